This is an optimization exercise on Yosys and OpenROAD, whose aim is small area, a short achievable clock period and few clock cycles, not a production implementation.
In this exercise RTL edits were held to simulation tests only and were not proved equivalent to the original.
Order is by start time. A run may have started before the one above it ended, and the first run may already hold edits.
Not every run is shown, and edits may drop behaviour that the tests do not exercise.
The clock port is modelled as an ideal driver; clocking choices that lean on that would not hold on a real chip.

### design.v
module alu #(
    parameter INST_W = 4,
    parameter INT_W  = 6,
    parameter FRAC_W = 10,
    parameter DATA_W = INT_W + FRAC_W
)(
    input                      i_clk,
    input                      i_rst_n,
    input                      i_in_valid,
    output                     o_busy,
    input         [INST_W-1:0] i_inst,
    input  signed [DATA_W-1:0] i_data_a,
    input  signed [DATA_W-1:0] i_data_b,
    output                     o_out_valid,
    output        [DATA_W-1:0] o_data
);
parameter IDLE = 2'b00;
parameter MAT_INPUT = 2'b01;
parameter MAT_OUTPUT = 2'b10;
reg [1:0] state, next_state;
wire [INST_W-1:0] inst = i_inst;
wire signed [DATA_W-1:0] a = i_data_a;
wire signed [DATA_W-1:0] b = i_data_b;
reg busy;
reg out_valid;
reg [DATA_W-1:0] data;
reg [35:0] data_acc_r;
reg [3:0] cnt;
reg [1:0] mat [0:7][0:7];
integer i, j;
assign o_busy = busy;
assign o_out_valid = out_valid;
assign o_data = data;
function automatic signed [DATA_W-1:0] add;
    input signed [DATA_W-1:0] a, b;
    reg signed [DATA_W:0] sum;
    begin
        sum = a + b;
        if(sum > $signed({2'b00, {(DATA_W-1){1'b1}}})) begin
            add = {1'b0, {(DATA_W-1){1'b1}}};
        end else if(sum < $signed({2'b11, {(DATA_W-1){1'b0}}})) begin
            add = {1'b1, {(DATA_W-1){1'b0}}};
        end else begin
            add = sum[DATA_W-1:0];
        end
    end
endfunction
function automatic signed [DATA_W-1:0] sub;
    input signed [DATA_W-1:0] a, b;
    reg signed [DATA_W:0] diff;
    begin
        diff = a - b;
        if(diff > $signed({2'b00, {(DATA_W-1){1'b1}}})) begin
            sub = {1'b0, {(DATA_W-1){1'b1}}};
        end else if(diff < $signed({2'b11, {(DATA_W-1){1'b0}}})) begin
            sub = {1'b1, {(DATA_W-1){1'b0}}};
        end else begin
            sub = diff[DATA_W-1:0];
        end
    end
endfunction
wire signed [35:0] data_acc_w = data_acc_r;
wire signed [36:0] mac_w = a * b + data_acc_w;
wire signed [26:0] mac_res_w = (mac_w + (1 <<< 9)) >>> 10;
function automatic signed [DATA_W-1:0] MAC;
    input signed [26:0] a;
        begin
        if (a > $signed({2'b00, {(DATA_W-1){1'b1}}})) begin
            MAC = {1'b0, {(DATA_W-1){1'b1}}};
        end
        else if (a < $signed({2'b11, {(DATA_W-1){1'b0}}})) begin
            MAC = {1'b1, {(DATA_W-1){1'b0}}};
        end
        else begin
            MAC = a[15:0];
        end
    end  
endfunction
function automatic signed [35:0] acc;
    input signed [36:0] mac;
    begin
        if(mac > $signed({2'b00, {(35){1'b1}}})) begin
            acc = {1'b0, {(35){1'b1}}};
        end else if(mac < $signed({2'b11, {(35){1'b0}}})) begin
            acc = {1'b1, {(35){1'b0}}};
        end else begin
            acc = mac[35:0];
        end
    end
endfunction
function automatic signed [DATA_W-1:0] sin_taylor;
    input signed [15:0] a;
    reg signed [31:0] a2;
    reg signed [47:0] a3;
    reg signed [79:0] a5;
    reg signed [96:0] sin0, sin1, sin2;
    reg signed [96:0] sin_res;
    reg signed [DATA_W:0] sin;
    begin
        a2 = a * a;
        a3 = a2 * a;
        a5 = a3 * a2;
        sin0 = a <<< 50;
        sin1 = (16'sh00ab * a3) <<< 20;
        sin2 = 16'sh0009 * a5;
        sin_res = sin0 - sin1 + sin2 + (1 <<< 49);
        sin = sin_res[66:50];
        if(sin > $signed({2'b00, {(DATA_W-1){1'b1}}})) begin
            sin_taylor = {1'b0, {(DATA_W-1){1'b1}}};
        end else if(sin < $signed({2'b11, {(DATA_W-1){1'b0}}})) begin
            sin_taylor = {1'b1, {(DATA_W-1){1'b0}}};
        end else begin
            sin_taylor = sin[DATA_W-1:0];
        end      
    end
endfunction 
function automatic [DATA_W-1:0] B2G;
    input [DATA_W-1:0] a;
    reg [DATA_W-1:0] temp;
    begin
        temp = a >> 1'b1;
        B2G = temp ^ a;
    end
endfunction    
function automatic [DATA_W-1:0] LRCW;
    input [DATA_W-1:0] a, b;
    integer i;
    reg [DATA_W-1:0] temp;
    begin
        temp = b;
        for(i = 0; i < DATA_W; i = i + 1) begin
            temp = a[i] ? {temp[DATA_W-2:0], ~temp[DATA_W-1]} : temp;
        end
        LRCW = temp;
    end
endfunction
function automatic [DATA_W-1:0] RROT;
    input [DATA_W-1:0] a, b;
    integer i;
    reg [3:0] count, bb;
    reg [DATA_W-1:0] temp;
    begin
        temp = a;
        bb = b[3:0];
        count = 4'b0;
        for(i = 0; i < DATA_W; i = i + 1) begin
            temp = (count < bb) ? {temp[0], temp[DATA_W-1:1]} : temp;
            count = (count < bb) ? count + 1 : count;
        end
        RROT = temp;
    end
endfunction
function automatic [DATA_W-1:0] CLZ;
    input [DATA_W-1:0] a;
    integer i;
    reg stop;
    begin
        CLZ = 0;
        stop = 0;
        for(i = DATA_W - 1; i >= 0; i = i - 1) begin
            if(!stop) begin
                CLZ = a[i] ? CLZ : CLZ + 1;
                stop = a[i] ? 1 : 0;
            end
        end
    end
endfunction
function automatic [DATA_W-1:0] RM4;
    input [DATA_W-1:0] a, b;
    integer i;
    begin
        RM4 = 0;
        for(i = 0; i < 13; i = i + 1) begin
            RM4[i] = (a[i +: 4] == b[15-i -: 4]);
        end
    end    
endfunction
always @(posedge i_clk or negedge i_rst_n) begin
    if (!i_rst_n)
        state <= IDLE;
    else
        state <= next_state;
end
always @(*) begin
    next_state = state;
    case(state)
        IDLE: begin
            if(i_in_valid) begin
                case(i_inst)
                    4'b1001: next_state = MAT_INPUT;
                    default: next_state = IDLE;
                endcase
            end
        end
        MAT_INPUT: begin
            if(cnt == 7 && i_in_valid) next_state = MAT_OUTPUT;
            else next_state = MAT_INPUT;
        end
        MAT_OUTPUT: begin
            if(cnt == 8) next_state = IDLE;
            else next_state = MAT_OUTPUT;
        end
    endcase
end
always @(posedge i_clk or negedge i_rst_n) begin
    if(!i_rst_n) begin
        busy <= 0;
        out_valid <=0;
        data <= 0;
        data_acc_r <= 0;
        cnt <= 0;
        for(i = 0; i < 8; i = i + 1) begin
            for(j = 0; j < 8; j = j + 1) begin
                mat[i][j] <= 0;
            end
        end
    end else begin
        case(state)
            IDLE:begin
                out_valid <= 0;
                busy <= 0;
                if(i_in_valid) begin
                    case (inst)
                        4'b0000: data <= add(a, b);
                        4'b0001: data <= sub(a, b);
                        4'b0010: begin
                            data <= MAC(mac_res_w);
                            data_acc_r <= acc(mac_w);
                        end
                        4'b0011: data <= sin_taylor(a);
                        4'b0100: data <= B2G(a);
                        4'b0101: data <= LRCW(a, b);
                        4'b0110: data <= RROT(a, b);
                        4'b0111: data <= CLZ(a);
                        4'b1000: data <= RM4(a, b);
                        4'b1001: begin
                            for(i = 0; i < 8; i = i + 1) begin
                                mat[0][i] <= i_data_a[(i << 1) +:2];
                            end
                            cnt <= 1;
                        end
                        default: data <= {DATA_W{1'b0}};
                    endcase    
                    out_valid <= (inst != 4'b1001) ? 1'b1 : 0;
                    busy <= (inst != 4'b1001) ? 1'b1 : 0;
                end else begin
                    out_valid <= 1'b0;
                end
            end
            MAT_INPUT: begin  
                if(i_in_valid) begin
                        for(i = 0; i < 8; i = i + 1) begin
                            mat[cnt[2:0]][i] <= i_data_a[(i << 1) +:2];
                        end
                        cnt <= (cnt == 7) ? 0 : cnt + 1;
                        busy <= (cnt == 7) ? 1 : 0;
                end
            end
            MAT_OUTPUT: begin
                if(cnt < 8) begin
                    data <= {mat[0][7-cnt], mat[1][7-cnt], mat[2][7-cnt], mat[3][7-cnt],
                            mat[4][7-cnt], mat[5][7-cnt], mat[6][7-cnt], mat[7][7-cnt]};
                    cnt <= cnt + 1;
                    out_valid <= 1'b1;
                    busy <= 1'b1;
                end else begin
                    cnt <= 0;
                    out_valid <= 0;
                    busy <= 0;                    
                end
            end
            default: begin
            end
        endcase
    end 
end
endmodule
### run.sh
#!/bin/bash
# synth_recipe.tcl (not shown) runs the flow's synth.tcl, then flattens the netlist and writes it again
# the make line also repeats each setting of config.mk as NAME=value (left out here)
make -C /OpenROAD-flow-scripts/flow DESIGN_CONFIG=/design/flow/config.mk WORK_HOME=/design/flow/orfs CLKGATE_MAP_FILE= SYNTH_SCRIPT=/design/flow/synth_recipe.tcl finish
### config.mk
export PLATFORM = sky130hd
export DESIGN_NAME = alu
export DESIGN_NICKNAME = alu
export VERILOG_FILES = /design/flow/design.v
export SDC_FILE = /design/flow/constraint.sdc
export NUM_CORES = 4
export LEC_CHECK = 0
export CAP_MARGIN = 20
export CORE_MARGIN = 2
export CORE_UTILIZATION = 40
export SLEW_MARGIN = 20
### constraint.sdc
create_clock -name core_clock -period 36.0 [get_ports {i_clk}]
set_input_delay 7.2000 -clock core_clock [delete_from_list [all_inputs] [get_ports {i_clk}]]
set_output_delay 7.2000 -clock core_clock [all_outputs]
set_load 0.01 [all_outputs]
==> load_flow_metrics.sql, run 1 <==
INSERT INTO impl_metrics (metric_group, metric, value, unit) VALUES
('sta', 'timing.fmax', '28.5', 'MHz'),
('synth', 'synth_top_cell_area_share', '0.433', ''),
('drt', 'drtPass1Iterations', '8', ''),
('placed_design', 'detailedPlacementHpwl', '319000', 'µm'),
('finish', 'layout-drive-gt1-share', '0.0458', ''),
('sta', 'timing.slew.headroom', '0.166', ''),
('sta', 'hold_violations', '0', ''),
('synth', 'post_synth.cell_area_avg', '8.66', 'µm²'),
('grt', 'grt_antenna_before_repair', '32', ''),
('synth', 'netlist_instances', '13600', ''),
('critical_path', 'critPathArrivalTime', '35490', 'ps'),
('placed_design', 'detailedPlace.worstSlack', '788', 'ps'),
('die', 'placement_rows', '199', ''),
('min_path', 'worst_hold_class', 'reg2reg', ''),
('clock_network', 'cts.sink_count', '188', ''),
('drt', 'vias_per_cell', '5.55', ''),
('synth', 'synth_edf_count', '0', ''),
('clock_network', 'cts.reportedPaths.clkPinSlew', '80', 'ps'),
('clock_network', 'ctsLongestPathBuffers', '2', ''),
('drt', 'routed_wl', '404000', 'µm'),
('synth', 'ys_top_cells_by_count', '2,857 x inv_1, 2,548 x fa_1, 1,809 x nand2_1, 1,091 x ha_1, 959 x nor2_1', ''),
('clock_network', 'ctsHoldBuffers', '0', ''),
('clock_network', 'insertion_delay', '520', 'ps'),
('placed_design', 'gp_congestion', '1.00', ''),
('critical_path', 'worst_path_most_repeated_cell', 'fa_1', ''),
('critical_path', 'max_stage_delay', '960', 'ps'),
('die', 'initial_utilization', '0.401', ''),
('clock_network', 'cts-buffers-inserted', '17', ''),
('finish', 'seq_area', '4700', 'µm²'),
('die', 'fp.dieH', '546', 'µm'),
('clock_network', 'ctsHtreeMaxLevel', '4', ''),
('critical_path', 'endpoint_kind', 'flip-flop', ''),
('critical_path', 'timing_worst_setup_path_type', 'in2reg', ''),
('finish', 'fillerInstances', '29600', ''),
('grt', 'grt.total_usage', '0.274', ''),
('sta', 'fin_setup_tns', '0', 'ps'),
('die', 'die_x', '546', 'µm'),
('finish', 'multi_input_gate_area', '100000', 'µm²'),
('synth', 'synth_top_family_by_area', 'adder cells', ''),
('drt', 'drt_first_iter_violations', '8788', ''),
('synth', 'fraction_of_synthesized_cell_area_in_xor_and_xnor_cells', '0.0317', ''),
('placed_design', 'cell_area_placed', '123000', 'µm²'),
('sta', 'slew_violations', '0', ''),
('outcome', 'run_status', 'complete, no violations', ''),
('critical_path', 'timing.critical_path.required', '36340', 'ps'),
('critical_path', 'critPathSlowestCell', 'a211oi_1', ''),
('placed_design', 'port_buffer_count', '56', ''),
('drt', 'num_vias', '95500', ''),
('clock_network', 'post_cts.repair.setup_buffers', '0', ''),
('synth', 'ys_types', '127', ''),
('synth', 'synthesis.yosys.warnings', '2', ''),
('finish', 'syn2layout_area_growth', '5.31', '%'),
('drt', 'antenna_violating_nets_post_route', '0', ''),
('sta', 'worst_tran_pin_value', '1240', 'ps'),
('synth', 'dominant_synthesized_flop_cell', 'dfrtp_1', ''),
('grt', 'wire_length_of_the_first_global_routing_pass', '620000', 'µm'),
('sta', 'max_clock_skew', '23.4', 'ps'),
('synth', 'yosys-top-cells-area', 'fa_1 43%, ha_1 12%, inv_1 9.1%', ''),
('clock_network', 'cts_resized', '0', ''),
('die', 'design.portCount', '57', ''),
('drt', 'avgRoutedWirePerCell', '23.5', 'µm'),
('die', 'core_area', '293000', 'µm²'),
('flow_run', 'maxCapViolCount', '0', ''),
('synth', 'synthMuxAreaShare', '0.0206', ''),
('die', 'design.die.area', '299000', 'µm²'),
('drt', 'post-route-drc-count', '0', ''),
('sta', 'rsz0062_at_grt', 'no', ''),
('synth', 'yosys.cell_count.top_type', 'inv_1', ''),
('sta', 'timing.final.ws_setup', '852', 'ps'),
('synth', 'synth_simple_gate_area_share', '0.141', ''),
('finish', 'num-nets-final', '17000', '');
==> layer usage <==
layer | routed length [µm] | track usage | up-vias
met5 | 167 | 0.00176 | -
met4 | 18900 | 0.107 | 16
met3 | 39900 | 0.0580 | 827
met1 | 163000 | 0.367 | 48600
li1 | - | - | 41800
met2 | 182000 | 0.431 | 4261
==> state kept, by name, indices dropped and copies added (netlist names) <==
| name | cells |
|---|---|
| data | 16 |
| busy | 1 |
| mat | 128 |
| state | 2 |
| cnt | 4 |
| data_acc_r | 36 |
| out_valid | 1 |
==> critical path, delay by kind of cell <==
| kind | cells | cell delay (ps) |
|---|---|---|
| xor+xnor | 9 | 2710 |
| buf+inv | 21 | 2990 |
| simple gates | 12 | 2820 |
| fa+ha+maj | 28 | 12820 |
| compound gates | 24 | 6860 |
==> cell type report <==
cell class              instances  share of cell area
well taps                    3919              0.0396
multi-input cells            9852               0.809
diodes                         11            0.000222
repair buffers                323              0.0206
clock inverters                13             0.00121
clock buffers                  19             0.00357
flip-flops and latches        188              0.0380
inverters                    2894              0.0877
==> cells by family after synthesis <==
family | Yosys count
compound gates | 1807
buf+inv | 3545
other cells | 1
mux | 231
flops | 188
simple gates | 3783
fa+ha+maj | 3640
xor+xnor | 390
==> worst paths after layout <==
path	from	end	slack, ps	cells past startpoint
setup / recovery	i_data_a[4]	data[10]	850	94
hold reg to reg	data_acc_r[1]	data_acc_r[1]	490	2
setup reg to reg	data_acc_r[15]	data[10]	26570	26
min in group asynchronous	i_rst_n	mat[39][0]	6730	1
max in group asynchronous	i_rst_n	data_acc_r[35]	27180	3
hold / removal	data_acc_r[1]	data_acc_r[1]	490	2
==> stage by stage <==
stage                     hold WS, ps  utilization  cells
after CTS                         502        0.422  17200
after floorplan                   456            -  13600
after global placement            478        0.420  17200
after detailed placement          482        0.420  17200
final                             494        0.423  17200
after global routing              526        0.423  17200
==> layout by cell type (no fill, tap or decap), types with 86 or more instances in the layout <==
| cell type | synthesis | routed |
|---|---|---|
| a211oi_1 | 107 | 105 |
| and2_1 | 178 | 178 |
| xor2_1 | 107 | 86 |
| a22oi_1 | 101 | 101 |
| ha_1 | 1091 | 1089 |
| nor2_1 | 959 | 959 |
| nand3_1 | 154 | 153 |
| nand2b_1 | 107 | 107 |
| buf_4 | 3 | 280 |
| nand2_1 | 1809 | 1809 |
| inv_1 | 2857 | 2847 |
| fa_1 | 2548 | 2547 |
| a21o_1 | 152 | 152 |
| mux2i_1 | 159 | 159 |
| dfrtp_1 | 188 | 188 |
| o21ai_0 | 367 | 366 |
| nor3_1 | 170 | 170 |
| xnor2_1 | 258 | 219 |
| a21oi_1 | 371 | 363 |
Testbench counts, summed over its fixed seeds: cycles 10,810.
Power of run 1 is left out: the tool's default activity adds up to more than one toggle a clock period on the data nets, which glitch-free logic cannot reach.
## Run 2: large edit since run 1, in outline
design.v: 277 -> 1665 lines; modules unchanged: 0
  alu: edited, 277 -> 1657 lines, shown in part
  fa_cell: new, 4 lines
  ha_cell: new, 4 lines
==> module alu as of run 2, first 57 of 1657 lines <==
module alu #(
    parameter INST_W = 4,
    parameter INT_W  = 6,
    parameter FRAC_W = 10,
    parameter DATA_W = INT_W + FRAC_W
)(
    input                      i_clk,
    input                      i_rst_n,
    input                      i_in_valid,
    output                     o_busy,
    input         [INST_W-1:0] i_inst,
    input  signed [DATA_W-1:0] i_data_a,
    input  signed [DATA_W-1:0] i_data_b,
    output                     o_out_valid,
    output        [DATA_W-1:0] o_data
);
reg        busy;
reg [2:0]  rows_left;    
reg [1:0]  sc;           
reg        s0_v, s0_row, s0_last;
reg [3:0]  s0_inst;
reg [15:0] s0_a, s0_b;
wire acc_row   = (rows_left != 3'd0);
wire acc_sine  = i_in_valid & ~acc_row & (i_inst == 4'd3);
wire [1:0] sc_n = acc_sine ? 2'd3 : (sc != 2'd0 ? sc - 2'd1 : 2'd0);
always @(posedge i_clk or negedge i_rst_n) begin
    if (!i_rst_n) begin
        busy <= 1'b0;
        rows_left <= 3'd0;
        sc <= 2'd0;
        s0_v <= 1'b0;
        s0_row <= 1'b0;
        s0_last <= 1'b0;
    end else begin
        sc <= sc_n;
        busy <= (sc_n != 2'd0);
        s0_v <= i_in_valid;
        s0_row <= acc_row & (rows_left != 3'd1);
        s0_last <= acc_row & (rows_left == 3'd1);
        if (i_in_valid) begin
            if (acc_row) rows_left <= rows_left - 3'd1;
            else if (i_inst == 4'd9) rows_left <= 3'd7;
        end
    end
end
always @(posedge i_clk) begin
    s0_inst <= i_inst;
    s0_b <= i_data_b;
    if (!busy) s0_a <= i_data_a;
end
assign o_busy = busy;
wire s0_rowany = s0_row | s0_last;
wire s1_op     = s0_v & ~s0_rowany;
wire s1_mac    = s1_op & (s0_inst == 4'd2);
wire s1_sine   = s1_op & (s0_inst == 4'd3);
wire s1_hdr    = s1_op & (s0_inst == 4'd9);
wire s1_simple = s1_op & ~s1_mac & ~s1_sine & ~s1_hdr;
==> module fa_cell as of run 2 <==
module fa_cell(input a, input b, input c, output s, output co);
assign s = a ^ b ^ c;
assign co = (a & b) | (a & c) | (b & c);
endmodule
==> module ha_cell as of run 2 <==
module ha_cell(input a, input b, output s, output co);
assign s = a ^ b;
assign co = a & b;
endmodule
--- a/config.mk
+++ b/config.mk
@@ -10,2 +10,3 @@
 export CORE_UTILIZATION = 40
 export SLEW_MARGIN = 20
+export SYNTH_HIERARCHICAL = 1
==> load_flow_metrics.sql, run 2 <==
INSERT INTO impl_metrics (metric_group, metric, value, unit) VALUES
('synth', 'ys_async_sr_fraction', '0.145', ''),
('synth', 'netlist_instances', '4790', ''),
('finish', 'core_util_final', '0.436', ''),
('grt', 'pin_count_of_the_biggest_net_entering_global_routing', '119', ''),
('sta', 'hold_violations', '0', ''),
('placed_design', 'port_buffer_count', '56', ''),
('synth', 'synth_edf_count', '144', ''),
('critical_path', 'critPathSlowestCell', 'fa_1', ''),
('synth', 'dominant_synthesized_flop_cell', 'dfxtp_1', ''),
('die', 'initial_utilization', '0.404', ''),
('sta', 'rsz0062_at_grt', 'no', ''),
('die', 'die_x', '338', 'µm'),
('clock_network', 'ctsHtreeMaxLevel', '2', ''),
('synth', 'ys_top_cells_by_count', '602 x xnor2_1, 428 x fa_1, 407 x nand2_1, 338 x a22oi_1, 328 x clkbuf_1', ''),
('critical_path', 'path_max_fanout', '48', ''),
('drt', 'drt_first_iter_violations', '4068', ''),
('critical_path', 'reg2reg_depth', '38', ''),
('synth', 'post_synth.cell_area_avg', '9.34', 'µm²'),
('synth', 'post_synthesis_sequential_area_ratio', '0.218', ''),
('critical_path', 'r2r_start', 's0_a[3]', ''),
('placed_design', 'detailedPlacementHpwl', '112000', 'µm'),
('grt', 'grt.overflow.total', '0', ''),
('synth', 'synth_top_family_by_area', 'adder cells', ''),
('min_path', 'number_of_instances_on_the_worst_hold_path', '0', ''),
('critical_path', 'critPathArrivalTime', '11290', 'ps'),
('sta', 'setup_violations', '0', ''),
('die', 'fp.dieH', '338', 'µm'),
('critical_path', 'reg2reg_slack', '25200', 'ps'),
('placed_design', 'placed_cells', '6071', ''),
('critical_path', 'endpoint_kind', 'flip-flop', ''),
('synth', 'synthMuxAreaShare', '0.0414', ''),
('critical_path', 'cp-start-kind', 'flip-flop', ''),
('clock_network', 'insertion_delay', '630', 'ps'),
('die', 'placement_rows', '122', ''),
('clock_network', 'ctsHoldBuffers', '0', ''),
('grt', 'grt.total_usage', '0.272', ''),
('synth', 'synth_top_cell_area_share', '0.191', ''),
('sta', 'fin_crit', '10800', 'ps'),
('drt', 'num_vias', '37900', ''),
('grt', 'wire_length_of_the_first_global_routing_pass', '241000', 'µm'),
('drt', 'routed_wl', '159000', 'µm'),
('sta', 'fin_setup_tns', '0', 'ps'),
('synth', 'ys_types', '104', ''),
('critical_path', 'timing.critical_path.required', '36490', 'ps'),
('synth', 'synthesis.yosys.warnings', '7', ''),
('die', 'core_area', '111000', 'µm²'),
('clock_network', 'cts_resized', '0', ''),
('sta', 'timing.fmax', '92.6', 'MHz'),
('synth', 'synth-compound-area-share', '0.202', ''),
('sta', 'max_clock_skew', '37.3', 'ps'),
('critical_path', 'worst_path_most_repeated_cell', 'fa_1', ''),
('finish', 'final_common_cell', 'xnor2_1', ''),
('clock_network', 'cts-buffers-inserted', '46', ''),
('clock_network', 'ctsLongestPathBuffers', '3', ''),
('flow_run', 'maxCapViolCount', '0', ''),
('finish', 'instances_no_fill', '6158', ''),
('sta', 'timing.slew.headroom', '0.193', ''),
('min_path', 'worst_hold_class', 'reg2reg', ''),
('sta', 'worst_tran_pin_value', '1210', 'ps'),
('grt', 'grt_pass1_vias', '37500', ''),
('synth', 'post_syn_area', '44700', 'µm²'),
('sta', 'slew_violations', '0', ''),
('drt', 'avgRoutedWirePerCell', '25.8', 'µm'),
('clock_network', 'post_cts.repair.setup_buffers', '0', ''),
('clock_network', 'clk_root_buffer_cell', 'clkbuf_16', ''),
('finish', 'syn2layout_area_growth', '8.08', '%'),
('critical_path', 'timing_worst_setup_path_type', 'reg2reg', ''),
('grt', 'grt_antenna_before_repair', '2', ''),
('critical_path', 'max_stage_delay', '570', 'ps'),
('synth', 'post-synth-top-area-cell', 'fa_1', ''),
('clock_network', 'cts.sink_count', '401', ''),
('synth', 'synth.ff_latch_count', '401', ''),
('outcome', 'run_status', 'complete, no violations', ''),
('finish', 'num-nets-final', '5331', ''),
('drt', 'antenna_violating_nets_post_route', '0', ''),
('synth', 'yosys.cell_count.top_type', 'xnor2_1', ''),
('synth', 'fraction_of_synthesized_cell_area_in_xor_and_xnor_cells', '0.138', ''),
('drt', 'drtPass1Iterations', '6', ''),
('critical_path', 'r2r-end', 'acc[26]', ''),
('min_path', 'hold-path-endpoint', 'M[42]', ''),
('finish', 'reg_top3', 'M (112), Q (112), G (67)', ''),
('drt', 'vias_per_cell', '6.15', ''),
('synth', 'yosys-top-cells-area', 'fa_1 19%, xnor2_1 12%, edfxtp_1 9.7%', ''),
('die', 'design.portCount', '57', ''),
('synth', 'post_synth_fa_ha_maj_area_fraction', '0.260', ''),
('clock_network', 'cts.reportedPaths.clkPinSlew', '70', 'ps'),
('die', 'design.die.area', '115000', 'µm²'),
('drt', 'post-route-drc-count', '0', ''),
('placed_design', 'gp_congestion', '0.953', ''),
('min_path', 'hold_path_startpoint', 'M[58]', ''),
('sta', 'layout_worst_path_cycle_share', '0.300', ''),
('synth', 'synth_simple_gate_area_share', '0.0999', ''),
('finish', 'layout-drive-gt1-share', '0.0623', ''),
('critical_path', 'crit_path_start', 's0_a[3]', ''),
('clock_network', 'tritoncts', 'done', ''),
('finish', 'layout.cells.most_common_list', '597 x xnor2_1, 428 x fa_1, 407 x nand2_1, 338 x a22oi_1, 265 x o21ai_0', '');
[run 2: cell count changes after synthesis, sizes merged, moves of 224 or more]
cell	previous run	this run
nor2	962	256
nand2	1810	410
ha	1091	233
clkbuf	552	328
inv	2869	102
a22oi	101	339
xnor2	270	605
fa	2548	428
[run 2: kinds of logic after synthesis]
kind of cell               after synthesis
and+or+nand+nor                        971
AOI/OAI and AO/OA                     1393
xor gates and xnor gates               692
muxes                                  182
DFF                                    401
adders and majority gates              675
buffers and inverters                  476
[run 2: worst max path at each step]
stage          slack (ps)       to  depth (start not counted)
6_report            25200  acc[26]                         38
5_1_grt             24510  acc[31]                         38
4_1_cts             25300  acc[26]                         38
3_5_place_dp        25380  acc[26]                         38
3_3_place_gp        25430  acc[26]                         38
2_1_floorplan       26510  acc[14]                         39
[run 2: critical path, delay by kind of cell (launching register included)]
family                   cells  cell delay, ps
buffers and inverters        3             930
flip-flops                   1             360
adder cells (fa/ha/maj)      9            3790
AND/OR/NAND/NOR              5             840
AO/OA/AOI/OAI               18            4130
XOR/XNOR                     2             240
multiplexers                 1             260
[run 2: stage by stage]
step	worst slack (ps)	cell area (µm²)	hold slack, ps
after detailed placement	25380	46800	419
after CTS	25300	48400	438
final	25200	48400	431
after global routing	24510	48400	450
after floorplan	26510	44700	406
after global placement	25430	46800	417
[run 2: layer usage]
metal	vias to the layer above	wire length, µm	GRT usage
li1	16700	-	-
met1	18700	66200	0.371
met2	2019	70000	0.418
met3	429	15600	0.0573
met4	2	7400	0.116
met5	-	10	0
[run 2: area by class of cell]
cell class              count  area, µm²
well taps                1488       1860
clock buffers              55       1230
fillers                 10900      62500
multi-input cells        3913      33400
clock inverters            30        288
repair buffers            165       1390
inverters                 104        393
flip-flops and latches    401       9760
diodes                      2       5.00
[run 2: modules after synthesis (local to each module, per instance)]
module	flops+latches	area, µm²	cells inside
alu	401	35600	4310
fa_cell	0	20.0	1
ha_cell	0	12.5	1
Testbench counts for the RTL of run 2, summed over its fixed seeds: cycles 7,097.
Power of run 2 is left out for the same reason.
--- run 3: outline of the changes from run 2 ---
design.v: 1665 -> 1706 lines; modules unchanged: 2
  alu: edited, 1657 -> 1695 lines, shown in part
  bsel_cell: new, 3 lines
==> module alu, changes in run 3, first 53 of 2698 lines <==
@@ -16,1266 +16,1351 @@
 );
 reg        busy;
-reg [2:0]  rows_left;    
+reg [2:0]  rl;           
 reg [1:0]  sc;           
-reg        s0_v, s0_row, s0_last;
+reg        s0_v;
 reg [3:0]  s0_inst;
 reg [15:0] s0_a, s0_b;
-wire acc_row   = (rows_left != 3'd0);
-wire acc_sine  = i_in_valid & ~acc_row & (i_inst == 4'd3);
+wire       s0_row   = (rl != 3'd0) & (rl != 3'd1);    
+wire       s0_last  = (rl == 3'd1);                    
+wire [2:0] rl_n = !s0_v ? rl : (rl != 3'd0) ? rl - 3'd1 : (s0_inst == 4'd9) ? 3'd7 : 3'd0;
+wire acc_sine  = i_in_valid & (i_inst == 4'd3) & (rl_n == 3'd0);
 wire [1:0] sc_n = acc_sine ? 2'd3 : (sc != 2'd0 ? sc - 2'd1 : 2'd0);
 always @(posedge i_clk or negedge i_rst_n) begin
     if (!i_rst_n) begin
         busy <= 1'b0;
-        rows_left <= 3'd0;
+        rl <= 3'd0;
         sc <= 2'd0;
         s0_v <= 1'b0;
-        s0_row <= 1'b0;
-        s0_last <= 1'b0;
     end else begin
         sc <= sc_n;
         busy <= (sc_n != 2'd0);
         s0_v <= i_in_valid;
-        s0_row <= acc_row & (rows_left != 3'd1);
-        s0_last <= acc_row & (rows_left == 3'd1);
-        if (i_in_valid) begin
-            if (acc_row) rows_left <= rows_left - 3'd1;
-            else if (i_inst == 4'd9) rows_left <= 3'd7;
-        end
+        rl <= rl_n;
     end
 end
 always @(posedge i_clk) begin
     s0_inst <= i_inst;
+    s0_a <= i_data_a;
     s0_b <= i_data_b;
-    if (!busy) s0_a <= i_data_a;
 end
 assign o_busy = busy;
 wire s0_rowany = s0_row | s0_last;
-wire s1_op     = s0_v & ~s0_rowany;
-wire s1_mac    = s1_op & (s0_inst == 4'd2);
-wire s1_sine   = s1_op & (s0_inst == 4'd3);
-wire s1_hdr    = s1_op & (s0_inst == 4'd9);
-wire s1_simple = s1_op & ~s1_mac & ~s1_sine & ~s1_hdr;
-wire s1_shift  = s1_hdr | (s0_v & s0_row);
==> module bsel_cell as of run 3 <==
module bsel_cell(input one, input two, input neg, input x0, input x1, output p);
assign p = ((one & x0) | (two & x1)) ^ neg;
endmodule
==> load_flow_metrics.sql, run 3 <==
INSERT INTO impl_metrics (metric_group, metric, value, unit) VALUES
('synth', 'synth_edf_count', '152', ''),
('clock_network', 'post_cts.repair.setup_buffers', '0', ''),
('die', 'design.portCount', '57', ''),
('drt', 'detailroute.wirelength.met3', '12600', 'µm'),
('die', 'fp.dieH', '350', 'µm'),
('die', 'placement_rows', '126', ''),
('synth', 'ys_top_cells_by_count', '587 x xnor2_1, 480 x a22oi_2, 428 x fa_1, 286 x a21oi_1, 247 x nand2_1', ''),
('finish', 'layout.cells.most_common_list', '587 x xnor2_1, 480 x a22oi_2, 428 x fa_1, 286 x a21oi_1, 245 x nand2_1', ''),
('sta', 'layout_worst_path_cycle_share', '0.251', ''),
('placed_design', 'detailedPlacementHpwl', '112000', 'µm'),
('synth', 'netlist_instances', '4656', ''),
('finish', 'num-nets-final', '5364', ''),
('flow_run', 'maxCapViolCount', '0', ''),
('sta', 'timing.fmax', '111', 'MHz'),
('grt', 'grt.total_usage', '0.261', ''),
('finish', 'seq_area', '10900', 'µm²'),
('die', 'die_x', '350', 'µm'),
('grt', 'grt_pass1_vias', '39200', ''),
('sta', 'fin_setup_tns', '0', 'ps'),
('die', 'initial_utilization', '0.404', ''),
('sta', 'hold_violations', '0', ''),
('clock_network', 'clk_root_buffer_cell', 'clkbuf_16', ''),
('clock_network', 'cts_resized', '0', ''),
('drt', 'routed-wl-met2', '73300', 'µm'),
('sta', 'fin_crit', '9040', 'ps'),
('critical_path', 'timing_worst_setup_path_type', 'reg2reg', ''),
('sta', 'worst_tran_pin_value', '1290', 'ps'),
('synth', 'ys_async_sr_fraction', '0.140', ''),
('sta', 'rsz0062_at_grt', 'no', ''),
('synth', 'post_synthesis_sequential_area_ratio', '0.227', ''),
('critical_path', 'path_max_fanout', '48', ''),
('clock_network', 'cts.sink_count', '450', ''),
('clock_network', 'insertion_delay', '670', 'ps'),
('critical_path', 'endpoint_kind', 'flip-flop', ''),
('outcome', 'run_status', 'complete, no violations', ''),
('sta', 'final.hold.worst_slack', '435', 'ps'),
('placed_design', 'gp_congestion', '0.974', ''),
('drt', 'avgRoutedWirePerCell', '25.7', 'µm'),
('finish', 'syn2layout_area_growth', '9.56', '%'),
('min_path', 'worst_hold_class', 'reg2reg', ''),
('clock_network', 'ctsHtreeMaxLevel', '2', ''),
('finish', 'core_util_final', '0.443', ''),
('drt', 'antenna_violating_nets_post_route', '0', ''),
('critical_path', 'cp-start-kind', 'flip-flop', ''),
('finish', 'instances_no_fill', '6258', ''),
('synth', 'ys_types', '95', ''),
('placed_design', 'placed_cells', '6157', ''),
('drt', 'vias_per_cell', '6.13', ''),
('drt', 'highest_layer_used_for_signal_routing', 'met5', ''),
('sta', 'slew_violations', '0', ''),
('synth', 'post-synth-top-area-cell', 'fa_1', ''),
('drt', 'routed_wl', '161000', 'µm'),
('synth', 'synth.ff_latch_count', '450', ''),
('placed_design', 'port_buffer_count', '56', ''),
('clock_network', 'cts-buffers-inserted', '52', ''),
('clock_network', 'tritoncts', 'done', ''),
('grt', 'grt_antenna_before_repair', '1', ''),
('synth', 'yosys.cell_count.top_type', 'xnor2_1', ''),
('die', 'design.die.area', '122000', 'µm²'),
('clock_network', 'cts.reportedPaths.clkPinSlew', '70', 'ps'),
('clock_network', 'ctsLongestPathBuffers', '3', ''),
('finish', 'final_common_cell', 'xnor2_1', ''),
('drt', 'drt_first_iter_violations', '3883', ''),
('clock_network', 'ctsHoldBuffers', '0', ''),
('grt', 'grt.overflow.total', '0', ''),
('drt', 'drtPass1Iterations', '6', ''),
('synth', 'dominant_synthesized_flop_cell', 'dfxtp_1', ''),
('finish', 'multi_input_gate_area', '35700', 'µm²'),
('synth', 'post_synth.cell_area_avg', '10.3', 'µm²'),
('die', 'core_area', '118000', 'µm²'),
('synth', 'yosys-top-cells-area', 'fa_1 18%, a22oi_2 13%, xnor2_1 11%', ''),
('critical_path', 'timing.critical_path.required', '36560', 'ps'),
('drt', 'm1WireLength', '70400', 'µm'),
('finish', 'reg_top3', 'M (112), Q (112), G (67)', ''),
('grt', 'pin_count_of_the_biggest_net_entering_global_routing', '93', ''),
('drt', 'num_vias', '38400', ''),
('sta', 'setup_violations', '0', ''),
('critical_path', 'critPathArrivalTime', '9600', 'ps'),
('sta', 'max_clock_skew', '74.7', 'ps'),
('synth', 'post_syn_area', '47800', 'µm²'),
('finish', 'layout-drive-gt1-share', '0.181', ''),
('synth', 'synth_top_cell_area_share', '0.179', ''),
('synth', 'synthesis.yosys.warnings', '7', ''),
('grt', 'wire_length_of_the_first_global_routing_pass', '246000', 'µm'),
('sta', 'timing.slew.headroom', '0.129', ''),
('drt', 'post-route-drc-count', '0', ''),
('finish', 'fillerInstances', '11300', '');
run 3: metal layers:
metal,GRT usage,vias up
li1,-,17000
met1,0.359,19400
met2,0.412,1672
met3,0.0524,283
met4,0.0840,2
met5,0,-
run 3: logic make-up (layout without fill, tap and decap cells):
family          after synthesis  in the layout  share of synthesized area
other cells                   1              9                  0.0000784
buf+inv                     389            447                     0.0315
flops                       450            450                      0.227
xor+xnor                    651            651                      0.119
simple gates                912            912                     0.0937
fa+ha+maj                   648            648                      0.237
mux                         178            178                     0.0401
compound gates             1427           1427                      0.252
run 3: area by class of cell:
type,instances,share of cell area
timing repair buffer,187,0.0297
clock buffer,74,0.0278
antenna,1,0.0000478
clock inverter,24,0.00499
tap,1536,0.0367
sequential,450,0.207
multi-input combinational,3824,0.682
inverter,162,0.0116
run 3: Yosys stat by module, one instance, submodules excluded:
module | copies in the design | area (µm²)
alu | 1 | 28500
bsel_cell | 480 | 21.3
fa_cell | 414 | 20.0
ha_cell | 66 | 12.5
run 3: worst max-delay path, stage by stage (launching register included):
cell and delay [ps]:
dfrtp_4 690, buf_4 430, nand2_2 140, buf_4 650
o21ai_2 540, a22oi_2 330, xnor2_1 170, fa_1 470
fa_1 510, fa_1 520, fa_1 520, fa_1 490
ha_1 380, a21oi_1 180, o21ai_0 140, o41ai_1 510
nand2b_1 130, a211oi_1 720, o21ai_0 480, a21bo_2 380
a2111o_1 420, nand3_1 70
run 3: path summary, 6_finish.rpt:
kind	from	to	slack, ps	depth (start not counted)
min	Q[9]	out_d[9]	430	2
max in group asynchronous	i_rst_n	s1_copy	28540	1
max reg2reg	s1_fresh	G[59]	26960	21
max	s1_fresh	G[59]	26960	21
min in group asynchronous	i_rst_n	out_v	6690	1
min reg2reg	Q[9]	out_d[9]	430	2
run 3: per-stage QoR:
step           setup WS [ps]  area (µm²)
2_1_floorplan          28050       47800
3_3_place_gp           27280       50600
3_5_place_dp           27160       50600
4_1_cts                27100       52300
5_1_grt                26640       52400
6_report               26960       52400
Testbench counts for the RTL of run 3, summed over its fixed seeds: cycles 7,105.
Power of run 3 is left out for the same reason.
==> run 4: changes to the inputs <==
==> flow/run.sh (new file) <==
#!/bin/bash
# Standard synthesis, then the standard layout steps with a larger setup
# margin for repair_timing and plain buffers on the ports. Each step's make
# output goes to its own log file here.
set -euo pipefail
bash standard.sh synth > flow_synth.log 2>&1
bash standard.sh SETUP_SLACK_MARGIN=28 "BUFFER_PORTS_ARGS=-buffer_cell sky130_fd_sc_hd__buf_2" finish > flow_layout.log 2>&1
==> standard.sh (new file) <==
#!/bin/bash
# synth_recipe.tcl (not shown) runs the flow's synth.tcl, then flattens the netlist and writes it again
# the make line also repeats each setting of config.mk as NAME=value (left out here)
make -C /OpenROAD-flow-scripts/flow DESIGN_CONFIG=/design/flow/config.mk WORK_HOME=/design/flow/orfs CLKGATE_MAP_FILE= SYNTH_SCRIPT=/design/flow/synth_recipe.tcl "${@:-finish}"
--- a/config.mk
+++ b/config.mk
@@ -8,5 +8,5 @@
 export CAP_MARGIN = 20
 export CORE_MARGIN = 2
-export CORE_UTILIZATION = 40
+export CORE_UTILIZATION = 50
 export SLEW_MARGIN = 20
 export SYNTH_HIERARCHICAL = 1
removed: run.sh
==> load_flow_metrics.sql, run 4 <==
INSERT INTO impl_metrics (metric_group, metric, value, unit) VALUES
('critical_path', 'timing.critical_path.required', '28800', 'ps'),
('critical_path', 'critPathArrivalTime', '1120', 'ps'),
('synth', 'post_syn_area', '47800', 'µm²'),
('critical_path', 'endpoint_kind', 'primary output', ''),
('clock_network', 'tritoncts', 'done', ''),
('clock_network', 'insertion_delay', '640', 'ps'),
('sta', 'final.hold.worst_slack', '437', 'ps'),
('die', 'die_x', '313', 'µm'),
('synth', 'dominant_synthesized_flop_cell', 'dfxtp_1', ''),
('grt', 'wire_length_of_the_first_global_routing_pass', '244000', 'µm'),
('synth', 'netlist_instances', '4656', ''),
('die', 'fp.dieH', '313', 'µm'),
('drt', 'antenna_violating_nets_post_route', '0', ''),
('min_path', 'worst_hold_class', 'reg2reg', ''),
('die', 'design.die.area', '98100', 'µm²'),
('sta', 'slew_violations', '0', ''),
('drt', 'drt_first_iter_violations', '3641', ''),
('grt', 'grt_antenna_before_repair', '3', ''),
('min_path', 'hold_path_startpoint', 'M[102]', ''),
('synth', 'synthesis.yosys.warnings', '7', ''),
('critical_path', 'r2r_start', 's1_fresh', ''),
('sta', 'fin_setup_tns', '0', 'ps'),
('finish', 'instances_no_fill', '5987', ''),
('drt', 'post-route-drc-count', '0', ''),
('finish', 'layout.cells.most_common_list', '587 x xnor2_1, 481 x a22oi_2, 428 x fa_1, 286 x a21oi_1, 245 x nand2_1', ''),
('critical_path', 'critical_path_cell_count', '1', ''),
('finish', 'layout-drive-gt1-share', '0.196', ''),
('clock_network', 'cts-buffers-inserted', '52', ''),
('grt', 'grt.total_usage', '0.323', ''),
('finish', 'final_common_cell', 'xnor2_1', ''),
('sta', 'worst_tran_pin_value', '1130', 'ps'),
('finish', 'num-nets-final', '5363', ''),
('placed_design', 'port_buffer_count', '56', ''),
('drt', 'drtPass1Iterations', '6', ''),
('clock_network', 'cts.reportedPaths.clkPinSlew', '60', 'ps'),
('drt', 'vias_per_cell', '6.40', ''),
('clock_network', 'ctsHtreeMaxLevel', '2', ''),
('die', 'placement_rows', '113', ''),
('clock_network', 'ctsHoldBuffers', '0', ''),
('placed_design', 'detailedPlacementHpwl', '113000', 'µm'),
('die', 'core_area', '94900', 'µm²'),
('synth', 'post-synth-top-area-cell', 'fa_1', ''),
('outcome', 'run_status', 'complete, no violations', ''),
('synth', 'post_synthesis_sequential_area_ratio', '0.227', ''),
('critical_path', 'path_max_fanout', '1', ''),
('synth', 'ys_top_cells_by_count', '587 x xnor2_1, 480 x a22oi_2, 428 x fa_1, 286 x a21oi_1, 247 x nand2_1', ''),
('die', 'initial_utilization', '0.504', ''),
('placed_design', 'gp_congestion', '0.979', ''),
('critical_path', 'reg2reg_slack', '28190', 'ps'),
('synth', 'synth.ff_latch_count', '450', ''),
('synth', 'synth_top_cell_area_share', '0.179', ''),
('critical_path', 'max_stage_delay', '350', 'ps'),
('critical_path', 'worstPathBufferInverterCount', '1', ''),
('sta', 'hold_violations', '0', ''),
('min_path', 'hold-path-endpoint', 'M[86]', ''),
('drt', 'routed_wl', '160000', 'µm'),
('sta', 'timing.fmax', '120', 'MHz'),
('grt', 'grt.overflow.total', '0', ''),
('drt', 'num_vias', '38300', ''),
('placed_design', 'placed_cells', '5885', ''),
('synth', 'post_synth.cell_area_avg', '10.3', 'µm²'),
('finish', 'syn2layout_area_growth', '8.88', '%'),
('critical_path', 'critPathSlowestCell', 'dfrtp_1', ''),
('sta', 'layout_worst_path_cycle_share', '0.231', ''),
('min_path', 'number_of_instances_on_the_worst_hold_path', '0', ''),
('critical_path', 'crit_path_start', 'busy', ''),
('finish', 'fillerInstances', '8494', ''),
('sta', 'max_clock_skew', '42.2', 'ps'),
('flow_run', 'maxCapViolCount', '0', ''),
('sta', 'fin_crit', '8320', 'ps'),
('critical_path', 'timing.critical_path.cells', 'buf_2', ''),
('finish', 'reg_top3', 'M (112), Q (112), G (67)', ''),
('critical_path', 'cp-start-kind', 'flip-flop', ''),
('synth', 'ys_types', '95', ''),
('clock_network', 'clk_root_buffer_cell', 'clkbuf_16', ''),
('synth', 'ys_async_sr_fraction', '0.140', ''),
('clock_network', 'cts.sink_count', '450', ''),
('critical_path', 'r2r-end', 'G[51]', ''),
('critical_path', 'reg2reg_depth', '20', ''),
('grt', 'pin_count_of_the_biggest_net_entering_global_routing', '103', ''),
('sta', 'rsz0062_at_grt', 'yes', ''),
('synth', 'yosys-top-cells-area', 'fa_1 18%, a22oi_2 13%, xnor2_1 11%', ''),
('critical_path', 'timing_worst_setup_path_type', 'reg2out', ''),
('grt', 'grt_pass1_vias', '38300', ''),
('sta', 'setup_violations', '0', ''),
('sta', 'timing.slew.headroom', '0.245', ''),
('drt', 'avgRoutedWirePerCell', '26.7', 'µm'),
('synth', 'yosys.cell_count.top_type', 'xnor2_1', ''),
('synth', 'synth_edf_count', '152', ''),
('die', 'design.portCount', '57', ''),
('critical_path', 'crit_family', 'flip-flops', ''),
('clock_network', 'ctsLongestPathBuffers', '3', '');
## run 4: cell counts after synthesis
Identical to the previous run, type by type.
## run 4: per-module statistics from Yosys (local to each module, per instance)
module     cells inside  flip-flops and latches  copies in the design  area (µm²)
bsel_cell             2                       0                   480        21.3
alu                3216                     450                     1       28500
ha_cell               1                       0                    66        12.5
fa_cell               1                       0                   414        20.0
## run 4: cell type report
cell class	instances	area (µm²)	area share
Clock buffer	73	1550	0.0297
Timing Repair Buffer	186	1320	0.0254
Tap cell	1265	1580	0.0304
Antenna cell	2	5.00	0.0000962
Inverter	162	608	0.0117
Multi-Input combinational cell	3824	35800	0.688
Sequential cell	450	10900	0.209
Clock inverter	25	314	0.00603
## run 4: cells by family after synthesis
family,after synthesis,share of synthesized area
other,1,0.0000784
adders and majority gates,648,0.237
muxes,178,0.0401
buffers and inverters,389,0.0315
DFF,450,0.227
xor gates and xnor gates,651,0.119
AOI/OAI and AO/OA,1427,0.252
and+or+nand+nor,912,0.0937
## run 4: through the flow
stage               setup WS [ps]  utilization  cell area, µm²
detailed placement          27620        0.527           50000
CTS                         27650        0.546           51800
finish                      27680        0.549           52100
global placement            27760        0.526           49900
global route                27610        0.549           52000
floorplan                   28050            -           47800
## run 4: per-layer routing
| layer | vias to the layer above | part of all wire | routed length, µm | track usage |
|---|---|---|---|---|
| met5 | - | 0.00014 | 23 | 0 |
| li1 | 17000 | - | - | - |
| met4 | 4 | 0.025 | 4080 | 0.0869 |
| met3 | 261 | 0.089 | 14200 | 0.0682 |
| met2 | 1737 | 0.45 | 71400 | 0.497 |
| met1 | 19300 | 0.44 | 70300 | 0.461 |
## run 4: how the worst max path moves through the flow
stage	end
after detailed placement	G[51]
after CTS	o_busy
after floorplan	sc[0]
final	o_busy
after global placement	G[59]
after global routing	o_busy
## run 4: timing repair
| item | CTS | global route |
|---|---|---|
| resized for setup | 4 | 26 |
| buffers inserted | 0 | 1 |
| setup endpoints to repair | 31 | 30 |
Power of run 4 is left out for the same reason.
==> run 5: changes to the inputs <==
--- a/design.v
+++ b/design.v
@@ -17,38 +17,44 @@
 reg        busy;
 reg [2:0]  rl;           
-reg [1:0]  sc;           
 reg        s0_v;
 reg [3:0]  s0_inst;
 reg [15:0] s0_a, s0_b;
+reg [1:0]  sp;           
+reg        s1_sine;
 wire       s0_row   = (rl != 3'd0) & (rl != 3'd1);    
 wire       s0_last  = (rl == 3'd1);                    
-wire [2:0] rl_n = !s0_v ? rl : (rl != 3'd0) ? rl - 3'd1 : (s0_inst == 4'd9) ? 3'd7 : 3'd0;
-wire acc_sine  = i_in_valid & (i_inst == 4'd3) & (rl_n == 3'd0);
-wire [1:0] sc_n = acc_sine ? 2'd3 : (sc != 2'd0 ? sc - 2'd1 : 2'd0);
+wire       s0_rowany = (rl != 3'd0);
+wire       s0_op    = s0_v & ~s0_rowany;
+wire       u_mac    = s0_op & (s0_inst == 4'd2);
+wire       u_sine   = s0_op & (s0_inst == 4'd3);
+wire       unit_nx  = s1_sine | (sp == 2'd1) | (sp == 2'd2);   
+wire       hold     = (u_mac | u_sine) & unit_nx;
+wire       s0_take  = s0_v & ~hold;
+wire [2:0] rl_n = !s0_take ? rl : (rl != 3'd0) ? rl - 3'd1 : (s0_inst == 4'd9) ? 3'd7 : 3'd0;
+wire       in_unit  = i_in_valid & ((i_inst == 4'd2) | (i_inst == 4'd3)) & (rl_n == 3'd0);
+wire       busy_n   = (hold | in_unit) & ((u_sine & ~hold) | s1_sine | (sp == 2'd1));
 always @(posedge i_clk or negedge i_rst_n) begin
     if (!i_rst_n) begin
         busy <= 1'b0;
         rl <= 3'd0;
-        sc <= 2'd0;
         s0_v <= 1'b0;
     end else begin
-        sc <= sc_n;
-        busy <= (sc_n != 2'd0);
-        s0_v <= i_in_valid;
+        busy <= busy_n;
+        s0_v <= hold | i_in_valid;
         rl <= rl_n;
     end
 end
 always @(posedge i_clk) begin
-    s0_inst <= i_inst;
-    s0_a <= i_data_a;
-    s0_b <= i_data_b;
+    if (!hold) begin
+        s0_inst <= i_inst;
+        s0_a <= i_data_a;
+        s0_b <= i_data_b;
+    end
 end
 assign o_busy = busy;
-wire s0_rowany = s0_row | s0_last;
-wire s0_op     = s0_v & ~s0_rowany;
-wire d_mac     = s0_op & (s0_inst == 4'd2);
-wire d_sine    = s0_op & (s0_inst == 4'd3);
+wire d_mac     = u_mac & ~hold;
+wire d_sine    = u_sine & ~hold;
 wire d_hdr     = s0_op & (s0_inst == 4'd9);
-wire d_simple  = s0_op & ~d_mac & ~d_sine & ~d_hdr;
+wire d_simple  = s0_op & ~u_mac & ~u_sine & ~d_hdr;
 wire d_shift   = d_hdr | (s0_v & s0_row);
 wire d_copy    = s0_v & s0_last;
@@ -114,5 +120,5 @@
 end
 wire [19:0] a9 = {{4{s0_a[15]}}, s0_a} + {s0_a[15], s0_a, 3'b000};
-reg        s1_mac, s1_sine, s1_simple, s1_shift, s1_copy, s1_fresh;
+reg        s1_mac, s1_simple, s1_shift, s1_copy, s1_fresh;
 reg [7:0]  b_one, b_two, b_neg;   
 reg [19:0] s1_x;     
@@ -135,5 +141,5 @@
 end
 always @(posedge i_clk) begin
-    if (s0_v) begin
+    if (d_mac | d_sine) begin
         b_one <= bd_one;
         b_two <= bd_two;
@@ -144,10 +150,7 @@
             d_simple ? {4'd0, r_simple} : {4'd0, s0_a};
 end
-reg [1:0] sp;        
 reg [66:0] G;
 reg [36:0] accm;     
 wire [35:0] acc = (accm[36] != accm[35]) ? {accm[36], {35{~accm[36]}}} : accm[35:0];
-reg s2_v;
-reg [1:0] s2_kind;   
 wire [66:0] ux = s1_fresh ? {{47{s1_x[19]}}, s1_x} : G;
 wire [66:0] uc = s1_mac  ? {{31{acc[35]}}, acc} :
@@ -1634,22 +1637,48 @@
         sp <= 2'd0;
         accm <= 37'd0;
-        s2_v <= 1'b0;
-        s2_kind <= 2'd0;
     end else begin
         sp <= s1_sine ? 2'd1 : (sp == 2'd3 ? 2'd0 : (sp != 2'd0 ? sp + 2'd1 : 2'd0));
         if (s1_mac) accm <= uy[36:0];
-        s2_v <= s1_simple | s1_mac | (sp == 2'd3);
-        s2_kind <= s1_mac ? 2'd1 : (s1_simple ? 2'd0 : 2'd2);
     end
 end
 always @(posedge i_clk) begin
-    G[66:16] <= uy[66:16];
-    G[15:0] <= s1_simple ? s1_x[15:0] : uy[15:0];
+    G <= uy;
+end
+wire [36:0] mr = G[36:0] + 37'd512;
+wire [26:0] mq = mr[36:10];
+wire [15:0] r_mac = (mq[26:15] != {12{mq[15]}}) ? {mq[26], {15{~mq[26]}}} : mq[15:0];
+reg        l1_v, l1_mac, l1_sine, l1_shift, l1_copy;
+reg [3:0]  l2_f, l3_f, l4_f;      
+reg [15:0] l1_d, l2_d, l3_d, l4_d;
+always @(posedge i_clk or negedge i_rst_n) begin
+    if (!i_rst_n) begin
+        l1_v <= 1'b0; l1_mac <= 1'b0; l1_sine <= 1'b0; l1_shift <= 1'b0; l1_copy <= 1'b0;
+        l2_f <= 4'd0; l3_f <= 4'd0; l4_f <= 4'd0;
+    end else begin
+        l1_v <= s1_simple | s1_mac | s1_sine;
+        l1_mac <= s1_mac;
+        l1_sine <= s1_sine;
+        l1_shift <= s1_shift;
+        l1_copy <= s1_copy;
+        l2_f <= {l1_v, l1_sine, l1_shift, l1_copy};
+        l3_f <= l2_f;
+        l4_f <= l3_f;
+    end
+end
+always @(posedge i_clk) begin
+    l1_d <= s1_x[15:0];
+    l2_d <= l1_mac ? r_mac : l1_d;
+    l3_d <= l2_d;
+    l4_d <= l3_d;
 end
+wire s2_v    = l4_f[3];
+wire s2_sine = l4_f[2];
+wire s2_shift = l4_f[1];
+wire s2_copy = l4_f[0];
 reg [111:0] M;
 always @(posedge i_clk) begin
-    if (s1_shift) M <= {s1_x[15:0], M[111:16]};
+    if (s2_shift) M <= {l4_d, M[111:16]};
 end
-wire [127:0] rows = {s1_x[15:0], M};
+wire [127:0] rows = {l4_d, M};
 reg [127:0] W;       
 integer k, r;
@@ -1659,10 +1688,7 @@
             W[16*k + 14 - 2*r +: 2] = rows[16*r + 2*(7-k) +: 2];
 end
-wire [36:0] mr = G[36:0] + 37'd512;
-wire [26:0] mq = mr[36:10];
-wire [15:0] r_mac = (mq[26:15] != {12{mq[15]}}) ? {mq[26], {15{~mq[26]}}} : mq[15:0];
 wire [16:0] sv = G[66:50];
 wire [15:0] r_sin = (sv[16] != sv[15]) ? {sv[16], {15{~sv[16]}}} : sv[15:0];
-wire [15:0] R2 = (s2_kind == 2'd1) ? r_mac : (s2_kind == 2'd2) ? r_sin : G[15:0];
+wire [15:0] R2 = s2_sine ? r_sin : l4_d;
 reg [111:0] Q;        
 reg [6:0]  qv;        
@@ -1677,6 +1703,6 @@
         out_v <= 1'b0;
     end else begin
-        out_v <= q_ne | s2_v | s1_copy;
-        if (s1_copy) qv <= 7'h7f;
+        out_v <= q_ne | s2_v | s2_copy;
+        if (s2_copy) qv <= 7'h7f;
         else if (s2_v & q_ne) qv <= {qv_sh[5:0], 1'b1};
         else qv <= qv_sh;
@@ -1686,5 +1712,5 @@
     out_d <= q_ne ? Q[15:0] : (s2_v ? R2 : W[15:0]);
     for (i = 0; i < 7; i = i + 1) begin
-        if (s1_copy) Q[16*i +: 16] <= W[16*(i+1) +: 16];
+        if (s2_copy) Q[16*i +: 16] <= W[16*(i+1) +: 16];
         else if (q_app[i]) Q[16*i +: 16] <= R2;
         else if (i < 6) Q[16*i +: 16] <= Q[16*(i+1) +: 16];
==> load_flow_metrics.sql, run 5 <==
INSERT INTO impl_metrics (metric_group, metric, value, unit) VALUES
('outcome', 'run_status', 'complete, no violations', ''),
('critical_path', 'critPathSlowestCell', 'dfrtp_1', ''),
('finish', 'final_common_cell', 'xnor2_1', ''),
('grt', 'grt_antenna_before_repair', '2', ''),
('sta', 'timing.slew.headroom', '0.170', ''),
('finish', 'num-nets-final', '5208', ''),
('synth', 'netlist_instances', '4413', ''),
('critical_path', 'timing.critical_path.cells', 'buf_2', ''),
('synth', 'yosys.cell_count.top_type', 'xnor2_1', ''),
('clock_network', 'ctsHoldBuffers', '0', ''),
('die', 'core_area', '95200', 'µm²'),
('critical_path', 'path_max_fanout', '1', ''),
('die', 'fp.dieH', '314', 'µm'),
('drt', 'avgRoutedWirePerCell', '26.0', 'µm'),
('die', 'design.die.area', '98600', 'µm²'),
('flow_run', 'maxCapViolCount', '0', ''),
('critical_path', 'cp-start-kind', 'flip-flop', ''),
('clock_network', 'ctsHtreeMaxLevel', '2', ''),
('synth', 'ys_top_cells_by_count', '568 x xnor2_1, 480 x a22oi_2, 428 x fa_1, 316 x o21ai_0, 270 x nand2_1', ''),
('clock_network', 'cts-buffers-inserted', '53', ''),
('synth', 'synth_top_cell_area_share', '0.178', ''),
('drt', 'drt_first_iter_violations', '3533', ''),
('die', 'placement_rows', '113', ''),
('grt', 'pin_count_of_the_biggest_net_entering_global_routing', '78', ''),
('sta', 'fin_crit', '8440', 'ps'),
('finish', 'layout-drive-gt1-share', '0.219', ''),
('die', 'design.portCount', '57', ''),
('drt', 'antenna_violating_nets_post_route', '0', ''),
('synth', 'post-synth-top-area-cell', 'fa_1', ''),
('placed_design', 'detailedPlacementHpwl', '105000', 'µm'),
('synth', 'post_synth.cell_area_avg', '10.9', 'µm²'),
('synth', 'ys_types', '87', ''),
('finish', 'reg_top3', 'M (112), Q (112), G (67)', ''),
('finish', 'layout.cells.most_common_list', '568 x xnor2_1, 480 x a22oi_2, 428 x fa_1, 276 x o21ai_0, 268 x nand2_1', ''),
('sta', 'timing.fmax', '118', 'MHz'),
('placed_design', 'port_buffer_count', '56', ''),
('die', 'die_x', '314', 'µm'),
('clock_network', 'insertion_delay', '650', 'ps'),
('finish', 'fillerInstances', '8338', ''),
('min_path', 'worst_hold_class', 'reg2reg', ''),
('critical_path', 'crit_family', 'flip-flops', ''),
('finish', 'core_util_final', '0.557', ''),
('clock_network', 'clk_root_buffer_cell', 'clkbuf_16', ''),
('clock_network', 'tritoncts', 'done', ''),
('clock_network', 'cts.reportedPaths.clkPinSlew', '70', 'ps'),
('critical_path', 'endpoint_kind', 'primary output', ''),
('critical_path', 'worstPathBufferInverterCount', '1', ''),
('synth', 'synth.ff_latch_count', '526', ''),
('sta', 'layout_worst_path_cycle_share', '0.234', ''),
('clock_network', 'ctsLongestPathBuffers', '3', ''),
('synth', 'dominant_synthesized_flop_cell', 'dfxtp_1', ''),
('synth', 'post_synthesis_sequential_area_ratio', '0.266', ''),
('synth', 'synth_edf_count', '188', ''),
('sta', 'slew_violations', '0', ''),
('grt', 'grt.overflow.total', '0', ''),
('sta', 'setup_violations', '0', ''),
('sta', 'hold_violations', '0', ''),
('drt', 'drtPass1Iterations', '6', ''),
('sta', 'final.hold.worst_slack', '326', 'ps'),
('critical_path', 'critPathArrivalTime', '1240', 'ps'),
('placed_design', 'gp_congestion', '0.953', ''),
('clock_network', 'cts.sink_count', '526', ''),
('synth', 'yosys-top-cells-area', 'fa_1 18%, a22oi_2 13%, edfxtp_1 12%', ''),
('sta', 'worst_tran_pin_value', '1210', 'ps'),
('drt', 'vias_per_cell', '6.26', ''),
('sta', 'max_clock_skew', '46.8', 'ps'),
('drt', 'num_vias', '36500', ''),
('synth', 'post_syn_area', '48000', 'µm²'),
('critical_path', 'timing_worst_setup_path_type', 'reg2out', ''),
('grt', 'grt_pass1_vias', '36700', ''),
('sta', 'fin_setup_tns', '0', 'ps'),
('critical_path', 'timing.critical_path.required', '28800', 'ps'),
('critical_path', 'max_stage_delay', '430', 'ps'),
('grt', 'wire_length_of_the_first_global_routing_pass', '233000', 'µm'),
('grt', 'grt.total_usage', '0.308', ''),
('finish', 'syn2layout_area_growth', '10.3', '%'),
('sta', 'rsz0062_at_grt', 'yes', ''),
('drt', 'routed_wl', '152000', 'µm'),
('die', 'initial_utilization', '0.505', ''),
('drt', 'post-route-drc-count', '0', ''),
('synth', 'ys_async_sr_fraction', '0.143', ''),
('synth', 'synthesis.yosys.warnings', '7', '');
run 5: cell types whose count changed after synthesis, moves of 36 or more:
| cell | delta |
|---|---|
| o21ai_0 | +121 |
| nor2b_1 | -36 |
| mux2i_1 | +69 |
| nor2_1 | -50 |
| edfxtp_1 | +36 |
| a21oi_1 | -72 |
| nand3_1 | -51 |
| o21ai_1 | -43 |
run 5: logic make-up (layout without fill, tap and decap cells):
group,after synthesis,count (layout),synth area share
other,1,10,0.0000781
flip-flops,526,526,0.266
adder cells (fa/ha/maj),648,648,0.236
XOR/XNOR,660,660,0.121
AND/OR/NAND/NOR,688,688,0.0661
buffers and inverters,346,491,0.0278
multiplexers,253,253,0.0552
AO/OA/AOI/OAI,1291,1291,0.228
run 5: worst paths after layout:
check	end	slack [ps]	start	cells after the start
worst min register to register	l3_d[6]	330	l2_d[6]	0
max in group asynchronous	l4_f[0]	28250	i_rst_n	2
worst max register to register	G[62]	28240	b_two[1]	22
worst max-delay path	o_out_valid	27560	out_v	1
min in group asynchronous	accm[29]	6460	i_rst_n	1
worst min-delay path	l3_d[6]	330	l2_d[6]	0
run 5: cell type report:
cell class	count	area, µm²	share of cell area
multi-input cells	3548	34300	0.648
flip-flops and latches	526	12800	0.242
clock inverters	22	282	0.00531
repair buffers	236	1880	0.0355
inverters	156	588	0.0111
well taps	1265	1580	0.0299
diodes	2	5.00	0.0000944
clock buffers	77	1520	0.0286
run 5: stage by stage:
stage	setup WS [ps]	cells	cell area, µm²
finish	27560	5832	53000
global route	27520	5830	53000
CTS	27540	5777	52400
detailed placement	27300	5676	50400
global placement	27380	5676	50300
floorplan	28010	4420	48100
run 5: per-module statistics from Yosys (local to each module, per instance):
module,copies in the design,cells inside
alu,1,2973
bsel_cell,480,2
fa_cell,414,1
ha_cell,66,1
run 5: what timing repair did:
action | in CTS | in global routing
buffers inserted | 2 | 52
gates cloned | 0 | 0
pin swaps | 0 | 8
gates resized for setup | 40 | 38
setup endpoints to repair | 44 | 35
run 5: routing by layer:
metal  part of all wire  wire (µm)  up-vias  GRT usage
met5                  0          0        -          0
met4              0.031       4690        0     0.0895
met3              0.085      12900      326     0.0614
met2               0.44      66700     1656      0.468
met1               0.44      67300    18400      0.446
li1                   -          -    16100          -
Testbench counts for the RTL of run 5, summed over its fixed seeds: cycles 6,264.
Power of run 5 is left out for the same reason.
==> run 6: changes to the inputs <==
--- a/design.v
+++ b/design.v
@@ -1676,16 +1676,4 @@
 wire s2_shift = l4_f[1];
 wire s2_copy = l4_f[0];
-reg [111:0] M;
-always @(posedge i_clk) begin
-    if (s2_shift) M <= {l4_d, M[111:16]};
-end
-wire [127:0] rows = {l4_d, M};
-reg [127:0] W;       
-integer k, r;
-always @(*) begin
-    for (k = 0; k < 8; k = k + 1)
-        for (r = 0; r < 8; r = r + 1)
-            W[16*k + 14 - 2*r +: 2] = rows[16*r + 2*(7-k) +: 2];
-end
 wire [16:0] sv = G[66:50];
 wire [15:0] r_sin = (sv[16] != sv[15]) ? {sv[16], {15{~sv[16]}}} : sv[15:0];
@@ -1693,26 +1681,42 @@
 reg [111:0] Q;        
 reg [6:0]  qv;        
+reg [6:0]  qr;        
 reg [15:0] out_d;
 reg        out_v;
-wire       q_ne = qv[0];
-wire [6:0] qv_sh = {1'b0, qv[6:1]};
-wire [6:0] q_app = ~qv_sh & {qv_sh[5:0], 1'b1};    
+wire [127:0] rows = {l4_d, Q};
+reg  [127:0] W;       
+integer k, r;
+always @(*) begin
+    for (k = 0; k < 8; k = k + 1)
+        for (r = 0; r < 8; r = r + 1)
+            W[16*k + 14 - 2*r +: 2] = rows[16*r + 2*(7-k) +: 2];
+end
+wire       in_any  = s2_v | s2_shift;               
+wire       q_pop   = qv[0] & ~qr[0];                
+wire [6:0] qv_b    = q_pop ? {1'b0, qv[6:1]} : qv;   
+wire [6:0] q_app   = ~qv_b & {qv_b[5:0], 1'b1};    
+wire       direct  = ~qv[0] & s2_v;                 
 always @(posedge i_clk or negedge i_rst_n) begin
     if (!i_rst_n) begin
         qv <= 7'd0;
+        qr <= 7'd0;
         out_v <= 1'b0;
     end else begin
-        out_v <= q_ne | s2_v | s2_copy;
-        if (s2_copy) qv <= 7'h7f;
-        else if (s2_v & q_ne) qv <= {qv_sh[5:0], 1'b1};
-        else qv <= qv_sh;
+        out_v <= s2_copy | q_pop | direct;
+        if (s2_copy) begin
+            qv <= 7'h7f;
+            qr <= 7'd0;
+        end else begin
+            qv <= (in_any & ~direct) ? (qv_b | q_app) : qv_b;
+            qr <= (q_pop ? {1'b0, qr[6:1]} : qr) | ((s2_shift) ? q_app : 7'd0);
+        end
     end
 end
 always @(posedge i_clk) begin
-    out_d <= q_ne ? Q[15:0] : (s2_v ? R2 : W[15:0]);
+    out_d <= s2_copy ? W[15:0] : (q_pop ? Q[15:0] : R2);
     for (i = 0; i < 7; i = i + 1) begin
         if (s2_copy) Q[16*i +: 16] <= W[16*(i+1) +: 16];
         else if (q_app[i]) Q[16*i +: 16] <= R2;
-        else if (i < 6) Q[16*i +: 16] <= Q[16*(i+1) +: 16];
+        else if (q_pop && i < 6) Q[16*i +: 16] <= Q[16*(i+1) +: 16];
     end
 end
==> load_flow_metrics.sql, run 6 <==
INSERT INTO impl_metrics (metric_group, metric, value, unit) VALUES
('outcome', 'run_status', 'complete, no violations', ''),
('die', 'die_x', '308', 'µm'),
('clock_network', 'ctsLongestPathBuffers', '3', ''),
('drt', 'drt_first_iter_violations', '3207', ''),
('drt', 'vias_per_cell', '6.29', ''),
('die', 'design.portCount', '57', ''),
('placed_design', 'detailedPlacementHpwl', '101000', 'µm'),
('finish', 'core_util_final', '0.547', ''),
('critical_path', 'timing.critical_path.cells', 'buf_2', ''),
('drt', 'num_vias', '35400', ''),
('critical_path', 'critPathArrivalTime', '1140', 'ps'),
('synth', 'synth_top_cell_area_share', '0.186', ''),
('synth', 'post_synthesis_sequential_area_ratio', '0.229', ''),
('synth', 'dominant_synthesized_flop_cell', 'edfxtp_1', ''),
('synth', 'yosys-top-cells-area', 'fa_1 19%, a22oi_2 13%, edfxtp_1 11%', ''),
('sta', 'fin_crit', '8340', 'ps'),
('grt', 'grt.total_usage', '0.307', ''),
('clock_network', 'ctsHtreeMaxLevel', '2', ''),
('clock_network', 'clk_root_buffer_cell', 'clkbuf_16', ''),
('synth', 'post_syn_area', '46100', 'µm²'),
('sta', 'hold_violations', '0', ''),
('flow_run', 'maxCapViolCount', '0', ''),
('synth', 'ys_types', '91', ''),
('clock_network', 'tritoncts', 'done', ''),
('sta', 'timing.slew.headroom', '0.254', ''),
('sta', 'max_clock_skew', '36.9', 'ps'),
('finish', 'layout.cells.most_common_list', '588 x xnor2_1, 480 x a22oi_2, 428 x fa_1, 281 x nand2_1, 258 x o21ai_0', ''),
('clock_network', 'insertion_delay', '610', 'ps'),
('critical_path', 'timing.critical_path.required', '28800', 'ps'),
('sta', 'worst_tran_pin_value', '1120', 'ps'),
('die', 'placement_rows', '111', ''),
('drt', 'drtPass1Iterations', '5', ''),
('synth', 'ys_async_sr_fraction', '0.195', ''),
('drt', 'antenna_violating_nets_post_route', '0', ''),
('drt', 'post-route-drc-count', '0', ''),
('die', 'core_area', '91500', 'µm²'),
('sta', 'fin_setup_tns', '0', 'ps'),
('synth', 'yosys.cell_count.top_type', 'xnor2_1', ''),
('critical_path', 'cp-start-kind', 'flip-flop', ''),
('finish', 'syn2layout_area_growth', '8.59', '%'),
('grt', 'grt_pass1_vias', '35500', ''),
('critical_path', 'timing_worst_setup_path_type', 'reg2out', ''),
('finish', 'largest_register_ffs', '112', ''),
('critical_path', 'crit_family', 'flip-flops', ''),
('critical_path', 'worstPathBufferInverterCount', '1', ''),
('critical_path', 'critPathSlowestCell', 'dfrtp_1', ''),
('die', 'initial_utilization', '0.504', ''),
('die', 'design.die.area', '94600', 'µm²'),
('grt', 'pin_count_of_the_biggest_net_entering_global_routing', '97', ''),
('drt', 'avgRoutedWirePerCell', '25.9', 'µm'),
('finish', 'final_common_cell', 'xnor2_1', ''),
('synth', 'synthesis.yosys.warnings', '8', ''),
('grt', 'wire_length_of_the_first_global_routing_pass', '223000', 'µm'),
('placed_design', 'gp_congestion', '0.982', ''),
('placed_design', 'cell_area_placed', '48200', 'µm²'),
('grt', 'gr-usage-met2', '0.483', ''),
('clock_network', 'cts-buffers-inserted', '46', ''),
('grt', 'use_met1', '0.441', ''),
('drt', 'routed_wl', '146000', 'µm'),
('sta', 'setup_violations', '0', ''),
('synth', 'synth.ff_latch_count', '421', ''),
('sta', 'timing.fmax', '120', 'MHz'),
('clock_network', 'cts.reportedPaths.clkPinSlew', '60', 'ps'),
('clock_network', 'cts.sink_count', '421', ''),
('die', 'fp.dieH', '308', 'µm'),
('synth', 'synth_edf_count', '172', ''),
('sta', 'slew_violations', '0', ''),
('critical_path', 'path_max_fanout', '1', ''),
('grt', 'grt.busiest_layer', 'met2', ''),
('sta', 'layout_worst_path_cycle_share', '0.232', ''),
('critical_path', 'max_stage_delay', '380', 'ps'),
('placed_design', 'port_buffer_count', '56', ''),
('finish', 'layout-drive-gt1-share', '0.206', ''),
('synth', 'post-synth-top-area-cell', 'fa_1', ''),
('synth', 'netlist_instances', '4378', ''),
('grt', 'grt.overflow.total', '0', ''),
('synth', 'post_synth.cell_area_avg', '10.5', 'µm²'),
('synth', 'ys_top_cells_by_count', '588 x xnor2_1, 480 x a22oi_2, 428 x fa_1, 300 x o21ai_0, 283 x nand2_1', ''),
('critical_path', 'endpoint_kind', 'primary output', ''),
('grt', 'grt.met3_usage', '0.0467', ''),
('grt', 'grt_antenna_before_repair', '2', ''),
('sta', 'rsz0062_at_grt', 'yes', ''),
('finish', 'reg_top3', 'Q (112), G (67), accm (37)', ''),
('finish', 'max_flop_register', 'Q', ''),
('min_path', 'worst_hold_class', 'reg2reg', ''),
('finish', 'num-nets-final', '5096', ''),
('sta', 'final.hold.worst_slack', '310', 'ps'),
('finish', 'insertedDiodeCount', '0', ''),
('finish', 'fillerInstances', '8124', ''),
('finish', 'finish.instance_area', '50100', 'µm²');
==> run 6: cell types whose count changed in the layout (fill, tap and decap cells not counted), moves of 13 or more <==
cell      before  now
dfxtp_1      253  161
buf_4        154  107
nor2_1       185  212
mux2_2        82  105
xnor2_1      568  588
xor2_1        91   71
o21ai_0      276  258
a31oi_1       20   36
edfxtp_1     188  172
buf_6         26   11
nand2_1      268  281
nor3_1        30   43
==> run 6: logic make-up (layout without fill, tap and decap cells) <==
logic type                 count (synthesis)  after routing  synth area share
AOI/OAI and AO/OA                       1295           1295             0.237
and+or+nand+nor                          736            736            0.0725
xor gates and xnor gates                 659            659             0.125
adders and majority gates                648            648             0.246
DFF                                      421            421             0.229
buffers and inverters                    356            418            0.0300
muxes                                    262            262            0.0601
other                                      1              8         0.0000813
==> run 6: per-module statistics from Yosys, one instance, submodules excluded <==
module,times used,flops+latches,cell area [µm²],cells inside
alu,1,421,26800,2938
bsel_cell,480,0,21.3,2
fa_cell,414,0,20.0,1
ha_cell,66,0,12.5,1
==> run 6: repair_timing <==
| item | in CTS | in global routing |
|---|---|---|
| gates resized for setup | 25 | 14 |
| endpoints found under the setup margin | 40 | 33 |
| hold buffers | 0 | 0 |
| setup buffers | 1 | 2 |
| gates cloned | 0 | 1 |
==> run 6: layer usage <==
layer  part of all wire  up-vias
li1                   -    15900
met1               0.45    17900
met2               0.46     1433
met3              0.073      254
met4              0.025        2
met5           0.000096        -
==> run 6: path summary, 6_finish.rpt <==
kind,start,to,slack (ps),cells past startpoint
max in group asynchronous,i_rst_n,s1_fresh,28600,2
worst max register to register,b_one[1],G[65],28400,20
worst min register to register,l3_d[0],l4_d[0],310,0
min in group asynchronous,i_rst_n,s0_v,6400,1
worst max-delay path,out_v,o_out_valid,27660,1
worst min-delay path,l3_d[0],l4_d[0],310,0
==> run 6: layout make-up <==
cell class	count	area [µm²]	share of cell area
Clock inverter	23	244	0.00487
Inverter	158	593	0.0118
Clock buffer	63	1330	0.0265
Sequential cell	421	10600	0.211
Multi-Input combinational cell	3608	34500	0.689
Timing Repair Buffer	174	1330	0.0265
Tap cell	1186	1480	0.0296
==> run 6: per-stage QoR <==
stage / instances / setup WS (ps)
2_1_floorplan: 4385 / 27980
3_3_place_gp: 5539 / 27560
3_5_place_dp: 5543 / 27530
4_1_cts: 5630 / 27640
5_1_grt: 5633 / 27630
6_report: 5633 / 27660
Testbench counts for the RTL of run 6, summed over its fixed seeds: cycles 6,264.
Power of run 6 is left out for the same reason.
==> run 7: too many edits to list; what changed since run 6 <==
design.v: 1736 -> 1736 lines; modules unchanged: 2
  alu: edited, 1725 -> 1728 lines, shown in part
  removed: bsel_cell
==> module alu, changes in run 7, first 42 of 1039 lines <==
@@ -59,10 +59,9 @@
 wire d_shift   = d_hdr | (s0_v & s0_row);
 wire d_copy    = s0_v & s0_last;
-wire signed [16:0] s_add = $signed(s0_a) + $signed(s0_b);
-wire signed [16:0] s_sub = $signed(s0_a) - $signed(s0_b);
-wire [15:0] r_add = (s_add[16] != s_add[15]) ? {s_add[16], {15{~s_add[16]}}} : s_add[15:0];
-wire [15:0] r_sub = (s_sub[16] != s_sub[15]) ? {s_sub[16], {15{~s_sub[16]}}} : s_sub[15:0];
-wire [15:0] r_gray = s0_a ^ {1'b0, s0_a[15:1]};
 integer i;
+wire        is_sub = s0_inst[0];
+wire signed [16:0] s_as = $signed({s0_a[15], s0_a}) + $signed({s0_b[15] ^ is_sub, s0_b ^ {16{is_sub}}}) + is_sub;
+wire [15:0] r_as = (s_as[16] != s_as[15]) ? {s_as[16], {15{~s_as[16]}}} : s_as[15:0];
+wire [15:0] r_gray = s0_a ^ {1'b0, s0_a[15:1]};
 wire [1:0] pc1 [0:7];
 wire [2:0] pc2 [0:3];
@@ -81,8 +80,14 @@
 endgenerate
 wire [4:0] pc = pc3[0] + pc3[1];
-wire is_lrcw = (s0_inst == 4'd5);
-wire [4:0]  sh_n = is_lrcw ? pc : {1'b0, 4'd0 - s0_b[3:0]};
-wire [31:0] sh_d = is_lrcw ? {s0_b, ~s0_b} : {s0_a, s0_a};
-wire [31:0] sh_o = sh_d << sh_n;
+wire        is_lrcw = (s0_inst == 4'd5);
+wire [3:0]  rot_n = is_lrcw ? pc[3:0] : (4'd0 - s0_b[3:0]);
+wire [15:0] rot_d = is_lrcw ? s0_b : s0_a;
+wire [31:0] rot_w = {rot_d, rot_d} << rot_n;
+wire [15:0] rot_o = rot_w[31:16];
+reg  [15:0] wrap;    
+always @(*) begin
+    for (i = 0; i < 16; i = i + 1) wrap[i] = is_lrcw & ((i < pc) ? 1'b1 : 1'b0);
+end
+wire [15:0] r_sh = rot_o ^ wrap;
 wire        z8 = (s0_a[15:8] == 8'd0);
 wire [7:0]  h8 = z8 ? s0_a[7:0] : s0_a[15:8];
@@ -100,9 +105,7 @@
 always @(*) begin
     case (s0_inst)
-        4'd0: r_simple = r_add;
-        4'd1: r_simple = r_sub;
+        4'd0, 4'd1: r_simple = r_as;
         4'd4: r_simple = r_gray;
-        4'd5: r_simple = sh_o[31:16];
==> flow/run.sh (replaced) <==
#!/bin/bash
# Standard synthesis, then the standard layout steps with a larger setup
# margin for repair_timing, plain buffers on the ports and larger clock-tree
# sink clusters. After clock-tree synthesis the root buffer, which only drives
# the two buffers of the next level, is removed (the clock port then drives
# those two buffers). Each step's output goes to its own log file here.
set -euo pipefail
HERE=$(pwd)
ARGS=(SETUP_SLACK_MARGIN=28
  "BUFFER_PORTS_ARGS=-buffer_cell sky130_fd_sc_hd__buf_2"
  "CTS_ARGS=-sink_clustering_enable -repair_clock_nets -sink_clustering_size 25 -sink_clustering_max_diameter 80")
bash standard.sh synth > flow_synth.log 2>&1
bash standard.sh "${ARGS[@]}" cts > flow_cts.log 2>&1
CTS_ODB=$HERE/orfs/results/$FLOW_PLATFORM/alu/base/4_cts.odb
IN_ODB=$CTS_ODB OUT_ODB=$CTS_ODB.tmp openroad -no_init -exit "$HERE/flow/rmroot.tcl" > flow_rmroot.log 2>&1
mv "$CTS_ODB.tmp" "$CTS_ODB"
bash standard.sh "${ARGS[@]}" finish > flow_layout.log 2>&1
==> flow/rmroot.tcl (new file) <==
# Remove the clock-tree root buffer that only fans out to the next level,
# driving its loads straight from the clock port.
read_db $::env(IN_ODB)
set block [ord::get_db_block]
set clk_net [$block findNet i_clk]
set iterms [$clk_net getITerms]
if {[llength $iterms] == 1} {
  set root [[lindex $iterms 0] getInst]
  set out_net ""
  foreach it [$root getITerms] {
    if {[$it isOutputSignal]} { set out_net [$it getNet] }
  }
  set loads [$out_net getITerms]
  set nl 0
  foreach it $loads { if {[$it isInputSignal]} { incr nl } }
  puts "root [$root getName] drives $nl pins"
  if {$nl <= 4} {
    foreach it $loads {
      if {[$it isInputSignal]} { $it disconnect; $it connect $clk_net }
    }
    foreach it [$root getITerms] { if {[$it getNet] ne "NULL"} { $it disconnect } }
    odb::dbInst_destroy $root
    odb::dbNet_destroy $out_net
    puts "removed root buffer"
  }
}
write_db $::env(OUT_ODB)
==> load_flow_metrics.sql, run 7 <==
INSERT INTO impl_metrics (metric_group, metric, value, unit) VALUES
('critical_path', 'crit_family', 'flip-flops', ''),
('synth', 'dominant_synthesized_flop_cell', 'edfxtp_1', ''),
('grt', 'grt_antenna_before_repair', '0', ''),
('drt', 'drtPass1Iterations', '6', ''),
('min_path', 'worst_hold_class', 'reg2reg', ''),
('die', 'initial_utilization', '0.503', ''),
('sta', 'fin_setup_tns', '0', 'ps'),
('sta', 'max_clock_skew', '25.4', 'ps'),
('clock_network', 'cts.reportedPaths.clkPinSlew', '90', 'ps'),
('flow_run', 'maxCapViolCount', '0', ''),
('clock_network', 'post_cts.repair.setup_buffers', '0', ''),
('die', 'fp.dieH', '299', 'µm'),
('min_path', 'number_of_instances_on_the_worst_hold_path', '0', ''),
('placed_design', 'detailedPlacementHpwl', '93100', 'µm'),
('sta', 'rsz0062_at_grt', 'yes', ''),
('synth', 'ys_top_cells_by_count', '559 x xnor2_1, 479 x a22oi_1, 427 x fa_1, 331 x clkbuf_1, 251 x nand2_1', ''),
('sta', 'slew_violations', '0', ''),
('synth', 'netlist_instances', '4380', ''),
('synth', 'synth-compound-area-share', '0.184', ''),
('clock_network', 'clk_root_buffer_cell', 'clkbuf_16', ''),
('sta', 'hold_violations', '0', ''),
('synth', 'synthMuxAreaShare', '0.0692', ''),
('critical_path', 'endpoint_kind', 'primary output', ''),
('critical_path', 'critical_path_cell_count', '1', ''),
('clock_network', 'tritoncts', 'done', ''),
('drt', 'avgRoutedWirePerCell', '25.5', 'µm'),
('grt', 'wire_length_of_the_first_global_routing_pass', '211000', 'µm'),
('sta', 'fin_crit', '8160', 'ps'),
('die', 'core_area', '86500', 'µm²'),
('critical_path', 'path_max_fanout', '1', ''),
('critical_path', 'max_stage_delay', '390', 'ps'),
('sta', 'worst_tran_pin_value', '1110', 'ps'),
('die', 'placement_rows', '108', ''),
('clock_network', 'ctsHtreeMaxLevel', '1', ''),
('critical_path', 'worstPathBufferInverterCount', '1', ''),
('critical_path', 'timing.critical_path.to', 'o_out_valid', ''),
('drt', 'antenna_violating_nets_post_route', '0', ''),
('synth', 'synth_top_family_by_area', 'adder cells', ''),
('grt', 'grt_pass1_vias', '34400', ''),
('finish', 'max_flop_register', 'Q', ''),
('finish', 'final_common_cell', 'xnor2_1', ''),
('finish', 'largest_register_ffs', '112', ''),
('sta', 'layout_worst_path_cycle_share', '0.227', ''),
('finish', 'num-nets-final', '4861', ''),
('finish', 'instances_no_fill', '5367', ''),
('die', 'design.die.area', '89400', 'µm²'),
('drt', 'post-route-drc-count', '0', ''),
('synth', 'synthesis.yosys.warnings', '8', ''),
('sta', 'timing.fmax', '123', 'MHz'),
('synth', 'post_synth_fa_ha_maj_area_fraction', '0.254', ''),
('critical_path', 'r2r_start', 's1_fresh', ''),
('finish', 'layout-drive-gt1-share', '0.0867', ''),
('critical_path', 'critPathArrivalTime', '960', 'ps'),
('placed_design', 'gp_congestion', '0.945', ''),
('critical_path', 'timing_worst_setup_path_type', 'reg2out', ''),
('sta', 'setup_violations', '0', ''),
('synth', 'post_syn_area', '43500', 'µm²'),
('critical_path', 'critPathSlowestCell', 'dfrtp_1', ''),
('clock_network', 'cts.sink_count', '421', ''),
('synth', 'yosys.cell_count.top_type', 'xnor2_1', ''),
('critical_path', 'r2r-end', 'G[65]', ''),
('drt', 'num_vias', '34200', ''),
('finish', 'reg_top3', 'Q (112), G (67), accm (37)', ''),
('placed_design', 'port_buffer_count', '56', ''),
('grt', 'grt.overflow.total', '0', ''),
('grt', 'grt.total_usage', '0.301', ''),
('critical_path', 'timing.critical_path.required', '28800', 'ps'),
('clock_network', 'ctsLongestPathBuffers', '3', ''),
('synth', 'post-synth-top-area-cell', 'fa_1', ''),
('synth', 'synth_edf_count', '172', ''),
('finish', 'layout.cells.most_common_list', '559 x xnor2_1, 479 x a22oi_1, 427 x fa_1, 250 x nand2_1, 224 x o21ai_0', ''),
('critical_path', 'cp-start-kind', 'flip-flop', ''),
('finish', 'syn2layout_area_growth', '5.00', '%'),
('clock_network', 'cts-buffers-inserted', '24', ''),
('critical_path', 'crit_path_start', 'out_v', ''),
('placed_design', 'placed_cells', '5323', ''),
('synth', 'fraction_of_synthesized_cell_area_in_xor_and_xnor_cells', '0.136', ''),
('clock_network', 'insertion_delay', '460', 'ps'),
('synth', 'synth_simple_gate_area_share', '0.0693', ''),
('drt', 'drt_first_iter_violations', '3494', ''),
('synth', 'post_synthesis_sequential_area_ratio', '0.243', ''),
('synth', 'ys_types', '87', ''),
('die', 'design.portCount', '57', ''),
('critical_path', 'reg2reg_slack', '28260', 'ps'),
('drt', 'routed_wl', '137000', 'µm'),
('grt', 'pin_count_of_the_biggest_net_entering_global_routing', '103', ''),
('synth', 'synth_top_cell_area_share', '0.196', ''),
('die', 'die_x', '299', 'µm'),
('drt', 'vias_per_cell', '6.36', ''),
('synth', 'synth.ff_latch_count', '421', ''),
('synth', 'post_synth.cell_area_avg', '9.93', 'µm²'),
('outcome', 'run_status', 'complete, no violations', ''),
('critical_path', 'timing.critical_path.cells', 'buf_6', ''),
('synth', 'yosys-top-cells-area', 'fa_1 20%, edfxtp_1 12%, xnor2_1 11%', ''),
('synth', 'ys_async_sr_fraction', '0.195', ''),
('finish', 'insertedDiodeCount', '0', ''),
('sta', 'timing.slew.headroom', '0.256', ''),
('critical_path', 'reg2reg_depth', '21', '');
## run 7: cell type report
type                    instances  area [µm²]
fillers                      7853       40800
multi-input cells            3451       31200
flip-flops and latches        421       10600
well taps                    1155        1450
repair buffers                169        1210
clock buffers                  32         631
inverters                     128         480
clock inverters                11         181
## run 7: what timing repair did
| item | 4_1_cts | 5_1_grt |
|---|---|---|
| endpoints found under the hold margin | 0 | 0 |
| endpoints found under the setup margin | 24 | 36 |
| hold buffers | 0 | 0 |
| gates cloned | 0 | 0 |
| resized for setup | 7 | 9 |
## run 7: metrics by stage
| step | hold WS, ps | area (µm²) | setup WS [ps] | utilization |
|---|---|---|---|---|
| after detailed placement | 312 | 44800 | 27650 | 0.518 |
| after floorplan | 310 | 43500 | 28180 | - |
| after global routing | 321 | 45700 | 27810 | 0.528 |
| after global placement | 311 | 44800 | 27670 | 0.518 |
| final | 325 | 45700 | 27840 | 0.528 |
| after CTS | 323 | 45700 | 27670 | 0.528 |
## run 7: layer usage
metal,up-vias,part of all wire,global-route usage
li1,15200,-,-
met1,17200,0.44,0.431
met2,1550,0.45,0.472
met3,253,0.079,0.0516
met4,0,0.026,0.0790
met5,-,0,0
## run 7: kinds of logic (layout without fill, tap and decap cells)
kind of cell               Yosys count  after routing
and+or+nand+nor                    665            665
xor gates and xnor gates           674            674
adders and majority gates          628            628
DFF                                421            421
buffers and inverters              508            340
muxes                              288            288
AOI/OAI and AO/OA                 1196           1196
## run 7: per-module statistics from Yosys, one instance, submodules excluded
module / flops+latches / copies in the design
ha_cell: 0 / 66
fa_cell: 0 / 414
alu: 421 / 1
## run 7: worst min-delay path by stage
stage | startpoint | to | slack (ps)
after floorplan | l2_d[0] | l3_d[0] | 310
after global placement | l2_d[0] | l3_d[0] | 310
after detailed placement | l3_d[2] | l4_d[2] | 310
after CTS | l2_d[1] | l3_d[1] | 320
final | l2_d[1] | l3_d[1] | 330
after global routing | l2_d[1] | l3_d[1] | 320
Testbench counts for the RTL of run 7, summed over its fixed seeds: cycles 6,264.
Power of run 7 is left out for the same reason.
==> run 8: changes to the inputs <==
--- a/design.v
+++ b/design.v
@@ -1635,5 +1635,468 @@
 wire [66:0] ur0 = {t_959,t_957,t_955,t_953,t_951,t_949,t_947,t_945,t_943,t_941,t_939,t_937,t_935,t_933,t_931,t_929,t_927,t_925,t_923,t_921,t_919,t_917,t_915,t_913,t_911,t_909,t_907,t_905,t_903,t_901,t_899,t_897,t_895,t_893,t_891,t_889,t_887,t_885,t_883,t_881,t_879,t_877,t_875,t_873,t_871,t_869,t_867,t_865,t_863,t_861,t_859,t_857,t_855,t_853,t_851,t_849,t_847,t_845,t_843,t_841,t_839,t_837,t_835,t_833,t_831,t_829,t_827};
 wire [66:0] ur1 = {t_958,t_956,t_954,t_952,t_950,t_948,t_946,t_944,t_942,t_940,t_938,t_936,t_934,t_932,t_930,t_928,t_926,t_924,t_922,t_920,t_918,t_916,t_914,t_912,t_910,t_908,t_906,t_904,t_902,t_900,t_898,t_896,t_894,t_892,t_890,t_888,t_886,t_884,t_882,t_880,t_878,t_876,t_874,t_872,t_870,t_868,t_866,t_864,t_862,t_860,t_858,t_856,t_854,t_852,t_850,t_848,t_846,t_844,t_842,t_840,t_838,t_836,t_834,t_832,t_830,t_828,1'b0};
-wire [66:0] uy = ur0 + ur1;
+wire [66:0] uy_g0 = ur0 & ur1;
+wire [66:0] uy_p0 = ur0 ^ ur1;
+wire uy_G0_1 = uy_g0[1] | (uy_p0[1] & uy_g0[0]);
+wire uy_P0_1 = uy_p0[1] & uy_p0[0];
+wire uy_G0_3 = uy_g0[3] | (uy_p0[3] & uy_g0[2]);
+wire uy_P0_3 = uy_p0[3] & uy_p0[2];
+wire uy_G0_5 = uy_g0[5] | (uy_p0[5] & uy_g0[4]);
+wire uy_P0_5 = uy_p0[5] & uy_p0[4];
+wire uy_G0_7 = uy_g0[7] | (uy_p0[7] & uy_g0[6]);
+wire uy_P0_7 = uy_p0[7] & uy_p0[6];
+wire uy_G0_9 = uy_g0[9] | (uy_p0[9] & uy_g0[8]);
+wire uy_P0_9 = uy_p0[9] & uy_p0[8];
+wire uy_G0_11 = uy_g0[11] | (uy_p0[11] & uy_g0[10]);
+wire uy_P0_11 = uy_p0[11] & uy_p0[10];
+wire uy_G0_13 = uy_g0[13] | (uy_p0[13] & uy_g0[12]);
+wire uy_P0_13 = uy_p0[13] & uy_p0[12];
+wire uy_G0_15 = uy_g0[15] | (uy_p0[15] & uy_g0[14]);
+wire uy_P0_15 = uy_p0[15] & uy_p0[14];
+wire uy_G0_17 = uy_g0[17] | (uy_p0[17] & uy_g0[16]);
+wire uy_P0_17 = uy_p0[17] & uy_p0[16];
+wire uy_G0_19 = uy_g0[19] | (uy_p0[19] & uy_g0[18]);
+wire uy_P0_19 = uy_p0[19] & uy_p0[18];
+wire uy_G0_21 = uy_g0[21] | (uy_p0[21] & uy_g0[20]);
+wire uy_P0_21 = uy_p0[21] & uy_p0[20];
+wire uy_G0_23 = uy_g0[23] | (uy_p0[23] & uy_g0[22]);
+wire uy_P0_23 = uy_p0[23] & uy_p0[22];
+wire uy_G0_25 = uy_g0[25] | (uy_p0[25] & uy_g0[24]);
+wire uy_P0_25 = uy_p0[25] & uy_p0[24];
+wire uy_G0_27 = uy_g0[27] | (uy_p0[27] & uy_g0[26]);
+wire uy_P0_27 = uy_p0[27] & uy_p0[26];
+wire uy_G0_29 = uy_g0[29] | (uy_p0[29] & uy_g0[28]);
+wire uy_P0_29 = uy_p0[29] & uy_p0[28];
+wire uy_G0_31 = uy_g0[31] | (uy_p0[31] & uy_g0[30]);
+wire uy_P0_31 = uy_p0[31] & uy_p0[30];
+wire uy_G0_33 = uy_g0[33] | (uy_p0[33] & uy_g0[32]);
+wire uy_P0_33 = uy_p0[33] & uy_p0[32];
+wire uy_G0_35 = uy_g0[35] | (uy_p0[35] & uy_g0[34]);
+wire uy_P0_35 = uy_p0[35] & uy_p0[34];
+wire uy_G0_37 = uy_g0[37] | (uy_p0[37] & uy_g0[36]);
+wire uy_P0_37 = uy_p0[37] & uy_p0[36];
+wire uy_G0_39 = uy_g0[39] | (uy_p0[39] & uy_g0[38]);
+wire uy_P0_39 = uy_p0[39] & uy_p0[38];
+wire uy_G0_41 = uy_g0[41] | (uy_p0[41] & uy_g0[40]);
+wire uy_P0_41 = uy_p0[41] & uy_p0[40];
+wire uy_G0_43 = uy_g0[43] | (uy_p0[43] & uy_g0[42]);
+wire uy_P0_43 = uy_p0[43] & uy_p0[42];
+wire uy_G0_45 = uy_g0[45] | (uy_p0[45] & uy_g0[44]);
+wire uy_P0_45 = uy_p0[45] & uy_p0[44];
+wire uy_G0_47 = uy_g0[47] | (uy_p0[47] & uy_g0[46]);
+wire uy_P0_47 = uy_p0[47] & uy_p0[46];
+wire uy_G0_49 = uy_g0[49] | (uy_p0[49] & uy_g0[48]);
+wire uy_P0_49 = uy_p0[49] & uy_p0[48];
+wire uy_G0_51 = uy_g0[51] | (uy_p0[51] & uy_g0[50]);
+wire uy_P0_51 = uy_p0[51] & uy_p0[50];
+wire uy_G0_53 = uy_g0[53] | (uy_p0[53] & uy_g0[52]);
+wire uy_P0_53 = uy_p0[53] & uy_p0[52];
+wire uy_G0_55 = uy_g0[55] | (uy_p0[55] & uy_g0[54]);
+wire uy_P0_55 = uy_p0[55] & uy_p0[54];
+wire uy_G0_57 = uy_g0[57] | (uy_p0[57] & uy_g0[56]);
+wire uy_P0_57 = uy_p0[57] & uy_p0[56];
+wire uy_G0_59 = uy_g0[59] | (uy_p0[59] & uy_g0[58]);
+wire uy_P0_59 = uy_p0[59] & uy_p0[58];
+wire uy_G0_61 = uy_g0[61] | (uy_p0[61] & uy_g0[60]);
+wire uy_P0_61 = uy_p0[61] & uy_p0[60];
+wire uy_G0_63 = uy_g0[63] | (uy_p0[63] & uy_g0[62]);
+wire uy_P0_63 = uy_p0[63] & uy_p0[62];
+wire uy_G0_65 = uy_g0[65] | (uy_p0[65] & uy_g0[64]);
+wire uy_P0_65 = uy_p0[65] & uy_p0[64];
+wire uy_G1_2 = uy_g0[2] | (uy_p0[2] & uy_G0_1);
+wire uy_P1_2 = uy_p0[2] & uy_P0_1;
+wire uy_G1_3 = uy_G0_3 | (uy_P0_3 & uy_G0_1);
+wire uy_P1_3 = uy_P0_3 & uy_P0_1;
+wire uy_G1_6 = uy_g0[6] | (uy_p0[6] & uy_G0_5);
+wire uy_P1_6 = uy_p0[6] & uy_P0_5;
+wire uy_G1_7 = uy_G0_7 | (uy_P0_7 & uy_G0_5);
+wire uy_P1_7 = uy_P0_7 & uy_P0_5;
+wire uy_G1_10 = uy_g0[10] | (uy_p0[10] & uy_G0_9);
+wire uy_P1_10 = uy_p0[10] & uy_P0_9;
+wire uy_G1_11 = uy_G0_11 | (uy_P0_11 & uy_G0_9);
+wire uy_P1_11 = uy_P0_11 & uy_P0_9;
+wire uy_G1_14 = uy_g0[14] | (uy_p0[14] & uy_G0_13);
+wire uy_P1_14 = uy_p0[14] & uy_P0_13;
+wire uy_G1_15 = uy_G0_15 | (uy_P0_15 & uy_G0_13);
+wire uy_P1_15 = uy_P0_15 & uy_P0_13;
+wire uy_G1_18 = uy_g0[18] | (uy_p0[18] & uy_G0_17);
+wire uy_P1_18 = uy_p0[18] & uy_P0_17;
+wire uy_G1_19 = uy_G0_19 | (uy_P0_19 & uy_G0_17);
+wire uy_P1_19 = uy_P0_19 & uy_P0_17;
+wire uy_G1_22 = uy_g0[22] | (uy_p0[22] & uy_G0_21);
+wire uy_P1_22 = uy_p0[22] & uy_P0_21;
+wire uy_G1_23 = uy_G0_23 | (uy_P0_23 & uy_G0_21);
+wire uy_P1_23 = uy_P0_23 & uy_P0_21;
+wire uy_G1_26 = uy_g0[26] | (uy_p0[26] & uy_G0_25);
+wire uy_P1_26 = uy_p0[26] & uy_P0_25;
+wire uy_G1_27 = uy_G0_27 | (uy_P0_27 & uy_G0_25);
+wire uy_P1_27 = uy_P0_27 & uy_P0_25;
+wire uy_G1_30 = uy_g0[30] | (uy_p0[30] & uy_G0_29);
+wire uy_P1_30 = uy_p0[30] & uy_P0_29;
+wire uy_G1_31 = uy_G0_31 | (uy_P0_31 & uy_G0_29);
+wire uy_P1_31 = uy_P0_31 & uy_P0_29;
+wire uy_G1_34 = uy_g0[34] | (uy_p0[34] & uy_G0_33);
+wire uy_P1_34 = uy_p0[34] & uy_P0_33;
+wire uy_G1_35 = uy_G0_35 | (uy_P0_35 & uy_G0_33);
+wire uy_P1_35 = uy_P0_35 & uy_P0_33;
+wire uy_G1_38 = uy_g0[38] | (uy_p0[38] & uy_G0_37);
+wire uy_P1_38 = uy_p0[38] & uy_P0_37;
+wire uy_G1_39 = uy_G0_39 | (uy_P0_39 & uy_G0_37);
+wire uy_P1_39 = uy_P0_39 & uy_P0_37;
+wire uy_G1_42 = uy_g0[42] | (uy_p0[42] & uy_G0_41);
+wire uy_P1_42 = uy_p0[42] & uy_P0_41;
+wire uy_G1_43 = uy_G0_43 | (uy_P0_43 & uy_G0_41);
+wire uy_P1_43 = uy_P0_43 & uy_P0_41;
+wire uy_G1_46 = uy_g0[46] | (uy_p0[46] & uy_G0_45);
+wire uy_P1_46 = uy_p0[46] & uy_P0_45;
+wire uy_G1_47 = uy_G0_47 | (uy_P0_47 & uy_G0_45);
+wire uy_P1_47 = uy_P0_47 & uy_P0_45;
+wire uy_G1_50 = uy_g0[50] | (uy_p0[50] & uy_G0_49);
+wire uy_P1_50 = uy_p0[50] & uy_P0_49;
+wire uy_G1_51 = uy_G0_51 | (uy_P0_51 & uy_G0_49);
+wire uy_P1_51 = uy_P0_51 & uy_P0_49;
+wire uy_G1_54 = uy_g0[54] | (uy_p0[54] & uy_G0_53);
+wire uy_P1_54 = uy_p0[54] & uy_P0_53;
+wire uy_G1_55 = uy_G0_55 | (uy_P0_55 & uy_G0_53);
+wire uy_P1_55 = uy_P0_55 & uy_P0_53;
+wire uy_G1_58 = uy_g0[58] | (uy_p0[58] & uy_G0_57);
+wire uy_P1_58 = uy_p0[58] & uy_P0_57;
+wire uy_G1_59 = uy_G0_59 | (uy_P0_59 & uy_G0_57);
+wire uy_P1_59 = uy_P0_59 & uy_P0_57;
+wire uy_G1_62 = uy_g0[62] | (uy_p0[62] & uy_G0_61);
+wire uy_P1_62 = uy_p0[62] & uy_P0_61;
+wire uy_G1_63 = uy_G0_63 | (uy_P0_63 & uy_G0_61);
+wire uy_P1_63 = uy_P0_63 & uy_P0_61;
+wire uy_G1_66 = uy_g0[66] | (uy_p0[66] & uy_G0_65);
+wire uy_P1_66 = uy_p0[66] & uy_P0_65;
+wire uy_G2_4 = uy_g0[4] | (uy_p0[4] & uy_G1_3);
+wire uy_P2_4 = uy_p0[4] & uy_P1_3;
+wire uy_G2_5 = uy_G0_5 | (uy_P0_5 & uy_G1_3);
+wire uy_P2_5 = uy_P0_5 & uy_P1_3;
+wire uy_G2_6 = uy_G1_6 | (uy_P1_6 & uy_G1_3);
+wire uy_P2_6 = uy_P1_6 & uy_P1_3;
+wire uy_G2_7 = uy_G1_7 | (uy_P1_7 & uy_G1_3);
+wire uy_P2_7 = uy_P1_7 & uy_P1_3;
+wire uy_G2_12 = uy_g0[12] | (uy_p0[12] & uy_G1_11);
+wire uy_P2_12 = uy_p0[12] & uy_P1_11;
+wire uy_G2_13 = uy_G0_13 | (uy_P0_13 & uy_G1_11);
+wire uy_P2_13 = uy_P0_13 & uy_P1_11;
+wire uy_G2_14 = uy_G1_14 | (uy_P1_14 & uy_G1_11);
+wire uy_P2_14 = uy_P1_14 & uy_P1_11;
+wire uy_G2_15 = uy_G1_15 | (uy_P1_15 & uy_G1_11);
+wire uy_P2_15 = uy_P1_15 & uy_P1_11;
+wire uy_G2_20 = uy_g0[20] | (uy_p0[20] & uy_G1_19);
+wire uy_P2_20 = uy_p0[20] & uy_P1_19;
+wire uy_G2_21 = uy_G0_21 | (uy_P0_21 & uy_G1_19);
+wire uy_P2_21 = uy_P0_21 & uy_P1_19;
+wire uy_G2_22 = uy_G1_22 | (uy_P1_22 & uy_G1_19);
+wire uy_P2_22 = uy_P1_22 & uy_P1_19;
+wire uy_G2_23 = uy_G1_23 | (uy_P1_23 & uy_G1_19);
+wire uy_P2_23 = uy_P1_23 & uy_P1_19;
+wire uy_G2_28 = uy_g0[28] | (uy_p0[28] & uy_G1_27);
+wire uy_P2_28 = uy_p0[28] & uy_P1_27;
+wire uy_G2_29 = uy_G0_29 | (uy_P0_29 & uy_G1_27);
+wire uy_P2_29 = uy_P0_29 & uy_P1_27;
+wire uy_G2_30 = uy_G1_30 | (uy_P1_30 & uy_G1_27);
+wire uy_P2_30 = uy_P1_30 & uy_P1_27;
+wire uy_G2_31 = uy_G1_31 | (uy_P1_31 & uy_G1_27);
+wire uy_P2_31 = uy_P1_31 & uy_P1_27;
+wire uy_G2_36 = uy_g0[36] | (uy_p0[36] & uy_G1_35);
+wire uy_P2_36 = uy_p0[36] & uy_P1_35;
+wire uy_G2_37 = uy_G0_37 | (uy_P0_37 & uy_G1_35);
+wire uy_P2_37 = uy_P0_37 & uy_P1_35;
+wire uy_G2_38 = uy_G1_38 | (uy_P1_38 & uy_G1_35);
+wire uy_P2_38 = uy_P1_38 & uy_P1_35;
+wire uy_G2_39 = uy_G1_39 | (uy_P1_39 & uy_G1_35);
+wire uy_P2_39 = uy_P1_39 & uy_P1_35;
+wire uy_G2_44 = uy_g0[44] | (uy_p0[44] & uy_G1_43);
+wire uy_P2_44 = uy_p0[44] & uy_P1_43;
+wire uy_G2_45 = uy_G0_45 | (uy_P0_45 & uy_G1_43);
+wire uy_P2_45 = uy_P0_45 & uy_P1_43;
+wire uy_G2_46 = uy_G1_46 | (uy_P1_46 & uy_G1_43);
+wire uy_P2_46 = uy_P1_46 & uy_P1_43;
+wire uy_G2_47 = uy_G1_47 | (uy_P1_47 & uy_G1_43);
+wire uy_P2_47 = uy_P1_47 & uy_P1_43;
+wire uy_G2_52 = uy_g0[52] | (uy_p0[52] & uy_G1_51);
+wire uy_P2_52 = uy_p0[52] & uy_P1_51;
+wire uy_G2_53 = uy_G0_53 | (uy_P0_53 & uy_G1_51);
+wire uy_P2_53 = uy_P0_53 & uy_P1_51;
+wire uy_G2_54 = uy_G1_54 | (uy_P1_54 & uy_G1_51);
+wire uy_P2_54 = uy_P1_54 & uy_P1_51;
+wire uy_G2_55 = uy_G1_55 | (uy_P1_55 & uy_G1_51);
+wire uy_P2_55 = uy_P1_55 & uy_P1_51;
+wire uy_G2_60 = uy_g0[60] | (uy_p0[60] & uy_G1_59);
+wire uy_P2_60 = uy_p0[60] & uy_P1_59;
+wire uy_G2_61 = uy_G0_61 | (uy_P0_61 & uy_G1_59);
+wire uy_P2_61 = uy_P0_61 & uy_P1_59;
+wire uy_G2_62 = uy_G1_62 | (uy_P1_62 & uy_G1_59);
+wire uy_P2_62 = uy_P1_62 & uy_P1_59;
+wire uy_G2_63 = uy_G1_63 | (uy_P1_63 & uy_G1_59);
+wire uy_P2_63 = uy_P1_63 & uy_P1_59;
+wire uy_G3_8 = uy_g0[8] | (uy_p0[8] & uy_G2_7);
+wire uy_P3_8 = uy_p0[8] & uy_P2_7;
+wire uy_G3_9 = uy_G0_9 | (uy_P0_9 & uy_G2_7);
+wire uy_P3_9 = uy_P0_9 & uy_P2_7;
+wire uy_G3_10 = uy_G1_10 | (uy_P1_10 & uy_G2_7);
+wire uy_P3_10 = uy_P1_10 & uy_P2_7;
+wire uy_G3_11 = uy_G1_11 | (uy_P1_11 & uy_G2_7);
+wire uy_P3_11 = uy_P1_11 & uy_P2_7;
+wire uy_G3_12 = uy_G2_12 | (uy_P2_12 & uy_G2_7);
+wire uy_P3_12 = uy_P2_12 & uy_P2_7;
+wire uy_G3_13 = uy_G2_13 | (uy_P2_13 & uy_G2_7);
+wire uy_P3_13 = uy_P2_13 & uy_P2_7;
+wire uy_G3_14 = uy_G2_14 | (uy_P2_14 & uy_G2_7);
+wire uy_P3_14 = uy_P2_14 & uy_P2_7;
+wire uy_G3_15 = uy_G2_15 | (uy_P2_15 & uy_G2_7);
+wire uy_P3_15 = uy_P2_15 & uy_P2_7;
+wire uy_G3_24 = uy_g0[24] | (uy_p0[24] & uy_G2_23);
+wire uy_P3_24 = uy_p0[24] & uy_P2_23;
+wire uy_G3_25 = uy_G0_25 | (uy_P0_25 & uy_G2_23);
+wire uy_P3_25 = uy_P0_25 & uy_P2_23;
+wire uy_G3_26 = uy_G1_26 | (uy_P1_26 & uy_G2_23);
+wire uy_P3_26 = uy_P1_26 & uy_P2_23;
+wire uy_G3_27 = uy_G1_27 | (uy_P1_27 & uy_G2_23);
+wire uy_P3_27 = uy_P1_27 & uy_P2_23;
+wire uy_G3_28 = uy_G2_28 | (uy_P2_28 & uy_G2_23);
+wire uy_P3_28 = uy_P2_28 & uy_P2_23;
+wire uy_G3_29 = uy_G2_29 | (uy_P2_29 & uy_G2_23);
+wire uy_P3_29 = uy_P2_29 & uy_P2_23;
+wire uy_G3_30 = uy_G2_30 | (uy_P2_30 & uy_G2_23);
+wire uy_P3_30 = uy_P2_30 & uy_P2_23;
+wire uy_G3_31 = uy_G2_31 | (uy_P2_31 & uy_G2_23);
+wire uy_P3_31 = uy_P2_31 & uy_P2_23;
+wire uy_G3_40 = uy_g0[40] | (uy_p0[40] & uy_G2_39);
+wire uy_P3_40 = uy_p0[40] & uy_P2_39;
+wire uy_G3_41 = uy_G0_41 | (uy_P0_41 & uy_G2_39);
+wire uy_P3_41 = uy_P0_41 & uy_P2_39;
+wire uy_G3_42 = uy_G1_42 | (uy_P1_42 & uy_G2_39);
+wire uy_P3_42 = uy_P1_42 & uy_P2_39;
+wire uy_G3_43 = uy_G1_43 | (uy_P1_43 & uy_G2_39);
+wire uy_P3_43 = uy_P1_43 & uy_P2_39;
+wire uy_G3_44 = uy_G2_44 | (uy_P2_44 & uy_G2_39);
+wire uy_P3_44 = uy_P2_44 & uy_P2_39;
+wire uy_G3_45 = uy_G2_45 | (uy_P2_45 & uy_G2_39);
+wire uy_P3_45 = uy_P2_45 & uy_P2_39;
+wire uy_G3_46 = uy_G2_46 | (uy_P2_46 & uy_G2_39);
+wire uy_P3_46 = uy_P2_46 & uy_P2_39;
+wire uy_G3_47 = uy_G2_47 | (uy_P2_47 & uy_G2_39);
+wire uy_P3_47 = uy_P2_47 & uy_P2_39;
+wire uy_G3_56 = uy_g0[56] | (uy_p0[56] & uy_G2_55);
+wire uy_P3_56 = uy_p0[56] & uy_P2_55;
+wire uy_G3_57 = uy_G0_57 | (uy_P0_57 & uy_G2_55);
+wire uy_P3_57 = uy_P0_57 & uy_P2_55;
+wire uy_G3_58 = uy_G1_58 | (uy_P1_58 & uy_G2_55);
+wire uy_P3_58 = uy_P1_58 & uy_P2_55;
+wire uy_G3_59 = uy_G1_59 | (uy_P1_59 & uy_G2_55);
+wire uy_P3_59 = uy_P1_59 & uy_P2_55;
+wire uy_G3_60 = uy_G2_60 | (uy_P2_60 & uy_G2_55);
+wire uy_P3_60 = uy_P2_60 & uy_P2_55;
+wire uy_G3_61 = uy_G2_61 | (uy_P2_61 & uy_G2_55);
+wire uy_P3_61 = uy_P2_61 & uy_P2_55;
+wire uy_G3_62 = uy_G2_62 | (uy_P2_62 & uy_G2_55);
+wire uy_P3_62 = uy_P2_62 & uy_P2_55;
+wire uy_G3_63 = uy_G2_63 | (uy_P2_63 & uy_G2_55);
+wire uy_P3_63 = uy_P2_63 & uy_P2_55;
+wire uy_G4_16 = uy_g0[16] | (uy_p0[16] & uy_G3_15);
+wire uy_P4_16 = uy_p0[16] & uy_P3_15;
+wire uy_G4_17 = uy_G0_17 | (uy_P0_17 & uy_G3_15);
+wire uy_P4_17 = uy_P0_17 & uy_P3_15;
+wire uy_G4_18 = uy_G1_18 | (uy_P1_18 & uy_G3_15);
+wire uy_P4_18 = uy_P1_18 & uy_P3_15;
+wire uy_G4_19 = uy_G1_19 | (uy_P1_19 & uy_G3_15);
+wire uy_P4_19 = uy_P1_19 & uy_P3_15;
+wire uy_G4_20 = uy_G2_20 | (uy_P2_20 & uy_G3_15);
+wire uy_P4_20 = uy_P2_20 & uy_P3_15;
+wire uy_G4_21 = uy_G2_21 | (uy_P2_21 & uy_G3_15);
+wire uy_P4_21 = uy_P2_21 & uy_P3_15;
+wire uy_G4_22 = uy_G2_22 | (uy_P2_22 & uy_G3_15);
+wire uy_P4_22 = uy_P2_22 & uy_P3_15;
+wire uy_G4_23 = uy_G2_23 | (uy_P2_23 & uy_G3_15);
+wire uy_P4_23 = uy_P2_23 & uy_P3_15;
+wire uy_G4_24 = uy_G3_24 | (uy_P3_24 & uy_G3_15);
+wire uy_P4_24 = uy_P3_24 & uy_P3_15;
+wire uy_G4_25 = uy_G3_25 | (uy_P3_25 & uy_G3_15);
+wire uy_P4_25 = uy_P3_25 & uy_P3_15;
+wire uy_G4_26 = uy_G3_26 | (uy_P3_26 & uy_G3_15);
+wire uy_P4_26 = uy_P3_26 & uy_P3_15;
+wire uy_G4_27 = uy_G3_27 | (uy_P3_27 & uy_G3_15);
+wire uy_P4_27 = uy_P3_27 & uy_P3_15;
+wire uy_G4_28 = uy_G3_28 | (uy_P3_28 & uy_G3_15);
+wire uy_P4_28 = uy_P3_28 & uy_P3_15;
+wire uy_G4_29 = uy_G3_29 | (uy_P3_29 & uy_G3_15);
+wire uy_P4_29 = uy_P3_29 & uy_P3_15;
+wire uy_G4_30 = uy_G3_30 | (uy_P3_30 & uy_G3_15);
+wire uy_P4_30 = uy_P3_30 & uy_P3_15;
+wire uy_G4_31 = uy_G3_31 | (uy_P3_31 & uy_G3_15);
+wire uy_P4_31 = uy_P3_31 & uy_P3_15;
+wire uy_G4_48 = uy_g0[48] | (uy_p0[48] & uy_G3_47);
+wire uy_P4_48 = uy_p0[48] & uy_P3_47;
+wire uy_G4_49 = uy_G0_49 | (uy_P0_49 & uy_G3_47);
+wire uy_P4_49 = uy_P0_49 & uy_P3_47;
+wire uy_G4_50 = uy_G1_50 | (uy_P1_50 & uy_G3_47);
+wire uy_P4_50 = uy_P1_50 & uy_P3_47;
+wire uy_G4_51 = uy_G1_51 | (uy_P1_51 & uy_G3_47);
+wire uy_P4_51 = uy_P1_51 & uy_P3_47;
+wire uy_G4_52 = uy_G2_52 | (uy_P2_52 & uy_G3_47);
+wire uy_P4_52 = uy_P2_52 & uy_P3_47;
+wire uy_G4_53 = uy_G2_53 | (uy_P2_53 & uy_G3_47);
+wire uy_P4_53 = uy_P2_53 & uy_P3_47;
+wire uy_G4_54 = uy_G2_54 | (uy_P2_54 & uy_G3_47);
+wire uy_P4_54 = uy_P2_54 & uy_P3_47;
+wire uy_G4_55 = uy_G2_55 | (uy_P2_55 & uy_G3_47);
+wire uy_P4_55 = uy_P2_55 & uy_P3_47;
+wire uy_G4_56 = uy_G3_56 | (uy_P3_56 & uy_G3_47);
+wire uy_P4_56 = uy_P3_56 & uy_P3_47;
+wire uy_G4_57 = uy_G3_57 | (uy_P3_57 & uy_G3_47);
+wire uy_P4_57 = uy_P3_57 & uy_P3_47;
+wire uy_G4_58 = uy_G3_58 | (uy_P3_58 & uy_G3_47);
+wire uy_P4_58 = uy_P3_58 & uy_P3_47;
+wire uy_G4_59 = uy_G3_59 | (uy_P3_59 & uy_G3_47);
+wire uy_P4_59 = uy_P3_59 & uy_P3_47;
+wire uy_G4_60 = uy_G3_60 | (uy_P3_60 & uy_G3_47);
+wire uy_P4_60 = uy_P3_60 & uy_P3_47;
+wire uy_G4_61 = uy_G3_61 | (uy_P3_61 & uy_G3_47);
+wire uy_P4_61 = uy_P3_61 & uy_P3_47;
+wire uy_G4_62 = uy_G3_62 | (uy_P3_62 & uy_G3_47);
+wire uy_P4_62 = uy_P3_62 & uy_P3_47;
+wire uy_G4_63 = uy_G3_63 | (uy_P3_63 & uy_G3_47);
+wire uy_P4_63 = uy_P3_63 & uy_P3_47;
+wire uy_G5_32 = uy_g0[32] | (uy_p0[32] & uy_G4_31);
+wire uy_P5_32 = uy_p0[32] & uy_P4_31;
+wire uy_G5_33 = uy_G0_33 | (uy_P0_33 & uy_G4_31);
+wire uy_P5_33 = uy_P0_33 & uy_P4_31;
+wire uy_G5_34 = uy_G1_34 | (uy_P1_34 & uy_G4_31);
+wire uy_P5_34 = uy_P1_34 & uy_P4_31;
+wire uy_G5_35 = uy_G1_35 | (uy_P1_35 & uy_G4_31);
+wire uy_P5_35 = uy_P1_35 & uy_P4_31;
+wire uy_G5_36 = uy_G2_36 | (uy_P2_36 & uy_G4_31);
+wire uy_P5_36 = uy_P2_36 & uy_P4_31;
+wire uy_G5_37 = uy_G2_37 | (uy_P2_37 & uy_G4_31);
+wire uy_P5_37 = uy_P2_37 & uy_P4_31;
+wire uy_G5_38 = uy_G2_38 | (uy_P2_38 & uy_G4_31);
+wire uy_P5_38 = uy_P2_38 & uy_P4_31;
+wire uy_G5_39 = uy_G2_39 | (uy_P2_39 & uy_G4_31);
+wire uy_P5_39 = uy_P2_39 & uy_P4_31;
+wire uy_G5_40 = uy_G3_40 | (uy_P3_40 & uy_G4_31);
+wire uy_P5_40 = uy_P3_40 & uy_P4_31;
+wire uy_G5_41 = uy_G3_41 | (uy_P3_41 & uy_G4_31);
+wire uy_P5_41 = uy_P3_41 & uy_P4_31;
+wire uy_G5_42 = uy_G3_42 | (uy_P3_42 & uy_G4_31);
+wire uy_P5_42 = uy_P3_42 & uy_P4_31;
+wire uy_G5_43 = uy_G3_43 | (uy_P3_43 & uy_G4_31);
+wire uy_P5_43 = uy_P3_43 & uy_P4_31;
+wire uy_G5_44 = uy_G3_44 | (uy_P3_44 & uy_G4_31);
+wire uy_P5_44 = uy_P3_44 & uy_P4_31;
+wire uy_G5_45 = uy_G3_45 | (uy_P3_45 & uy_G4_31);
+wire uy_P5_45 = uy_P3_45 & uy_P4_31;
+wire uy_G5_46 = uy_G3_46 | (uy_P3_46 & uy_G4_31);
+wire uy_P5_46 = uy_P3_46 & uy_P4_31;
+wire uy_G5_47 = uy_G3_47 | (uy_P3_47 & uy_G4_31);
+wire uy_P5_47 = uy_P3_47 & uy_P4_31;
+wire uy_G5_48 = uy_G4_48 | (uy_P4_48 & uy_G4_31);
+wire uy_P5_48 = uy_P4_48 & uy_P4_31;
+wire uy_G5_49 = uy_G4_49 | (uy_P4_49 & uy_G4_31);
+wire uy_P5_49 = uy_P4_49 & uy_P4_31;
+wire uy_G5_50 = uy_G4_50 | (uy_P4_50 & uy_G4_31);
+wire uy_P5_50 = uy_P4_50 & uy_P4_31;
+wire uy_G5_51 = uy_G4_51 | (uy_P4_51 & uy_G4_31);
+wire uy_P5_51 = uy_P4_51 & uy_P4_31;
+wire uy_G5_52 = uy_G4_52 | (uy_P4_52 & uy_G4_31);
+wire uy_P5_52 = uy_P4_52 & uy_P4_31;
+wire uy_G5_53 = uy_G4_53 | (uy_P4_53 & uy_G4_31);
+wire uy_P5_53 = uy_P4_53 & uy_P4_31;
+wire uy_G5_54 = uy_G4_54 | (uy_P4_54 & uy_G4_31);
+wire uy_P5_54 = uy_P4_54 & uy_P4_31;
+wire uy_G5_55 = uy_G4_55 | (uy_P4_55 & uy_G4_31);
+wire uy_P5_55 = uy_P4_55 & uy_P4_31;
+wire uy_G5_56 = uy_G4_56 | (uy_P4_56 & uy_G4_31);
+wire uy_P5_56 = uy_P4_56 & uy_P4_31;
+wire uy_G5_57 = uy_G4_57 | (uy_P4_57 & uy_G4_31);
+wire uy_P5_57 = uy_P4_57 & uy_P4_31;
+wire uy_G5_58 = uy_G4_58 | (uy_P4_58 & uy_G4_31);
+wire uy_P5_58 = uy_P4_58 & uy_P4_31;
+wire uy_G5_59 = uy_G4_59 | (uy_P4_59 & uy_G4_31);
+wire uy_P5_59 = uy_P4_59 & uy_P4_31;
+wire uy_G5_60 = uy_G4_60 | (uy_P4_60 & uy_G4_31);
+wire uy_P5_60 = uy_P4_60 & uy_P4_31;
+wire uy_G5_61 = uy_G4_61 | (uy_P4_61 & uy_G4_31);
+wire uy_P5_61 = uy_P4_61 & uy_P4_31;
+wire uy_G5_62 = uy_G4_62 | (uy_P4_62 & uy_G4_31);
+wire uy_P5_62 = uy_P4_62 & uy_P4_31;
+wire uy_G5_63 = uy_G4_63 | (uy_P4_63 & uy_G4_31);
+wire uy_P5_63 = uy_P4_63 & uy_P4_31;
+wire uy_G6_64 = uy_g0[64] | (uy_p0[64] & uy_G5_63);
+wire uy_P6_64 = uy_p0[64] & uy_P5_63;
+wire uy_G6_65 = uy_G0_65 | (uy_P0_65 & uy_G5_63);
+wire uy_P6_65 = uy_P0_65 & uy_P5_63;
+wire uy_G6_66 = uy_G1_66 | (uy_P1_66 & uy_G5_63);
+wire uy_P6_66 = uy_P1_66 & uy_P5_63;
+wire [66:0] uy;
+assign uy[0] = uy_p0[0];
+assign uy[1] = uy_p0[1] ^ uy_g0[0];
+assign uy[2] = uy_p0[2] ^ uy_G0_1;
+assign uy[3] = uy_p0[3] ^ uy_G1_2;
+assign uy[4] = uy_p0[4] ^ uy_G1_3;
+assign uy[5] = uy_p0[5] ^ uy_G2_4;
+assign uy[6] = uy_p0[6] ^ uy_G2_5;
+assign uy[7] = uy_p0[7] ^ uy_G2_6;
+assign uy[8] = uy_p0[8] ^ uy_G2_7;
+assign uy[9] = uy_p0[9] ^ uy_G3_8;
+assign uy[10] = uy_p0[10] ^ uy_G3_9;
+assign uy[11] = uy_p0[11] ^ uy_G3_10;
+assign uy[12] = uy_p0[12] ^ uy_G3_11;
+assign uy[13] = uy_p0[13] ^ uy_G3_12;
+assign uy[14] = uy_p0[14] ^ uy_G3_13;
+assign uy[15] = uy_p0[15] ^ uy_G3_14;
+assign uy[16] = uy_p0[16] ^ uy_G3_15;
+assign uy[17] = uy_p0[17] ^ uy_G4_16;
+assign uy[18] = uy_p0[18] ^ uy_G4_17;
+assign uy[19] = uy_p0[19] ^ uy_G4_18;
+assign uy[20] = uy_p0[20] ^ uy_G4_19;
+assign uy[21] = uy_p0[21] ^ uy_G4_20;
+assign uy[22] = uy_p0[22] ^ uy_G4_21;
+assign uy[23] = uy_p0[23] ^ uy_G4_22;
+assign uy[24] = uy_p0[24] ^ uy_G4_23;
+assign uy[25] = uy_p0[25] ^ uy_G4_24;
+assign uy[26] = uy_p0[26] ^ uy_G4_25;
+assign uy[27] = uy_p0[27] ^ uy_G4_26;
+assign uy[28] = uy_p0[28] ^ uy_G4_27;
+assign uy[29] = uy_p0[29] ^ uy_G4_28;
+assign uy[30] = uy_p0[30] ^ uy_G4_29;
+assign uy[31] = uy_p0[31] ^ uy_G4_30;
+assign uy[32] = uy_p0[32] ^ uy_G4_31;
+assign uy[33] = uy_p0[33] ^ uy_G5_32;
+assign uy[34] = uy_p0[34] ^ uy_G5_33;
+assign uy[35] = uy_p0[35] ^ uy_G5_34;
+assign uy[36] = uy_p0[36] ^ uy_G5_35;
+assign uy[37] = uy_p0[37] ^ uy_G5_36;
+assign uy[38] = uy_p0[38] ^ uy_G5_37;
+assign uy[39] = uy_p0[39] ^ uy_G5_38;
+assign uy[40] = uy_p0[40] ^ uy_G5_39;
+assign uy[41] = uy_p0[41] ^ uy_G5_40;
+assign uy[42] = uy_p0[42] ^ uy_G5_41;
+assign uy[43] = uy_p0[43] ^ uy_G5_42;
+assign uy[44] = uy_p0[44] ^ uy_G5_43;
+assign uy[45] = uy_p0[45] ^ uy_G5_44;
+assign uy[46] = uy_p0[46] ^ uy_G5_45;
+assign uy[47] = uy_p0[47] ^ uy_G5_46;
+assign uy[48] = uy_p0[48] ^ uy_G5_47;
+assign uy[49] = uy_p0[49] ^ uy_G5_48;
+assign uy[50] = uy_p0[50] ^ uy_G5_49;
+assign uy[51] = uy_p0[51] ^ uy_G5_50;
+assign uy[52] = uy_p0[52] ^ uy_G5_51;
+assign uy[53] = uy_p0[53] ^ uy_G5_52;
+assign uy[54] = uy_p0[54] ^ uy_G5_53;
+assign uy[55] = uy_p0[55] ^ uy_G5_54;
+assign uy[56] = uy_p0[56] ^ uy_G5_55;
+assign uy[57] = uy_p0[57] ^ uy_G5_56;
+assign uy[58] = uy_p0[58] ^ uy_G5_57;
+assign uy[59] = uy_p0[59] ^ uy_G5_58;
+assign uy[60] = uy_p0[60] ^ uy_G5_59;
+assign uy[61] = uy_p0[61] ^ uy_G5_60;
+assign uy[62] = uy_p0[62] ^ uy_G5_61;
+assign uy[63] = uy_p0[63] ^ uy_G5_62;
+assign uy[64] = uy_p0[64] ^ uy_G5_63;
+assign uy[65] = uy_p0[65] ^ uy_G6_64;
+assign uy[66] = uy_p0[66] ^ uy_G6_65;
 always @(posedge i_clk or negedge i_rst_n) begin
     if (!i_rst_n) begin
==> load_flow_metrics.sql, run 8 <==
INSERT INTO impl_metrics (metric_group, metric, value, unit) VALUES
('sta', 'worst_tran_pin_value', '1150', 'ps'),
('clock_network', 'ctsLongestPathBuffers', '3', ''),
('sta', 'slew_violations', '0', ''),
('synth', 'netlist_instances', '4184', ''),
('die', 'core_area', '83700', 'µm²'),
('placed_design', 'detailedPlacementHpwl', '84100', 'µm'),
('synth', 'ys_top_cells_by_count', '552 x xnor2_1, 480 x a22oi_1, 432 x fa_1, 318 x clkbuf_1, 228 x nand2_1', ''),
('sta', 'rsz0062_at_grt', 'yes', ''),
('synth', 'post_synthesis_sequential_area_ratio', '0.250', ''),
('min_path', 'hold_path_startpoint', 'l3_d[2]', ''),
('critical_path', 'critPathArrivalTime', '1000', 'ps'),
('grt', 'grt.total_usage', '0.293', ''),
('sta', 'fin_setup_tns', '0', 'ps'),
('finish', 'largest_register_ffs', '112', ''),
('drt', 'drt_first_iter_violations', '3272', ''),
('critical_path', 'max_stage_delay', '410', 'ps'),
('finish', 'layout.cells.most_common_list', '552 x xnor2_1, 480 x a22oi_1, 432 x fa_1, 227 x nand2_1, 214 x o21ai_0', ''),
('synth', 'yosys-top-cells-area', 'fa_1 20%, edfxtp_1 12%, xnor2_1 11%', ''),
('synth', 'yosys.cell_count.top_type', 'xnor2_1', ''),
('die', 'placement_rows', '106', ''),
('finish', 'reg_top3', 'Q (112), G (67), accm (37)', ''),
('sta', 'timing.slew.headroom', '0.233', ''),
('clock_network', 'cts.sink_count', '421', ''),
('drt', 'drtPass1Iterations', '7', ''),
('grt', 'pin_count_of_the_biggest_net_entering_global_routing', '102', ''),
('die', 'design.die.area', '86800', 'µm²'),
('synth', 'ys_types', '89', ''),
('critical_path', 'endpoint_kind', 'primary output', ''),
('placed_design', 'port_buffer_count', '56', ''),
('sta', 'layout_worst_path_cycle_share', '0.228', ''),
('synth', 'ys_async_sr_fraction', '0.195', ''),
('sta', 'fin_crit', '8200', 'ps'),
('finish', 'max_flop_register', 'Q', ''),
('grt', 'wire_length_of_the_first_global_routing_pass', '198000', 'µm'),
('finish', 'num-nets-final', '4682', ''),
('synth', 'post_syn_area', '42200', 'µm²'),
('die', 'initial_utilization', '0.505', ''),
('min_path', 'worst_hold_class', 'reg2reg', ''),
('drt', 'num_vias', '32100', ''),
('drt', 'routed_wl', '126000', 'µm'),
('critical_path', 'timing.critical_path.required', '28800', 'ps'),
('critical_path', 'crit_path_start', 'out_v', ''),
('critical_path', 'critPathSlowestCell', 'dfrtp_1', ''),
('outcome', 'run_status', 'complete, no violations', ''),
('critical_path', 'timing_worst_setup_path_type', 'reg2out', ''),
('clock_network', 'clk_root_buffer_cell', 'clkbuf_16', ''),
('clock_network', 'cts.reportedPaths.clkPinSlew', '100', 'ps'),
('die', 'die_x', '295', 'µm'),
('finish', 'syn2layout_area_growth', '5.02', '%'),
('finish', 'layout-drive-gt1-share', '0.0924', ''),
('synth', 'synth.ff_latch_count', '421', ''),
('drt', 'vias_per_cell', '6.22', ''),
('clock_network', 'cts-buffers-inserted', '24', ''),
('drt', 'post-route-drc-count', '0', ''),
('clock_network', 'ctsHtreeMaxLevel', '1', ''),
('placed_design', 'gp_congestion', '0.939', ''),
('critical_path', 'path_max_fanout', '1', ''),
('critical_path', 'worstPathBufferInverterCount', '1', ''),
('synth', 'post-synth-top-area-cell', 'fa_1', ''),
('drt', 'antenna_violating_nets_post_route', '0', ''),
('flow_run', 'maxCapViolCount', '0', ''),
('sta', 'hold_violations', '0', ''),
('critical_path', 'r2r_start', 'b_neg[4]', ''),
('clock_network', 'insertion_delay', '460', 'ps'),
('synth', 'synth_edf_count', '172', ''),
('sta', 'max_clock_skew', '37.7', 'ps'),
('grt', 'grt_antenna_before_repair', '0', ''),
('die', 'fp.dieH', '295', 'µm'),
('synth', 'synth_top_cell_area_share', '0.205', ''),
('synth', 'synthesis.yosys.warnings', '8', ''),
('clock_network', 'ctsHoldBuffers', '0', ''),
('drt', 'avgRoutedWirePerCell', '24.5', 'µm'),
('sta', 'setup_violations', '0', ''),
('synth', 'dominant_synthesized_flop_cell', 'edfxtp_1', ''),
('sta', 'timing.fmax', '122', 'MHz'),
('critical_path', 'timing.critical_path.cells', 'buf_6', ''),
('synth', 'post_synth.cell_area_avg', '10.1', 'µm²'),
('die', 'design.portCount', '57', ''),
('grt', 'grt.overflow.total', '0', ''),
('critical_path', 'crit_family', 'flip-flops', ''),
('grt', 'grt_pass1_vias', '33100', ''),
('finish', 'insertedDiodeCount', '0', ''),
('critical_path', 'cp-start-kind', 'flip-flop', ''),
('clock_network', 'tritoncts', 'done', ''),
('finish', 'final_common_cell', 'xnor2_1', '');
-- run 8: per-module statistics from Yosys (local to each module, per instance) --
module | cells | cell area [µm²]
fa_cell | 1 | 20.0
ha_cell | 1 | 12.5
alu | 3704 | 33100
-- run 8: cells by family after synthesis --
kind of cell | count (synthesis) | share of synthesized area
flip-flops | 421 | 0.250
AO/OA/AOI/OAI | 1104 | 0.173
XOR/XNOR | 669 | 0.139
AND/OR/NAND/NOR | 595 | 0.0641
buffers and inverters | 505 | 0.0453
multiplexers | 257 | 0.0644
adder cells (fa/ha/maj) | 633 | 0.264
-- run 8: repair_timing --
action,in CTS,in global routing
pin swaps,0,1
endpoints found under the setup margin,20,88
resized for setup,3,22
buffers inserted,0,1
hold endpoints to repair,0,0
-- run 8: path summary, 6_finish.rpt --
path                                    end  slack, ps  depth (start not counted)
worst max-delay path            o_out_valid      27800                          1
worst min-delay path                l4_d[2]        330                          0
worst max register to register        G[65]      28180                         20
worst min register to register      l4_d[2]        330                          0
max in group asynchronous           l4_f[0]      28370                          2
min in group asynchronous              s0_v       6650                          1
-- run 8: worst reg2reg max path, cell delays in order, from the launching register on --
cell      delay (ps)
edfxtp_1         340
buf_4            500
buf_4            730
xnor2_1          260
fa_1             530
fa_1             530
fa_1             560
fa_1             580
fa_1             570
ha_1             280
a211oi_1         250
nor2_1            80
nor2_1           160
o211ai_1         310
nand3b_1         280
o21a_4           240
a221o_1          380
a41o_1           300
or2_2            290
fa_1             380
xor2_1           170
-- run 8: cell type report --
class	instances	area, µm²
fillers	7581	39300
flip-flops and latches	421	10600
repair buffers	165	1160
clock inverters	12	139
multi-input cells	3258	29900
well taps	1134	1420
inverters	141	529
clock buffers	31	626
-- run 8: layer usage --
metal / GRT usage / vias to the layer above / routed length, µm
met5: 0 / - / 0
met4: 0.0851 / 0 / 3570
met3: 0.0411 / 251 / 9120
met2: 0.474 / 1460 / 58800
met1: 0.409 / 16100 / 54900
li1: - / 14300 / -
-- run 8: per-stage QoR --
step / instances / hold WS, ps / setup WS (ps) / util / cell area [µm²]
finish: 5162 / 331 / 27800 / 0.530 / 44300
global route: 5162 / 336 / 27760 / 0.530 / 44300
CTS: 5162 / 329 / 27620 / 0.529 / 44300
detailed placement: 5118 / 314 / 27460 / 0.519 / 43500
global placement: 5117 / 312 / 27390 / 0.519 / 43400
floorplan: 4184 / 310 / 28180 / - / 42200
Testbench counts for the RTL of run 8, summed over its fixed seeds: cycles 6,264.
Power of run 8 is left out for the same reason.
==> run 9: changes to the inputs <==
--- a/config.mk
+++ b/config.mk
@@ -8,5 +8,5 @@
 export CAP_MARGIN = 20
 export CORE_MARGIN = 2
-export CORE_UTILIZATION = 50
+export CORE_UTILIZATION = 65
 export SLEW_MARGIN = 20
 export SYNTH_HIERARCHICAL = 1
==> load_flow_metrics.sql, run 9 <==
INSERT INTO impl_metrics (metric_group, metric, value, unit) VALUES
('outcome', 'run_status', 'complete, no violations', ''),
('finish', 'layout-drive-gt1-share', '0.0914', ''),
('placed_design', 'detailedPlacementHpwl', '88000', 'µm'),
('critical_path', 'r2r_start', 's1_fresh', ''),
('finish', 'layout.cells.most_common_list', '552 x xnor2_1, 480 x a22oi_1, 432 x fa_1, 227 x nand2_1, 214 x o21ai_0', ''),
('finish', 'num-nets-final', '4681', ''),
('synth', 'post_synth.cell_area_avg', '10.1', 'µm²'),
('clock_network', 'post_cts.repair.setup_buffers', '0', ''),
('grt', 'pin_count_of_the_biggest_net_entering_global_routing', '99', ''),
('die', 'placement_rows', '93', ''),
('critical_path', 'critPathArrivalTime', '970', 'ps'),
('drt', 'routed_wl', '133000', 'µm'),
('die', 'design.portCount', '57', ''),
('synth', 'ys_async_sr_fraction', '0.195', ''),
('clock_network', 'tritoncts', 'done', ''),
('finish', 'syn2layout_area_growth', '4.25', '%'),
('sta', 'fin_crit', '8170', 'ps'),
('synth', 'synth.ff_latch_count', '421', ''),
('critical_path', 'path_max_fanout', '1', ''),
('finish', 'fillerInstances', '4939', ''),
('clock_network', 'ctsHtreeMaxLevel', '1', ''),
('placed_design', 'port_buffer_count', '56', ''),
('min_path', 'number_of_instances_on_the_worst_hold_path', '0', ''),
('synth', 'post-synth-top-area-cell', 'fa_1', ''),
('sta', 'layout_worst_path_cycle_share', '0.227', ''),
('clock_network', 'cts.reportedPaths.clkPinSlew', '100', 'ps'),
('grt', 'grt_pass1_vias', '35400', ''),
('drt', 'drt_first_iter_violations', '3996', ''),
('die', 'fp.dieH', '259', 'µm'),
('finish', 'final_common_cell', 'xnor2_1', ''),
('drt', 'post-route-drc-count', '0', ''),
('sta', 'timing.fmax', '122', 'MHz'),
('sta', 'fin_setup_tns', '0', 'ps'),
('placed_design', 'gp_congestion', '0.967', ''),
('critical_path', 'worstPathBufferInverterCount', '1', ''),
('finish', 'multi_input_gate_area', '29900', 'µm²'),
('clock_network', 'ctsLongestPathBuffers', '3', ''),
('min_path', 'hold-path-endpoint', 'l3_d[1]', ''),
('critical_path', 'crit_family', 'flip-flops', ''),
('finish', 'max_flop_register', 'Q', ''),
('sta', 'max_clock_skew', '21.6', 'ps'),
('synth', 'ys_top_cells_by_count', '552 x xnor2_1, 480 x a22oi_1, 432 x fa_1, 318 x clkbuf_1, 228 x nand2_1', ''),
('synth', 'post_synthesis_sequential_area_ratio', '0.250', ''),
('critical_path', 'cp-start-kind', 'flip-flop', ''),
('critical_path', 'r2r-end', 'G[65]', ''),
('finish', 'reg_top3', 'Q (112), G (67), accm (37)', ''),
('critical_path', 'endpoint_kind', 'primary output', ''),
('synth', 'netlist_instances', '4184', ''),
('grt', 'grt.overflow.total', '0', ''),
('drt', 'drtPass1Iterations', '6', ''),
('min_path', 'worst_hold_class', 'reg2reg', ''),
('synth', 'ys_types', '89', ''),
('clock_network', 'clk_root_buffer_cell', 'clkbuf_16', ''),
('drt', 'vias_per_cell', '6.95', ''),
('sta', 'hold_violations', '0', ''),
('die', 'die_x', '259', 'µm'),
('critical_path', 'reg2reg_depth', '21', ''),
('grt', 'grt_antenna_before_repair', '0', ''),
('die', 'design.die.area', '67000', 'µm²'),
('synth', 'synth_top_cell_area_share', '0.205', ''),
('die', 'initial_utilization', '0.656', ''),
('drt', 'antenna_violating_nets_post_route', '0', ''),
('synth', 'synth_edf_count', '172', ''),
('sta', 'rsz0062_at_grt', 'yes', ''),
('critical_path', 'max_stage_delay', '390', 'ps'),
('finish', 'seq_area', '10600', 'µm²'),
('sta', 'setup_violations', '0', ''),
('finish', 'core_util_final', '0.684', ''),
('synth', 'synthesis.yosys.warnings', '8', ''),
('synth', 'dominant_synthesized_flop_cell', 'edfxtp_1', ''),
('grt', 'grt.total_usage', '0.393', ''),
('drt', 'avgRoutedWirePerCell', '27.3', 'µm'),
('critical_path', 'timing.critical_path.cells', 'buf_2', ''),
('clock_network', 'cts_resized', '10', ''),
('finish', 'largest_register_ffs', '112', ''),
('synth', 'yosys-top-cells-area', 'fa_1 20%, edfxtp_1 12%, xnor2_1 11%', ''),
('flow_run', 'maxCapViolCount', '0', ''),
('die', 'core_area', '64300', 'µm²'),
('synth', 'post_syn_area', '42200', 'µm²'),
('critical_path', 'timing.critical_path.required', '28800', 'ps'),
('critical_path', 'reg2reg_slack', '28080', 'ps'),
('finish', 'insertedDiodeCount', '0', ''),
('grt', 'wire_length_of_the_first_global_routing_pass', '204000', 'µm'),
('critical_path', 'timing_worst_setup_path_type', 'reg2out', ''),
('min_path', 'hold_path_startpoint', 'l2_d[1]', ''),
('sta', 'timing.slew.headroom', '0.255', ''),
('sta', 'slew_violations', '0', ''),
('clock_network', 'cts-buffers-inserted', '23', ''),
('synth', 'yosys.cell_count.top_type', 'xnor2_1', ''),
('clock_network', 'ctsHoldBuffers', '0', ''),
('critical_path', 'critPathSlowestCell', 'dfrtp_1', ''),
('clock_network', 'cts.sink_count', '421', ''),
('sta', 'worst_tran_pin_value', '1120', 'ps'),
('clock_network', 'insertion_delay', '450', 'ps'),
('drt', 'num_vias', '33900', '');
-- run 9: cell counts after synthesis --
No cell type changed its count.
-- run 9: area by class of cell --
class	count	share of cell area
clock buffers	33	0.0139
flip-flops and latches	421	0.240
multi-input cells	3258	0.680
clock inverters	8	0.00279
repair buffers	165	0.0271
inverters	141	0.0120
well taps	855	0.0243
-- run 9: worst max-delay path by stage --
stage	cells past startpoint	slack, ps	to	startpoint
after global routing	1	27810	o_out_valid	out_v
final	1	27830	o_out_valid	out_v
after global placement	21	27520	G[65]	s1_fresh
after detailed placement	2	27610	s1_fresh	i_rst_n
after CTS	1	27670	o_out_valid	out_v
after floorplan	4	28180	busy	i_inst[3]
-- run 9: kinds of logic after synthesis --
| logic type | after synthesis | synth area share |
|---|---|---|
| flops | 421 | 0.250 |
| buf+inv | 505 | 0.0453 |
| fa+ha+maj | 633 | 0.264 |
| simple gates | 595 | 0.0641 |
| mux | 257 | 0.0644 |
| compound gates | 1104 | 0.173 |
| xor+xnor | 669 | 0.139 |
-- run 9: per-layer routing --
layer / up-vias / part of all wire / track usage
li1: 14300 / - / -
met1: 16800 / 0.39 / 0.517
met2: 2325 / 0.46 / 0.626
met3: 505 / 0.10 / 0.0909
met4: 0 / 0.048 / 0.171
met5: - / 0 / 0
-- run 9: Yosys stat by module, one instance, submodules excluded --
| module | copies in the design | cells inside | area (µm²) | flip-flops and latches |
|---|---|---|---|---|
| fa_cell | 414 | 1 | 20.0 | 0 |
| ha_cell | 66 | 1 | 12.5 | 0 |
| alu | 1 | 3704 | 33100 | 421 |
-- run 9: through the flow --
step	cells	hold WS, ps	worst slack (ps)	area, µm²
2_1_floorplan	4184	310	28180	42200
3_3_place_gp	4838	312	27520	43100
3_5_place_dp	4840	312	27610	43100
4_1_cts	4882	331	27670	43900
5_1_grt	4881	331	27810	44000
6_report	4881	333	27830	44000
Power of run 9 is left out for the same reason.
==> run 10: changes to the inputs <==
--- a/config.mk
+++ b/config.mk
@@ -6,7 +6,7 @@
 export NUM_CORES = 4
 export LEC_CHECK = 0
-export CAP_MARGIN = 20
+export CAP_MARGIN = 5
 export CORE_MARGIN = 2
-export CORE_UTILIZATION = 65
-export SLEW_MARGIN = 20
+export CORE_UTILIZATION = 50
+export SLEW_MARGIN = 5
 export SYNTH_HIERARCHICAL = 1
==> load_flow_metrics.sql, run 10 <==
INSERT INTO impl_metrics (metric_group, metric, value, unit) VALUES
('synth', 'ys_top_cells_by_count', '552 x xnor2_1, 480 x a22oi_1, 432 x fa_1, 318 x clkbuf_1, 228 x nand2_1', ''),
('die', 'initial_utilization', '0.505', ''),
('placed_design', 'port_buffer_count', '56', ''),
('synth', 'post-synth-top-area-cell', 'fa_1', ''),
('synth', 'ys_async_sr_fraction', '0.195', ''),
('synth', 'post_synthesis_sequential_area_ratio', '0.250', ''),
('die', 'design.die.area', '86800', 'µm²'),
('critical_path', 'worstPathBufferInverterCount', '1', ''),
('synth', 'synth_edf_count', '172', ''),
('critical_path', 'timing.critical_path.cells', 'buf_6', ''),
('critical_path', 'path_max_fanout', '1', ''),
('clock_network', 'cts-buffers-inserted', '25', ''),
('outcome', 'run_status', 'complete, no violations', ''),
('critical_path', 'crit_family', 'flip-flops', ''),
('finish', 'syn2layout_area_growth', '5.08', '%'),
('synth', 'synth_top_cell_area_share', '0.205', ''),
('sta', 'fin_crit', '8210', 'ps'),
('clock_network', 'ctsLongestPathBuffers', '3', ''),
('finish', 'insertedDiodeCount', '0', ''),
('clock_network', 'ctsHtreeMaxLevel', '1', ''),
('die', 'core_area', '83700', 'µm²'),
('clock_network', 'cts.reportedPaths.clkPinSlew', '100', 'ps'),
('clock_network', 'insertion_delay', '460', 'ps'),
('synth', 'post_syn_area', '42200', 'µm²'),
('drt', 'routed_wl', '127000', 'µm'),
('die', 'die_x', '295', 'µm'),
('synth', 'dominant_synthesized_flop_cell', 'edfxtp_1', ''),
('critical_path', 'critPathArrivalTime', '1010', 'ps'),
('synth', 'netlist_instances', '4184', ''),
('sta', 'worst_tran_pin_value', '1150', 'ps'),
('die', 'design.portCount', '57', ''),
('finish', 'largest_register_ffs', '112', ''),
('grt', 'wire_length_of_the_first_global_routing_pass', '197000', 'µm'),
('min_path', 'worst_hold_class', 'reg2reg', ''),
('synth', 'post_synth.cell_area_avg', '10.1', 'µm²'),
('synth', 'yosys-top-cells-area', 'fa_1 20%, edfxtp_1 12%, xnor2_1 11%', ''),
('sta', 'hold_violations', '0', ''),
('sta', 'slew_violations', '0', ''),
('synth', 'yosys.cell_count.top_type', 'xnor2_1', ''),
('sta', 'layout_worst_path_cycle_share', '0.228', ''),
('synth', 'synth.ff_latch_count', '421', ''),
('finish', 'max_flop_register', 'Q', ''),
('drt', 'vias_per_cell', '6.24', ''),
('finish', 'fillerInstances', '7552', ''),
('grt', 'grt_antenna_before_repair', '0', ''),
('critical_path', 'critPathSlowestCell', 'dfrtp_1', ''),
('critical_path', 'endpoint_kind', 'primary output', ''),
('drt', 'avgRoutedWirePerCell', '24.5', 'µm'),
('grt', 'grt.total_usage', '0.292', ''),
('clock_network', 'tritoncts', 'done', ''),
('drt', 'drt_first_iter_violations', '3073', ''),
('critical_path', 'timing.critical_path.required', '28800', 'ps'),
('drt', 'drtPass1Iterations', '6', ''),
('placed_design', 'gp_congestion', '0.939', ''),
('finish', 'reg_top3', 'Q (112), G (67), accm (37)', ''),
('sta', 'rsz0062_at_grt', 'yes', ''),
('critical_path', 'max_stage_delay', '420', 'ps'),
('grt', 'grt.overflow.total', '0', ''),
('clock_network', 'cts.sink_count', '421', ''),
('sta', 'timing.fmax', '122', 'MHz'),
('drt', 'num_vias', '32200', ''),
('die', 'placement_rows', '106', ''),
('finish', 'layout-drive-gt1-share', '0.0926', ''),
('clock_network', 'ctsHoldBuffers', '0', ''),
('synth', 'synthesis.yosys.warnings', '8', ''),
('finish', 'num-nets-final', '4682', ''),
('synth', 'ys_types', '89', ''),
('finish', 'final_common_cell', 'xnor2_1', ''),
('drt', 'antenna_violating_nets_post_route', '0', ''),
('flow_run', 'maxCapViolCount', '0', ''),
('grt', 'pin_count_of_the_biggest_net_entering_global_routing', '102', ''),
('clock_network', 'clk_root_buffer_cell', 'clkbuf_16', ''),
('sta', 'max_clock_skew', '27.7', 'ps'),
('sta', 'fin_setup_tns', '0', 'ps'),
('finish', 'layout.cells.most_common_list', '552 x xnor2_1, 480 x a22oi_1, 432 x fa_1, 227 x nand2_1, 214 x o21ai_0', ''),
('critical_path', 'timing_worst_setup_path_type', 'reg2out', ''),
('drt', 'post-route-drc-count', '0', ''),
('grt', 'grt_pass1_vias', '32900', ''),
('placed_design', 'detailedPlacementHpwl', '83900', 'µm'),
('sta', 'timing.slew.headroom', '0.231', ''),
('sta', 'setup_violations', '0', ''),
('critical_path', 'cp-start-kind', 'flip-flop', ''),
('die', 'fp.dieH', '295', 'µm');
-- run 10: cell count changes in the layout (fill, tap and decap cells not counted), sizes merged --
cell,previous run,this run
buf,165,164
bufinv,1,0
clkbuf,33,32
clkinv,3,5
clkinvlp,1,0
inv,144,149
-- run 10: cell families after synthesis --
| family | share of synthesized area |
|---|---|
| and+or+nand+nor | 0.0641 |
| DFF | 0.250 |
| muxes | 0.0644 |
| adders and majority gates | 0.264 |
| xor gates and xnor gates | 0.139 |
| AOI/OAI and AO/OA | 0.173 |
| buffers and inverters | 0.0453 |
-- run 10: path summary, 6_finish.rpt --
path,startpoint,end,cells after the start,slack [ps]
setup / recovery,out_v,o_out_valid,1,27790
max in group asynchronous,i_rst_n,l4_f[0],2,28330
hold / removal,l3_d[5],l4_d[5],0,330
setup reg to reg,b_neg[3],G[65],20,28210
hold reg to reg,l3_d[5],l4_d[5],0,330
min in group asynchronous,i_rst_n,s0_v,1,6640
-- run 10: final cells by class --
class	count	area (µm²)	share of cell area
inverter	141	529	0.0119
clock inverter	13	169	0.00381
clock buffer	32	631	0.0142
multi-input combinational	3258	29900	0.674
timing repair buffer	164	1160	0.0261
tap	1134	1420	0.0320
sequential	421	10600	0.238
-- run 10: metal layers --
metal | track usage | wire (µm)
met1 | 0.408 | 54900
met5 | 0 | 0
met3 | 0.0446 | 9340
met2 | 0.477 | 59300
met4 | 0.0719 | 2940
-- run 10: timing repair --
action | 4_1_cts | 5_1_grt
pin swaps | 0 | 1
setup buffers | 0 | 1
resized for setup | 5 | 23
setup endpoints to repair | 20 | 86
-- run 10: modules after synthesis, one instance, submodules excluded --
module / flops+latches / cell area, µm² / cells / times used
alu: 421 / 33100 / 3704 / 1
fa_cell: 0 / 20.0 / 1 / 414
ha_cell: 0 / 12.5 / 1 / 66
-- run 10: through the flow --
stage | hold slack, ps | setup WS, ps | cells | util | instance area, µm²
3_3_place_gp | 312 | 27390 | 5117 | 0.519 | 43400
4_1_cts | 331 | 27620 | 5163 | 0.529 | 44300
2_1_floorplan | 310 | 28180 | 4184 | - | 42200
6_report | 328 | 27790 | 5163 | 0.530 | 44400
5_1_grt | 340 | 27760 | 5163 | 0.530 | 44400
3_5_place_dp | 313 | 27450 | 5117 | 0.519 | 43400
Power of run 10 is left out for the same reason.

re-timing with driven ports:
How much do the figures lean on ideal ports? The routed layouts below were timed once more, with nothing changed but the port constraints.
Step 1 (the two cells are an assumption about what drives the block):
set clk [get_ports {i_clk}]
set_driving_cell -lib_cell sky130_fd_sc_hd__clkbuf_16 $clk
set_driving_cell -lib_cell sky130_fd_sc_hd__buf_2 [delete_from_list [all_inputs] $clk]
Step 2 times the ports against the registers' clock, not the clock port: input delays grow and output delays shrink by t, the midpoint of the rising clock arrivals with the driver on.
Slacks: ideal / step 1 / step 2; pairs: ideal / step 1.
run | t, ns | setup slack, ns | worst setup path after step 2 | latest minus earliest clock arrival (ns) | cell pins on the clock port's net
run 1 | 0.579 | 0.852 / 0.899 / 0.320 | input to register | 0.025 / 0.024 | 1
run 2 | 0.679 | 25.197 / 25.197 / 25.197 | register to register | 0.037 / 0.037 | 1
run 3 | 0.703 | 26.961 / 26.961 / 26.961 | register to register | 0.075 / 0.075 | 1
run 4 | 0.688 | 27.681 / 27.613 / 27.872 | input, reset recovery | 0.043 / 0.042 | 1
run 5 | 0.682 | 27.560 / 27.503 / 27.601 | input, reset recovery | 0.047 / 0.047 | 1
run 6 | 0.657 | 27.663 / 27.604 / 27.836 | input to register | 0.041 / 0.040 | 1
run 7 | 0.523 | 27.843 / 27.762 / 27.602 | input, reset recovery | 0.030 / 0.030 | 2
run 8 | 0.530 | 27.795 / 27.710 / 27.895 | input, reset recovery | 0.042 / 0.043 | 2
run 9 | 0.522 | 27.826 / 27.740 / 27.875 | input, reset recovery | 0.022 / 0.021 | 2
run 10 | 0.527 | 27.789 / 27.710 / 27.862 | input, reset recovery | 0.030 / 0.030 | 2
After both steps setup and hold are still met in every run listed. For run 1, which loses most, drivers alone change the setup slack by +0.047 ns; drivers and shift together by -0.532 ns. Setup slack includes reset recovery checks.
